What follows belongs to an exercise in optimizing a design on an open flow for small area; a production flow would make more cautious choices.
In this exercise RTL edits were held to simulation tests only and were not proved equivalent to the original.
Order is by start time. A run may have started before the one above it ended, and the first run may already hold edits.
The series may have gaps, and a smaller design here may also do less where the tests do not look.
Power and IR drop assume default switching activity.

--- design/flow/config.mk ---
export PLATFORM = sky130hd
export DESIGN_NAME = systolic_array
export DESIGN_NICKNAME = systolic_array
export VERILOG_FILES = /design/flow/design.v
export SDC_FILE = /design/flow/constraint.sdc
export NUM_CORES = 4
export LEC_CHECK = 0
export CAP_MARGIN = 20
export CORE_MARGIN = 2
export CORE_UTILIZATION = 40
export PLACE_DENSITY = 0.6
export SLEW_MARGIN = 20
--- design/flow/constraint.sdc ---
create_clock -name core_clock -period 6.0 [get_ports {clk}]
set_input_delay 1.2000 -clock core_clock [delete_from_list [all_inputs] [get_ports {clk}]]
set_output_delay 1.2000 -clock core_clock [all_outputs]
set_load 0.01 [all_outputs]
--- design/flow/design.v ---
 module systolic_array_pe #(
     parameter input_width = 8 
 )
 (
     input clk, reset,  
     input [0:input_width - 1]  in_a, in_b,
     output [0:input_width - 1] out_a, out_b, 
     output [0:2 * input_width - 1] out_c
 );
    reg [0:input_width - 1] a_r, b_r;
    reg [0:2 * input_width - 1] c_r;  
    always @(posedge clk)
    begin
        if(reset) {a_r, b_r, c_r} <= 0;
        else
        begin
            a_r <= in_a;
            b_r <= in_b;
            c_r <= in_a * in_b + c_r;
        end
    end
    assign out_a = a_r;
    assign out_b = b_r;
    assign out_c = c_r;
 endmodule
 module systolic_array #(
     parameter m = 8,  
     parameter n = 8,  
     parameter  input_width = 8
 )
 (
     input clk, reset,
     input [0:m * input_width - 1] in_row,  
     input [0:n * input_width - 1] in_col,  
     output [0:m * n * 2 * input_width - 1] out
 );
    wire [0:n * input_width - 1] col_wire [0:m];
    wire [0:m * input_width - 1] row_wire [0:n];
    assign col_wire[0] = in_col;
    assign row_wire[0] = in_row;
    genvar i, j;
    generate
    begin
        for(i = 0; i < m; i = i + 1)
        begin : for_row
            for(j = 0; j < n; j = j + 1)
            begin : for_col
                systolic_array_pe #(
                    .input_width(input_width)
                )
                pe
                (
                    .clk(clk),
                    .reset(reset),
                    .in_a( row_wire[j][ (i * input_width)+:input_width ] ),
                    .in_b( col_wire[i][ (j * input_width)+:input_width ] ),
                    .out_a( row_wire[j + 1][ (i * input_width)+:input_width ] ),
                    .out_b( col_wire[i + 1][ (j * input_width)+:input_width ] ),
                    .out_c( out[ ((i * n + j) * 2 * input_width)+:2 * input_width] )
                );
            end
        end
    end
    endgenerate
 endmodule
--- design/flow/run.sh ---
#!/bin/bash
# synth_recipe.tcl (not shown) runs the flow's synth.tcl, then flattens the netlist and writes it again
# the make line also repeats each setting of config.mk as NAME=value (left out here)
make -C /OpenROAD-flow-scripts/flow DESIGN_CONFIG=/design/flow/config.mk WORK_HOME=/design/flow/orfs CLKGATE_MAP_FILE= SYNTH_SCRIPT=/design/flow/synth_recipe.tcl finish
==> results of run 1 <==
==> stage by stage <==
step | utilization (%) | power [mW] | hold slack (ns)
after floorplan | - | 19.2 | 0.504
after global placement | 43.7 | 21.9 | 0.570
after CTS | 45.5 | 39.5 | 0.592
final | 45.6 | 38.9 | 0.590
after global routing | 45.6 | 41.1 | 0.606
after detailed placement | 43.7 | 22.0 | 0.578
==> metal layers <==
metal,track usage [%],wire (um)
met1,28.8,253000
met2,39.1,287000
met3,5.64,43600
met4,9.69,29400
met5,0,153
==> Yosys cell counts, drive strengths merged (310+ instances only) <==
| cell | n |
|---|---|
| nand2 | 2287 |
| o21ai | 401 |
| xnor2 | 332 |
| nor2 | 881 |
| inv | 6142 |
| clkbuf | 512 |
| and2 | 2055 |
| ha | 2240 |
| a21oi | 310 |
| fa | 3200 |
| dfxtp | 1920 |
| nor2b | 1340 |
==> kinds of logic (layout without fill, tap and decap cells) <==
kind of cell               after synthesis  count (layout)  share of synthesized area [%]
AOI/OAI and AO/OA                     1714            1714                           5.42
xor gates and xnor gates               589             589                           2.47
adders and majority gates             5440            5440                           44.1
buffers and inverters                 6708            7857                           12.1
DFF                                   1920            1920                           18.4
muxes                                   47              47                          0.252
other                                    0             136                              0
and+or+nand+nor                       7078            7078                           17.3
==> worst max-delay path by stage <==
| stage | startpoint | to | slack, ns | depth (start not counted) |
|---|---|---|---|---|
| finish | in_col[61] | genblk0.for_row[0].for_col[7].pe.c_r[2] | 0.90 | 16 |
| global route | in_col[63] | genblk0.for_row[0].for_col[7].pe.c_r[2] | 0.75 | 16 |
| CTS | in_col[13] | genblk0.for_row[0].for_col[1].pe.c_r[1] | 1.04 | 15 |
| detailed placement | in_col[13] | genblk0.for_row[0].for_col[1].pe.c_r[1] | 0.02 | 15 |
| global placement | in_col[53] | genblk0.for_row[0].for_col[6].pe.c_r[1] | 0.08 | 15 |
| floorplan | in_col[15] | genblk0.for_row[0].for_col[1].pe.c_r[1] | 0.69 | 16 |
==> state kept, by name, summed over array words and instances (netlist names) <==
signal	flops
genblk0.for_row.for_col.pe.a_r	448
genblk0.for_row.for_col.pe.c_r	1024
genblk0.for_row.for_col.pe.b_r	448
==> power groups by stage <==
stage	combinational, mW	sequential, mW	clock, mW
after floorplan	5.15	14.0	0
after global placement	7.56	14.4	0
after detailed placement	7.68	14.4	0
after CTS	7.76	14.1	17.7
after global routing	8.79	14.1	18.1
final	7.68	14.1	17.2
==> final cells by class <==
type                    instances  area [um2]
multi-input cells           14900      145000
flip-flops and latches       1920       38400
repair buffers               1237       12300
diodes                        136         340
well taps                    6942        8690
clock inverters               129        1750
fillers                     50700      283000
clock buffers                 349        7550
inverters                    6142       23100
==> critical path: stages <==
cell	delay, ns
clkdlybuf4s50_1	0.71
nand2_1	0.15
fa_1	0.53
fa_1	0.55
inv_1	0.05
fa_1	0.48
inv_1	0.05
fa_1	0.48
inv_1	0.05
ha_1	0.36
and2_1	0.17
o21ai_0	0.10
a31oi_1	0.30
nor2_1	0.13
o21ai_0	0.24
mux2_2	0.36
==> metrics.md, run 1 <==
| Metric | Value |
|---|---|
| YS warnings | `2` |
| Post-CTS setup buffers | `0` |
| RSZ-0062 raised after global routing | `false` |
| Internal reg-to-reg setup slack | `1.07 ns` |
| CTS tree | `done` |
| Die Height | `727 um` |
| Worst Hold End | `genblk0.for_row[5].for_col[4].pe.c_r[15]` |
| Starting Density | `40.1%` |
| First-pass GRT wire length | `952000 um` |
| IO Pins | `1154` |
| Worst VDD drop | `0.000230 V` |
| Vias per std cell | `4.79` |
| PortBufs | `1153` |
| Area Growth Syn to Fin | `13.6%` |
| Final Cycle Share | `85.0%` |
| Layout Nets | `30000` |
| Combinational power share | `19.7%` |
| Yosys top cell by area | `fa_1` |
| Critical path type | `input pin to register` |
| Worst Tran Pin Value | `1.17 ns` |
| Fmax | `0.196 GHz` |
| Worst slack, placed | `0.0172 ns` |
| Grt total ovfl | `0` |
| Post-synth EDFFs | `0` |
| Post-route cell area | `237000 um2` |
| # setup viols final | `0` |
| Critical path data arrival time | `5.92 ns` |
| Ys flop type | `dfxtp_1` |
| Clock power share | `44.1%` |
| Num CTS Buffers | `268` |
| Clk pin slew, worst setup/hold paths | `0.06 ns` |
| R2R cell count | `14` |
| Most frequent cells in the layout | `6141 x inv_1, 3200 x fa_1, 2287 x nand2_1` |
| Dpl cell area | `228000 um2` |
| Reg2reg start | `genblk0.for_row[3].for_col[1].pe.b_r[7]` |
| Gpl congestion | `0.910` |
| Sequential area share after synthesis | `18.4%` |
| Worst R2R End | `genblk0.for_row[4].for_col[1].pe.c_r[1]` |
| Pre-antenna DRT Iters | `5` |
| Initial antenna violation count | `41` |
| #FFs+latches synth | `1920` |
| Min-delay worst type | `register to register` |
| Hold path depth | `2` |
| Die Wd | `727 um` |
| Post-cts hold buffer count | `0` |
| Syn Nets | `29100` |
| Cell internal pwr | `26.9 mW` |
| Pin count of the biggest net entering global routing | `177` |
| Root Buffer | `clkbuf_16` |
| Number of global-route vias before repair | `160000` |
| Sw power | `12.1 mW` |
| Crit end category | `register` |
| Startpoint type of the worst setup path | `input pin` |
| Post-Syn Area | `209000 um2` |
| Setup WS post-layout | `0.902 ns` |
| TNS Setup | `0 ns` |
| Hold Vio Cnt, Final | `0` |
| Sw frac | `31.0%` |
| Gate Count Post-Synth | `23500` |
| Worst EP required | `6.82 ns` |
| Final wirelength | `612000 um` |
| Avg Inst Size Synth | `8.89 um2` |
| Non-filler cells, final | `31700` |
| Final slew viol count | `0` |
| Dpl cells | `31100` |
| DRC | `0` |
| Via Count | `152000` |
| Initial DRC count | `6843` |
| Flop pwr share | `36.2%` |
| Full die area | `528000 um2` |
| Detailed placer's ending HPWL | `509000 um` |
| HP Start | `genblk0.for_row[5].for_col[4].pe.c_r[15]` |
| Synth area leaders | `fa_1 31%, dfxtp_1 18%, ha_1 13%` |
| PostCTS Resize Cnt | `0` |
| Final ANT Viol Nets | `0` |
| Asr flop ratio synth | `0%` |
| DR WL/cell | `19.3 um` |
| CTS Buffer Depth | `4` |
| Synth cell types | `73` |
| Worst slew margin | `21.6%` |
| Skew-Pair Late Insertion Delay | `0.95 ns` |
| Worst Path Max Fanout | `9` |
| Most common cell after layout, fill and taps aside | `inv_1` |
| Clock sink count | `1920` |
| Min Tclk post-route | `5.10 ns` |
| Area of the core | `521000 um2` |
| Worst clock skew | `0.0651 ns` |
| Max-Cap Viols | `0` |
| Outcome | `no timing/DRC/antenna violations` |
| Total GRT Usage | `23.4%` |
| Share of cells above drive strength 1 | `2.51%` |
| Htree depth | `5` |
| Yosys top cell area share | `30.7%` |
| Site row count | `265` |
| Lkg Pwr | `119 nW` |
| Pwr Density | `164 nW/um2` |
==> run 2, diff against run 1 <==
==> design/flow/design.v (replaced) <==
module sa_fa (input a, b, c, output s, co);
    assign s = a ^ b ^ c;
    assign co = (a & b) | (a & c) | (b & c);
endmodule
module sa_ha (input a, b, output s, co);
    assign s = a ^ b;
    assign co = a & b;
endmodule
module systolic_array #(
    parameter m = 8,
    parameter n = 8,
    parameter input_width = 8
)
(
    input clk, reset,
    input [0:m * input_width - 1] in_row,
    input [0:n * input_width - 1] in_col,
    output [0:m * n * 2 * input_width - 1] out
);
    wire [7:0] an [0:7][0:7];
    wire [7:0] bn [0:7][0:7];
    reg [7:0] ar [0:7][0:6];
    reg [7:0] br [0:6][0:7];
    reg [15:0] acc [0:7][0:7];
    reg [6:0] r;
    always @(posedge clk)
        r <= {r[5:0], 1'b0} | {7{reset}};
    genvar i, j, k;
    generate
        for (i = 0; i < 8; i = i + 1) begin : g_in
            for (k = 0; k < 8; k = k + 1) begin : g_bit
                assign an[i][0][k] = ~in_row[8 * i + 7 - k];
                assign bn[0][i][k] = ~in_col[8 * i + 7 - k];
            end
        end
        for (i = 0; i < 8; i = i + 1) begin : g_row
            for (j = 0; j < 8; j = j + 1) begin : g_col
                if (j < 7) begin : g_a
                    always @(posedge clk) ar[i][j] <= an[i][j];
                    assign an[i][j + 1] = ar[i][j];
                end
                if (i < 7) begin : g_b
                    always @(posedge clk) br[i][j] <= bn[i][j];
                    assign bn[i + 1][j] = br[i][j];
                end
                wire mk = (i > j ? i : j) == 0 ? 1'b0 : r[(i > j ? i : j) - 1];
                wire [7:0] am = an[i][j] | {8{mk}};
                wire [7:0] bm = bn[i][j];
                wire [15:0] c = acc[i][j];
                wire [15:0] sum;
                wire [63:0] pp;
                for (k = 0; k < 64; k = k + 1) begin : g_pp
                    assign pp[k] = ~(am[k / 8] | bm[k % 8]);
                end
                wire s0, k0;
                sa_ha u0 (c[0], pp[0], s0, k0);
                wire s1, k1;
                sa_fa u1 (c[1], pp[1], pp[8], s1, k1);
                wire s2, k2;
                sa_ha u2 (k0, s1, s2, k2);
                wire s3, k3;
                sa_fa u3 (c[2], pp[16], pp[2], s3, k3);
                wire s4, k4;
                sa_fa u4 (pp[9], k1, s3, s4, k4);
                wire s5, k5;
                sa_ha u5 (k2, s4, s5, k5);
                wire s6, k6;
                sa_fa u6 (c[3], pp[10], pp[17], s6, k6);
                wire s7, k7;
                sa_fa u7 (pp[24], pp[3], k3, s7, k7);
                wire s8, k8;
                sa_fa u8 (s6, k4, s7, s8, k8);
                wire s9, k9;
                sa_ha u9 (k5, s8, s9, k9);
                wire s10, k10;
                sa_fa u10 (c[4], pp[11], pp[18], s10, k10);
                wire s11, k11;
                sa_fa u11 (pp[25], pp[32], pp[4], s11, k11);
                wire s12, k12;
                sa_fa u12 (k6, s10, s11, s12, k12);
                wire s13, k13;
                sa_fa u13 (k7, s12, k8, s13, k13);
                wire s14, k14;
                sa_ha u14 (k9, s13, s14, k14);
                wire s15, k15;
                sa_fa u15 (c[5], pp[12], pp[19], s15, k15);
                wire s16, k16;
                sa_fa u16 (pp[26], pp[33], pp[40], s16, k16);
                wire s17, k17;
                sa_fa u17 (pp[5], k10, k11, s17, k17);
                wire s18, k18;
                sa_fa u18 (s15, s16, k12, s18, k18);
                wire s19, k19;
                sa_fa u19 (s17, s18, k13, s19, k19);
                wire s20, k20;
                sa_ha u20 (k14, s19, s20, k20);
                wire s21, k21;
                sa_fa u21 (c[6], pp[13], pp[20], s21, k21);
                wire s22, k22;
                sa_fa u22 (pp[27], pp[34], pp[41], s22, k22);
                wire s23, k23;
                sa_fa u23 (pp[48], pp[6], k15, s23, k23);
                wire s24, k24;
                sa_fa u24 (k16, s21, s22, s24, k24);
                wire s25, k25;
                sa_fa u25 (k17, s23, s24, s25, k25);
                wire s26, k26;
                sa_fa u26 (k18, s25, k19, s26, k26);
                wire s27, k27;
                sa_ha u27 (k20, s26, s27, k27);
                wire s28, k28;
                sa_fa u28 (c[7], pp[14], pp[21], s28, k28);
                wire s29, k29;
                sa_fa u29 (pp[28], pp[35], pp[42], s29, k29);
                wire s30, k30;
                sa_fa u30 (pp[49], pp[56], pp[7], s30, k30);
                wire s31, k31;
                sa_fa u31 (k21, k22, s28, s31, k31);
                wire s32, k32;
                sa_fa u32 (s29, s30, k23, s32, k32);
                wire s33, k33;
                sa_fa u33 (k24, s31, s32, s33, k33);
                wire s34, k34;
                sa_fa u34 (k25, s33, k26, s34, k34);
                wire s35, k35;
                sa_ha u35 (k27, s34, s35, k35);
                wire s36, k36;
                sa_fa u36 (c[8], pp[15], pp[22], s36, k36);
                wire s37, k37;
                sa_fa u37 (pp[29], pp[36], pp[43], s37, k37);
                wire s38, k38;
                sa_fa u38 (pp[50], pp[57], k28, s38, k38);
                wire s39, k39;
                sa_fa u39 (k29, k30, s36, s39, k39);
                wire s40, k40;
                sa_fa u40 (s37, k31, s38, s40, k40);
                wire s41, k41;
                sa_fa u41 (s39, k32, s40, s41, k41);
                wire s42, k42;
                sa_fa u42 (k33, s41, k34, s42, k42);
                wire s43, k43;
                sa_ha u43 (k35, s42, s43, k43);
                wire s44, k44;
                sa_fa u44 (c[9], pp[23], pp[30], s44, k44);
                wire s45, k45;
                sa_fa u45 (pp[37], pp[44], pp[51], s45, k45);
                wire s46, k46;
                sa_fa u46 (pp[58], k36, k37, s46, k46);
                wire s47, k47;
                sa_fa u47 (s44, s45, k38, s47, k47);
                wire s48, k48;
                sa_fa u48 (k39, s46, k40, s48, k48);
                wire s49, k49;
                sa_fa u49 (s47, k41, s48, s49, k49);
                wire s50, k50;
                sa_fa u50 (s49, k42, k43, s50, k50);
                wire s51, k51;
                sa_fa u51 (c[10], pp[31], pp[38], s51, k51);
                wire s52, k52;
                sa_fa u52 (pp[45], pp[52], pp[59], s52, k52);
                wire s53, k53;
                sa_fa u53 (k44, k45, s51, s53, k53);
                wire s54, k54;
                sa_fa u54 (s52, k46, s53, s54, k54);
                wire s55, k55;
                sa_fa u55 (k47, s54, k48, s55, k55);
                wire s56, k56;
                sa_fa u56 (s55, k49, k50, s56, k56);
                wire s57, k57;
                sa_fa u57 (c[11], pp[39], pp[46], s57, k57);
                wire s58, k58;
                sa_fa u58 (pp[53], pp[60], k51, s58, k58);
                wire s59, k59;
                sa_fa u59 (k52, s57, k53, s59, k59);
                wire s60, k60;
                sa_fa u60 (s58, k54, s59, s60, k60);
                wire s61, k61;
                sa_fa u61 (s60, k55, k56, s61, k61);
                wire s62, k62;
                sa_fa u62 (c[12], pp[47], pp[54], s62, k62);
                wire s63, k63;
                sa_fa u63 (pp[61], k57, s62, s63, k63);
                wire s64, k64;
                sa_fa u64 (k58, s63, k59, s64, k64);
                wire s65, k65;
                sa_fa u65 (k60, s64, k61, s65, k65);
                wire s66, k66;
                sa_fa u66 (c[13], pp[55], pp[62], s66, k66);
                wire s67, k67;
                sa_fa u67 (k62, s66, k63, s67, k67);
                wire s68, k68;
                sa_fa u68 (s67, k64, k65, s68, k68);
                wire s69, k69;
                sa_fa u69 (c[14], pp[63], k66, s69, k69);
                wire s70, k70;
                sa_fa u70 (s69, k67, k68, s70, k70);
                wire x71 = c[15] ^ k69;
                wire x72 = x71 ^ k70;
                assign sum = {x72, s70, s68, s65, s61, s56, s50, s43, s35, s27, s20, s14, s9, s5, s2, s0};
                always @(posedge clk)
                    acc[i][j] <= reset ? 16'd0 : sum;
                for (k = 0; k < 16; k = k + 1) begin : g_out
                    assign out[16 * (8 * i + j) + k] = acc[i][j][15 - k];
                end
            end
        end
    endgenerate
endmodule
--- a/design/flow/config.mk
+++ b/design/flow/config.mk
@@ -10,3 +10,5 @@
 export CORE_UTILIZATION = 40
 export PLACE_DENSITY = 0.6
 export SLEW_MARGIN = 20
+export SYNTH_HIERARCHICAL = 1
+export SYNTH_MINIMUM_KEEP_SIZE = 0
==> metrics.md, run 2 <==
| Metric | Value |
|---|---|
| Gpl congestion | `0.964 (+6.0%)` |
| CP delay by family, top | `adder cells` |
| Starting Density | `40.1% (about the same)` |
| Pin count of the biggest net entering global routing | `167 (-5.6%)` |
| Lkg Pwr | `98.5 nW (-17%)` |
| Min-delay worst type | `register to register` |
| Grt total ovfl | `0 (unchanged)` |
| Initial DRC count | `6113 (-11%)` |
| Initial antenna violation count | `39 (-4.9%)` |
| Critical path type | `register to register` |
| Root Buffer | `clkbuf_16` |
| Fmax | `0.147 GHz (-25%)` |
| Syn Nets | `18200 (-37%)` |
| Worst Tran Pin Value | `0.878 ns (-0.296 ns)` |
| Die Height | `634 um (-13%)` |
| Worst slew margin | `41.5% (+20 points)` |
| Gate Count Post-Synth | `13500 (-42%)` |
| Pwr Density | `201 nW/um2 (+23%)` |
| Avg Inst Size Synth | `11.7 um2 (+32%)` |
| Cell mode on critical path | `fa_2` |
| Critical path data arrival time | `7.66 ns (+1.74 ns)` |
| Share of cells above drive strength 1 | `27.3% (+25 points)` |
| Worst EP required | `6.85 ns (+0.03 ns)` |
| Ys flop type | `dfxtp_1` |
| Final Cycle Share | `113% (+28 points)` |
| Flop pwr share | `36.8% (+0.6 points)` |
| Dpl cell area | `190000 um2 (-17%)` |
| Asr flop ratio synth | `0% (unchanged)` |
| Sw frac | `30.8% (-0.15 points)` |
| Fail Reasons | `setup timing` |
| Number of flip-flops in the largest register | `1024 (unchanged)` |
| Combinational power share | `23.6% (+3.9 points)` |
| Sw power | `12.5 mW (+3.3%)` |
| RSZ-0062 raised after global routing | `true` |
| Worst Path Max Fanout | `8 (-1)` |
| Worst clock skew | `0.0541 ns (-0.0110 ns)` |
| Worst VDD drop | `0.000272 V (+18%)` |
| Post-synth EDFFs | `0 (unchanged)` |
| Post-synth top cells | `3968 x fa_1, 3750 x nor2_1, 1927 x dfxtp_1` |
| Yosys top cell area share | `50.0% (+19 points)` |
| Most numerous cell in the Yosys netlist | `fa_1` |
| CTS tree | `done` |
| Skew-Pair Late Insertion Delay | `0.98 ns (+0.03 ns)` |
| Htree depth | `4 (-1)` |
| TNS Setup | `-104.65 ns (-104.65 ns)` |
| Area Growth Syn to Fin | `26.5%` |
| Pwr Total | `40.4 mW (+3.8%)` |
| Dpl cells | `20600 (-34%)` |
| Num CTS Buffers | `242 (-9.7%)` |
| Final wirelength | `513000 um (-16%)` |
| # setup viols final | `214 (+214)` |
| Clock power share | `39.6% (-4.5 points)` |
| Sequential area share after synthesis | `24.3% (+5.9 points)` |
| Site row count | `231 (-13%)` |
| Crit end category | `register` |
| Vias per std cell | `4.85 (+1.4%)` |
| Final slew viol count | `0 (unchanged)` |
| Total GRT Usage | `26.1% (+2.7 points)` |
| Clock sink count | `1927 (+0.36%)` |
| Outcome | `complete, but fails checks` |
| IO Pins | `1154 (unchanged)` |
| Post-cts hold buffer count | `0 (unchanged)` |
| Clk pin slew, worst setup/hold paths | `0.06 ns (about the same)` |
| Slowest-stage cell, CP | `fa_1` |
| Cell internal pwr | `28.0 mW (+4.0%)` |
| Cell chain of the critical path | `buf_4 > buf_12 > or2_4 > nor2_4 > fa_1 > fa_2 > fa_2 > fa_2 > fa_2 > fa_2 > fa_2 > fa_1 > ha_2 > fa_2 > fa_2 > fa_2 > fa_2 > fa_2 > fa_2 > xnor3_1 > nor2_1` |
| Die Wd | `634 um (-13%)` |
| DRC | `0 (unchanged)` |
| Largest registers | `acc (1024), ar (448), br (448)` |
| Detailed placer's ending HPWL | `438000 um (-14%)` |
| Startpoint type of the worst setup path | `register` |
| Non-filler cells, final | `21300 (-33%)` |
| CTS Buffer Depth | `4 (unchanged)` |
| First-pass GRT wire length | `768000 um (-19%)` |
| Full die area | `402000 um2 (-24%)` |
| CP max stage delay | `0.46 ns (-0.25 ns)` |
| Register with the most flip-flops | `acc` |
| Yosys top cell by area | `fa_1` |
| YS warnings | `10 (+8)` |
| Worst slack, placed | `-1.85 ns (-1.87 ns)` |
| Post-route cell area | `201000 um2 (-15%)` |
| Most frequent cells in the layout | `3499 x nor2_1, 3121 x fa_1, 1920 x dfxtp_1` |
| Area of the core | `395000 um2 (-24%)` |
| Layout Nets | `20400 (-32%)` |
| Synth cell types | `18 (-75%)` |
| Hold Vio Cnt, Final | `0 (unchanged)` |
| Setup WS post-layout | `-0.807 ns (-1.71 ns)` |
| #FFs+latches synth | `1927 (+0.36%)` |
| Most common cell after layout, fill and taps aside | `nor2_1` |
| Buffers & Inverters on Critical Path | `2 (-2)` |
| Synth area leaders | `fa_1 50%, dfxtp_1 24%, nor2_1 8.9%` |
| PortBufs | `1153 (unchanged)` |
| Post-Syn Area | `159000 um2 (-24%)` |
| DR WL/cell | `24.1 um (+25%)` |
| Via Count | `103000 (-32%)` |
| Number of global-route vias before repair | `117000 (-27%)` |
| Pre-antenna DRT Iters | `6 (+1)` |
| Max-Cap Viols | `0 (unchanged)` |
| Final ANT Viol Nets | `0 (unchanged)` |
| Min Tclk post-route | `6.81 ns (+1.71 ns)` |
## run 2: through the flow
stage                     hold WS [ns]  util, %
after floorplan                  0.323        -
after global placement           0.334     48.0
after detailed placement         0.355     48.0
after CTS                        0.354     50.4
after global routing             0.374     50.8
final                            0.354     50.8
## run 2: area by class of cell
cell class,instances,area (um2)
Fill cell,34700,195000
Multi-Input combinational cell,10300,118000
Sequential cell,1927,38600
Timing Repair Buffer,3118,27700
Clock buffer,297,6610
Tap cell,5242,6560
Clock inverter,154,2060
Inverter,128,539
Antenna cell,116,290
## run 2: timing repair
| action | CTS | global route |
|---|---|---|
| pin swaps | 90 | 94 |
| gates resized for setup | 203 | 230 |
| setup buffers | 20 | 21 |
| endpoints found under the setup margin | 237 | 256 |
| gates cloned | 6 | 9 |
## run 2: per-module statistics from Yosys (local to each module, per instance)
module | cells | times used | cell area [um2]
systolic_array | 8977 | 1 | 72100
sa_fa | 1 | 3968 | 20.0
sa_ha | 1 | 576 | 12.5
## run 2: kinds of logic (layout without fill, tap and decap cells)
logic type / after synthesis / in the layout / share of synthesized area (%)
fa+ha+maj: 4544 / 4544 / 54.6
other cells: 0 / 116 / 0
flops: 1927 / 1927 / 24.3
simple gates: 5679 / 5679 / 16.5
xor+xnor: 64 / 64 / 0.908
buf+inv: 1307 / 3697 / 3.74
## run 2: final timing paths
check,slack (ns),end,startpoint,cells after the start
max,-0.81,acc[36][15],r[3],21
min,0.35,br[13][7],br[5][7],0
max reg2reg,-0.81,acc[36][15],r[3],21
min reg2reg,0.35,br[13][7],br[5][7],0
## run 2: metal layers
layer | track usage, % | part of all wire (%) | up-vias | wire length, um
met1 | 32.4 | 39 | 54100 | 199000
met5 | 0 | 0.015 | - | 76
li1 | - | - | 44900 | -
met2 | 41.7 | 47 | 3272 | 241000
met4 | 16.4 | 7.7 | 12 | 39300
met3 | 5.39 | 6.6 | 881 | 34000
## run 2: power by group through the flow
stage	clock network, mW	logic [mW]	registers (mW)
detailed placement	0	9.45	15.2
finish	16.0	9.53	14.9
global placement	0	9.35	15.2
global route	16.9	10.6	15.0
floorplan	0	5.21	14.8
CTS	16.4	9.62	14.9
==> run 3, diff against run 2 <==
==> design/flow/design.v (replaced) <==
module sa_fa (input a, b, c, output s, co);
    assign s = a ^ b ^ c;
    assign co = (a & b) | (a & c) | (b & c);
endmodule
module sa_ha (input a, b, output s, co);
    assign s = a ^ b;
    assign co = a & b;
endmodule
module sa_xor (input a, b, output y);
    assign y = a ^ b;
endmodule
module sa_xnor (input a, b, output y);
    assign y = ~(a ^ b);
endmodule
module sa_nand (input a, b, output y);
    assign y = ~(a & b);
endmodule
module sa_andn (input a, bn, output y);
    assign y = a & ~bn;
endmodule
module sa_and (input a, b, output y);
    assign y = a & b;
endmodule
module sa_aoi (input p, c, g, output y);
    assign y = ~((p & c) | g);
endmodule
module sa_oai (input pn, cn, gn, output y);
    assign y = ~((pn | cn) & gn);
endmodule
module systolic_array #(
    parameter m = 8,
    parameter n = 8,
    parameter input_width = 8
)
(
    input clk, reset,
    input [0:m * input_width - 1] in_row,
    input [0:n * input_width - 1] in_col,
    output [0:m * n * 2 * input_width - 1] out
);
    wire [7:0] an [0:7][0:7];
    wire [7:0] bn [0:7][0:7];
    reg [7:0] ar [0:7][0:6];
    reg [7:0] br [0:6][0:7];
    reg [15:0] acc [0:7][0:7];
    genvar i, j, k;
    generate
        for (i = 0; i < 8; i = i + 1) begin : g_in
            for (k = 0; k < 8; k = k + 1) begin : g_bit
                assign an[i][0][k] = ~in_row[8 * i + 7 - k];
                assign bn[0][i][k] = ~in_col[8 * i + 7 - k];
            end
        end
        for (i = 0; i < 8; i = i + 1) begin : g_row
            for (j = 0; j < 8; j = j + 1) begin : g_col
                if (j < 7) begin : g_a
                    always @(posedge clk) ar[i][j] <= an[i][j] | {8{reset}};
                    assign an[i][j + 1] = ar[i][j];
                end
                if (i < 7) begin : g_b
                    always @(posedge clk) br[i][j] <= bn[i][j] | {8{reset}};
                    assign bn[i + 1][j] = br[i][j];
                end
                wire [63:0] pp;
                for (k = 0; k < 64; k = k + 1) begin : g_pp
                    assign pp[k] = ~(an[i][j][k / 8] | bn[i][j][k % 8]);
                end
                wire [15:0] c = acc[i][j];
                wire [15:0] sum;
                if (i == 0 || j == 0) begin : g_port
                    wire s1, k2;
                    sa_ha u2 (c[0], pp[0], s1, k2);
                    wire s3, k4;
                    sa_ha u4 (c[1], pp[1], s3, k4);
                    wire s5, k6;
                    sa_fa u6 (pp[8], k2, s3, s5, k6);
                    wire s7, k8;
                    sa_ha u8 (c[2], pp[16], s7, k8);
                    wire s9, k10;
                    sa_fa u10 (pp[2], pp[9], k4, s9, k10);
                    wire s11, k12;
                    sa_fa u12 (s7, k6, s9, s11, k12);
                    wire s13, k14;
                    sa_ha u14 (c[3], pp[10], s13, k14);
                    wire s15, k16;
                    sa_fa u16 (pp[17], pp[24], pp[3], s15, k16);
                    wire s17, k18;
                    sa_fa u18 (k8, s13, s15, s17, k18);
                    wire s19, k20;
                    sa_fa u20 (k10, s17, k12, s19, k20);
                    wire s21, k22;
                    sa_ha u22 (c[4], pp[11], s21, k22);
                    wire s23, k24;
                    sa_fa u24 (pp[18], pp[25], pp[32], s23, k24);
                    wire s25, k26;
                    sa_fa u26 (pp[4], k14, s21, s25, k26);
                    wire s27, k28;
                    sa_fa u28 (k16, s23, s25, s27, k28);
                    wire s29, k30;
                    sa_fa u30 (k18, s27, k20, s29, k30);
                    wire s31, k32;
                    sa_fa u32 (c[5], pp[12], pp[19], s31, k32);
                    wire s33, k34;
                    sa_fa u34 (pp[26], pp[33], pp[40], s33, k34);
                    wire s35, k36;
                    sa_fa u36 (pp[5], k22, k24, s35, k36);
                    wire s37, k38;
                    sa_fa u38 (s31, s33, k26, s37, k38);
                    wire s39, k40;
                    sa_fa u40 (s35, k28, s37, s39, k40);
                    wire s41, k42;
                    sa_ha u42 (s39, k30, s41, k42);
                    wire s43, k44;
                    sa_ha u44 (c[6], pp[13], s43, k44);
                    wire s45, k46;
                    sa_fa u46 (pp[20], pp[27], pp[34], s45, k46);
                    wire s47, k48;
                    sa_fa u48 (pp[41], pp[48], pp[6], s47, k48);
                    wire s49, k50;
                    sa_fa u50 (s43, k32, k34, s49, k50);
                    wire s51, k52;
                    sa_fa u52 (s45, s47, k36, s51, k52);
                    wire s53, k54;
                    sa_fa u54 (s49, k38, s51, s53, k54);
                    wire s55, k56;
                    sa_fa u56 (k40, s53, k42, s55, k56);
                    wire s57, k58;
                    sa_fa u58 (c[7], pp[14], pp[21], s57, k58);
                    wire s59, k60;
                    sa_fa u60 (pp[28], pp[35], pp[42], s59, k60);
                    wire s61, k62;
                    sa_fa u62 (pp[49], pp[56], pp[7], s61, k62);
                    wire s63, k64;
                    sa_fa u64 (k44, k46, k48, s63, k64);
                    wire s65, k66;
                    sa_fa u66 (s57, s59, s61, s65, k66);
                    wire s67, k68;
                    sa_fa u68 (k50, s63, s65, s67, k68);
                    wire s69, k70;
                    sa_fa u70 (k52, s67, k54, s69, k70);
                    wire s71, k72;
                    sa_ha u72 (s69, k56, s71, k72);
                    wire s73, k74;
                    sa_fa u74 (c[8], pp[15], pp[22], s73, k74);
                    wire s75, k76;
                    sa_fa u76 (pp[29], pp[36], pp[43], s75, k76);
                    wire s77, k78;
                    sa_fa u78 (pp[50], pp[57], k58, s77, k78);
                    wire s79, k80;
                    sa_fa u80 (k60, k62, s73, s79, k80);
                    wire s81, k82;
                    sa_fa u82 (s75, k64, s77, s81, k82);
                    wire s83, k84;
                    sa_fa u84 (k66, s79, k68, s83, k84);
                    wire s85, k86;
                    sa_fa u86 (s81, s83, k70, s85, k86);
                    wire s87, k88;
                    sa_fa u88 (c[9], pp[23], pp[30], s87, k88);
                    wire s89, k90;
                    sa_fa u90 (pp[37], pp[44], pp[51], s89, k90);
                    wire s91, k92;
                    sa_fa u92 (pp[58], k74, k76, s91, k92);
                    wire s93, k94;
                    sa_fa u94 (s87, s89, k78, s93, k94);
                    wire s95, k96;
                    sa_fa u96 (k80, s91, s93, s95, k96);
                    wire s97, k98;
                    sa_fa u98 (k82, k84, s95, s97, k98);
                    wire s99, k100;
                    sa_fa u100 (c[10], pp[31], pp[38], s99, k100);
                    wire s101, k102;
                    sa_fa u102 (pp[45], pp[52], pp[59], s101, k102);
                    wire s103, k104;
                    sa_fa u104 (k88, k90, s101, s103, k104);
                    wire s105, k106;
                    sa_fa u106 (s99, k92, s103, s105, k106);
                    wire s107, k108;
                    sa_fa u108 (k94, s105, k96, s107, k108);
                    wire s109, k110;
                    sa_fa u110 (c[11], pp[39], pp[46], s109, k110);
                    wire s111, k112;
                    sa_fa u112 (pp[53], pp[60], k100, s111, k112);
                    wire s113, k114;
                    sa_fa u114 (k102, s109, k104, s113, k114);
                    wire s115, k116;
                    sa_fa u116 (s111, k106, s113, s115, k116);
                    wire s117, k118;
                    sa_fa u118 (c[12], pp[47], pp[54], s117, k118);
                    wire s119, k120;
                    sa_fa u120 (pp[61], k110, s117, s119, k120);
                    wire s121, k122;
                    sa_fa u122 (k112, s119, k114, s121, k122);
                    wire s123, k124;
                    sa_fa u124 (c[13], pp[55], pp[62], s123, k124);
                    wire s125, k126;
                    sa_fa u126 (k118, s123, k120, s125, k126);
                    wire s127, k128;
                    sa_fa u128 (c[14], pp[63], k124, s127, k128);
                    wire w129;
                    sa_xor u129 (s85, k72, w129);
                    wire w130;
                    sa_nand u130 (s85, k72, w130);
                    wire w131;
                    sa_xnor u131 (s97, k86, w131);
                    wire w132;
                    sa_nand u132 (s97, k86, w132);
                    wire w133;
                    sa_xor u133 (w131, w130, w133);
                    wire w134;
                    sa_oai u134 (w131, w130, w132, w134);
                    wire w135;
                    sa_xor u135 (s107, k98, w135);
                    wire w136;
                    sa_and u136 (s107, k98, w136);
                    wire w137;
                    sa_xor u137 (w135, w134, w137);
                    wire w138;
                    sa_aoi u138 (w135, w134, w136, w138);
                    wire w139;
                    sa_xnor u139 (s115, k108, w139);
                    wire w140;
                    sa_nand u140 (s115, k108, w140);
                    wire w141;
                    sa_xor u141 (w139, w138, w141);
                    wire w142;
                    sa_oai u142 (w139, w138, w140, w142);
                    wire w143;
                    sa_xor u143 (s121, k116, w143);
                    wire w144;
                    sa_and u144 (s121, k116, w144);
                    wire w145;
                    sa_xor u145 (w143, w142, w145);
                    wire w146;
                    sa_aoi u146 (w143, w142, w144, w146);
                    wire w147;
                    sa_xnor u147 (s125, k122, w147);
                    wire w148;
                    sa_nand u148 (s125, k122, w148);
                    wire w149;
                    sa_xor u149 (w147, w146, w149);
                    wire w150;
                    sa_oai u150 (w147, w146, w148, w150);
                    wire w151;
                    sa_xor u151 (s127, k126, w151);
                    wire w152;
                    sa_and u152 (s127, k126, w152);
                    wire w153;
                    sa_xor u153 (w151, w150, w153);
                    wire w154;
                    sa_aoi u154 (w151, w150, w152, w154);
                    wire w155 = ~(c[15] ^ k128 ^ w154);
                    assign sum = {w155, w153, w149, w145, w141, w137, w133, w129, s71, s55, s41, s29, s19, s11, s5, s1};
                end else begin : g_reg
                    wire s1, k2;
                    sa_ha u2 (c[0], pp[0], s1, k2);
                    wire s3, k4;
                    sa_ha u4 (c[1], pp[1], s3, k4);
                    wire s5, k6;
                    sa_fa u6 (pp[8], k2, s3, s5, k6);
                    wire s7, k8;
                    sa_ha u8 (c[2], pp[16], s7, k8);
                    wire s9, k10;
                    sa_fa u10 (pp[2], pp[9], k4, s9, k10);
                    wire s11, k12;
                    sa_fa u12 (s7, k6, s9, s11, k12);
                    wire s13, k14;
                    sa_ha u14 (c[3], pp[10], s13, k14);
                    wire s15, k16;
                    sa_fa u16 (pp[17], pp[24], pp[3], s15, k16);
                    wire s17, k18;
                    sa_fa u18 (k8, s13, s15, s17, k18);
                    wire s19, k20;
                    sa_fa u20 (k10, s17, k12, s19, k20);
                    wire s21, k22;
                    sa_ha u22 (c[4], pp[11], s21, k22);
                    wire s23, k24;
                    sa_fa u24 (pp[18], pp[25], pp[32], s23, k24);
                    wire s25, k26;
                    sa_fa u26 (pp[4], k14, s21, s25, k26);
                    wire s27, k28;
                    sa_fa u28 (k16, s23, s25, s27, k28);
                    wire s29, k30;
                    sa_fa u30 (k18, s27, k20, s29, k30);
                    wire s31, k32;
                    sa_fa u32 (c[5], pp[12], pp[19], s31, k32);
                    wire s33, k34;
                    sa_fa u34 (pp[26], pp[33], pp[40], s33, k34);
                    wire s35, k36;
                    sa_fa u36 (pp[5], k22, k24, s35, k36);
                    wire s37, k38;
                    sa_fa u38 (s31, s33, k26, s37, k38);
                    wire s39, k40;
                    sa_fa u40 (s35, k28, s37, s39, k40);
                    wire s41, k42;
                    sa_ha u42 (s39, k30, s41, k42);
                    wire s43, k44;
                    sa_ha u44 (c[6], pp[13], s43, k44);
                    wire s45, k46;
                    sa_fa u46 (pp[20], pp[27], pp[34], s45, k46);
                    wire s47, k48;
                    sa_fa u48 (pp[41], pp[48], pp[6], s47, k48);
                    wire s49, k50;
                    sa_fa u50 (s43, k32, k34, s49, k50);
                    wire s51, k52;
                    sa_fa u52 (s45, s47, k36, s51, k52);
                    wire s53, k54;
                    sa_fa u54 (s49, k38, s51, s53, k54);
                    wire s55, k56;
                    sa_fa u56 (k40, s53, k42, s55, k56);
                    wire s57, k58;
                    sa_fa u58 (c[7], pp[14], pp[21], s57, k58);
                    wire s59, k60;
                    sa_fa u60 (pp[28], pp[35], pp[42], s59, k60);
                    wire s61, k62;
                    sa_fa u62 (pp[49], pp[56], pp[7], s61, k62);
                    wire s63, k64;
                    sa_fa u64 (k44, k46, k48, s63, k64);
                    wire s65, k66;
                    sa_fa u66 (s57, s59, s61, s65, k66);
                    wire s67, k68;
                    sa_fa u68 (k50, s63, s65, s67, k68);
                    wire s69, k70;
                    sa_fa u70 (k52, s67, k54, s69, k70);
                    wire s71, k72;
                    sa_ha u72 (s69, k56, s71, k72);
                    wire s73, k74;
                    sa_fa u74 (c[8], pp[15], pp[22], s73, k74);
                    wire s75, k76;
                    sa_fa u76 (pp[29], pp[36], pp[43], s75, k76);
                    wire s77, k78;
                    sa_fa u78 (pp[50], pp[57], k58, s77, k78);
                    wire s79, k80;
                    sa_fa u80 (k60, k62, s73, s79, k80);
                    wire s81, k82;
                    sa_fa u82 (s75, k64, s77, s81, k82);
                    wire s83, k84;
                    sa_fa u84 (k66, s79, k68, s83, k84);
                    wire s85, k86;
                    sa_fa u86 (s81, s83, k70, s85, k86);
                    wire s87, k88;
                    sa_ha u88 (s85, k72, s87, k88);
                    wire s89, k90;
                    sa_fa u90 (c[9], pp[23], pp[30], s89, k90);
                    wire s91, k92;
                    sa_fa u92 (pp[37], pp[44], pp[51], s91, k92);
                    wire s93, k94;
                    sa_fa u94 (pp[58], k74, k76, s93, k94);
                    wire s95, k96;
                    sa_fa u96 (s89, s91, k78, s95, k96);
                    wire s97, k98;
                    sa_fa u98 (k80, s93, s95, s97, k98);
                    wire s99, k100;
                    sa_fa u100 (k82, k84, s97, s99, k100);
                    wire s101, k102;
                    sa_fa u102 (s99, k86, k88, s101, k102);
                    wire s103, k104;
                    sa_fa u104 (c[10], pp[31], pp[38], s103, k104);
                    wire s105, k106;
                    sa_fa u106 (pp[45], pp[52], pp[59], s105, k106);
                    wire s107, k108;
                    sa_fa u108 (k90, k92, s103, s107, k108);
                    wire s109, k110;
                    sa_fa u110 (s105, k94, s107, s109, k110);
                    wire s111, k112;
                    sa_fa u112 (k96, s109, k98, s111, k112);
                    wire s113, k114;
                    sa_fa u114 (s111, k100, k102, s113, k114);
                    wire s115, k116;
                    sa_fa u116 (c[11], pp[39], pp[46], s115, k116);
                    wire s117, k118;
                    sa_fa u118 (pp[53], pp[60], k104, s117, k118);
                    wire s119, k120;
                    sa_fa u120 (k106, s115, k108, s119, k120);
                    wire s121, k122;
                    sa_fa u122 (s117, k110, s119, s121, k122);
                    wire s123, k124;
                    sa_fa u124 (s121, k112, k114, s123, k124);
                    wire s125, k126;
                    sa_fa u126 (c[12], pp[47], pp[54], s125, k126);
                    wire s127, k128;
                    sa_fa u128 (pp[61], k116, s125, s127, k128);
                    wire s129, k130;
                    sa_fa u130 (k118, s127, k120, s129, k130);
                    wire s131, k132;
                    sa_fa u132 (c[13], pp[55], pp[62], s131, k132);
                    wire s133, k134;
                    sa_fa u134 (k126, s131, k128, s133, k134);
                    wire s135, k136;
                    sa_fa u136 (c[14], pp[63], k132, s135, k136);
                    wire w137;
                    sa_xor u137 (s129, k122, w137);
                    wire w138;
                    sa_and u138 (s129, k122, w138);
                    wire w139;
                    sa_xor u139 (w137, k124, w139);
                    wire w140;
                    sa_aoi u140 (w137, k124, w138, w140);
                    wire w141;
                    sa_xnor u141 (s133, k130, w141);
                    wire w142;
                    sa_nand u142 (s133, k130, w142);
                    wire w143;
                    sa_xor u143 (w141, w140, w143);
                    wire w144;
                    sa_oai u144 (w141, w140, w142, w144);
                    wire w145;
                    sa_xor u145 (s135, k134, w145);
                    wire w146;
                    sa_and u146 (s135, k134, w146);
                    wire w147;
                    sa_xor u147 (w145, w144, w147);
                    wire w148;
                    sa_aoi u148 (w145, w144, w146, w148);
                    wire w149 = ~(c[15] ^ k136 ^ w148);
                    assign sum = {w149, w147, w143, w139, s123, s113, s101, s87, s71, s55, s41, s29, s19, s11, s5, s1};
                end
                always @(posedge clk)
                    acc[i][j] <= reset ? 16'd0 : sum;
                for (k = 0; k < 16; k = k + 1) begin : g_out
                    assign out[16 * (8 * i + j) + k] = acc[i][j][15 - k];
                end
            end
        end
    endgenerate
endmodule
==> metrics.md, run 3 <==
| Metric | Value |
|---|---|
| Outcome | `no timing/DRC/antenna violations` |
| Met3 WL | `35400 um (+4.0%)` |
| Layout Nets | `19500 (-4.3%)` |
| Vias per std cell | `4.93 (+1.7%)` |
| Initial DRC count | `4992 (-18%)` |
| Post-synth EDFFs | `0 (unchanged)` |
| Critical path data arrival time | `6.59 ns (-1.07 ns)` |
| Sequential area share after synthesis | `23.7% (-0.63 points)` |
| Post-cts hold buffer count | `0 (unchanged)` |
| Clk pin slew, worst setup/hold paths | `0.06 ns (about the same)` |
| Met2 WL | `238000 um (-1.3%)` |
| Die Height | `641 um (+1.1%)` |
| Final core occ | `46.8% (-3.9 points)` |
| Die Wd | `641 um (+1.1%)` |
| Dpl cells | `20200 (-2.0%)` |
| Number of global-route vias before repair | `116000 (-1.0%)` |
| Final ANT Viol Nets | `0 (unchanged)` |
| Post-CTS setup buffers | `0 (-100%)` |
| Yosys top cell area share | `46.0% (-4.0 points)` |
| # setup viols final | `0 (-100%)` |
| CP max stage delay | `0.59 ns (+0.13 ns)` |
| Site row count | `233 (+0.87%)` |
| Cell mode on critical path | `fa_1` |
| Asr flop ratio synth | `0% (unchanged)` |
| Worst VDD drop | `0.000245 V (-9.8%)` |
| Cell chain of the critical path | `nor2_1 > ha_1 > fa_1 > fa_1 > fa_1 > fa_1 > ha_1 > fa_1 > ha_1 > ha_1 > fa_1 > fa_1 > fa_1 > a21oi_2 > o21ai_1 > a21oi_2 > xor3_1 > nor2_1` |
| Fmax | `0.174 GHz (+19%)` |
| Initial antenna violation count | `19 (-51%)` |
| Detailed placer's ending HPWL | `395000 um (-9.8%)` |
| PortBufs | `1153 (unchanged)` |
| Final Cycle Share | `95.7% (-18 points)` |
| TNS Setup | `0 ns (+104.65 ns)` |
| Worst EP required | `6.85 ns (about the same)` |
| Ys flop type | `dfxtp_1` |
| Top Layer Used | `met5` |
| Post-synth top cells | `3731 x fa_1, 3200 x nor2_1, 1920 x dfxtp_1` |
| CTS tree | `done` |
| Pin count of the biggest net entering global routing | `202 (+21%)` |
| Number of flip-flops in the largest register | `1024 (unchanged)` |
| Via Count | `102000 (-0.73%)` |
| Yosys top cell by area | `fa_1` |
| Clock sink count | `1920 (-0.36%)` |
| Synth cell types | `17 (-1)` |
| RSZ-0062 raised after global routing | `false` |
| Non-filler cells, final | `20800 (-2.4%)` |
| Startpoint type of the worst setup path | `register` |
| Register with the most flip-flops | `acc` |
| YS warnings | `10 (unchanged)` |
| Final slew viol count | `0 (unchanged)` |
| Min-delay worst type | `register to register` |
| Synth area leaders | `fa_1 46%, dfxtp_1 24%, nor2_1 7.4%` |
| Worst slack, placed | `-0.0593 ns (+1.79 ns)` |
| Min Tclk post-route | `5.74 ns (-1.07 ns)` |
| Avg Inst Size Synth | `11.4 um2 (-3.1%)` |
| Starting Density | `40.2% (+0.098 points)` |
| Hold Vio Cnt, Final | `0 (unchanged)` |
| DRT met1 WL | `186000 um (-6.7%)` |
| Full die area | `411000 um2 (+2.3%)` |
| PostCTS Resize Cnt | `0 (-100%)` |
| Final wirelength | `484000 um (-5.6%)` |
| Largest registers | `acc (1024), ar (448), br (448)` |
| Max-Cap Viols | `0 (unchanged)` |
| Skew-Pair Late Insertion Delay | `0.95 ns (-0.03 ns)` |
| CTS Buffer Depth | `4 (unchanged)` |
| Most numerous cell in the Yosys netlist | `fa_1` |
| Total GRT Usage | `24.0% (-2.0 points)` |
| Critical path type | `register to register` |
| Area Growth Syn to Fin | `16.4%` |
| CP delay by family, top | `adder cells` |
| Area of the core | `403000 um2 (+2.0%)` |
| Crit end category | `register` |
| Worst slew margin | `33.7% (-7.8 points)` |
| Slowest-stage cell, CP | `dfxtp_1` |
| Gpl congestion | `0.903 (-6.3%)` |
| DRC | `0 (unchanged)` |
| Pwr Density | `194 nW/um2 (-3.8%)` |
| Root Buffer | `clkbuf_16` |
| Grt total ovfl | `0 (unchanged)` |
| First-pass GRT wire length | `742000 um (-3.4%)` |
| IO Pins | `1154 (unchanged)` |
| Most common cell after layout, fill and taps aside | `fa_1` |
| Most frequent cells in the layout | `3731 x fa_1, 3200 x nor2_1, 1920 x dfxtp_1` |
| Num CTS Buffers | `244 (+0.83%)` |
| Htree depth | `4 (unchanged)` |
| Buffers & Inverters on Critical Path | `0 (-2)` |
| Worst Path Max Fanout | `9 (+1)` |
| #FFs+latches synth | `1920 (-0.36%)` |
| Pre-antenna DRT Iters | `7 (+1)` |
| Lkg Pwr | `88.7 nW (-10%)` |
| Setup WS post-layout | `0.259 ns (+1.07 ns)` |
| DR WL/cell | `23.3 um (-3.3%)` |
| Worst Tran Pin Value | `0.994 ns (+0.116 ns)` |
| Post-Syn Area | `162000 um2 (+2.3%)` |
| Syn Nets | `18700 (+2.7%)` |
| Share of cells above drive strength 1 | `11.4% (-16 points)` |
| Gate Count Post-Synth | `14300 (+5.5%)` |
| Worst clock skew | `0.0631 ns (+0.00903 ns)` |
| Pwr Total | `36.6 mW (-9.5%)` |
## run 3: cell types whose count changed in the layout (fill, tap and decap cells not counted), moves of 519 or more
cell	previous run	this run
buf_4	1853	393
fa_2	847	0
nor2b_1	952	1856
or2_2	186	768
fa_1	3121	3731
nor2_2	519	0
## run 3: worst min-delay path, stage by stage (launching register included)
cell and delay (ns):
dfxtp_1 0.33, ha_1 0.13, nor2b_1 0.11
## run 3: area by class of cell
| type | instances | area (um2) |
|---|---|---|
| sequential | 1920 | 38400 |
| multi-input combinational | 11400 | 120000 |
| timing repair buffer | 1555 | 14700 |
| fill | 37100 | 214000 |
| tap | 5405 | 6760 |
| antenna | 82 | 205 |
| clock inverter | 146 | 2050 |
| clock buffer | 309 | 6690 |
## run 3: logic make-up after synthesis
kind of cell             count (synthesis)  synth area share [%]
AND/OR/NAND/NOR                       6268                  19.0
adder cells (fa/ha/maj)               4292                  50.3
flip-flops                            1920                  23.7
buffers and inverters                  997                  2.32
XOR/XNOR                               553                  3.57
AO/OA/AOI/OAI                          237                  1.06
## run 3: routing by layer
layer / up-vias / GRT usage [%]
met5: - / 0
met4: 4 / 10.7
met3: 695 / 5.95
met2: 2809 / 40.6
met1: 54100 / 29.1
li1: 44800 / -
## run 3: final timing paths
check | from | endpoint | slack [ns] | cells past startpoint
worst min register to register | acc[48][0] | acc[48][0] | 0.60 | 2
worst max-delay path | ar[12][0] | acc[14][15] | 0.26 | 18
worst min-delay path | acc[48][0] | acc[48][0] | 0.60 | 2
worst max register to register | ar[12][0] | acc[14][15] | 0.26 | 18
## run 3: per-stage QoR
step / area (um2) / hold slack [ns]
after floorplan: 162000 / 0.575
after global placement: 180000 / 0.571
after detailed placement: 180000 / 0.580
after CTS: 189000 / 0.600
after global routing: 189000 / 0.630
final: 189000 / 0.595
## run 3: per-module statistics from Yosys (local to each module, per instance)
module	area, um2	cells
systolic_array	73400	8997
sa_fa	20.0	1
sa_ha	12.5	1
sa_aoi	8.76	1
sa_xnor	8.76	1
sa_xor	8.76	1
sa_and	6.26	1
sa_oai	5.00	1
sa_nand	3.75	1
## run 3: report_power, final
group          total (mW)  internal (mW)  switching, mW
Clock                16.2           9.72           6.52
Sequential           14.1           13.3          0.817
Combinational        6.27           3.18           3.09
==> run 4, diff against run 3 <==
--- a/design/flow/design.v
+++ b/design/flow/design.v
@@ -12,6 +12,9 @@
 module sa_xnor (input a, b, output y);
     assign y = ~(a ^ b);
 endmodule
+module sa_inv (input a, output y);
+    assign y = ~a;
+endmodule
 module sa_nand (input a, b, output y);
     assign y = ~(a & b);
 endmodule
@@ -47,17 +50,28 @@
     generate
         for (i = 0; i < 8; i = i + 1) begin : g_in
             for (k = 0; k < 8; k = k + 1) begin : g_bit
-                assign an[i][0][k] = ~in_row[8 * i + 7 - k];
-                assign bn[0][i][k] = ~in_col[8 * i + 7 - k];
+                sa_inv u_a (in_row[8 * i + 7 - k], an[i][0][k]);
+                sa_inv u_b (in_col[8 * i + 7 - k], bn[0][i][k]);
             end
         end
         for (i = 0; i < 8; i = i + 1) begin : g_row
             for (j = 0; j < 8; j = j + 1) begin : g_col
-                if (j < 7) begin : g_a
+                wire [7:0] ain, bin;
+                for (k = 0; k < 8; k = k + 1) begin : g_op
+                    assign ain[k] = in_row[8 * i + 7 - k];
+                    assign bin[k] = in_col[8 * j + 7 - k];
+                end
+                if (j == 0) begin : g_a0
+                    always @(posedge clk) ar[i][j] <= ~(ain & {8{~reset}});
+                    assign an[i][j + 1] = ar[i][j];
+                end else if (j < 7) begin : g_a
                     always @(posedge clk) ar[i][j] <= an[i][j] | {8{reset}};
                     assign an[i][j + 1] = ar[i][j];
                 end
-                if (i < 7) begin : g_b
+                if (i == 0) begin : g_b0
+                    always @(posedge clk) br[i][j] <= ~(bin & {8{~reset}});
+                    assign bn[i + 1][j] = br[i][j];
+                end else if (i < 7) begin : g_b
                     always @(posedge clk) br[i][j] <= bn[i][j] | {8{reset}};
                     assign bn[i + 1][j] = br[i][j];
                 end
@@ -66,7 +80,7 @@
                     assign pp[k] = ~(an[i][j][k / 8] | bn[i][j][k % 8]);
                 end
                 wire [15:0] c = acc[i][j];
-                wire [15:0] sum;
+                wire [15:0] sum, sum_n;
                 if (i == 0 || j == 0) begin : g_port
                     wire s1, k2;
                     sa_ha u2 (c[0], pp[0], s1, k2);
@@ -197,7 +211,7 @@
                     wire s127, k128;
                     sa_fa u128 (c[14], pp[63], k124, s127, k128);
                     wire w129;
-                    sa_xor u129 (s85, k72, w129);
+                    sa_xnor u129 (s85, k72, w129);
                     wire w130;
                     sa_nand u130 (s85, k72, w130);
                     wire w131;
@@ -205,7 +219,7 @@
                     wire w132;
                     sa_nand u132 (s97, k86, w132);
                     wire w133;
-                    sa_xor u133 (w131, w130, w133);
+                    sa_xnor u133 (w131, w130, w133);
                     wire w134;
                     sa_oai u134 (w131, w130, w132, w134);
                     wire w135;
@@ -213,7 +227,7 @@
                     wire w136;
                     sa_and u136 (s107, k98, w136);
                     wire w137;
-                    sa_xor u137 (w135, w134, w137);
+                    sa_xnor u137 (w135, w134, w137);
                     wire w138;
                     sa_aoi u138 (w135, w134, w136, w138);
                     wire w139;
@@ -221,7 +235,7 @@
                     wire w140;
                     sa_nand u140 (s115, k108, w140);
                     wire w141;
-                    sa_xor u141 (w139, w138, w141);
+                    sa_xnor u141 (w139, w138, w141);
                     wire w142;
                     sa_oai u142 (w139, w138, w140, w142);
                     wire w143;
@@ -229,7 +243,7 @@
                     wire w144;
                     sa_and u144 (s121, k116, w144);
                     wire w145;
-                    sa_xor u145 (w143, w142, w145);
+                    sa_xnor u145 (w143, w142, w145);
                     wire w146;
                     sa_aoi u146 (w143, w142, w144, w146);
                     wire w147;
@@ -237,7 +251,7 @@
                     wire w148;
                     sa_nand u148 (s125, k122, w148);
                     wire w149;
-                    sa_xor u149 (w147, w146, w149);
+                    sa_xnor u149 (w147, w146, w149);
                     wire w150;
                     sa_oai u150 (w147, w146, w148, w150);
                     wire w151;
@@ -245,11 +259,12 @@
                     wire w152;
                     sa_and u152 (s127, k126, w152);
                     wire w153;
-                    sa_xor u153 (w151, w150, w153);
+                    sa_xnor u153 (w151, w150, w153);
                     wire w154;
                     sa_aoi u154 (w151, w150, w152, w154);
-                    wire w155 = ~(c[15] ^ k128 ^ w154);
+                    wire w155 = c[15] ^ k128 ^ w154;
                     assign sum = {w155, w153, w149, w145, w141, w137, w133, w129, s71, s55, s41, s29, s19, s11, s5, s1};
+                    assign sum_n = 16'b1111111100000000;
                 end else begin : g_reg
                     wire s1, k2;
                     sa_ha u2 (c[0], pp[0], s1, k2);
@@ -392,7 +407,7 @@
                     wire w138;
                     sa_and u138 (s129, k122, w138);
                     wire w139;
-                    sa_xor u139 (w137, k124, w139);
+                    sa_xnor u139 (w137, k124, w139);
                     wire w140;
                     sa_aoi u140 (w137, k124, w138, w140);
                     wire w141;
@@ -400,7 +415,7 @@
                     wire w142;
                     sa_nand u142 (s133, k130, w142);
                     wire w143;
-                    sa_xor u143 (w141, w140, w143);
+                    sa_xnor u143 (w141, w140, w143);
                     wire w144;
                     sa_oai u144 (w141, w140, w142, w144);
                     wire w145;
@@ -408,14 +423,15 @@
                     wire w146;
                     sa_and u146 (s135, k134, w146);
                     wire w147;
-                    sa_xor u147 (w145, w144, w147);
+                    sa_xnor u147 (w145, w144, w147);
                     wire w148;
                     sa_aoi u148 (w145, w144, w146, w148);
-                    wire w149 = ~(c[15] ^ k136 ^ w148);
+                    wire w149 = c[15] ^ k136 ^ w148;
                     assign sum = {w149, w147, w143, w139, s123, s113, s101, s87, s71, s55, s41, s29, s19, s11, s5, s1};
+                    assign sum_n = 16'b1111000000000000;
                 end
                 always @(posedge clk)
-                    acc[i][j] <= reset ? 16'd0 : sum;
+                    acc[i][j] <= reset ? 16'd0 : sum ^ sum_n;
                 for (k = 0; k < 16; k = k + 1) begin : g_out
                     assign out[16 * (8 * i + j) + k] = acc[i][j][15 - k];
                 end
==> design/flow/flow/run.sh (new file) <==
#!/bin/bash
# The standard layout (standard.sh, unchanged synthesis), with the port
# buffers made as the smallest buffer cell rather than a delay buffer.
set -euo pipefail
export BUFFER_PORTS_ARGS="-buffer_cell sky130_fd_sc_hd__buf_1"
bash standard.sh > standard.log 2>&1
==> design/flow/standard.sh (new file) <==
#!/bin/bash
# synth_recipe.tcl (not shown) runs the flow's synth.tcl, then flattens the netlist and writes it again
# the make line also repeats each setting of config.mk as NAME=value (left out here)
make -C /OpenROAD-flow-scripts/flow DESIGN_CONFIG=/design/flow/config.mk WORK_HOME=/design/flow/orfs CLKGATE_MAP_FILE= SYNTH_SCRIPT=/design/flow/synth_recipe.tcl "${@:-finish}"
removed: design/flow/run.sh
==> metrics.md, run 4 <==
| Metric | Value |
|---|---|
| Outcome | `no timing/DRC/antenna violations` |
| Grt total ovfl | `0 (unchanged)` |
| Vias per std cell | `4.99 (+1.2%)` |
| Post-route cell area | `178000 um2 (-5.9%)` |
| Setup WS post-layout | `0.228 ns (-0.0316 ns)` |
| Sw power | `10.3 mW (-1.1%)` |
| DRC | `0 (unchanged)` |
| Htree depth | `4 (unchanged)` |
| Clock power share | `44.2% (-0.2 points)` |
| PostCTS Resize Cnt | `0 (unchanged)` |
| IO Pins | `1154 (unchanged)` |
| CTS Buffer Depth | `4 (unchanged)` |
| Gate Count Post-Synth | `14600 (+2.6%)` |
| Post-synth EDFFs | `0 (unchanged)` |
| CTS tree | `done` |
| Layout Nets | `19500 (+0.041%)` |
| Critical path data arrival time | `6.68 ns (+0.09 ns)` |
| Die Wd | `638 um (-0.44%)` |
| # setup viols final | `0 (unchanged)` |
| Clk pin slew, worst setup/hold paths | `0.06 ns (about the same)` |
| Number of global-route vias before repair | `114000 (-1.2%)` |
| Startpoint type of the worst setup path | `register` |
| Dpl cell area | `169000 um2 (-6.0%)` |
| Dpl cells | `20100 (-0.63%)` |
| Root Buffer | `clkbuf_16` |
| Initial antenna violation count | `33 (+14)` |
| Avg Inst Size Synth | `11.0 um2 (-3.4%)` |
| Asr flop ratio synth | `0% (unchanged)` |
| Final slew viol count | `0 (unchanged)` |
| Post-Syn Area | `161000 um2 (-0.88%)` |
| Combinational power share | `15.9% (-1.2 points)` |
| Max-Cap Viols | `0 (unchanged)` |
| Worst clock skew | `0.111 ns (+0.0474 ns)` |
| TNS Setup | `0 ns (unchanged)` |
| Clock sink count | `1920 (unchanged)` |
| Critical path type | `register to register` |
| #FFs+latches synth | `1920 (unchanged)` |
| Total GRT Usage | `24.1% (+0.095 points)` |
| Synth area leaders | `fa_1 46%, dfxtp_1 24%, nor2_1 10%` |
| Initial DRC count | `5743 (+15%)` |
| Sw frac | `29.3% (+0.77 points)` |
| Via Count | `103000 (+0.25%)` |
| Final wirelength | `485000 um (+0.11%)` |
| Synth cell types | `20 (+3)` |
| PortBufs | `1153 (unchanged)` |
| Cell internal pwr | `24.9 mW (-4.7%)` |
| RSZ-0062 raised after global routing | `false` |
| Most common cell after layout, fill and taps aside | `nor2_1` |
| DR WL/cell | `23.6 um (+1.1%)` |
| Post-synth top cells | `4412 x nor2_1, 3731 x fa_1, 1920 x dfxtp_1` |
| Post-cts hold buffer count | `0 (unchanged)` |
| Most numerous cell in the Yosys netlist | `nor2_1` |
| Most frequent cells in the layout | `4412 x nor2_1, 3731 x fa_1, 1919 x dfxtp_1` |
| Yosys top cell by area | `fa_1` |
| Site row count | `232 (-0.43%)` |
| Post-CTS setup buffers | `0 (unchanged)` |
| Ys flop type | `dfxtp_1` |
| Pwr Density | `198 nW/um2 (+2.4%)` |
| Skew-Pair Late Insertion Delay | `0.97 ns (+0.02 ns)` |
| Yosys top cell area share | `46.4% (+0.41 points)` |
| Syn Nets | `19100 (+2.0%)` |
| Gpl congestion | `0.942 (+4.2%)` |
| Worst EP required | `6.91 ns (+0.06 ns)` |
| Register with the most flip-flops | `acc` |
| Final Cycle Share | `96.2% (+0.53 points)` |
| Num CTS Buffers | `239 (-2.0%)` |
| Worst slack, placed | `0.0514 ns (+0.111 ns)` |
| Pin count of the biggest net entering global routing | `164 (-19%)` |
| Worst Tran Pin Value | `0.913 ns (-0.0807 ns)` |
| Final ANT Viol Nets | `0 (unchanged)` |
| Fmax | `0.173 GHz (-0.55%)` |
| Min-delay worst type | `input pin to register` |
| Starting Density | `40.2% (about the same)` |
| Largest registers | `acc (1024), ar (448), br (448)` |
| Flop pwr share | `39.9% (+1.4 points)` |
| YS warnings | `13 (+3)` |
| Worst slew margin | `39.1% (+5.4 points)` |
| Non-filler cells, final | `20600 (-0.97%)` |
| Min Tclk post-route | `5.77 ns (+0.0316 ns)` |
| Lkg Pwr | `84.8 nW (-4.4%)` |
| Full die area | `407000 um2 (-0.88%)` |
| Area of the core | `400000 um2 (-0.86%)` |
| Sequential area share after synthesis | `23.9% (+0.21 points)` |
| Crit end category | `register` |
| Number of flip-flops in the largest register | `1024 (unchanged)` |
| Hold Vio Cnt, Final | `0 (unchanged)` |
| Detailed placer's ending HPWL | `399000 um (+0.92%)` |
| Share of cells above drive strength 1 | `10.5% (-0.82 points)` |
| Pre-antenna DRT Iters | `5 (-2)` |
| First-pass GRT wire length | `737000 um (-0.60%)` |
| Area Growth Syn to Fin | `10.5%` |
| Worst Path Max Fanout | `9 (unchanged)` |
| Worst VDD drop | `0.000343 V (+40%)` |
| Die Height | `638 um (-0.44%)` |
==> run 4: cell count changes in the layout (fill, tap and decap cells not counted), sizes merged, moves of 12 or more <==
| cell | delta |
|---|---|
| clkinvlp | -12 |
| and2 | -64 |
| inv | +123 |
| nor2 | +1212 |
| buf | +1036 |
| bufinv | -14 |
| clkbuf | +16 |
| xor2 | -252 |
| clkdlybuf4s50 | -1152 |
| nor2b | -1148 |
| xnor2 | +252 |
| diode | -60 |
==> run 4: path summary, 6_finish.rpt <==
check,to,slack [ns],startpoint,cells past startpoint
setup / recovery,acc[21][15],0.23,br[13][1],18
hold / removal,ar[35][0],0.43,in_row[47],2
setup reg to reg,acc[21][15],0.23,br[13][1],18
hold reg to reg,br[41][2],0.58,br[33][2],1
==> run 4: layer usage <==
| metal | track usage, % | share of wire (%) | vias to the layer above |
|---|---|---|---|
| met5 | 0 | 0.0097 | - |
| met4 | 15.1 | 7.6 | 8 |
| met3 | 5.60 | 7.2 | 848 |
| met2 | 39.0 | 47 | 3198 |
| met1 | 29.2 | 38 | 53800 |
| li1 | - | - | 44800 |
==> run 4: final cells by class <==
type | count | area [um2]
clock buffer | 324 | 6910
tap | 5265 | 6590
sequential | 1920 | 38400
antenna | 22 | 55.1
clock inverter | 117 | 1520
multi-input combinational | 11400 | 117000
inverter | 128 | 480
fill | 37600 | 222000
timing repair buffer | 1440 | 6700
==> run 4: power by group through the flow <==
stage	clock network, mW	registers [mW]	logic [mW]
after global placement	0	14.4	5.58
after global routing	16.5	14.1	6.35
after floorplan	0	14.0	4.08
after CTS	16.1	14.1	5.69
final	15.6	14.1	5.60
after detailed placement	0	14.4	5.63
==> run 4: stage by stage <==
| stage | utilization, % | hold slack, ns | power (mW) |
|---|---|---|---|
| final | 44.5 | 0.427 | 35.3 |
| after CTS | 44.4 | 0.329 | 35.8 |
| after detailed placement | 42.3 | 0.581 | 20.0 |
| after floorplan | - | 0.629 | 18.1 |
| after global routing | 44.5 | 0.387 | 37.0 |
| after global placement | 42.3 | 0.571 | 19.9 |
==> run 4: modules after synthesis (local to each module, per instance) <==
module          times used  flops+latches  cells  cell area [um2]
sa_fa                 3731              0      1             20.0
sa_oai                  94              0      1             5.00
sa_xor                 143              0      1             8.76
sa_and                 143              0      1             6.26
sa_ha                  561              0      1             12.5
systolic_array           1           1920   9237            71400
sa_inv                 128              0      1             3.75
sa_aoi                 143              0      1             8.76
sa_nand                109              0      1             3.75
sa_xnor                346              0      1             8.76
==> run 4: kinds of logic after synthesis <==
group / share of synthesized area [%]
AO/OA/AOI/OAI: 1.07
XOR/XNOR: 3.61
adder cells (fa/ha/maj): 50.8
buffers and inverters: 3.34
flip-flops: 23.9
AND/OR/NAND/NOR: 17.3
==> run 4: critical path, stage by stage (launching register included) <==
cell and delay, ns:
dfxtp_1 0.62, nor2_1 0.11, ha_1 0.30, fa_1 0.41, fa_1 0.43, fa_1 0.42
fa_1 0.39, ha_1 0.20, fa_1 0.38, ha_1 0.19, ha_1 0.19, fa_1 0.40
fa_1 0.39, fa_1 0.46, a21oi_2 0.20, o21ai_1 0.14, a21oi_2 0.17, xor3_1 0.23
nor2_1 0.09
==> run 5, diff against run 4 <==
==> design/flow/flow/run.sh (replaced) <==
#!/bin/bash
# The standard layout (standard.sh, unchanged synthesis), with the port
# buffers made as the smallest buffer cell rather than a delay buffer, and a
# clock tree of smaller buffers without dummy loads.
set -euo pipefail
export BUFFER_PORTS_ARGS="-buffer_cell sky130_fd_sc_hd__buf_1"
export CTS_ARGS="-sink_clustering_enable -repair_clock_nets -dont_use_dummy_load -buf_list {sky130_fd_sc_hd__clkbuf_4 sky130_fd_sc_hd__clkbuf_8}"
bash standard.sh > standard.log 2>&1
==> metrics.md, run 5 <==
| Metric | Value |
|---|---|
| Outcome | `no timing/DRC/antenna violations` |
| Share of cells above drive strength 1 | `10.4% (-0.16 points)` |
| Die Wd | `638 um (unchanged)` |
| First-pass GRT wire length | `738000 um (about the same)` |
| Site row count | `232 (unchanged)` |
| PortBufs | `1153 (unchanged)` |
| Final slew viol count | `0 (unchanged)` |
| # setup viols final | `0 (unchanged)` |
| Final ANT Viol Nets | `0 (unchanged)` |
| Worst clock skew | `0.0966 ns (-0.0140 ns)` |
| Initial antenna violation count | `41 (+24%)` |
| Number of global-route vias before repair | `115000 (+0.53%)` |
| Clock sink count | `1920 (unchanged)` |
| Vias per std cell | `5.02 (+0.55%)` |
| Total GRT Usage | `24.2% (+0.036 points)` |
| PostCTS Resize Cnt | `0 (unchanged)` |
| Number of flip-flops in the largest register | `1024 (unchanged)` |
| Clk pin slew, worst setup/hold paths | `0.06 ns (about the same)` |
| Worst VDD drop | `0.000209 V (-39%)` |
| Worst Path Max Fanout | `9 (unchanged)` |
| Via Count | `103000 (+0.32%)` |
| Yosys top cell by area | `fa_1` |
| Pre-antenna DRT Iters | `6 (+1)` |
| Gate Count Post-Synth | `14600 (unchanged)` |
| #FFs+latches synth | `1920 (unchanged)` |
| YS warnings | `13 (unchanged)` |
| Die Height | `638 um (unchanged)` |
| Setup WS post-layout | `0.274 ns (+0.0461 ns)` |
| Synth cell types | `20 (unchanged)` |
| Post-synth EDFFs | `0 (unchanged)` |
| Post-cts hold buffer count | `0 (unchanged)` |
| Min-delay worst type | `input pin to register` |
| Synth area leaders | `fa_1 46%, dfxtp_1 24%, nor2_1 10%` |
| Worst slew margin | `38.5% (-0.63 points)` |
| Non-filler cells, final | `20500 (-0.23%)` |
| Sequential area share after synthesis | `23.9% (unchanged)` |
| Worst slack, placed | `0.0514 ns (unchanged)` |
| Final wirelength | `485000 um (+0.13%)` |
| Starting Density | `40.2% (unchanged)` |
| CTS Buffer Depth | `4 (unchanged)` |
| DRC | `0 (unchanged)` |
| Post-Syn Area | `161000 um2 (unchanged)` |
| Layout Nets | `19600 (+0.72%)` |
| Fmax | `0.175 GHz (+0.81%)` |
| Most common cell after layout, fill and taps aside | `nor2_1` |
| TNS Setup | `0 ns (unchanged)` |
| Post-CTS setup buffers | `0 (unchanged)` |
| Avg Inst Size Synth | `11.0 um2 (unchanged)` |
| Yosys top cell area share | `46.4% (unchanged)` |
| DR WL/cell | `23.7 um (+0.36%)` |
| Lkg Pwr | `83.4 nW (-1.6%)` |
| Min Tclk post-route | `5.73 ns (-0.0461 ns)` |
| Detailed placer's ending HPWL | `399000 um (unchanged)` |
| Slowest-stage cell, CP | `dfxtp_1` |
| Most numerous cell in the Yosys netlist | `nor2_1` |
| Ys flop type | `dfxtp_1` |
| Syn Nets | `19100 (unchanged)` |
| Cell mode on critical path | `fa_1` |
| Skew-Pair Late Insertion Delay | `1.10 ns (+0.13 ns)` |
| Pwr Total | `30.8 mW (-13%)` |
| Largest registers | `acc (1024), ar (448), br (448)` |
| Area Growth Syn to Fin | `8.52%` |
| Startpoint type of the worst setup path | `register` |
| Full die area | `407000 um2 (unchanged)` |
| Num CTS Buffers | `380 (+59%)` |
| Critical path type | `register to register` |
| Dpl cells | `20100 (unchanged)` |
| Asr flop ratio synth | `0% (unchanged)` |
| CTS tree | `done` |
| Worst EP required | `7.01 ns (+0.10 ns)` |
| Pin count of the biggest net entering global routing | `164 (unchanged)` |
| Most frequent cells in the layout | `4412 x nor2_1, 3731 x fa_1, 1919 x dfxtp_1` |
| RSZ-0062 raised after global routing | `false` |
| Crit end category | `register` |
| Register with the most flip-flops | `acc` |
| Hold Vio Cnt, Final | `0 (unchanged)` |
| Cell chain of the critical path | `nor2_1 > ha_1 > fa_1 > fa_1 > fa_1 > fa_1 > ha_1 > fa_1 > ha_1 > ha_1 > fa_1 > fa_1 > fa_1 > a21oi_2 > o21ai_1 > a21oi_2 > xor3_1 > nor2_1` |
| Worst Tran Pin Value | `0.923 ns (+0.00951 ns)` |
| Critical path data arrival time | `6.74 ns (+0.06 ns)` |
| Post-synth top cells | `4412 x nor2_1, 3731 x fa_1, 1920 x dfxtp_1` |
| Worst hold slack | `0.303 ns (-0.124 ns)` |
| Max-Cap Viols | `0 (unchanged)` |
| Pwr Density | `176 nW/um2 (-11%)` |
| Initial DRC count | `5546 (-3.4%)` |
| Gpl congestion | `0.942 (unchanged)` |
| CP max stage delay | `0.70 ns (+0.08 ns)` |
| Final Cycle Share | `95.4% (-0.77 points)` |
| Grt total ovfl | `0 (unchanged)` |
| IO Pins | `1154 (unchanged)` |
| Root Buffer | `clkbuf_8` |
| Htree depth | `5 (+1)` |
| Area of the core | `400000 um2 (unchanged)` |
[run 5: final timing paths]
check	from	end	slack (ns)	depth (start not counted)
worst max-delay path	br[46][1]	acc[54][15]	0.27	18
worst min-delay path	in_row[30]	ar[21][1]	0.30	2
worst max register to register	br[46][1]	acc[54][15]	0.27	18
worst min register to register	br[33][2]	br[41][2]	0.53	1
[run 5: modules after synthesis (local to each module, per instance)]
module / cells / flops+latches
systolic_array: 9237 / 1920
sa_aoi: 1 / 0
sa_inv: 1 / 0
sa_ha: 1 / 0
sa_nand: 1 / 0
sa_xor: 1 / 0
sa_xnor: 1 / 0
sa_fa: 1 / 0
sa_oai: 1 / 0
sa_and: 1 / 0
[run 5: layout make-up]
class                           instances  area (um2)
Timing Repair Buffer                 1440        6700
Inverter                              128         480
Tap cell                             5265        6590
Fill cell                           37900      225000
Clock buffer                          380        5230
Multi-Input combinational cell      11400      117000
Sequential cell                      1920       38400
Antenna cell                           35        87.6
[run 5: cells by family after synthesis]
family,Yosys count,share of synthesized area [%]
buffers and inverters,1365,3.34
flip-flops,1920,23.9
AND/OR/NAND/NOR,6268,17.3
XOR/XNOR,553,3.61
adder cells (fa/ha/maj),4292,50.8
AO/OA/AOI/OAI,237,1.07
[run 5: layer usage]
| layer | wire, um | GRT usage (%) |
|---|---|---|
| met5 | 90 | 0 |
| met4 | 37400 | 15.2 |
| met3 | 37400 | 6.20 |
| met2 | 228000 | 38.8 |
| met1 | 183000 | 29.0 |
[run 5: through the flow]
stage / cell area, um2 / utilization (%)
after floorplan: 161000 / -
after global placement: 169000 / 42.3
after detailed placement: 169000 / 42.3
after CTS: 175000 / 43.6
after global routing: 175000 / 43.7
final: 175000 / 43.7
[run 5: report_power, final]
| part | switching, mW | total (mW) | internal, mW |
|---|---|---|---|
| logic | 3.19 | 5.60 | 2.41 |
| clock network | 5.56 | 11.1 | 5.51 |
| registers | 0.794 | 14.1 | 13.3 |
[run 5: critical path: cells and delay by family, from the launching register on]
family	cells	cell delay, ns
adders and majority gates	12	4.04
DFF	1	0.70
and+or+nand+nor	2	0.20
AOI/OAI and AO/OA	3	0.48
xor gates and xnor gates	1	0.22
==> run 6, diff against run 5 <==
--- a/design/flow/design.v
+++ b/design/flow/design.v
@@ -46,6 +46,8 @@
     reg [7:0] ar [0:7][0:6];
     reg [7:0] br [0:6][0:7];
     reg [15:0] acc [0:7][0:7];
+    wire reset_n;
+    sa_inv u_rn (reset, reset_n);
     genvar i, j, k;
     generate
         for (i = 0; i < 8; i = i + 1) begin : g_in
@@ -62,14 +64,22 @@
                     assign bin[k] = in_col[8 * j + 7 - k];
                 end
                 if (j == 0) begin : g_a0
-                    always @(posedge clk) ar[i][j] <= ~(ain & {8{~reset}});
+                    wire [7:0] d;
+                    for (k = 0; k < 8; k = k + 1) begin : g_d
+                        sa_nand u (ain[k], reset_n, d[k]);
+                    end
+                    always @(posedge clk) ar[i][j] <= d;
                     assign an[i][j + 1] = ar[i][j];
                 end else if (j < 7) begin : g_a
                     always @(posedge clk) ar[i][j] <= an[i][j] | {8{reset}};
                     assign an[i][j + 1] = ar[i][j];
                 end
                 if (i == 0) begin : g_b0
-                    always @(posedge clk) br[i][j] <= ~(bin & {8{~reset}});
+                    wire [7:0] d;
+                    for (k = 0; k < 8; k = k + 1) begin : g_d
+                        sa_nand u (bin[k], reset_n, d[k]);
+                    end
+                    always @(posedge clk) br[i][j] <= d;
                     assign bn[i + 1][j] = br[i][j];
                 end else if (i < 7) begin : g_b
                     always @(posedge clk) br[i][j] <= bn[i][j] | {8{reset}};
@@ -169,102 +179,94 @@
                     wire s85, k86;
                     sa_fa u86 (s81, s83, k70, s85, k86);
                     wire s87, k88;
-                    sa_fa u88 (c[9], pp[23], pp[30], s87, k88);
+                    sa_ha u88 (s85, k72, s87, k88);
                     wire s89, k90;
-                    sa_fa u90 (pp[37], pp[44], pp[51], s89, k90);
+                    sa_fa u90 (c[9], pp[23], pp[30], s89, k90);
                     wire s91, k92;
-                    sa_fa u92 (pp[58], k74, k76, s91, k92);
+                    sa_fa u92 (pp[37], pp[44], pp[51], s91, k92);
                     wire s93, k94;
-                    sa_fa u94 (s87, s89, k78, s93, k94);
+                    sa_fa u94 (pp[58], k74, k76, s93, k94);
                     wire s95, k96;
-                    sa_fa u96 (k80, s91, s93, s95, k96);
+                    sa_fa u96 (s89, s91, k78, s95, k96);
                     wire s97, k98;
-                    sa_fa u98 (k82, k84, s95, s97, k98);
+                    sa_fa u98 (k80, s93, s95, s97, k98);
                     wire s99, k100;
-                    sa_fa u100 (c[10], pp[31], pp[38], s99, k100);
+                    sa_fa u100 (k82, k84, s97, s99, k100);
                     wire s101, k102;
-                    sa_fa u102 (pp[45], pp[52], pp[59], s101, k102);
+                    sa_fa u102 (s99, k86, k88, s101, k102);
                     wire s103, k104;
-                    sa_fa u104 (k88, k90, s101, s103, k104);
+                    sa_fa u104 (c[10], pp[31], pp[38], s103, k104);
                     wire s105, k106;
-                    sa_fa u106 (s99, k92, s103, s105, k106);
+                    sa_fa u106 (pp[45], pp[52], pp[59], s105, k106);
                     wire s107, k108;
-                    sa_fa u108 (k94, s105, k96, s107, k108);
+                    sa_fa u108 (k90, k92, s103, s107, k108);
                     wire s109, k110;
-                    sa_fa u110 (c[11], pp[39], pp[46], s109, k110);
+                    sa_fa u110 (s105, k94, s107, s109, k110);
                     wire s111, k112;
-                    sa_fa u112 (pp[53], pp[60], k100, s111, k112);
+                    sa_fa u112 (k96, s109, k98, s111, k112);
                     wire s113, k114;
-                    sa_fa u114 (k102, s109, k104, s113, k114);
+                    sa_fa u114 (c[11], pp[39], pp[46], s113, k114);
                     wire s115, k116;
-                    sa_fa u116 (s111, k106, s113, s115, k116);
+                    sa_fa u116 (pp[53], pp[60], k104, s115, k116);
                     wire s117, k118;
-                    sa_fa u118 (c[12], pp[47], pp[54], s117, k118);
+                    sa_fa u118 (k106, s113, k108, s117, k118);
                     wire s119, k120;
-                    sa_fa u120 (pp[61], k110, s117, s119, k120);
+                    sa_fa u120 (s115, k110, s117, s119, k120);
                     wire s121, k122;
-                    sa_fa u122 (k112, s119, k114, s121, k122);
+                    sa_fa u122 (c[12], pp[47], pp[54], s121, k122);
                     wire s123, k124;
-                    sa_fa u124 (c[13], pp[55], pp[62], s123, k124);
+                    sa_fa u124 (pp[61], k114, s121, s123, k124);
                     wire s125, k126;
-                    sa_fa u126 (k118, s123, k120, s125, k126);
+                    sa_fa u126 (k116, s123, k118, s125, k126);
                     wire s127, k128;
-                    sa_fa u128 (c[14], pp[63], k124, s127, k128);
-                    wire w129;
-                    sa_xnor u129 (s85, k72, w129);
-                    wire w130;
-                    sa_nand u130 (s85, k72, w130);
-                    wire w131;
-                    sa_xnor u131 (s97, k86, w131);
-                    wire w132;
-                    sa_nand u132 (s97, k86, w132);
+                    sa_fa u128 (c[13], pp[55], pp[62], s127, k128);
+                    wire s129, k130;
+                    sa_fa u130 (k122, s127, k124, s129, k130);
+                    wire s131, k132;
+                    sa_fa u132 (c[14], pp[63], k128, s131, k132);
                     wire w133;
-                    sa_xnor u133 (w131, w130, w133);
+                    sa_xor u133 (s111, k100, w133);
                     wire w134;
-                    sa_oai u134 (w131, w130, w132, w134);
+                    sa_and u134 (s111, k100, w134);
                     wire w135;
-                    sa_xor u135 (s107, k98, w135);
+                    sa_xnor u135 (w133, k102, w135);
                     wire w136;
-                    sa_and u136 (s107, k98, w136);
+                    sa_aoi u136 (w133, k102, w134, w136);
                     wire w137;
-                    sa_xnor u137 (w135, w134, w137);
+                    sa_xnor u137 (s119, k112, w137);
                     wire w138;
-                    sa_aoi u138 (w135, w134, w136, w138);
+                    sa_nand u138 (s119, k112, w138);
                     wire w139;
-                    sa_xnor u139 (s115, k108, w139);
+                    sa_xnor u139 (w137, w136, w139);
                     wire w140;
-                    sa_nand u140 (s115, k108, w140);
+                    sa_oai u140 (w137, w136, w138, w140);
                     wire w141;
-                    sa_xnor u141 (w139, w138, w141);
+                    sa_xor u141 (s125, k120, w141);
                     wire w142;
-                    sa_oai u142 (w139, w138, w140, w142);
+                    sa_and u142 (s125, k120, w142);
                     wire w143;
-                    sa_xor u143 (s121, k116, w143);
+                    sa_xnor u143 (w141, w140, w143);
                     wire w144;
-                    sa_and u144 (s121, k116, w144);
+                    sa_aoi u144 (w141, w140, w142, w144);
                     wire w145;
-                    sa_xnor u145 (w143, w142, w145);
+                    sa_xnor u145 (s129, k126, w145);
                     wire w146;
-                    sa_aoi u146 (w143, w142, w144, w146);
+                    sa_nand u146 (s129, k126, w146);
                     wire w147;
-                    sa_xnor u147 (s125, k122, w147);
+                    sa_xnor u147 (w145, w144, w147);
                     wire w148;
-                    sa_nand u148 (s125, k122, w148);
+                    sa_oai u148 (w145, w144, w146, w148);
                     wire w149;
-                    sa_xnor u149 (w147, w146, w149);
+                    sa_xor u149 (s131, k130, w149);
                     wire w150;
-                    sa_oai u150 (w147, w146, w148, w150);
+                    sa_and u150 (s131, k130, w150);
                     wire w151;
-                    sa_xor u151 (s127, k126, w151);
+                    sa_xnor u151 (w149, w148, w151);
                     wire w152;
-                    sa_and u152 (s127, k126, w152);
-                    wire w153;
-                    sa_xnor u153 (w151, w150, w153);
-                    wire w154;
-                    sa_aoi u154 (w151, w150, w152, w154);
-                    wire w155 = c[15] ^ k128 ^ w154;
-                    assign sum = {w155, w153, w149, w145, w141, w137, w133, w129, s71, s55, s41, s29, s19, s11, s5, s1};
-                    assign sum_n = 16'b1111111100000000;
+                    sa_aoi u152 (w149, w148, w150, w152);
+                    wire w153 = c[15] ^ k132 ^ w152;
+                    assign sum = {w153, w151, w147, w143, w139, w135, s101, s87, s71, s55, s41, s29, s19, s11, s5, s1};
+                    assign sum_n = 16'b1111110000000000;
                 end else begin : g_reg
                     wire s1, k2;
                     sa_ha u2 (c[0], pp[0], s1, k2);
==> design/flow/flow/run.sh (replaced) <==
#!/bin/bash
# The standard layout (standard.sh, unchanged synthesis), with the port
# buffers made as the smallest buffer cell rather than a delay buffer, and a
# clock tree of smaller buffers without dummy loads.
set -euo pipefail
export BUFFER_PORTS_ARGS="-buffer_cell sky130_fd_sc_hd__buf_1"
export CTS_ARGS="-sink_clustering_enable -repair_clock_nets -dont_use_dummy_load -sink_clustering_size 10 -sink_clustering_max_diameter 70 -buf_list {sky130_fd_sc_hd__clkbuf_4 sky130_fd_sc_hd__clkbuf_8}"
bash standard.sh > standard.log 2>&1
--- a/design/flow/config.mk
+++ b/design/flow/config.mk
@@ -7,8 +7,8 @@
 export LEC_CHECK = 0
 export CAP_MARGIN = 20
 export CORE_MARGIN = 2
-export CORE_UTILIZATION = 40
-export PLACE_DENSITY = 0.6
+export CORE_UTILIZATION = 55
+export PLACE_DENSITY = 0.7
 export SLEW_MARGIN = 20
 export SYNTH_HIERARCHICAL = 1
 export SYNTH_MINIMUM_KEEP_SIZE = 0
==> metrics.md, run 6 <==
| Metric | Value |
|---|---|
| Outcome | `no timing/DRC/antenna violations` |
| Worst slack, placed | `-0.182 ns (-0.233 ns)` |
| Final Cycle Share | `95.6% (+0.14 points)` |
| Post-synth EDFFs | `0 (unchanged)` |
| Critical path data arrival time | `6.73 ns (about the same)` |
| Lkg Pwr | `83.2 nW (-0.31%)` |
| Site row count | `198 (-15%)` |
| Buffers & Inverters on Critical Path | `0 (unchanged)` |
| Fill count | `24500 (-35%)` |
| Pwr Total | `28.0 mW (-8.9%)` |
| CTS tree | `done` |
| Reg2reg start | `br[3][1]` |
| Sequential area share after synthesis | `23.9% (about the same)` |
| Worst slew margin | `22.0% (-16 points)` |
| Gate Count Post-Synth | `14600 (-0.50%)` |
| Synth Area in Adders | `51.0% (+0.28 points)` |
| Synth Area in Compound Gates | `1.02% (-0.047 points)` |
| Root Buffer | `clkbuf_8` |
| Initial DRC count | `7565 (+36%)` |
| #FFs+latches synth | `1920 (unchanged)` |
| Ys flop type | `dfxtp_1` |
| CP max stage delay | `0.61 ns (-0.09 ns)` |
| Largest registers | `acc (1024), ar (448), br (448)` |
| Most frequent cells in the layout | `4382 x nor2_1, 3746 x fa_1, 1920 x dfxtp_1` |
| Total GRT Usage | `32.1% (+8.0 points)` |
| Num CTS Buffers | `232 (-39%)` |
| Yosys top cell area share | `46.6% (+0.16 points)` |
| Crit end category | `register` |
| Setup WS post-layout | `0.266 ns (-0.00835 ns)` |
| DRC | `0 (unchanged)` |
| Post-route cell area | `172000 um2 (-1.8%)` |
| Synth cell types | `22 (+10%)` |
| PostCTS Resize Cnt | `0 (unchanged)` |
| Share of cells above drive strength 1 | `6.27% (-4.1 points)` |
| Post-cts hold buffer count | `0 (unchanged)` |
| Asr flop ratio synth | `0% (unchanged)` |
| Full die area | `297000 um2 (-27%)` |
| YS warnings | `13 (unchanged)` |
| R2R cell count | `18 (unchanged)` |
| Syn Nets | `19000 (-0.23%)` |
| Yosys top cell by area | `fa_1` |
| First-pass GRT wire length | `708000 um (-4.0%)` |
| Htree depth | `4 (-1)` |
| Area Growth Syn to Fin | `6.51%` |
| Vias per std cell | `5.46 (+8.7%)` |
| Skew-Pair Late Insertion Delay | `1.07 ns (-0.03 ns)` |
| Via Count | `104000 (+0.98%)` |
| Worst Tran Pin Value | `1.17 ns (+0.247 ns)` |
| Clk pin slew, worst setup/hold paths | `0.08 ns (+0.02 ns)` |
| Register with the most flip-flops | `acc` |
| Area of the core | `291000 um2 (-27%)` |
| PortBufs | `1153 (unchanged)` |
| Layout Nets | `19600 (-0.31%)` |
| Starting Density | `55.3% (+15 points)` |
| Post-Syn Area | `161000 um2 (about the same)` |
| Worst VDD drop | `0.000277 V (+33%)` |
| Worst Path Max Fanout | `9 (unchanged)` |
| Simple-Gate Fraction of Synth Area | `17.2% (-0.17 points)` |
| Pre-antenna DRT Iters | `6 (unchanged)` |
| Number of flip-flops in the largest register | `1024 (unchanged)` |
| Grt total ovfl | `0 (unchanged)` |
| Die Height | `545 um (-15%)` |
| Die Wd | `545 um (-15%)` |
| Critical Path End | `acc[11][15]` |
| Mux cell area share after synthesis | `0% (unchanged)` |
| Critical path startpoint | `br[3][1]` |
| Worst EP required | `6.99 ns (-0.02 ns)` |
| Final slew viol count | `0 (unchanged)` |
| Pin count of the biggest net entering global routing | `209 (+27%)` |
| CP delay by family, top | `adder cells` |
| Area of the multi-input gates | `117000 um2 (-0.20%)` |
| Slowest-stage cell, CP | `dfxtp_1` |
| Dpl cell area | `168000 um2 (-0.65%)` |
| Most numerous cell in the Yosys netlist | `nor2_1` |
| RSZ-0062 raised after global routing | `false` |
| Critical path type | `register to register` |
| Post-CTS setup buffers | `0 (unchanged)` |
| Initial antenna violation count | `59 (+44%)` |
| Dominant combinational cell family by area after synthesis | `adder cells` |
| Internal reg-to-reg setup slack | `0.27 ns (about the same)` |
| Worst R2R End | `acc[11][15]` |
| Min-delay worst type | `input pin to register` |
| Final core occ | `58.9% (+15 points)` |
| Synth Area in XOR/XNOR | `3.36% (-0.25 points)` |
| Worst hold slack | `0.307 ns (+0.00471 ns)` |
| IO Pins | `1154 (unchanged)` |
| Fmax | `0.174 GHz (-0.15%)` |
| FF/Latch Area | `38400 um2 (about the same)` |
| CTS Buffer Depth | `4 (unchanged)` |
| Avg Inst Size Synth | `11.1 um2 (+0.55%)` |
| Min Tclk post-route | `5.73 ns (+0.00835 ns)` |
| Max-Cap Viols | `0 (unchanged)` |
| Detailed placer's ending HPWL | `382000 um (-4.4%)` |
| Post-synth top cells | `4382 x nor2_1, 3746 x fa_1, 1920 x dfxtp_1` |
| Most common cell after layout, fill and taps aside | `nor2_1` |
| Number of global-route vias before repair | `114000 (-0.99%)` |
| Synth area leaders | `fa_1 47%, dfxtp_1 24%, nor2_1 10%` |
| Cell chain of the critical path | `nor2_1 > ha_1 > fa_1 > fa_1 > fa_1 > fa_1 > ha_1 > fa_1 > ha_1 > ha_1 > fa_1 > fa_1 > fa_1 > a21oi_2 > o21ai_1 > a21oi_2 > xor3_1 > nor2_1` |
| Pwr Density | `163 nW/um2 (-7.2%)` |
| Startpoint type of the worst setup path | `register` |
| DR WL/cell | `24.4 um (+3.2%)` |
| Gpl congestion | `0.997 (+5.9%)` |
| Hold Vio Cnt, Final | `0 (unchanged)` |
| WP depth | `18 (unchanged)` |
| Cell mode on critical path | `fa_1` |
| Clock sink count | `1920 (unchanged)` |
| Worst clock skew | `0.150 ns (+0.0534 ns)` |
| Final wirelength | `465000 um (-4.1%)` |
| Final ANT Viol Nets | `0 (unchanged)` |
| # setup viols final | `0 (unchanged)` |
[run 6: layout make-up]
cell class / instances / area share, %
antenna: 32 / 0.0467
clock buffer: 232 / 1.86
inverter: 129 / 0.285
multi-input combinational: 11300 / 68.2
sequential: 1920 / 22.4
tap: 3900 / 2.85
timing repair buffer: 1557 / 4.40
[run 6: modules after synthesis (local to each module, per instance)]
module          cell area [um2]  flops+latches  copies in the design  cells inside
systolic_array            71100           1920                     1          9095
sa_fa                      20.0              0                  3746             1
sa_ha                      12.5              0                   576             1
sa_aoi                     8.76              0                   143             1
sa_xnor                    8.76              0                   301             1
sa_xor                     8.76              0                   143             1
sa_and                     6.26              0                   143             1
sa_oai                     5.00              0                    79             1
sa_inv                     3.75              0                   129             1
sa_nand                    3.75              0                   207             1
[run 6: report_power, final]
| group | switching, mW | internal (mW) | total [mW] |
|---|---|---|---|
| Combinational | 3.21 | 2.46 | 5.67 |
| Clock | 4.92 | 3.40 | 8.32 |
| Sequential | 0.779 | 13.3 | 14.0 |
| Total | 8.90 | 19.1 | 28.0 |
[run 6: worst min path at each step]
stage                      end  slack [ns]  cells past startpoint        from
global placement     ar[34][2]        0.56                      1   ar[33][2]
floorplan           acc[13][0]        0.63                      2  acc[13][0]
global route         ar[28][0]        0.27                      2  in_row[39]
detailed placement   ar[34][2]        0.56                      1   ar[33][2]
CTS                  ar[28][1]        0.20                      2  in_row[38]
finish               ar[28][1]        0.31                      2  in_row[38]
[run 6: worst register-to-register path, cell delays in order, from the launching register on]
cell	delay [ns]
dfxtp_1	0.61
nor2_1	0.10
ha_1	0.30
fa_1	0.41
fa_1	0.42
fa_1	0.43
fa_1	0.42
ha_1	0.21
fa_1	0.38
ha_1	0.20
ha_1	0.20
fa_1	0.39
fa_1	0.39
fa_1	0.42
a21oi_2	0.19
o21ai_1	0.14
a21oi_2	0.15
xor3_1	0.22
nor2_1	0.08
[run 6: per-stage QoR]
stage	TNS [ns]	instances
floorplan	0	14600
global placement	-0.240	18800
detailed placement	-0.595	18800
CTS	0	19000
global route	0	19000
finish	0	19100
[run 6: logic make-up after synthesis]
| kind of cell | after synthesis |
|---|---|
| buffers and inverters | 1352 |
| adders and majority gates | 4322 |
| xor gates and xnor gates | 508 |
| DFF | 1920 |
| AOI/OAI and AO/OA | 222 |
| and+or+nand+nor | 6238 |
[run 6: metal layers]
| metal | up-vias | share of wire, % | GRT usage [%] |
|---|---|---|---|
| met1 | 54100 | 36 | 39.0 |
| met3 | 1091 | 10 | 10.5 |
| met4 | 44 | 8.3 | 22.0 |
| li1 | 44600 | - | - |
| met5 | - | 0.057 | 0 |
| met2 | 4234 | 45 | 48.8 |
==> run 7, diff against run 6 <==
--- a/design/flow/design.v
+++ b/design/flow/design.v
@@ -264,8 +264,11 @@
                     sa_xnor u151 (w149, w148, w151);
                     wire w152;
                     sa_aoi u152 (w149, w148, w150, w152);
-                    wire w153 = c[15] ^ k132 ^ w152;
-                    assign sum = {w153, w151, w147, w143, w139, w135, s101, s87, s71, s55, s41, s29, s19, s11, s5, s1};
+                    wire w153;
+                    sa_xor u153 (c[15], k132, w153);
+                    wire w154;
+                    sa_xor u154 (w153, w152, w154);
+                    assign sum = {w154, w151, w147, w143, w139, w135, s101, s87, s71, s55, s41, s29, s19, s11, s5, s1};
                     assign sum_n = 16'b1111110000000000;
                 end else begin : g_reg
                     wire s1, k2;
@@ -399,38 +402,35 @@
                     wire s129, k130;
                     sa_fa u130 (k118, s127, k120, s129, k130);
                     wire s131, k132;
-                    sa_fa u132 (c[13], pp[55], pp[62], s131, k132);
+                    sa_fa u132 (s129, k122, k124, s131, k132);
                     wire s133, k134;
-                    sa_fa u134 (k126, s131, k128, s133, k134);
+                    sa_fa u134 (c[13], pp[55], pp[62], s133, k134);
                     wire s135, k136;
-                    sa_fa u136 (c[14], pp[63], k132, s135, k136);
-                    wire w137;
-                    sa_xor u137 (s129, k122, w137);
-                    wire w138;
-                    sa_and u138 (s129, k122, w138);
+                    sa_fa u136 (k126, s133, k128, s135, k136);
+                    wire s137, k138;
+                    sa_fa u138 (c[14], pp[63], k134, s137, k138);
                     wire w139;
-                    sa_xnor u139 (w137, k124, w139);
+                    sa_xor u139 (s135, k130, w139);
                     wire w140;
-                    sa_aoi u140 (w137, k124, w138, w140);
+                    sa_and u140 (s135, k130, w140);
                     wire w141;
-                    sa_xnor u141 (s133, k130, w141);
+                    sa_xnor u141 (w139, k132, w141);
                     wire w142;
-                    sa_nand u142 (s133, k130, w142);
+                    sa_aoi u142 (w139, k132, w140, w142);
                     wire w143;
-                    sa_xnor u143 (w141, w140, w143);
+                    sa_xnor u143 (s137, k136, w143);
                     wire w144;
-                    sa_oai u144 (w141, w140, w142, w144);
+                    sa_nand u144 (s137, k136, w144);
                     wire w145;
-                    sa_xor u145 (s135, k134, w145);
+                    sa_xnor u145 (w143, w142, w145);
                     wire w146;
-                    sa_and u146 (s135, k134, w146);
+                    sa_oai u146 (w143, w142, w144, w146);
                     wire w147;
-                    sa_xnor u147 (w145, w144, w147);
+                    sa_xor u147 (c[15], k138, w147);
                     wire w148;
-                    sa_aoi u148 (w145, w144, w146, w148);
-                    wire w149 = c[15] ^ k136 ^ w148;
-                    assign sum = {w149, w147, w143, w139, s123, s113, s101, s87, s71, s55, s41, s29, s19, s11, s5, s1};
-                    assign sum_n = 16'b1111000000000000;
+                    sa_xnor u148 (w147, w146, w148);
+                    assign sum = {w148, w145, w141, s131, s123, s113, s101, s87, s71, s55, s41, s29, s19, s11, s5, s1};
+                    assign sum_n = 16'b1110000000000000;
                 end
                 always @(posedge clk)
                     acc[i][j] <= reset ? 16'd0 : sum ^ sum_n;
--- a/design/flow/config.mk
+++ b/design/flow/config.mk
@@ -7,8 +7,8 @@
 export LEC_CHECK = 0
 export CAP_MARGIN = 20
 export CORE_MARGIN = 2
-export CORE_UTILIZATION = 55
-export PLACE_DENSITY = 0.7
+export CORE_UTILIZATION = 65
+export PLACE_DENSITY = 0.75
 export SLEW_MARGIN = 20
 export SYNTH_HIERARCHICAL = 1
 export SYNTH_MINIMUM_KEEP_SIZE = 0
==> metrics.md, run 7 <==
| Metric | Value |
|---|---|
| Pwr Density | `163 nW/um2 (-0.12%)` |
| Cell mode on critical path | `fa_1` |
| Via Count | `106000 (+1.8%)` |
| # setup viols final | `0 (unchanged)` |
| Htree depth | `4 (unchanged)` |
| Vias per std cell | `5.78 (+5.8%)` |
| Syn Nets | `19000 (-0.18%)` |
| Gpl congestion | `1.04 (+4.2%)` |
| Detailed placer's ending HPWL | `387000 um (+1.5%)` |
| Sequential area share after synthesis | `24.1% (+0.22 points)` |
| Startpoint type of the worst setup path | `register` |
| Pin count of the biggest net entering global routing | `207 (-0.96%)` |
| RSZ-0062 raised after global routing | `false` |
| Post-cts hold buffer count | `0 (unchanged)` |
| Initial DRC count | `8086 (+6.9%)` |
| Min-delay worst type | `input pin to register` |
| Final Cycle Share | `97.5% (+1.9 points)` |
| Largest registers | `acc (1024), ar (448), br (448)` |
| Cell chain of the critical path | `nor2_1 > fa_1 > fa_1 > fa_1 > fa_1 > fa_1 > fa_1 > ha_1 > fa_1 > fa_1 > fa_1 > fa_1 > a21oi_2 > o21ai_1 > xnor2_1 > nor2_1` |
| Share of cells above drive strength 1 | `6.66% (+0.39 points)` |
| Pre-antenna DRT Iters | `6 (unchanged)` |
| Reg2reg start | `ar[30][2]` |
| Layout Nets | `19600 (+0.056%)` |
| Most frequent cells in the layout | `4333 x nor2_1, 3795 x fa_1, 1835 x dfxtp_1` |
| Most numerous cell in the Yosys netlist | `nor2_1` |
| YS warnings | `13 (unchanged)` |
| Post-CTS setup buffers | `0 (unchanged)` |
| Critical path data arrival time | `6.73 ns (about the same)` |
| Die Height | `499 um (-8.4%)` |
| Post-synth top cells | `4333 x nor2_1, 3795 x fa_1, 1920 x dfxtp_1` |
| Min Tclk post-route | `5.85 ns (+0.116 ns)` |
| Area of the multi-input gates | `116000 um2 (-0.85%)` |
| Post-Syn Area | `160000 um2 (-0.90%)` |
| Gate Count Post-Synth | `14500 (-0.57%)` |
| Yosys top cell by area | `fa_1` |
| Crit end category | `register` |
| Final core occ | `69.8% (+11 points)` |
| Max-Cap Viols | `0 (unchanged)` |
| Fmax | `0.171 GHz (-2.0%)` |
| Site row count | `181 (-8.6%)` |
| IO Pins | `1154 (unchanged)` |
| Num CTS Buffers | `220 (-5.2%)` |
| Worst clock skew | `0.0864 ns (-0.0636 ns)` |
| Worst VDD drop | `0.000243 V (-12%)` |
| Root Buffer | `clkbuf_8` |
| Final slew viol count | `0 (unchanged)` |
| Clk pin slew, worst setup/hold paths | `0.07 ns (about the same)` |
| CTS Buffer Depth | `3 (-1)` |
| Hold Vio Cnt, Final | `0 (unchanged)` |
| Critical path type | `register to register` |
| DRC | `0 (unchanged)` |
| Avg Inst Size Synth | `11.0 um2 (-0.33%)` |
| Clock sink count | `1920 (unchanged)` |
| Total GRT Usage | `39.1% (+7.0 points)` |
| Worst EP required | `6.88 ns (-0.11 ns)` |
| Final ANT Viol Nets | `0 (unchanged)` |
| Worst slew margin | `33.9% (+12 points)` |
| Lkg Pwr | `82.9 nW (-0.33%)` |
| Ys flop type | `dfxtp_1` |
| Die Wd | `499 um (-8.4%)` |
| Worst Path Max Fanout | `9 (unchanged)` |
| CTS tree | `done` |
| Initial antenna violation count | `65 (+10%)` |
| Non-filler cells, final | `18300 (-3.8%)` |
| #FFs+latches synth | `1920 (unchanged)` |
| Full die area | `249000 um2 (-16%)` |
| Area Growth Syn to Fin | `6.57% (about the same)` |
| Critical path startpoint | `ar[30][2]` |
| Yosys top cell area share | `47.6% (+1.0 points)` |
| Asr flop ratio synth | `0% (unchanged)` |
| Post-synth EDFFs | `0 (unchanged)` |
| Worst Tran Pin Value | `0.992 ns (-0.178 ns)` |
| Starting Density | `65.5% (+10 points)` |
| Number of flip-flops in the largest register | `1024 (unchanged)` |
| Fill count | `18100 (-26%)` |
| Dpl cells | `18100 (-3.9%)` |
| Skew-Pair Late Insertion Delay | `1.06 ns (about the same)` |
| First-pass GRT wire length | `725000 um (+2.4%)` |
| CP max stage delay | `0.59 ns (-0.02 ns)` |
| PortBufs | `1153 (unchanged)` |
| Area of the core | `244000 um2 (-16%)` |
| Dpl cell area | `167000 um2 (-0.85%)` |
| Synth area leaders | `fa_1 48%, dfxtp_1 24%, nor2_1 10%` |
| Grt total ovfl | `0 (unchanged)` |
| Post-route cell area | `170000 um2 (-0.85%)` |
| Outcome | `no timing/DRC/antenna violations` |
| Register with the most flip-flops | `acc` |
| Number of global-route vias before repair | `119000 (+4.6%)` |
| Final wirelength | `471000 um (+1.2%)` |
| Synth cell types | `19 (-14%)` |
| Most common cell after layout, fill and taps aside | `nor2_1` |
| HP Start | `in_row[26]` |
| DR WL/cell | `25.7 um (+5.2%)` |
| Slowest-stage cell, CP | `dfxtp_1` |
| FF/Latch Area | `38500 um2 (+0.28%)` |
## run 7: changes by cell type in the layout (fill, tap and decap cells not counted), moves of 30 or more
cell | previous run | this run
nor2b_1 | 658 | 787
dfxtp_1 | 1920 | 1835
dfxtp_2 | 0 | 84
and2b_1 | 80 | 0
xor3_1 | 64 | 0
buf_4 | 390 | 447
a21oi_2 | 143 | 94
and2_1 | 143 | 94
fa_1 | 3746 | 3795
nor2_1 | 4382 | 4333
xor2_1 | 143 | 173
## run 7: cell families (layout without fill, tap and decap cells)
logic type | Yosys count | count (layout) | share of synthesized area, %
AOI/OAI and AO/OA | 173 | 173 | 0.764
xor gates and xnor gates | 474 | 474 | 2.60
adders and majority gates | 4371 | 4371 | 52.1
buffers and inverters | 1352 | 1963 | 3.28
DFF | 1920 | 1920 | 24.1
other | 0 | 45 | 0
and+or+nand+nor | 6189 | 6189 | 17.1
## run 7: metal layers
metal	track usage [%]	up-vias	share of wire, %
met5	0	-	0.042
li1	-	44300	-
met1	47.1	54900	34
met4	30.2	32	9.6
met3	13.4	1407	11
met2	58.2	5265	45
## run 7: worst max-delay path, delay by kind of cell (launching register included)
| family | cells | cell delay [ns] |
|---|---|---|
| DFF | 1 | 0.59 |
| AOI/OAI and AO/OA | 2 | 0.32 |
| and+or+nand+nor | 2 | 0.18 |
| xor gates and xnor gates | 1 | 0.18 |
| adders and majority gates | 11 | 4.39 |
## run 7: what timing repair did
action | 4_1_cts | 5_1_grt
endpoints found under the setup margin | 0 | 38
endpoints found under the hold margin | 0 | 0
resized for setup | 0 | 86
## run 7: stage by stage
step	setup slack [ns]	hold WS, ns	TNS [ns]	power [mW]
2_1_floorplan	0.351	0.629	0	17.8
3_3_place_gp	-0.135	0.504	-0.284	19.8
3_5_place_dp	-0.165	0.499	-0.498	20.0
4_1_cts	0.0830	0.224	0	27.9
5_1_grt	0.000309	0.262	0	29.1
6_report	0.150	0.335	0	27.8
## run 7: final cells by class
cell class / count / area share, %
clock buffers: 220 / 1.78
diodes: 45 / 0.0662
repair buffers: 1614 / 4.69
flip-flops and latches: 1920 / 22.7
inverters: 129 / 0.288
multi-input cells: 11200 / 68.2
well taps: 3202 / 2.36
## run 7: path summary, 6_finish.rpt
| kind | end | slack, ns | cells after the start |
|---|---|---|---|
| min reg2reg | ar[22][0] | 0.51 | 1 |
| max | acc[35][15] | 0.15 | 16 |
| max reg2reg | acc[35][15] | 0.15 | 16 |
| min | ar[21][5] | 0.33 | 2 |
## run 7: power breakdown
part	switching [mW]	internal (mW)	total, mW
Sequential	0.725	13.3	14.0
Clock	4.77	3.22	7.99
Combinational	3.32	2.46	5.78
## run 7: Yosys stat by module, one instance, submodules excluded
module,flip-flops and latches,copies in the design
sa_oai,0,79
sa_xnor,0,301
sa_xor,0,173
systolic_array,1920,1
sa_and,0,94
sa_aoi,0,94
sa_inv,0,129
sa_nand,0,207
sa_ha,0,576
sa_fa,0,3795
==> run 8, diff against run 7 <==
--- a/design/flow/flow/run.sh
+++ b/design/flow/flow/run.sh
@@ -4,5 +4,6 @@
 # clock tree of smaller buffers without dummy loads.
 set -euo pipefail
 export BUFFER_PORTS_ARGS="-buffer_cell sky130_fd_sc_hd__buf_1"
+export GPL_KEEP_OVERFLOW=0
 export CTS_ARGS="-sink_clustering_enable -repair_clock_nets -dont_use_dummy_load -sink_clustering_size 10 -sink_clustering_max_diameter 70 -buf_list {sky130_fd_sc_hd__clkbuf_4 sky130_fd_sc_hd__clkbuf_8}"
 bash standard.sh > standard.log 2>&1
==> metrics.md, run 8 <==
| Metric | Value |
|---|---|
| Pwr Total | `27.5 mW (-0.76%)` |
| Most common cell after layout, fill and taps aside | `nor2_1` |
| Final wirelength | `458000 um (-2.8%)` |
| Starting Density | `65.5% (unchanged)` |
| CTS Buffer Depth | `3 (unchanged)` |
| Skew-Pair Late Insertion Delay | `1.01 ns (-0.05 ns)` |
| Worst EP required | `6.89 ns (about the same)` |
| Critical path data arrival time | `6.72 ns (about the same)` |
| Post-synth EDFFs | `0 (unchanged)` |
| Gpl congestion | `1.01 (-2.9%)` |
| Syn Nets | `19000 (unchanged)` |
| Worst Tran Pin Value | `0.830 ns (-0.161 ns)` |
| Site row count | `181 (unchanged)` |
| Die Wd | `499 um (unchanged)` |
| Worst slack, placed | `-0.343 ns (-0.178 ns)` |
| Asr flop ratio synth | `0% (unchanged)` |
| Yosys top cell by area | `fa_1` |
| Flop pwr share | `51.1% (+0.7 points)` |
| Largest registers | `acc (1024), ar (448), br (448)` |
| Share of cells above drive strength 1 | `4.07% (-2.6 points)` |
| Top Layer Used | `met5` |
| Synth area leaders | `fa_1 48%, dfxtp_1 24%, nor2_1 10%` |
| Ys flop type | `dfxtp_1` |
| Max-Cap Viols | `0 (unchanged)` |
| Worst clock skew | `0.104 ns (+0.0175 ns)` |
| Min Tclk post-route | `5.83 ns (-0.0200 ns)` |
| Final core occ | `68.7% (-1.1 points)` |
| Number of flip-flops in the largest register | `1024 (unchanged)` |
| Final Cycle Share | `97.2% (-0.33 points)` |
| Detailed placer's ending HPWL | `374000 um (-3.5%)` |
| Pre-antenna DRT Iters | `5 (-1)` |
| Area of the core | `244000 um2 (unchanged)` |
| Vias per std cell | `5.81 (+0.68%)` |
| Final ANT Viol Nets | `0 (unchanged)` |
| Area Growth Syn to Fin | `4.92%` |
| Post-Syn Area | `160000 um2 (unchanged)` |
| Cell internal pwr | `18.8 mW (-0.56%)` |
| Sequential area share after synthesis | `24.1% (unchanged)` |
| Register with the most flip-flops | `acc` |
| Clock sink count | `1920 (unchanged)` |
| Most numerous cell in the Yosys netlist | `nor2_1` |
| Gate Count Post-Synth | `14500 (unchanged)` |
| IO Pins | `1154 (unchanged)` |
| PortBufs | `1153 (unchanged)` |
| Worst slew margin | `44.9% (+11 points)` |
| # setup viols final | `0 (unchanged)` |
| Hold Vio Cnt, Final | `0 (unchanged)` |
| Full die area | `249000 um2 (unchanged)` |
| Layout Nets | `19200 (-2.1%)` |
| Most frequent cells in the layout | `4333 x nor2_1, 3795 x fa_1, 1830 x dfxtp_1` |
| Synth cell types | `19 (unchanged)` |
| Lkg Pwr | `81.3 nW (-2.0%)` |
| Critical path type | `register to register` |
| Htree depth | `4 (unchanged)` |
| CTS tree | `done` |
| Num CTS Buffers | `223 (+1.4%)` |
| TNS Setup | `0 ns (unchanged)` |
| Avg Inst Size Synth | `11.0 um2 (unchanged)` |
| CP max stage delay | `0.55 ns (-0.04 ns)` |
| Total GRT Usage | `37.8% (-1.3 points)` |
| Post-synth top cells | `4333 x nor2_1, 3795 x fa_1, 1920 x dfxtp_1` |
| DR WL/cell | `25.5 um (-0.63%)` |
| Number of global-route vias before repair | `117000 (-2.1%)` |
| Pwr Density | `165 nW/um2 (+0.80%)` |
| Yosys top cell area share | `47.6% (unchanged)` |
| DRT met1 WL | `158000 um (-2.8%)` |
| Post-CTS setup buffers | `0 (unchanged)` |
| Outcome | `no timing/DRC/antenna violations` |
| Sw power | `8.71 mW (-1.2%)` |
| Cell chain of the critical path | `nor2_1 > ha_1 > fa_1 > fa_1 > fa_1 > fa_1 > ha_1 > fa_1 > ha_1 > ha_1 > fa_1 > fa_1 > fa_1 > fa_1 > a21oi_2 > o21ai_1 > xnor2_1 > nor2_1` |
| Final slew viol count | `0 (unchanged)` |
| Dpl cell area | `164000 um2 (-1.6%)` |
| Initial DRC count | `7342 (-9.2%)` |
| DRC | `0 (unchanged)` |
| Post-route cell area | `167000 um2 (-1.5%)` |
| Grt total ovfl | `0 (unchanged)` |
| Crit end category | `register` |
| Via Count | `104000 (-1.5%)` |
| Met3 WL | `49700 um (-5.3%)` |
| YS warnings | `13 (unchanged)` |
| Worst VDD drop | `0.000243 V (about the same)` |
| Fmax | `0.172 GHz (+0.34%)` |
| Pin count of the biggest net entering global routing | `69 (-67%)` |
| Clock power share | `29.1% (+0.3 points)` |
| Clk pin slew, worst setup/hold paths | `0.08 ns (about the same)` |
| Met2 WL | `207000 um (-1.6%)` |
| Root Buffer | `clkbuf_8` |
| First-pass GRT wire length | `706000 um (-2.6%)` |
| Startpoint type of the worst setup path | `register` |
| Sw frac | `31.6% (-0.13 points)` |
| Die Height | `499 um (unchanged)` |
| #FFs+latches synth | `1920 (unchanged)` |
| Setup WS post-layout | `0.170 ns (+0.0200 ns)` |
| Cell mode on critical path | `fa_1` |
| Initial antenna violation count | `62 (-4.6%)` |
| Combinational power share | `19.8% (-1.0 points)` |
| Slowest-stage cell, CP | `dfxtp_1` |
| Worst Path Max Fanout | `9 (unchanged)` |
| Min-delay worst type | `input pin to register` |
## run 8: cell counts after synthesis
No cell type changed its count.
## run 8: path summary, 6_finish.rpt
check / start / end / slack, ns / cells past startpoint
setup reg to reg: ar[32][0] / acc[37][15] / 0.17 / 18
hold reg to reg: ar[43][0] / ar[44][0] / 0.58 / 1
setup / recovery: ar[32][0] / acc[37][15] / 0.17 / 18
hold / removal: in_row[63] / ar[49][0] / 0.36 / 2
## run 8: critical path: cells and delay by family (launching register included)
| family | cells | cell delay, ns |
|---|---|---|
| compound gates | 2 | 0.31 |
| xor+xnor | 1 | 0.17 |
| fa+ha+maj | 13 | 4.56 |
| flops | 1 | 0.55 |
| simple gates | 2 | 0.13 |
## run 8: per-layer routing
| layer | GRT usage [%] | up-vias |
|---|---|---|
| li1 | - | 43400 |
| met1 | 45.5 | 54300 |
| met2 | 56.7 | 5071 |
| met3 | 12.8 | 1378 |
| met4 | 28.6 | 30 |
| met5 | 0 | - |
## run 8: final cells by class
type	count	area [um2]
multi-input combinational	11200	116000
fill	18100	76300
sequential	1920	38500
tap	3202	4010
inverter	129	492
timing repair buffer	1198	5270
clock buffer	223	3070
antenna	54	135
## run 8: kinds of logic (layout without fill, tap and decap cells)
logic type | count (synthesis) | count (layout) | synth area share [%]
fa+ha+maj | 4371 | 4371 | 52.1
compound gates | 173 | 173 | 0.764
other cells | 0 | 54 | 0
buf+inv | 1352 | 1550 | 3.28
flops | 1920 | 1920 | 24.1
xor+xnor | 474 | 474 | 2.60
simple gates | 6189 | 6189 | 17.1
## run 8: per-module statistics from Yosys (local to each module, per instance)
| module | cell area (um2) | cells | times used |
|---|---|---|---|
| systolic_array | 69200 | 9031 | 1 |
| sa_fa | 20.0 | 1 | 3795 |
| sa_ha | 12.5 | 1 | 576 |
| sa_aoi | 8.76 | 1 | 94 |
| sa_xnor | 8.76 | 1 | 301 |
| sa_xor | 8.76 | 1 | 173 |
| sa_and | 6.26 | 1 | 94 |
| sa_oai | 5.00 | 1 | 79 |
| sa_inv | 3.75 | 1 | 129 |
| sa_nand | 3.75 | 1 | 207 |
## run 8: power by group through the flow
stage	combinational [mW]	sequential, mW	clock (mW)
finish	5.46	14.1	8.00
detailed placement	5.43	14.3	0
floorplan	3.85	14.0	0
global placement	5.30	14.4	0
CTS	5.48	14.1	8.17
global route	6.11	14.1	8.64
## run 8: timing repair
action	in CTS	in global routing
resized for setup	0	90
setup endpoints to repair	0	39
hold buffers	0	0
## run 8: metrics by stage
| stage | std cells | hold slack [ns] |
|---|---|---|
| floorplan | 14500 | 0.629 |
| global placement | 17600 | 0.568 |
| detailed placement | 17700 | 0.575 |
| CTS | 17900 | 0.291 |
| global route | 17900 | 0.302 |
| finish | 17900 | 0.365 |
==> run 9, diff against run 8 <==
==> design/flow/flow/run.sh (replaced) <==
#!/bin/bash
# The standard layout (standard.sh, unchanged synthesis), with the port
# buffers made as the smallest buffer cell rather than a delay buffer, and a
# clock tree of smaller buffers without dummy loads.
set -euo pipefail
export BUFFER_PORTS_ARGS="-buffer_cell sky130_fd_sc_hd__buf_1"
export GPL_KEEP_OVERFLOW=0
export CTS_ARGS="-sink_clustering_enable -repair_clock_nets -dont_use_dummy_load -sink_clustering_size 14 -sink_clustering_max_diameter 80 -buf_list {sky130_fd_sc_hd__clkbuf_4 sky130_fd_sc_hd__clkbuf_8}"
bash standard.sh > standard.log 2>&1
==> metrics.md, run 9 <==
| Metric | Value |
|---|---|
| First-pass GRT wire length | `705000 um (-0.25%)` |
| Skew-Pair Late Insertion Delay | `1.02 ns (about the same)` |
| Num CTS Buffers | `167 (-25%)` |
| Final slew viol count | `0 (unchanged)` |
| TNS Setup | `0 ns (unchanged)` |
| Final wirelength | `457000 um (-0.11%)` |
| Post-Syn Area | `160000 um2 (unchanged)` |
| Most common cell after layout, fill and taps aside | `nor2_1` |
| Startpoint type of the worst setup path | `register` |
| Final ANT Viol Nets | `0 (unchanged)` |
| Min-delay worst type | `input pin to register` |
| Total GRT Usage | `37.8% (-0.047 points)` |
| Worst Tran Pin Value | `0.781 ns (-0.0489 ns)` |
| Pre-antenna DRT Iters | `6 (+1)` |
| Max-Cap Viols | `0 (unchanged)` |
| Setup WS post-layout | `0.125 ns (-0.0451 ns)` |
| Clock sink count | `1920 (unchanged)` |
| Clk pin slew, worst setup/hold paths | `0.10 ns (+0.02 ns)` |
| Synth Area in Adders | `52.1% (unchanged)` |
| Initial antenna violation count | `60 (-3.2%)` |
| Avg Inst Size Synth | `11.0 um2 (unchanged)` |
| Dpl cells | `17700 (unchanged)` |
| Syn Nets | `19000 (unchanged)` |
| Largest registers | `acc (1024), ar (448), br (448)` |
| # setup viols final | `0 (unchanged)` |
| Post-synth EDFFs | `0 (unchanged)` |
| Most numerous cell in the Yosys netlist | `nor2_1` |
| Synth Area in XOR/XNOR | `2.60% (unchanged)` |
| Pwr Total | `26.5 mW (-3.7%)` |
| Min Tclk post-route | `5.88 ns (+0.0451 ns)` |
| Lkg Pwr | `80.9 nW (-0.50%)` |
| Final Cycle Share | `97.9% (+0.75 points)` |
| Detailed placer's ending HPWL | `374000 um (unchanged)` |
| Starting Density | `65.5% (unchanged)` |
| Die Height | `499 um (unchanged)` |
| Mux cell area share after synthesis | `0% (unchanged)` |
| Fmax | `0.170 GHz (-0.77%)` |
| DRC | `0 (unchanged)` |
| #FFs+latches synth | `1920 (unchanged)` |
| Share of cells above drive strength 1 | `3.73% (-0.33 points)` |
| Worst clock skew | `0.108 ns (+0.00414 ns)` |
| Full die area | `249000 um2 (unchanged)` |
| Pin count of the biggest net entering global routing | `69 (unchanged)` |
| DR WL/cell | `25.6 um (+0.25%)` |
| Htree depth | `4 (unchanged)` |
| Hold Vio Cnt, Final | `0 (unchanged)` |
| Worst EP required | `6.87 ns (-0.02 ns)` |
| Post-synth top cells | `4333 x nor2_1, 3795 x fa_1, 1920 x dfxtp_1` |
| Worst Path Max Fanout | `9 (unchanged)` |
| YS warnings | `13 (unchanged)` |
| Asr flop ratio synth | `0% (unchanged)` |
| Grt total ovfl | `0 (unchanged)` |
| Register with the most flip-flops | `acc` |
| Area Growth Syn to Fin | `4.43%` |
| Area of the core | `244000 um2 (unchanged)` |
| Ys flop type | `dfxtp_1` |
| Root Buffer | `clkbuf_8` |
| Sequential area share after synthesis | `24.1% (unchanged)` |
| Number of flip-flops in the largest register | `1024 (unchanged)` |
| Yosys top cell by area | `fa_1` |
| Die Wd | `499 um (unchanged)` |
| Non-filler cells, final | `17900 (-0.36%)` |
| CTS Buffer Depth | `3 (unchanged)` |
| Via Count | `104000 (-0.26%)` |
| Yosys top cell area share | `47.6% (unchanged)` |
| Pwr Density | `159 nW/um2 (-3.3%)` |
| Worst VDD drop | `0.000244 V (+0.33%)` |
| CTS tree | `done` |
| Layout Nets | `19100 (-0.29%)` |
| Initial DRC count | `7368 (+0.35%)` |
| Number of global-route vias before repair | `116000 (-0.43%)` |
| Site row count | `181 (unchanged)` |
| Synth Area in Compound Gates | `0.764% (unchanged)` |
| Simple-Gate Fraction of Synth Area | `17.1% (unchanged)` |
| Final core occ | `68.4% (-0.32 points)` |
| Outcome | `no timing/DRC/antenna violations` |
| Vias per std cell | `5.82 (about the same)` |
| IO Pins | `1154 (unchanged)` |
| Critical path data arrival time | `6.74 ns (+0.02 ns)` |
| Worst slack, placed | `-0.343 ns (unchanged)` |
| Gate Count Post-Synth | `14500 (unchanged)` |
| Crit end category | `register` |
| Worst slew margin | `48.1% (+3.2 points)` |
| Post-cts hold buffer count | `0 (unchanged)` |
| PortBufs | `1153 (unchanged)` |
| Synth cell types | `19 (unchanged)` |
| Gpl congestion | `1.01 (unchanged)` |
| Critical path type | `register to register` |
| Fill count | `18200 (+0.49%)` |
| Dominant combinational cell family by area after synthesis | `adder cells` |
| Synth area leaders | `fa_1 48%, dfxtp_1 24%, nor2_1 10%` |
| Most frequent cells in the layout | `4333 x nor2_1, 3795 x fa_1, 1825 x dfxtp_1` |
## run 9: cell counts after synthesis
Identical to the previous run, type by type.
## run 9: kinds of logic (layout without fill, tap and decap cells)
kind of cell             count (synthesis)  count (layout)
buffers and inverters                 1352            1494
AND/OR/NAND/NOR                       6189            6189
flip-flops                            1920            1920
other                                    0              46
XOR/XNOR                               474             474
adder cells (fa/ha/maj)               4371            4371
AO/OA/AOI/OAI                          173             173
## run 9: path summary, 6_finish.rpt
path / startpoint / to / slack, ns / cells past startpoint
max: ar[32][0] / acc[37][15] / 0.12 / 18
min: in_row[63] / ar[49][0] / 0.38 / 2
max reg2reg: ar[32][0] / acc[37][15] / 0.12 / 18
min reg2reg: ar[35][0] / ar[36][0] / 0.52 / 1
## run 9: per-module statistics from Yosys (local to each module, per instance)
module          cells inside  flops+latches
sa_nand                    1              0
sa_ha                      1              0
sa_xor                     1              0
sa_xnor                    1              0
sa_aoi                     1              0
sa_oai                     1              0
sa_inv                     1              0
sa_fa                      1              0
systolic_array          9031           1920
sa_and                     1              0
## run 9: area by class of cell
class / instances / area [um2] / share of cell area, %
clock buffers: 167 / 2300 / 1.38
well taps: 3202 / 4010 / 2.40
multi-input cells: 11200 / 116000 / 69.6
flip-flops and latches: 1920 / 38600 / 23.1
inverters: 129 / 492 / 0.295
repair buffers: 1198 / 5270 / 3.16
diodes: 46 / 115 / 0.0691
## run 9: worst max-delay path, stage by stage (launching register included)
cell and delay, ns:
dfxtp_1 0.57, nor2_1 0.08, ha_1 0.30, fa_1 0.41, fa_1 0.42, fa_1 0.41, fa_1 0.38, ha_1 0.21
fa_1 0.38, ha_1 0.21, ha_1 0.20, fa_1 0.40, fa_1 0.42, fa_1 0.40, fa_1 0.43, a21oi_2 0.20
o21ai_1 0.11, xnor2_1 0.17, nor2_1 0.05
## run 9: where the power goes
group / leakage [nW] / internal [mW] / switching [mW] / total, mW
combinational: 64.1 / 2.31 / 3.15 / 5.45
clock: 1.20 / 2.48 / 4.50 / 6.98
sequential: 15.6 / 13.3 / 0.818 / 14.1
## run 9: metrics by stage
stage | area [um2] | hold slack, ns
5_1_grt | 167000 | 0.332
3_3_place_gp | 163000 | 0.568
6_report | 167000 | 0.383
4_1_cts | 166000 | 0.282
2_1_floorplan | 160000 | 0.629
3_5_place_dp | 164000 | 0.575
## run 9: routing by layer
metal	global-route usage (%)	vias to the layer above	wire, um
met5	0	-	189
met4	28.6	32	43800
met3	12.4	1329	48800
met2	56.6	5050	206000
met1	45.7	54300	159000
li1	-	43300	-
## run 9: timing repair
item                                    in CTS  in global routing
setup buffers                                0                  0
endpoints found under the setup margin       0                 41
gates resized for setup                      0                 96
==> run 10, diff against run 9 <==
--- a/design/flow/design.v
+++ b/design/flow/design.v
@@ -63,14 +63,18 @@
                     assign ain[k] = in_row[8 * i + 7 - k];
                     assign bin[k] = in_col[8 * j + 7 - k];
                 end
-                if (j == 0) begin : g_a0
+                if (j == 7) begin : g_alast
+                end else if (j >= 7 - i) begin : g_an
+                    always @(posedge clk) ar[i][j] <= an[i][j];
+                    assign an[i][j + 1] = ar[i][j];
+                end else if (j == 0) begin : g_a0
                     wire [7:0] d;
                     for (k = 0; k < 8; k = k + 1) begin : g_d
                         sa_nand u (ain[k], reset_n, d[k]);
                     end
                     always @(posedge clk) ar[i][j] <= d;
                     assign an[i][j + 1] = ar[i][j];
-                end else if (j < 7) begin : g_a
+                end else begin : g_a
                     always @(posedge clk) ar[i][j] <= an[i][j] | {8{reset}};
                     assign an[i][j + 1] = ar[i][j];
                 end
==> design/flow/flow/run.sh (replaced) <==
#!/bin/bash
# The standard layout (standard.sh, unchanged synthesis), with the port
# buffers made as the smallest buffer cell rather than a delay buffer, and a
# clock tree of smaller buffers without dummy loads.
set -euo pipefail
export BUFFER_PORTS_ARGS="-buffer_cell sky130_fd_sc_hd__buf_1"
export GPL_KEEP_OVERFLOW=0
export CTS_ARGS="-sink_clustering_enable -repair_clock_nets -dont_use_dummy_load -sink_clustering_size 10 -sink_clustering_max_diameter 70 -buf_list {sky130_fd_sc_hd__clkbuf_4 sky130_fd_sc_hd__clkbuf_8}"
bash standard.sh > standard.log 2>&1
==> metrics.md, run 10 <==
| Metric | Value |
|---|---|
| Outcome | `no timing/DRC/antenna violations` |
| Min Tclk post-route | `5.87 ns (-0.00838 ns)` |
| Max-Cap Viols | `0 (unchanged)` |
| Ys flop type | `dfxtp_1` |
| IO Pins | `1154 (unchanged)` |
| Most frequent cells in the layout | `4333 x nor2_1, 3795 x fa_1, 1798 x dfxtp_1` |
| Dpl cell area | `163000 um2 (-0.79%)` |
| Most common cell after layout, fill and taps aside | `nor2_1` |
| Clock sink count | `1920 (unchanged)` |
| Yosys top cell by area | `fa_1` |
| Worst clock skew | `0.136 ns (+0.0285 ns)` |
| CTS tree | `done` |
| Skew-Pair Late Insertion Delay | `1.02 ns (about the same)` |
| Final Cycle Share | `97.8% (-0.14 points)` |
| Final ANT Viol Nets | `0 (unchanged)` |
| Post-CTS setup buffers | `0 (unchanged)` |
| Synth area leaders | `fa_1 48%, dfxtp_1 24%, nor2_1 10%` |
| Final wirelength | `449000 um (-1.8%)` |
| Initial DRC count | `7421 (+0.72%)` |
| Post-synth EDFFs | `0 (unchanged)` |
| #FFs+latches synth | `1920 (unchanged)` |
| CP max stage delay | `0.62 ns (+0.05 ns)` |
| DR WL/cell | `25.4 um (-0.78%)` |
| Starting Density | `65.3% (-0.22 points)` |
| Slowest-stage cell, CP | `dfxtp_1` |
| Via Count | `103000 (-1.0%)` |
| Avg Inst Size Synth | `11.1 um2 (+1.1%)` |
| Area Growth Syn to Fin | `4.73%` |
| Clk pin slew, worst setup/hold paths | `0.07 ns (-0.03 ns)` |
| Asr flop ratio synth | `0% (unchanged)` |
| Pin count of the biggest net entering global routing | `94 (+36%)` |
| Post-cts hold buffer count | `0 (unchanged)` |
| Critical path type | `register to register` |
| Cell mode on critical path | `fa_1` |
| Detailed placer's ending HPWL | `368000 um (-1.6%)` |
| Gate Count Post-Synth | `14200 (-1.7%)` |
| Area of the multi-input gates | `115000 um2 (-1.1%)` |
| Combinational power share | `20.1% (-0.5 points)` |
| Total GRT Usage | `37.4% (-0.42 points)` |
| Gpl congestion | `1.01 (about the same)` |
| Fmax | `0.170 GHz (+0.14%)` |
| Pwr Total | `27.9 mW (+5.3%)` |
| Full die area | `248000 um2 (-0.61%)` |
| Post-route cell area | `166000 um2 (-0.33%)` |
| Clock power share | `28.7% (+2.4 points)` |
| Worst VDD drop | `0.000209 V (-14%)` |
| TNS Setup | `0 ns (unchanged)` |
| Cell chain of the critical path | `nor2_1 > ha_1 > fa_1 > fa_1 > fa_1 > fa_1 > ha_1 > fa_1 > ha_1 > ha_1 > fa_1 > fa_1 > fa_1 > fa_1 > a21oi_2 > o21ai_1 > xnor2_1 > nor2_1` |
| First-pass GRT wire length | `697000 um (-1.1%)` |
| Yosys top cell area share | `47.9% (+0.29 points)` |
| # setup viols final | `0 (unchanged)` |
| Min-delay worst type | `input pin to register` |
| PortBufs | `1153 (unchanged)` |
| Register with the most flip-flops | `acc` |
| Pwr Density | `168 nW/um2 (+5.7%)` |
| FF/Latch Area | `38600 um2 (+0.10%)` |
| Fill count | `18200 (-0.19%)` |
| Sw power | `9.00 mW (+6.2%)` |
| Worst Tran Pin Value | `0.771 ns (-0.0108 ns)` |
| Startpoint type of the worst setup path | `register` |
| Htree depth | `4 (unchanged)` |
| Largest registers | `acc (1024), ar (448), br (448)` |
| Setup WS post-layout | `0.133 ns (+0.00838 ns)` |
| Hold Vio Cnt, Final | `0 (unchanged)` |
| YS warnings | `13 (unchanged)` |
| Most numerous cell in the Yosys netlist | `nor2_1` |
| Post-Syn Area | `159000 um2 (-0.62%)` |
| Worst Path Max Fanout | `9 (unchanged)` |
| Share of cells above drive strength 1 | `4.36% (+0.63 points)` |
| Worst slack, placed | `-0.357 ns (-0.0143 ns)` |
| Critical path data arrival time | `6.75 ns (about the same)` |
| Number of global-route vias before repair | `117000 (+0.58%)` |
| Pre-antenna DRT Iters | `8 (+2)` |
| Syn Nets | `18700 (-1.3%)` |
| Post-synth top cells | `4333 x nor2_1, 3795 x fa_1, 1920 x dfxtp_1` |
| Cell internal pwr | `18.9 mW (+4.9%)` |
| Vias per std cell | `5.82 (about the same)` |
| Die Height | `498 um (-0.31%)` |
| Sw frac | `32.2% (+0.26 points)` |
| Number of flip-flops in the largest register | `1024 (unchanged)` |
| Num CTS Buffers | `221 (+32%)` |
| Worst hold slack | `0.379 ns (-0.00394 ns)` |
| Grt total ovfl | `0 (unchanged)` |
| Die Wd | `498 um (-0.31%)` |
| Worst EP required | `6.88 ns (about the same)` |
| Initial antenna violation count | `47 (-22%)` |
| Synth cell types | `21 (+2)` |
| Crit end category | `register` |
| Final slew viol count | `0 (unchanged)` |
| Flop pwr share | `51.2% (-1.9 points)` |
| Root Buffer | `clkbuf_8` |
| DRC | `0 (unchanged)` |
| Worst slew margin | `48.8% (+0.72 points)` |
| Lkg Pwr | `82.1 nW (+1.6%)` |
| Layout Nets | `19000 (-0.90%)` |
| CTS Buffer Depth | `3 (unchanged)` |
| Sequential area share after synthesis | `24.2% (+0.15 points)` |
| Area of the core | `243000 um2 (-0.28%)` |
| Site row count | `181 (unchanged)` |
==> run 10: metal layers <==
metal	track usage (%)	wire length, um	up-vias
met5	0	237	-
met4	28.5	43100	38
met3	12.8	48500	1454
met2	57.4	205000	5173
met1	43.4	152000	53500
li1	-	-	42800
==> run 10: logic make-up (layout without fill, tap and decap cells) <==
logic type / after synthesis / in the layout / share of synthesized area, %
and+or+nand+nor: 5965 / 5965 / 16.5
adders and majority gates: 4371 / 4371 / 52.4
DFF: 1920 / 1920 / 24.2
buffers and inverters: 1328 / 1545 / 3.47
xor gates and xnor gates: 474 / 474 / 2.62
AOI/OAI and AO/OA: 173 / 173 / 0.768
other: 0 / 32 / 0
==> run 10: area by class of cell <==
cell class / instances / area share [%]
antenna: 32 / 0.0482
tap: 3202 / 2.41
sequential: 1920 / 23.2
multi-input combinational: 11000 / 69.0
inverter: 129 / 0.296
clock buffer: 221 / 1.83
timing repair buffer: 1195 / 3.15
==> run 10: path summary, 6_finish.rpt <==
path | from | end | slack [ns] | depth (start not counted)
setup / recovery | ar[8][0] | acc[10][15] | 0.13 | 18
hold / removal | in_row[55] | ar[42][0] | 0.38 | 2
setup reg to reg | ar[8][0] | acc[10][15] | 0.13 | 18
hold reg to reg | ar[30][5] | ar[31][5] | 0.41 | 0
==> run 10: stage by stage <==
| step | cells | util, % |
|---|---|---|
| detailed placement | 17400 | 67.0 |
| CTS | 17700 | 68.3 |
| finish | 17700 | 68.4 |
| floorplan | 14200 | - |
| global placement | 17400 | 66.6 |
| global route | 17700 | 68.3 |
==> run 10: worst max-delay path: cells and delay by family, from the launching register on <==
| family | cells | cell delay (ns) |
|---|---|---|
| DFF | 1 | 0.62 |
| AOI/OAI and AO/OA | 2 | 0.29 |
| and+or+nand+nor | 2 | 0.18 |
| adders and majority gates | 13 | 4.56 |
| xor gates and xnor gates | 1 | 0.16 |
==> run 10: what timing repair did <==
| action | in CTS | in global routing |
|---|---|---|
| endpoints found under the setup margin | 1 | 42 |
| pin swaps | 0 | 0 |
| hold endpoints to repair | 0 | 0 |
| resized for setup | 1 | 124 |
==> run 10: power groups by stage <==
| stage | combinational, mW | clock [mW] | sequential [mW] |
|---|---|---|---|
| 4_1_cts | 5.62 | 8.18 | 14.3 |
| 5_1_grt | 6.31 | 8.58 | 14.4 |
| 3_5_place_dp | 5.55 | 0 | 14.6 |
| 6_report | 5.62 | 8.01 | 14.3 |
| 2_1_floorplan | 4.06 | 0 | 14.1 |
| 3_3_place_gp | 5.47 | 0 | 14.6 |
==> run 10: Yosys stat by module (local to each module, per instance), a selection <==
| module | cell area [um2] | copies in the design |
|---|---|---|
| sa_ha | 12.5 | 576 |
| sa_aoi | 8.76 | 94 |
| sa_and | 6.26 | 94 |
| sa_fa | 20.0 | 3795 |
| systolic_array | 68200 | 1 |
| sa_oai | 5.00 | 79 |
| sa_xnor | 8.76 | 301 |
==> run 11, diff against run 10 <==
==> design/flow/flow/run.sh (replaced) <==
#!/bin/bash
# The standard layout (standard.sh, unchanged synthesis), with the port
# buffers made as the smallest buffer cell rather than a delay buffer, and a
# clock tree of smaller buffers without dummy loads.
set -euo pipefail
export BUFFER_PORTS_ARGS="-buffer_cell sky130_fd_sc_hd__buf_1"
export GPL_KEEP_OVERFLOW=0
export CTS_ARGS="-sink_clustering_enable -repair_clock_nets -dont_use_dummy_load -sink_clustering_size 14 -sink_clustering_max_diameter 80 -buf_list {sky130_fd_sc_hd__clkbuf_4 sky130_fd_sc_hd__clkbuf_8}"
bash standard.sh > standard.log 2>&1
==> metrics.md, run 11 <==
| Metric | Value |
|---|---|
| Root Buffer | `clkbuf_8` |
| PortBufs | `1153 (unchanged)` |
| Vias per std cell | `5.82 (about the same)` |
| Final Cycle Share | `97.7% (about the same)` |
| Lkg Pwr | `81.7 nW (-0.47%)` |
| Final ANT Viol Nets | `0 (unchanged)` |
| YS warnings | `13 (unchanged)` |
| Asr flop ratio synth | `0% (unchanged)` |
| Dpl cells | `17400 (unchanged)` |
| Crit end category | `register` |
| Most frequent cells in the layout | `4333 x nor2_1, 3795 x fa_1, 1797 x dfxtp_1` |
| Syn Nets | `18700 (unchanged)` |
| Combinational power share | `20.9% (+0.8 points)` |
| Worst clock skew | `0.102 ns (-0.0344 ns)` |
| Yosys top cell by area | `fa_1` |
| Worst slew margin | `48.7% (-0.089 points)` |
| IO Pins | `1154 (unchanged)` |
| GR Layer Usage met3 | `12.6% (-0.21 points)` |
| Critical path type | `register to register` |
| Synth cell types | `21 (unchanged)` |
| Sequential area share after synthesis | `24.2% (unchanged)` |
| DRC | `0 (unchanged)` |
| Clock sink count | `1920 (unchanged)` |
| Min-delay worst type | `input pin to register` |
| Ys flop type | `dfxtp_1` |
| First-pass GRT wire length | `694000 um (-0.36%)` |
| Sw frac | `32.4% (+0.16 points)` |
| Cell chain of the critical path | `nor2_1 > fa_1 > fa_1 > fa_1 > fa_1 > ha_1 > fa_1 > ha_1 > ha_1 > fa_1 > fa_1 > fa_1 > fa_1 > a21oi_2 > o21ai_1 > xnor2_1 > nor2_1` |
| Startpoint type of the worst setup path | `register` |
| Pwr Density | `163 nW/um2 (-3.4%)` |
| Gate Count Post-Synth | `14200 (unchanged)` |
| Initial DRC count | `7541 (+1.6%)` |
| Skew-Pair Late Insertion Delay | `0.99 ns (-0.03 ns)` |
| Slowest-stage cell, CP | `dfxtp_1` |
| Share of cells above drive strength 1 | `4.01% (-0.35 points)` |
| Cell mode on critical path | `fa_1` |
| Clock power share | `25.9% (-2.8 points)` |
| Initial antenna violation count | `46 (-2.1%)` |
| Layout Nets | `18900 (-0.28%)` |
| Cell internal pwr | `18.2 mW (-4.0%)` |
| Post-Syn Area | `159000 um2 (unchanged)` |
| Final wirelength | `447000 um (-0.38%)` |
| Post-synth top cells | `4333 x nor2_1, 3795 x fa_1, 1920 x dfxtp_1` |
| Min Tclk post-route | `5.86 ns (-0.00218 ns)` |
| # setup viols final | `0 (unchanged)` |
| Global-route met2 utilization | `57.6% (+0.14 points)` |
| Pwr Total | `26.9 mW (-3.8%)` |
| CTS Buffer Depth | `3 (unchanged)` |
| Number of flip-flops in the largest register | `1024 (unchanged)` |
| Number of global-route vias before repair | `116000 (-0.58%)` |
| Area Growth Syn to Fin | `4.26%` |
| CTS tree | `done` |
| Post-cts hold buffer count | `0 (unchanged)` |
| Met1 Use GR | `43.6% (+0.15 points)` |
| Detailed placer's ending HPWL | `368000 um (unchanged)` |
| #FFs+latches synth | `1920 (unchanged)` |
| Die Height | `498 um (unchanged)` |
| Sw power | `8.70 mW (-3.3%)` |
| Yosys top cell area share | `47.9% (unchanged)` |
| Hold Vio Cnt, Final | `0 (unchanged)` |
| Avg Inst Size Synth | `11.1 um2 (unchanged)` |
| Htree depth | `4 (unchanged)` |
| CP delay by family, top | `adder cells` |
| Most common cell after layout, fill and taps aside | `nor2_1` |
| Most used routing layer | `met2` |
| Post-CTS setup buffers | `0 (unchanged)` |
| Pre-antenna DRT Iters | `7 (-1)` |
| Total GRT Usage | `37.3% (-0.11 points)` |
| Pin count of the biggest net entering global routing | `94 (unchanged)` |
| Worst EP required | `6.87 ns (about the same)` |
| Fmax | `0.171 GHz (about the same)` |
| Clk pin slew, worst setup/hold paths | `0.09 ns (+0.02 ns)` |
| Synth area leaders | `fa_1 48%, dfxtp_1 24%, nor2_1 10%` |
| Site row count | `181 (unchanged)` |
| Buffers & Inverters on Critical Path | `0 (unchanged)` |
| Grt total ovfl | `0 (unchanged)` |
| Die Wd | `498 um (unchanged)` |
| Worst VDD drop | `0.000212 V (+1.6%)` |
| Critical path data arrival time | `6.74 ns (about the same)` |
| Full die area | `248000 um2 (unchanged)` |
| Via Count | `103000 (-0.42%)` |
| Area of the core | `243000 um2 (unchanged)` |
| Internal reg-to-reg setup slack | `0.14 ns (about the same)` |
| DR WL/cell | `25.4 um (about the same)` |
| Max-Cap Viols | `0 (unchanged)` |
| Largest registers | `acc (1024), ar (448), br (448)` |
| Post-synth EDFFs | `0 (unchanged)` |
| Non-filler cells, final | `17600 (-0.32%)` |
| Gpl congestion | `1.01 (unchanged)` |
| CP max stage delay | `0.58 ns (-0.04 ns)` |
| Final slew viol count | `0 (unchanged)` |
| Outcome | `no timing/DRC/antenna violations` |
| Worst Path Max Fanout | `9 (unchanged)` |
| Most numerous cell in the Yosys netlist | `nor2_1` |
| Starting Density | `65.3% (unchanged)` |
| Flop pwr share | `53.2% (+2.0 points)` |
| Register with the most flip-flops | `acc` |
| Num CTS Buffers | `167 (-24%)` |
| Worst Tran Pin Value | `0.768 ns (-0.00283 ns)` |
==> run 11: cell counts after synthesis <==
Identical to the previous run, type by type.
==> run 11: kinds of logic after synthesis <==
group                    Yosys count  synth area share [%]
XOR/XNOR                         474                  2.62
AO/OA/AOI/OAI                    173                 0.768
adder cells (fa/ha/maj)         4371                  52.4
buffers and inverters           1328                  3.47
AND/OR/NAND/NOR                 5965                  16.5
flip-flops                      1920                  24.2
==> run 11: through the flow <==
stage / setup TNS [ns] / hold slack [ns] / cell area, um2 / util (%) / setup slack [ns]
final: 0 / 0.347 / 165000 / 68.0 / 0.135
after global routing: -0.0363 / 0.273 / 165000 / 68.0 / -0.0281
after CTS: 0 / 0.240 / 165000 / 67.9 / 0.0439
after detailed placement: -2.30 / 0.474 / 163000 / 67.0 / -0.357
after global placement: - / 0.477 / 162000 / 66.6 / -96.32
after floorplan: 0 / 0.329 / 159000 / - / 0.339
==> run 11: metal layers <==
| metal | part of all wire [%] | up-vias | wire length [um] |
|---|---|---|---|
| met4 | 9.2 | 36 | 41000 |
| met1 | 34 | 53500 | 153000 |
| met2 | 46 | 5054 | 206000 |
| met5 | 0.051 | - | 227 |
| li1 | - | 42600 | - |
| met3 | 11 | 1290 | 47400 |
==> run 11: power by group through the flow <==
stage          logic (mW)  registers (mW)  clock network (mW)
6_report             5.62            14.3                6.97
5_1_grt              6.31            14.4                7.52
4_1_cts              5.62            14.3                7.14
3_5_place_dp         5.55            14.6                   0
3_3_place_gp         5.47            14.6                   0
2_1_floorplan        4.06            14.1                   0
==> run 11: per-module statistics from Yosys, one instance, submodules excluded <==
module,times used,cells
sa_ha,576,1
sa_xnor,301,1
sa_and,94,1
sa_xor,173,1
sa_aoi,94,1
sa_inv,129,1
sa_fa,3795,1
systolic_array,1,8791
sa_oai,79,1
sa_nand,199,1
==> run 11: final cells by class <==
class	instances	area, um2
multi-input cells	11000	115000
fillers	18300	77700
flip-flops and latches	1920	38600
repair buffers	1195	5230
well taps	3202	4010
clock buffers	167	2300
inverters	129	492
diodes	29	72.6
==> run 11: repair_timing <==
item,4_1_cts,5_1_grt
endpoints found under the hold margin,0,0
pin swaps,0,0
endpoints found under the setup margin,2,43
resized for setup,2,123
==> run 11: path summary, 6_finish.rpt <==
check | startpoint | end | depth (start not counted)
worst max-delay path | ar[35][2] | acc[41][15] | 17
worst min-delay path | in_row[2] | ar[0][5] | 2
worst max register to register | ar[35][2] | acc[41][15] | 17
worst min register to register | ar[30][2] | ar[31][2] | 0
==> run 11: worst reg2reg max path: stages, from the launching register on <==
cell and delay [ns]:
dfxtp_1 0.58, nor2_1 0.12, fa_1 0.56, fa_1 0.45, fa_1 0.45, fa_1 0.42, ha_1 0.22, fa_1 0.37
ha_1 0.20, ha_1 0.19, fa_1 0.39, fa_1 0.39, fa_1 0.39, fa_1 0.44, a21oi_2 0.24, o21ai_1 0.12
xnor2_1 0.19, nor2_1 0.05
==> run 12, diff against run 11 <==
==> design/flow/config.mk (replaced) <==
export PLATFORM = sky130hd
export DESIGN_NAME = systolic_array
export DESIGN_NICKNAME = systolic_array
export VERILOG_FILES = /design/flow/design.v
export SDC_FILE = /design/flow/constraint.sdc
export NUM_CORES = 4
export LEC_CHECK = 0
export CAP_MARGIN = 5
export CORE_MARGIN = 2
export CORE_UTILIZATION = 70
export PLACE_DENSITY = 0.8
export SLEW_MARGIN = 5
export SYNTH_HIERARCHICAL = 1
export SYNTH_MINIMUM_KEEP_SIZE = 0
==> metrics.md, run 12 <==
| Metric | Value |
|---|---|
| Critical path type | `register to register` |
| Pwr Density | `164 nW/um2 (+0.73%)` |
| Number of flip-flops in the largest register | `1024 (unchanged)` |
| Die Wd | `480 um (-3.6%)` |
| #FFs+latches synth | `1920 (unchanged)` |
| Synth Area in Compound Gates | `0.768% (unchanged)` |
| Yosys top cell by area | `fa_1` |
| Outcome | `no timing/DRC/antenna violations` |
| Post-route cell area | `165000 um2 (-0.30%)` |
| Dominant combinational cell family by area after synthesis | `adder cells` |
| Total GRT Usage | `40.7% (+3.4 points)` |
| Lkg Pwr | `81.6 nW (-0.14%)` |
| # setup viols final | `0 (unchanged)` |
| Syn Nets | `18700 (unchanged)` |
| Num CTS Buffers | `165 (-1.2%)` |
| Site row count | `174 (-3.9%)` |
| Fill count | `15700 (-14%)` |
| Avg Inst Size Synth | `11.1 um2 (unchanged)` |
| Post-Syn Area | `159000 um2 (unchanged)` |
| Synth area leaders | `fa_1 48%, dfxtp_1 24%, nor2_1 10%` |
| Area Growth Syn to Fin | `3.95%` |
| DRC | `0 (unchanged)` |
| Min-delay worst type | `input pin to register` |
| Worst Path Max Fanout | `9 (unchanged)` |
| Simple-Gate Fraction of Synth Area | `16.5% (unchanged)` |
| Synth Area in XOR/XNOR | `2.62% (unchanged)` |
| Worst clock skew | `0.0795 ns (-0.0225 ns)` |
| Most common cell after layout, fill and taps aside | `nor2_1` |
| Post-synth EDFFs | `0 (unchanged)` |
| Final Cycle Share | `97.8% (about the same)` |
| Clk pin slew, worst setup/hold paths | `0.10 ns (about the same)` |
| Startpoint type of the worst setup path | `register` |
| Most frequent cells in the layout | `4333 x nor2_1, 3795 x fa_1, 1800 x dfxtp_1` |
| Min Tclk post-route | `5.87 ns (+0.00558 ns)` |
| Layout Nets | `18900 (-0.053%)` |
| Full die area | `230000 um2 (-7.1%)` |
| Grt total ovfl | `0 (unchanged)` |
| Pre-antenna DRT Iters | `8 (+1)` |
| Final ANT Viol Nets | `0 (unchanged)` |
| Worst VDD drop | `0.000224 V (+5.6%)` |
| Skew-Pair Late Insertion Delay | `1.02 ns (+0.03 ns)` |
| Pin count of the biggest net entering global routing | `92 (-2.1%)` |
| Gpl congestion | `1.00 (-0.59%)` |
| Number of global-route vias before repair | `117000 (+0.97%)` |
| Register with the most flip-flops | `acc` |
| Die Height | `480 um (-3.6%)` |
| Area of the core | `225000 um2 (-7.4%)` |
| Via Count | `103000 (+0.92%)` |
| First-pass GRT wire length | `698000 um (+0.60%)` |
| Post-cts hold buffer count | `0 (unchanged)` |
| Most numerous cell in the Yosys netlist | `nor2_1` |
| Max-Cap Viols | `0 (unchanged)` |
| Mux cell area share after synthesis | `0% (unchanged)` |
| Gate Count Post-Synth | `14200 (unchanged)` |
| Asr flop ratio synth | `0% (unchanged)` |
| Root Buffer | `clkbuf_8` |
| Largest registers | `acc (1024), ar (448), br (448)` |
| Hold Vio Cnt, Final | `0 (unchanged)` |
| Share of cells above drive strength 1 | `3.92% (-0.088 points)` |
| Ys flop type | `dfxtp_1` |
| Worst slack, placed | `-0.460 ns (-0.103 ns)` |
| Clock sink count | `1920 (unchanged)` |
| Worst Tran Pin Value | `0.866 ns (+0.0986 ns)` |
| Critical path data arrival time | `6.76 ns (+0.02 ns)` |
| CTS Buffer Depth | `3 (unchanged)` |
| Sequential area share after synthesis | `24.2% (unchanged)` |
| Starting Density | `70.5% (+5.2 points)` |
| YS warnings | `13 (unchanged)` |
| DR WL/cell | `26.1 um (+2.7%)` |
| Final slew viol count | `0 (unchanged)` |
| Synth cell types | `21 (unchanged)` |
| Fmax | `0.170 GHz (about the same)` |
| Setup WS post-layout | `0.130 ns (-0.00558 ns)` |
| Detailed placer's ending HPWL | `371000 um (+0.81%)` |
| Crit end category | `register` |
| Final wirelength | `454000 um (+1.5%)` |
| Post-synth top cells | `4333 x nor2_1, 3795 x fa_1, 1920 x dfxtp_1` |
| CTS tree | `done` |
| Dpl cell area | `162000 um2 (-0.29%)` |
| IO Pins | `1154 (unchanged)` |
| Yosys top cell area share | `47.9% (unchanged)` |
| Dpl cells | `17200 (-1.3%)` |
| Initial DRC count | `7926 (+5.1%)` |
| Initial antenna violation count | `47 (+2.2%)` |
| Htree depth | `4 (unchanged)` |
| PortBufs | `1153 (unchanged)` |
| Worst slew margin | `42.5% (-6.3 points)` |
| Worst EP required | `6.89 ns (+0.02 ns)` |
| Vias per std cell | `5.94 (+2.2%)` |
| Non-filler cells, final | `17400 (-1.2%)` |
| Synth Area in Adders | `52.4% (unchanged)` |
[run 12: cell counts after synthesis]
No cell type changed its count.
[run 12: what timing repair did]
action / in CTS / in global routing
resized for setup: 0 / 123
setup buffers: 0 / 0
setup endpoints to repair: 0 / 42
[run 12: layout make-up]
| type | count | area, um2 | share of cell area, % |
|---|---|---|---|
| multi-input cells | 11000 | 115000 | 69.5 |
| flip-flops and latches | 1920 | 38600 | 23.4 |
| repair buffers | 1187 | 5020 | 3.05 |
| well taps | 2992 | 3740 | 2.27 |
| clock buffers | 165 | 2270 | 1.38 |
| inverters | 129 | 489 | 0.297 |
| diodes | 31 | 77.6 | 0.0471 |
[run 12: kinds of logic after synthesis]
kind of cell               after synthesis
DFF                                   1920
buffers and inverters                 1328
adders and majority gates             4371
and+or+nand+nor                       5965
xor gates and xnor gates               474
AOI/OAI and AO/OA                      173
[run 12: per-layer routing]
| metal | vias to the layer above | global-route usage, % | wire length, um | part of all wire (%) |
|---|---|---|---|---|
| met5 | - | 0 | 218 | 0.048 |
| met4 | 34 | 31.1 | 43900 | 9.7 |
| met3 | 1529 | 14.0 | 51100 | 11 |
| met2 | 5413 | 62.7 | 209000 | 46 |
| met1 | 53800 | 47.1 | 150000 | 33 |
| li1 | 42600 | - | - | - |
[run 12: path summary, 6_finish.rpt]
| path | start | to | slack (ns) | cells after the start |
|---|---|---|---|---|
| max reg2reg | br[7][2] | acc[15][15] | 0.13 | 16 |
| max | br[7][2] | acc[15][15] | 0.13 | 16 |
| min | in_row[6] | ar[0][1] | 0.37 | 2 |
| min reg2reg | ar[36][0] | ar[37][0] | 0.44 | 0 |
[run 12: power by group]
part	internal, mW	total [mW]	switching (mW)	leakage (nW)
clock network	2.45	6.97	4.52	1.19
registers	13.3	14.3	1.00	15.6
logic	2.40	5.70	3.30	64.8
total	18.2	27.0	8.82	81.6
[run 12: per-stage QoR]
stage	TNS, ns	power [mW]	util, %	hold WS, ns
finish	0	27.0	73.2	0.370
global route	-0.00392	28.2	73.2	0.357
CTS	0	27.1	73.1	0.309
detailed placement	-2.02	20.2	72.1	0.476
global placement	-	20.1	71.8	0.476
floorplan	0	18.2	-	0.329
[run 12: modules after synthesis, one instance, submodules excluded]
module,area [um2],cells,flops+latches
sa_xor,8.76,1,0
systolic_array,68200,8791,1920
sa_nand,3.75,1,0
sa_aoi,8.76,1,0
sa_oai,5.00,1,0
sa_inv,3.75,1,0
sa_fa,20.0,1,0
sa_xnor,8.76,1,0
sa_ha,12.5,1,0
sa_and,6.26,1,0
[run 12: critical path, cell delays in order, from the launching register on]
cell and delay (ns):
dfxtp_1 0.63, nor2_1 0.14, fa_1 0.45, fa_1 0.39, fa_1 0.48, fa_1 0.41, fa_1 0.41, fa_1 0.48
ha_1 0.23, fa_1 0.38, fa_1 0.40, fa_1 0.39, fa_1 0.43, a21oi_2 0.21, o21ai_1 0.11, xnor2_1 0.16
nor2_1 0.05

## separate check: timing with driven ports
In the flow no input, the clock included, has a driving cell. The finished layouts below were timed again as built, in two steps.
Step 1 sets driving cells, clkbuf_16 on the clock port and buf_2 on the other inputs (assumed; they add their load-dependent delay and slew).
Step 2 moves the port delays by t, midway between the first and last clock arrival at a register: inputs arrive t later, outputs are due t later. That takes back most of the time a late clock gives input paths.
a / b / c = ideal / step 1 / step 2; a / b = the first two.
| run | shift t [ns] | setup WS [ns] | worst data-port slew with drivers (ns) | cell pins on the clock port's net |
|---|---|---|---|---|
| run 1 | 1.035 | 0.902 / 0.985 / -0.050 | 0.16 | 1 |
| run 2 | 1.069 | -0.807 / -0.910 / -1.979 | 0.41 | 1 |
| run 3 | 1.047 | 0.259 / 0.259 / -0.149 | 0.19 | 1 |
| run 4 | 1.040 | 0.228 / 0.228 / -0.011 | 0.28 | 1 |
| run 5 | 1.155 | 0.274 / 0.274 / 0.003 | 0.27 | 1 |
| run 6 | 1.108 | 0.266 / 0.266 / -0.129 | 0.24 | 1 |
| run 7 | 1.125 | 0.150 / 0.150 / -0.197 | 0.29 | 1 |
| run 8 | 1.068 | 0.170 / 0.170 / -0.425 | 0.24 | 1 |
| run 9 | 1.065 | 0.125 / 0.125 / -0.422 | 0.30 | 1 |
| run 10 | 1.051 | 0.133 / 0.133 / -0.445 | 0.22 | 1 |
| run 11 | 1.077 | 0.135 / 0.135 / -0.396 | 0.21 | 1 |
| run 12 | 1.086 | 0.130 / 0.130 / -0.647 | 0.24 | 1 |
With both steps, setup timing fails in 10 of these runs, where it was met with ideal ports. For run 2, which loses most, drivers alone change the setup slack by -0.103 ns; drivers and shift together by -1.172 ns.
